Background: an optimization exercise with open tools, aiming at small area, a short achievable clock period and few clock cycles. Do not read the settings as production practice. Function was checked by simulation only, so behaviour that the tests miss may differ from the original. Runs are listed by start time; runs that overlapped did not see each other's results, and the first one shown may already differ from the original design. The series may have gaps, and a smaller design here may also do less where the tests do not look. Power and IR drop assume default switching activity.

[flow/config.mk]
export PLATFORM = sky130hd
export DESIGN_NAME = cpu
export DESIGN_NICKNAME = cpu
export VERILOG_FILES = /design/flow/design.v
export SDC_FILE = /design/flow/constraint.sdc
export NUM_CORES = 4
export LEC_CHECK = 0
export CAP_MARGIN = 20
export CELL_PAD_IN_SITES_DETAIL_PLACEMENT = 1
export CORE_MARGIN = 2
export CORE_UTILIZATION = 30
export PLACE_DENSITY = 0.4
export SLEW_MARGIN = 20
[flow/constraint.sdc]
create_clock -name core_clock -period 15.0 [get_ports {clk}]
set_input_delay 3.0000 -clock core_clock [delete_from_list [all_inputs] [get_ports {clk}]]
set_output_delay 3.0000 -clock core_clock [all_outputs]
set_load 0.01 [all_outputs]
[flow/design.v]
module Banco_reg (
  input  wire        Clk,
  input  wire        Reset,
  input  wire        RegWrite,
  input  wire [4:0]  ReadReg1,
  input  wire [4:0]  ReadReg2,
  input  wire [4:0]  WriteReg,
  input  wire [31:0] WriteData,
  output wire [31:0] ReadData1,
  output wire [31:0] ReadData2
);
  reg [31:0] Cluster [0:31];
  integer i;
  assign ReadData1 = Cluster[ReadReg1];
  assign ReadData2 = Cluster[ReadReg2];
  always @(posedge Clk or posedge Reset) begin
    if (Reset) begin
      for (i = 0; i < 32; i = i + 1)
        Cluster[i] <= 32'd0;
    end else if (RegWrite) begin
      Cluster[WriteReg] <= WriteData;
    end
  end
endmodule
module Instr_Reg (
  input  wire        Clk,
  input  wire        Reset,
  input  wire        Load_ir,
  input  wire [31:0] Entrada,
  output reg  [5:0]  Instr31_26,
  output reg  [4:0]  Instr25_21,
  output reg  [4:0]  Instr20_16,
  output reg  [15:0] Instr15_0
);
  always @(posedge Clk or posedge Reset) begin
    if (Reset) begin
      Instr31_26 <= 6'd0;
      Instr25_21 <= 5'd0;
      Instr20_16 <= 5'd0;
      Instr15_0  <= 16'd0;
    end else if (Load_ir) begin
      Instr31_26 <= Entrada[31:26];
      Instr25_21 <= Entrada[25:21];
      Instr20_16 <= Entrada[20:16];
      Instr15_0  <= Entrada[15:0];
    end
  end
endmodule
module RegDesloc (
  input  wire        Clk,
  input  wire        Reset,
  input  wire [2:0]  Shift,
  input  wire [4:0]  N,
  input  wire [31:0] Entrada,
  output wire [31:0] Saida
);
  reg [31:0] temp;
  reg [4:0]  n_shift;
  assign Saida = temp;
  always @(posedge Clk or posedge Reset) begin
    if (Reset) begin
      temp <= 32'd0;
    end else begin
      case (Shift)
        3'b001: temp <= Entrada;
        3'b010: temp <= temp << n_shift;
        3'b011: temp <= temp >> n_shift;
        3'b100: temp <= $signed(temp) >>> n_shift;
        3'b101: temp <= (temp >> n_shift) | (temp << (6'd32 - {1'b0, n_shift}));
        3'b110: temp <= (temp << n_shift) | (temp >> (6'd32 - {1'b0, n_shift}));
        default: temp <= temp;
      endcase
    end
  end
  always @(posedge Clk) begin
    if (Shift == 3'b001)
      n_shift <= N;
  end
endmodule
module Registrador (
  input  wire        Clk,
  input  wire        Reset,
  input  wire        Load,
  input  wire [31:0] Entrada,
  output reg  [31:0] Saida
);
  always @(posedge Clk or posedge Reset) begin
    if (Reset)
      Saida <= 32'd0;
    else if (Load)
      Saida <= Entrada;
  end
endmodule
module Shifterleft26to28(
    input wire [25:0] word26,
    output wire [27:0] word28
);
  assign word28 = {word26, 2'b00};
endmodule
module Shifterleft32(
  input wire [31:0] data_in,
  output wire [31:0] data_out
);
  assign data_out = data_in << 2;
endmodule
module controle(
  input wire clk, reset,
  input wire [5:0] OP, 
  input wire [5:0] func,
  input wire overflow, divzero,
  input wire GT, ET,
  output reg [2:0] MemReadCtrl, 
  output reg [1:0] EntEnd, 
  output reg [2:0] EntWrite, 
  output reg [1:0] ALUSrcA, 
  output reg [1:0] ALUSrcB,
  output reg [1:0] PCCtrl, 
  output reg [1:0] PCSource, 
  output reg [1:0] ShiftEntCtrl, 
  output reg [1:0] ShiftShiftCtrl,
  output reg LoCtrl, HiCtrl, DivSrcA, DivSrcB,
  output reg A_W, B_W, MDR_W, RegDiv_W, ALUOut_W,
  output reg PCWrite, EPC_W, Hi_W, Lo_W,
  output reg [2:0] ShifterCtrl,
  output reg [2:0] ALUCtrl,
  output reg [1:0] StoreCtrl, 
  output reg [1:0] LoadCtrl,
  output reg MemWrite, RegWrite, IRWrite, DivCtrl, MultCtrl
  );
    reg [5:0] state;
    reg [5:0] COUNTER;
    parameter RESET = 6'b000000;  
    parameter FETCH = 6'b000001;  
    parameter DECODE = 6'b000010;  
    parameter OP_ERROR = 6'b000011;  
    parameter OVERFLOW = 6'b000100;  
    parameter DIV_ZERO = 6'b000101;  
    parameter ADD = 6'b000110;  
    parameter AND = 6'b000111;  
    parameter DIV = 6'b001000;  
    parameter MULT = 6'b001001;  
    parameter JR = 6'b001010;  
    parameter MFHI = 6'b001011;
    parameter MFLO = 6'b001100;
    parameter SLL = 6'b001101;
    parameter SLLV = 6'b001111;
    parameter SLT = 6'b010000;
    parameter SRA = 6'b010001;
    parameter SRAV = 6'b010010;
    parameter SRL = 6'b010011;
    parameter SUB = 6'b010100;
    parameter BREAK = 6'b010101;
    parameter RTE = 6'b010110;
    parameter DIVM = 6'b010111;
    parameter ADDI = 6'b011000;
    parameter ADDIU = 6'b011001;
    parameter BEQ = 6'b011010;
    parameter BNE = 6'b011011;
    parameter BLE = 6'b011100;
    parameter BGT = 6'b011101;
    parameter SLLM = 6'b011110;
    parameter LB = 6'b011111;
    parameter LH = 6'b100000;
    parameter LUI = 6'b100001;
    parameter LW = 6'b100010;  
    parameter SB = 6'b100011;
    parameter SH = 6'b100100;
    parameter SLTI = 6'b100101;
    parameter SW = 6'b100111;  
    parameter J = 6'b101000;
    parameter JAL = 6'b101001;
    parameter ADDM = 6'b101010;
    parameter TypeR_OP = 6'b000000;
    parameter ADD_func = 6'b100000; 
    parameter AND_func = 6'b100100;
    parameter DIV_func = 6'b011010;
    parameter MULT_func = 6'b011000;
    parameter JR_func = 6'b001000;
    parameter MFHI_func = 6'b010000;
    parameter MFLO_func = 6'b010010;
    parameter SLL_func = 6'b000000;
    parameter SLLV_func = 6'b000100;
    parameter SLT_func = 6'b101010;
    parameter SRA_func = 6'b000011;
    parameter SRAV_func = 6'b000111;
    parameter SRL_func = 6'b000010;
    parameter SUB_func = 6'b100010;
    parameter BREAK_func = 6'b001101;
    parameter RTE_func = 6'b010011;
    parameter DIVM_func = 6'b000101;
    parameter ADDI_op = 6'b001000;
    parameter ADDIU_op = 6'b001001;
    parameter BEQ_op = 6'b000100;
    parameter BNE_op = 6'b000101;
    parameter BLE_op = 6'b000110;
    parameter BGT_op = 6'b000111;
    parameter ADDM_op = 6'b000001;
    parameter SLLM_op = 6'b000001;
    parameter LB_op = 6'b100000;
    parameter LH_op = 6'b100001;
    parameter LW_op = 6'b100011;
    parameter SB_op = 6'b101000;
    parameter SH_op = 6'b101001;
    parameter SW_op = 6'b101011;
    parameter SLTI_op = 6'b001010;
    parameter LUI_op = 6'b001111;
    parameter J_op = 6'b000010;
    parameter JAL_op = 6'b000011;
  reg [2:0] MemReadCtrl_v;
  reg [1:0] EntEnd_v;
  reg [2:0] EntWrite_v;
  reg [1:0] ALUSrcA_v;
  reg [1:0] ALUSrcB_v;
  reg [1:0] PCCtrl_v;
  reg [1:0] PCSource_v;
  reg [1:0] ShiftEntCtrl_v;
  reg [1:0] ShiftShiftCtrl_v;
  reg  LoCtrl_v;
  reg  HiCtrl_v;
  reg  DivSrcA_v;
  reg  DivSrcB_v;
  reg  A_W_v;
  reg  B_W_v;
  reg  MDR_W_v;
  reg  RegDiv_W_v;
  reg  ALUOut_W_v;
  reg  PCWrite_v;
  reg  EPC_W_v;
  reg  Hi_W_v;
  reg  Lo_W_v;
  reg [2:0] ShifterCtrl_v;
  reg [2:0] ALUCtrl_v;
  reg [1:0] StoreCtrl_v;
  reg [1:0] LoadCtrl_v;
  reg  MemWrite_v;
  reg  RegWrite_v;
  reg  IRWrite_v;
  reg  DivCtrl_v;
  reg  MultCtrl_v;
  reg [5:0] state_v;
  reg [5:0] COUNTER_v;
  always @(posedge clk) begin
    MemReadCtrl_v = MemReadCtrl;
    EntEnd_v = EntEnd;
    EntWrite_v = EntWrite;
    ALUSrcA_v = ALUSrcA;
    ALUSrcB_v = ALUSrcB;
    PCCtrl_v = PCCtrl;
    PCSource_v = PCSource;
    ShiftEntCtrl_v = ShiftEntCtrl;
    ShiftShiftCtrl_v = ShiftShiftCtrl;
    LoCtrl_v = LoCtrl;
    HiCtrl_v = HiCtrl;
    DivSrcA_v = DivSrcA;
    DivSrcB_v = DivSrcB;
    A_W_v = A_W;
    B_W_v = B_W;
    MDR_W_v = MDR_W;
    RegDiv_W_v = RegDiv_W;
    ALUOut_W_v = ALUOut_W;
    PCWrite_v = PCWrite;
    EPC_W_v = EPC_W;
    Hi_W_v = Hi_W;
    Lo_W_v = Lo_W;
    ShifterCtrl_v = ShifterCtrl;
    ALUCtrl_v = ALUCtrl;
    StoreCtrl_v = StoreCtrl;
    LoadCtrl_v = LoadCtrl;
    MemWrite_v = MemWrite;
    RegWrite_v = RegWrite;
    IRWrite_v = IRWrite;
    DivCtrl_v = DivCtrl;
    MultCtrl_v = MultCtrl;
    state_v = state;
    COUNTER_v = COUNTER;
      if(reset == 1'b1 || state_v == RESET) begin
          MemReadCtrl_v = 3'b000; 
          EntEnd_v = 2'b00; 
          EntWrite_v = 3'b000; 
          DivSrcA_v = 1'b0;
          DivSrcB_v = 1'b0;
          ALUSrcA_v = 2'b00; 
          ALUSrcB_v = 2'b00; 
          PCCtrl_v = 2'b00; 
          PCSource_v = 2'b00; 
          LoCtrl_v = 1'b0; 
          HiCtrl_v = 1'b0; 
          ShiftEntCtrl_v = 2'b00; 
          ShiftShiftCtrl_v = 2'b00; 
          A_W_v = 1'b0; 
          B_W_v = 1'b0;
          MDR_W_v = 1'b0;
          RegDiv_W_v = 1'b0;
          ALUOut_W_v = 1'b0;
          PCWrite_v = 1'b0;
          EPC_W_v = 1'b0;
          Hi_W_v = 1'b0;
          Lo_W_v = 1'b0;
          ShifterCtrl_v = 3'b000;
          ALUCtrl_v = 3'b000;
          StoreCtrl_v = 2'b00; 
          LoadCtrl_v = 2'b00;
          MemWrite_v = 1'b0;
          RegWrite_v = 1'b0;
          IRWrite_v = 1'b0;
          DivCtrl_v = 1'b0;
          MultCtrl_v = 1'b0;
          EntEnd_v = 2'b11;
          EntWrite_v = 3'b100;
          RegWrite_v = 1'b1;
          COUNTER_v = 6'b000000;
          state_v = FETCH;
      end 
      else begin
          case(state_v)
               FETCH: begin
                 if (COUNTER_v < 6'b000011) begin
                   A_W_v = 1'b0;
                   B_W_v = 1'b0;
                   MDR_W_v = 1'b0;
                   RegDiv_W_v = 1'b0; 
                   ALUOut_W_v = 1'b0;
                   PCWrite_v = 1'b0;
                   EPC_W_v = 1'b0;
                   Hi_W_v = 1'b0; 
                   Lo_W_v = 1'b0;
                   MemWrite_v = 1'b0;
                   RegWrite_v = 1'b0;
                   IRWrite_v = 1'b0;
                   MemReadCtrl_v = 3'b000;
                   ALUSrcA_v = 2'b00;
                   ALUSrcB_v = 2'b01;
                   ALUCtrl_v = 3'b001;
                   PCSource_v = 2'b01;
                   PCCtrl_v = 2'b01;
                   COUNTER_v = COUNTER_v + 6'b000001;  
                 end 
                 else begin
                  IRWrite_v = 1'b1;
                  PCWrite_v = 1'b1;
                  COUNTER_v = 6'b000000;
                  state_v = DECODE;
                 end
              end
              DECODE: begin
                if (COUNTER_v == 6'b000000) begin
                   A_W_v = 1'b0;
                   B_W_v = 1'b0;
                   MDR_W_v = 1'b0;
                   RegDiv_W_v = 1'b0; 
                   ALUOut_W_v = 1'b0;
                   PCWrite_v = 1'b0;
                   EPC_W_v = 1'b0;
                   Hi_W_v = 1'b0; 
                   Lo_W_v = 1'b0;
                   MemWrite_v = 1'b0;
                   RegWrite_v = 1'b0;
                   IRWrite_v = 1'b0;
                   A_W_v = 1'b1;
                   B_W_v = 1'b1;
                   ALUSrcA_v = 2'b00;
                   ALUSrcB_v = 2'b10;
                   ALUCtrl_v = 3'b001;
                   ALUOut_W_v = 1'b1;
                   	COUNTER_v = COUNTER_v + 6'b000001; 
                 	end
                  else if (COUNTER_v == 6'b000001) begin
                    A_W_v = 1'b1;
                    B_W_v = 1'b1;
                    ALUSrcA_v = 2'b00;
                    ALUSrcB_v = 2'b10;
                    ALUCtrl_v = 3'b001;
                    ALUOut_W_v = 1'b1;
                    COUNTER_v = 6'b000000;
                    case(OP)
                      TypeR_OP: begin
                        case (func)
                          ADD_func: state_v = ADD;
                          AND_func: state_v = AND;
                          SUB_func: state_v = SUB;
                          DIV_func: state_v = DIV;
                          MULT_func: state_v = MULT;
                          JR_func: state_v = JR;
                          MFHI_func: state_v = MFHI;
                          MFLO_func: state_v = MFLO;
                          SLL_func: state_v = SLL;
                          SLLV_func: state_v = SLLV;
                          SLT_func: state_v = SLT;
                          SRA_func: state_v = SRA;
                          SRAV_func: state_v = SRAV;
                          SRL_func: state_v = SRL;
                          BREAK_func: state_v = BREAK;
                          RTE_func: state_v = RTE;
                          DIVM_func: state_v = DIVM;
                          default: state_v = OP_ERROR;
                        endcase
                      end
                      ADDI_op: state_v = ADDI;
                      ADDIU_op: state_v = ADDIU;
                      BEQ_op: state_v = BEQ;
                      BNE_op: state_v = BNE;
                      BLE_op: state_v = BLE;
                      BGT_op: state_v = BGT;
                      ADDM_op: state_v = ADDM;
                      LB_op: state_v = LB;
                      LW_op: state_v = LW;
                      LH_op: state_v = LH;
                      LUI_op: state_v = LUI;
                      SB_op: state_v = SB;
                      SH_op: state_v = SH;
                      SW_op: state_v = SW;
                      SLTI_op: state_v = SLTI;
                      J_op: state_v = J;
                      JAL_op: state_v = JAL;
                      default: state_v = OP_ERROR;
                    endcase
                  end
              end
              OVERFLOW: begin  
                if(COUNTER_v < 6'b000011) begin
                  A_W_v = 1'b0;
                  B_W_v = 1'b0;
                  MDR_W_v = 1'b0;
                  RegDiv_W_v = 1'b0; 
                  ALUOut_W_v = 1'b0;
                  PCWrite_v = 1'b0;
                  EPC_W_v = 1'b0;
                  Hi_W_v = 1'b0; 
                  Lo_W_v = 1'b0;
                  MemWrite_v = 1'b0;
                  RegWrite_v = 1'b0;
                  IRWrite_v = 1'b0;
                  MemReadCtrl_v = 3'b010;
                  MemWrite_v = 1'b0;
                  ALUSrcA_v = 2'b00;
                  ALUSrcB_v = 3'b001;
                  ALUCtrl_v = 3'b010;
                  PCSource_v = 2'b01;
                  EPC_W_v = 1'b1;
                  COUNTER_v = COUNTER_v + 6'b000001;
                end
                else
                  if(COUNTER_v == 6'b000011) begin
                    PCCtrl_v = 2'b10;
                    PCWrite_v = 1'b1;
                    EPC_W_v = 1'b0;
                    COUNTER_v = COUNTER_v + 6'b000001;
                  end
                else
                if(COUNTER_v == 6'b000100) begin
                    COUNTER_v = 6'b000000;
                    state_v = FETCH;
                  end
              end
              OP_ERROR: begin  
                if(COUNTER_v < 6'b000011) begin
                  A_W_v = 1'b0;
                  B_W_v = 1'b0;
                  MDR_W_v = 1'b0;
                  RegDiv_W_v = 1'b0; 
                  ALUOut_W_v = 1'b0;
                  PCWrite_v = 1'b0;
                  EPC_W_v = 1'b0;
                  Hi_W_v = 1'b0; 
                  Lo_W_v = 1'b0;
                  MemWrite_v = 1'b0;
                  RegWrite_v = 1'b0;
                  IRWrite_v = 1'b0;
                  MemReadCtrl_v = 3'b001;
                  MemWrite_v = 1'b0;
                  ALUSrcA_v = 2'b00;
                  ALUSrcB_v = 3'b001;
                  ALUCtrl_v = 3'b010;
                  PCSource_v = 2'b01;
                  EPC_W_v = 1'b1;
                  COUNTER_v = COUNTER_v + 6'b000001;
                end
                else
                  if(COUNTER_v == 6'b000011) begin
                    PCCtrl_v = 2'b10;
                    PCWrite_v = 1'b1;
                    EPC_W_v = 1'b0;
                    COUNTER_v = COUNTER_v + 6'b000001;
                  end
                else
                if(COUNTER_v == 6'b000100) begin
                    COUNTER_v = 6'b000000;
                    state_v = FETCH;
                  end
              end
              DIV_ZERO: begin  
                if(COUNTER_v < 6'b000011) begin
                  A_W_v = 1'b0;
                  B_W_v = 1'b0;
                  MDR_W_v = 1'b0;
                  RegDiv_W_v = 1'b0; 
                  ALUOut_W_v = 1'b0;
                  PCWrite_v = 1'b0;
                  EPC_W_v = 1'b0;
                  Hi_W_v = 1'b0; 
                  Lo_W_v = 1'b0;
                  MemWrite_v = 1'b0;
                  RegWrite_v = 1'b0;
                  IRWrite_v = 1'b0;
                  MemReadCtrl_v = 3'b011;
                  MemWrite_v = 1'b0;
                  ALUSrcA_v = 2'b00;
                  ALUSrcB_v = 3'b001;
                  ALUCtrl_v = 3'b010;
                  PCSource_v = 2'b01;
                  EPC_W_v = 1'b1;
                  COUNTER_v = COUNTER_v + 6'b000001;
                end
                else
                  if(COUNTER_v == 6'b000011) begin
                    PCCtrl_v = 2'b10;
                    PCWrite_v = 1'b1;
                    EPC_W_v = 1'b0;
                    COUNTER_v = COUNTER_v + 6'b000001;
                  end
                else
                if(COUNTER_v == 6'b000100) begin
                    COUNTER_v = 6'b000000;
                    state_v = FETCH;
                  end
              end
              ADD: begin
                if(COUNTER_v == 6'b000000) begin
                  A_W_v = 1'b0;
                  B_W_v = 1'b0;
                  MDR_W_v = 1'b0;
                  RegDiv_W_v = 1'b0; 
                  ALUOut_W_v = 1'b0;
                  PCWrite_v = 1'b0;
                  EPC_W_v = 1'b0;
                  Hi_W_v = 1'b0; 
                  Lo_W_v = 1'b0;
                  MemWrite_v = 1'b0;
                  RegWrite_v = 1'b0;
                  IRWrite_v = 1'b0;
                  ALUSrcA_v = 2'b10;
                  ALUSrcB_v = 2'b00;
                  ALUCtrl_v = 3'b001;
				          ALUOut_W_v = 1'b1;
                  COUNTER_v = COUNTER_v + 6'b000001;
                end
                else
                  if(overflow == 1'b1) begin
                    state_v = OVERFLOW;
                    COUNTER_v = 6'b000000;
                  end
                else 
                  if(COUNTER_v == 6'b000001) begin
                    EntEnd_v = 2'b01;
                    EntWrite_v = 3'b000;
                    RegWrite_v = 1'b1;
                    COUNTER_v = 6'b000000;
                    state_v = FETCH;
                  end
              end
              AND: begin
                if(COUNTER_v == 6'b000000) begin
                  A_W_v = 1'b0;
                  B_W_v = 1'b0;
                  MDR_W_v = 1'b0;
                  RegDiv_W_v = 1'b0; 
                  ALUOut_W_v = 1'b0;
                  PCWrite_v = 1'b0;
                  EPC_W_v = 1'b0;
                  Hi_W_v = 1'b0; 
                  Lo_W_v = 1'b0;
                  MemWrite_v = 1'b0;
                  RegWrite_v = 1'b0;
                  IRWrite_v = 1'b0;
                  ALUSrcA_v = 2'b10;
                  ALUSrcB_v = 2'b00;
                  ALUCtrl_v = 3'b011;
                  ALUOut_W_v = 1'b1;
                  COUNTER_v = COUNTER_v + 6'b000001;
                end 
                else
                  if(COUNTER_v == 6'b000001) begin
                    EntEnd_v = 2'b01;
                    EntWrite_v = 3'b000;
                    RegWrite_v = 1'b1;
                    COUNTER_v = 6'b000000;
                    state_v = FETCH;
                  end
              end  
              SUB: begin
                if(COUNTER_v == 6'b000000) begin
                  A_W_v = 1'b0;
                  B_W_v = 1'b0;
                  MDR_W_v = 1'b0;
                  RegDiv_W_v = 1'b0; 
                  ALUOut_W_v = 1'b0;
                  PCWrite_v = 1'b0;
                  EPC_W_v = 1'b0;
                  Hi_W_v = 1'b0; 
                  Lo_W_v = 1'b0;
                  MemWrite_v = 1'b0;
                  RegWrite_v = 1'b0;
                  IRWrite_v = 1'b0;
                  ALUSrcA_v = 2'b10;
                  ALUSrcB_v = 2'b00;
                  ALUCtrl_v = 3'b010;
                  ALUOut_W_v = 1'b1;
                   COUNTER_v = COUNTER_v + 6'b000001;
                end
                else
                  if(overflow == 1'b1) begin
                    state_v = OVERFLOW;
                    COUNTER_v = 6'b000000;
                  end
                else 
                  if(COUNTER_v == 6'b000001) begin
                    EntEnd_v = 2'b01;
                    EntWrite_v = 3'b000;
                    RegWrite_v = 1'b1;
                    COUNTER_v = 6'b000000;
                    state_v = FETCH;
                  end 
              end
              ADDI: begin
                  if(COUNTER_v == 6'b000000) begin
                    A_W_v = 1'b0;
                    B_W_v = 1'b0;
                    MDR_W_v = 1'b0;
                    RegDiv_W_v = 1'b0; 
                    ALUOut_W_v = 1'b0;
                    PCWrite_v = 1'b0;
                    EPC_W_v = 1'b0;
                    Hi_W_v = 1'b0; 
                    Lo_W_v = 1'b0;
                    MemWrite_v = 1'b0;
                    RegWrite_v = 1'b0;
                    IRWrite_v = 1'b0;
                    ALUSrcA_v = 2'b10;
                    ALUSrcB_v = 2'b11;
                    ALUCtrl_v = 3'b001;
                    ALUOut_W_v = 1'b1;
                   COUNTER_v = COUNTER_v + 6'b000001;
                end
                else
                  if(overflow == 1'b1) begin
                    state_v = OVERFLOW;
                    COUNTER_v = 6'b000000;
                  end
                else
                  if(COUNTER_v == 6'b000001) begin
                    EntEnd_v = 2'b00;
                    EntWrite_v = 3'b000;
                    RegWrite_v = 1'b1;
                    COUNTER_v = 6'b000000;
                    state_v = FETCH;
                  end 
              end
              ADDIU: begin
                    if(COUNTER_v == 6'b000000) begin
                      A_W_v = 1'b0;
                      B_W_v = 1'b0;
                      MDR_W_v = 1'b0;
                      RegDiv_W_v = 1'b0; 
                      ALUOut_W_v = 1'b0;
                      PCWrite_v = 1'b0;
                      EPC_W_v = 1'b0;
                      Hi_W_v = 1'b0; 
                      Lo_W_v = 1'b0;
                      MemWrite_v = 1'b0;
                      RegWrite_v = 1'b0;
                      IRWrite_v = 1'b0;
                      ALUSrcA_v = 2'b10;
                      ALUSrcB_v = 2'b11;
                      ALUCtrl_v = 3'b001;
                      ALUOut_W_v = 1'b1;
                     COUNTER_v = COUNTER_v + 6'b000001;
                  end
                  else 
                    if(COUNTER_v == 6'b000001) begin
                      EntEnd_v = 2'b00;
                      EntWrite_v = 3'b000;
                      RegWrite_v = 1'b1;
                      COUNTER_v = 6'b000000;
                      state_v = FETCH;
                    end 
                end
              JR: begin
                      if(COUNTER_v == 6'b000000) begin
                        A_W_v = 1'b0;
                        B_W_v = 1'b0;
                        MDR_W_v = 1'b0;
                        RegDiv_W_v = 1'b0; 
                        ALUOut_W_v = 1'b0;
                        PCWrite_v = 1'b0;
                        EPC_W_v = 1'b0;
                        Hi_W_v = 1'b0; 
                        Lo_W_v = 1'b0;
                        MemWrite_v = 1'b0;
                        RegWrite_v = 1'b0;
                        IRWrite_v = 1'b0;
                        ALUSrcA_v = 2'b10;
                        ALUCtrl_v = 3'b000;
                        PCSource_v = 2'b01;
                        PCCtrl_v = 2'b01;
                        PCWrite_v = 1'b1;
                        COUNTER_v = 6'b000000;
                        state_v = FETCH;
                  end
		end
              MFHI: begin
                      if(COUNTER_v == 6'b000000) begin
                        A_W_v = 1'b0;
                        B_W_v = 1'b0;
                        MDR_W_v = 1'b0;
                        RegDiv_W_v = 1'b0; 
                        ALUOut_W_v = 1'b0;
                        PCWrite_v = 1'b0;
                        EPC_W_v = 1'b0;
                        Hi_W_v = 1'b0; 
                        Lo_W_v = 1'b0;
                        MemWrite_v = 1'b0;
                        RegWrite_v = 1'b0;
                        IRWrite_v = 1'b0;
                        EntWrite_v = 3'b010;
                        EntEnd_v = 2'b01;
                        RegWrite_v = 1'b1;
                        COUNTER_v = 6'b000000;
                        state_v = FETCH;
                  end
		        end
              MFLO: begin
                      if(COUNTER_v == 6'b000000) begin
                        A_W_v = 1'b0;
                        B_W_v = 1'b0;
                        MDR_W_v = 1'b0;
                        RegDiv_W_v = 1'b0; 
                        ALUOut_W_v = 1'b0;
                        PCWrite_v = 1'b0;
                        EPC_W_v = 1'b0;
                        Hi_W_v = 1'b0; 
                        Lo_W_v = 1'b0;
                        MemWrite_v = 1'b0;
                        RegWrite_v = 1'b0;
                        IRWrite_v = 1'b0;
                        EntWrite_v = 3'b011;
                        EntEnd_v = 2'b01;
                        RegWrite_v = 1'b1;
                        COUNTER_v = 6'b000000;
                        state_v = FETCH;
                    end
                  end
              SLL: begin
                if(COUNTER_v == 6'b000000) begin
                      A_W_v = 1'b0;
                      B_W_v = 1'b0;
                      MDR_W_v = 1'b0;
                      RegDiv_W_v = 1'b0; 
                      ALUOut_W_v = 1'b0;
                      PCWrite_v = 1'b0;
                      EPC_W_v = 1'b0;
                      Hi_W_v = 1'b0; 
                      Lo_W_v = 1'b0;
                      MemWrite_v = 1'b0;
                      RegWrite_v = 1'b0;
                      IRWrite_v = 1'b0;
                      ShiftEntCtrl_v = 2'b01;
                      ShiftShiftCtrl_v = 2'b01;
                      ShifterCtrl_v = 3'b001;
                     COUNTER_v = COUNTER_v + 6'b000001;
                  end
                  else 
                    if(COUNTER_v == 6'b000001) begin
                      ShifterCtrl_v = 3'b010;
                      COUNTER_v = COUNTER_v + 6'b000001;
                    end else if (COUNTER_v < 6'b000100) begin
                      ShifterCtrl_v = 3'b000;
                      COUNTER_v = COUNTER_v + 6'b000001;
                    end else if (COUNTER_v == 6'b000100) begin
                      EntWrite_v = 3'b001;
                      EntEnd_v = 2'b01;
                      RegWrite_v = 1'b1;
                      COUNTER_v = 6'b000000;
                      state_v = FETCH;
                    end
                end
              SRA: begin
                if(COUNTER_v == 6'b000000) begin
                      A_W_v = 1'b0;
                      B_W_v = 1'b0;
                      MDR_W_v = 1'b0;
                      RegDiv_W_v = 1'b0; 
                      ALUOut_W_v = 1'b0;
                      PCWrite_v = 1'b0;
                      EPC_W_v = 1'b0;
                      Hi_W_v = 1'b0; 
                      Lo_W_v = 1'b0;
                      MemWrite_v = 1'b0;
                      RegWrite_v = 1'b0;
                      IRWrite_v = 1'b0;
                      ShiftEntCtrl_v = 2'b01;
                      ShiftShiftCtrl_v = 2'b01;
                      ShifterCtrl_v = 3'b001;
                     COUNTER_v = COUNTER_v + 6'b000001;
                  end
                  else 
                    if(COUNTER_v == 6'b000001) begin
                      ShifterCtrl_v = 3'b100;
                      COUNTER_v = COUNTER_v + 6'b000001;
                    end else if (COUNTER_v < 6'b000100) begin
                      ShifterCtrl_v = 3'b000;
                      COUNTER_v = COUNTER_v + 6'b000001;
                    end else if (COUNTER_v == 6'b000100) begin
                      EntWrite_v = 3'b001;
                      EntEnd_v = 2'b01;
                      RegWrite_v = 1'b1;
                      COUNTER_v = 6'b000000;
                      state_v = FETCH;
                    end
                end
              SRL: begin
                if(COUNTER_v == 6'b000000) begin
                      A_W_v = 1'b0;
                      B_W_v = 1'b0;
                      MDR_W_v = 1'b0;
                      RegDiv_W_v = 1'b0; 
                      ALUOut_W_v = 1'b0;
                      PCWrite_v = 1'b0;
                      EPC_W_v = 1'b0;
                      Hi_W_v = 1'b0; 
                      Lo_W_v = 1'b0;
                      MemWrite_v = 1'b0;
                      RegWrite_v = 1'b0;
                      IRWrite_v = 1'b0;
                      ShiftEntCtrl_v = 2'b01;
                      ShiftShiftCtrl_v = 2'b01;
                      ShifterCtrl_v = 3'b001;
                     COUNTER_v = COUNTER_v + 6'b000001;
                  end
                  else 
                    if(COUNTER_v == 6'b000001) begin
                      ShifterCtrl_v = 3'b011;
                      COUNTER_v = COUNTER_v + 6'b000001;
                    end else if (COUNTER_v < 6'b000100) begin
                      ShifterCtrl_v = 3'b000;
                      COUNTER_v = COUNTER_v + 6'b000001;
                    end else if (COUNTER_v == 6'b000100) begin
                      EntWrite_v = 3'b001;
                      EntEnd_v = 2'b01;
                      RegWrite_v = 1'b1;
                      COUNTER_v = 6'b000000;
                      state_v = FETCH;
                    end
                end
              SLLV: begin
                if(COUNTER_v == 6'b000000) begin
                      A_W_v = 1'b0;
                      B_W_v = 1'b0;
                      MDR_W_v = 1'b0;
                      RegDiv_W_v = 1'b0; 
                      ALUOut_W_v = 1'b0;
                      PCWrite_v = 1'b0;
                      EPC_W_v = 1'b0;
                      Hi_W_v = 1'b0; 
                      Lo_W_v = 1'b0;
                      MemWrite_v = 1'b0;
                      RegWrite_v = 1'b0;
                      IRWrite_v = 1'b0;
                      ShiftEntCtrl_v = 2'b10;
                      ShiftShiftCtrl_v = 2'b00;
                      ShifterCtrl_v = 3'b001;
                     COUNTER_v = COUNTER_v + 6'b000001;
                  end
                  else 
                    if(COUNTER_v == 6'b000001) begin
                      ShifterCtrl_v = 3'b010;
                      COUNTER_v = COUNTER_v + 6'b000001;
                    end else if (COUNTER_v < 6'b000100) begin
                      ShifterCtrl_v = 3'b000;
                      COUNTER_v = COUNTER_v + 6'b000001;
                    end else if (COUNTER_v == 6'b000100) begin
                      EntWrite_v = 3'b001;
                      EntEnd_v = 2'b01;
                      RegWrite_v = 1'b1;
                      COUNTER_v = 6'b000000;
                      state_v = FETCH;
                    end
                end
              SRAV: begin
                if(COUNTER_v == 6'b000000) begin
                      A_W_v = 1'b0;
                      B_W_v = 1'b0;
                      MDR_W_v = 1'b0;
                      RegDiv_W_v = 1'b0; 
                      ALUOut_W_v = 1'b0;
                      PCWrite_v = 1'b0;
                      EPC_W_v = 1'b0;
                      Hi_W_v = 1'b0; 
                      Lo_W_v = 1'b0;
                      MemWrite_v = 1'b0;
                      RegWrite_v = 1'b0;
                      IRWrite_v = 1'b0;
                      ShiftEntCtrl_v = 2'b10;
                      ShiftShiftCtrl_v = 2'b00;
                      ShifterCtrl_v = 3'b001;
                     COUNTER_v = COUNTER_v + 6'b000001;
                  end
                  else 
                    if(COUNTER_v == 6'b000001) begin
                      ShifterCtrl_v = 3'b100;
                      COUNTER_v = COUNTER_v + 6'b000001;
                    end else if (COUNTER_v < 6'b000100) begin
                      ShifterCtrl_v = 3'b000;
                      COUNTER_v = COUNTER_v + 6'b000001;
                    end else if (COUNTER_v == 6'b000100) begin
                      EntWrite_v = 3'b001;
                      EntEnd_v = 2'b01;
                      RegWrite_v = 1'b1;
                      COUNTER_v = 6'b000000;
                      state_v = FETCH;
                    end
                end
              BEQ: begin
              	if(COUNTER_v == 6'b000000) begin
                      A_W_v = 1'b0;
                      B_W_v = 1'b0;
                      MDR_W_v = 1'b0;
                      RegDiv_W_v = 1'b0; 
                      ALUOut_W_v = 1'b0;
                      PCWrite_v = 1'b0;
                      EPC_W_v = 1'b0;
                      Hi_W_v = 1'b0; 
                      Lo_W_v = 1'b0;
                      MemWrite_v = 1'b0;
                      RegWrite_v = 1'b0;
                      IRWrite_v = 1'b0;
                      ALUSrcA_v = 2'b10;
                      ALUSrcB_v = 2'b00;
                      ALUCtrl_v = 3'b111;
                     COUNTER_v = COUNTER_v + 6'b000001;
                  end
                else if (COUNTER_v == 6'b000001) begin
                  if (ET == 1'b1) begin 
                    PCSource_v = 2'b10;
                    PCCtrl_v = 2'b01;
                    PCWrite_v = 1'b1;
                  end
                  COUNTER_v = COUNTER_v + 6'b000001;
                end
                else if (COUNTER_v == 6'b000010) begin
                  COUNTER_v = 6'b000000;
                  state_v = FETCH;
                end
	      end
              BNE: begin
              	if(COUNTER_v == 6'b000000) begin
                      A_W_v = 1'b0;
                      B_W_v = 1'b0;
                      MDR_W_v = 1'b0;
                      RegDiv_W_v = 1'b0; 
                      ALUOut_W_v = 1'b0;
                      PCWrite_v = 1'b0;
                      EPC_W_v = 1'b0;
                      Hi_W_v = 1'b0; 
                      Lo_W_v = 1'b0;
                      MemWrite_v = 1'b0;
                      RegWrite_v = 1'b0;
                      IRWrite_v = 1'b0;
                      ALUSrcA_v = 2'b10;
                      ALUSrcB_v = 2'b00;
                      ALUCtrl_v = 3'b111;
                     COUNTER_v = COUNTER_v + 6'b000001;
                  end
                else if (COUNTER_v == 6'b000001) begin
                  if (ET == 1'b0) begin 
                    PCSource_v = 2'b10;
                    PCCtrl_v = 2'b01;
                    PCWrite_v = 1'b1;
                  end
                  COUNTER_v = COUNTER_v + 6'b000001;
                end
                else if (COUNTER_v == 6'b000010) begin
                  COUNTER_v = 6'b000000;
                  state_v = FETCH;
                end
	      end
              BLE: begin
                if(COUNTER_v == 6'b000000) begin
                    A_W_v = 1'b0;
                    B_W_v = 1'b0;
                    MDR_W_v = 1'b0;
                    RegDiv_W_v = 1'b0; 
                    ALUOut_W_v = 1'b0;
                    PCWrite_v = 1'b0;
                    EPC_W_v = 1'b0;
                    Hi_W_v = 1'b0; 
                    Lo_W_v = 1'b0;
                    MemWrite_v = 1'b0;
                    RegWrite_v = 1'b0;
                    IRWrite_v = 1'b0;
                    ALUSrcA_v = 2'b10;
                    ALUSrcB_v = 2'b00;
                    ALUCtrl_v = 3'b111;
                   COUNTER_v = COUNTER_v + 6'b000001;
                  end
                else if (COUNTER_v == 6'b000001) begin
                  if (GT == 1'b0) begin 
                    PCSource_v = 2'b10;
                    PCCtrl_v = 2'b01;
                    PCWrite_v = 1'b1;
                  end
                  COUNTER_v = COUNTER_v + 6'b000001;
                end
                else if (COUNTER_v == 6'b000010) begin
                  COUNTER_v = 6'b000000;
                  state_v = FETCH;
                end
	       end
              BGT: begin
              if(COUNTER_v == 6'b000000) begin
                      A_W_v = 1'b0;
                      B_W_v = 1'b0;
                      MDR_W_v = 1'b0;
                      RegDiv_W_v = 1'b0; 
                      ALUOut_W_v = 1'b0;
                      PCWrite_v = 1'b0;
                      EPC_W_v = 1'b0;
                      Hi_W_v = 1'b0; 
                      Lo_W_v = 1'b0;
                      MemWrite_v = 1'b0;
                      RegWrite_v = 1'b0;
                      IRWrite_v = 1'b0;
                      ALUSrcA_v = 2'b10;
                      ALUSrcB_v = 2'b00;
                      ALUCtrl_v = 3'b111;
                     COUNTER_v = COUNTER_v + 6'b000001;
                  end
                else if (COUNTER_v == 6'b000001) begin
                  if (GT == 1'b1) begin 
                    PCSource_v = 2'b10;
                    PCCtrl_v = 2'b01;
                    PCWrite_v = 1'b1;
                  end
                  COUNTER_v = COUNTER_v + 6'b000001;
                end
                else if (COUNTER_v == 6'b000010) begin
                  COUNTER_v = 6'b000000;
                  state_v = FETCH;
                end
	      end 
              BREAK: begin
                if(COUNTER_v < 6'b000010) begin
                    A_W_v = 1'b0;
                    B_W_v = 1'b0;
                    MDR_W_v = 1'b0;
                    RegDiv_W_v = 1'b0; 
                    ALUOut_W_v = 1'b0;
                    PCWrite_v = 1'b0;
                    EPC_W_v = 1'b0;
                    Hi_W_v = 1'b0; 
                    Lo_W_v = 1'b0;
                    MemWrite_v = 1'b0;
                    RegWrite_v = 1'b0;
                    IRWrite_v = 1'b0;
                    ALUSrcA_v = 2'b00;
                    ALUSrcB_v = 2'b01;
                    ALUCtrl_v = 3'b010;
                    ALUOut_W_v = 1'b1;
                    COUNTER_v = COUNTER_v + 6'b000001;
                    end
                else if (COUNTER_v == 6'b000010) begin
                    PCSource_v = 2'b10;
                    PCCtrl_v = 2'b01;
                    PCWrite_v = 1'b1;
                    COUNTER_v = 6'b000000;
                    state_v = FETCH;
                  end
		end
              J: begin
                if(COUNTER_v == 6'b000000) begin
                    A_W_v = 1'b0;
                    B_W_v = 1'b0;
                    MDR_W_v = 1'b0;
                    RegDiv_W_v = 1'b0; 
                    ALUOut_W_v = 1'b0;
                    PCWrite_v = 1'b0;
                    EPC_W_v = 1'b0;
                    Hi_W_v = 1'b0; 
                    Lo_W_v = 1'b0;
                    MemWrite_v = 1'b0;
                    RegWrite_v = 1'b0;
                    IRWrite_v = 1'b0;
                    PCSource_v = 2'b00;
                    PCCtrl_v = 2'b01;
                    PCWrite_v = 1'b1;
                    COUNTER_v = 6'b000000;
                    state_v = FETCH;
                    end
		end
              JAL: begin
                if(COUNTER_v == 6'b000000) begin
                    A_W_v = 1'b0;
                    B_W_v = 1'b0;
                    MDR_W_v = 1'b0;
                    RegDiv_W_v = 1'b0; 
                    ALUOut_W_v = 1'b0;
                    PCWrite_v = 1'b0;
                    EPC_W_v = 1'b0;
                    Hi_W_v = 1'b0; 
                    Lo_W_v = 1'b0;
                    MemWrite_v = 1'b0;
                    RegWrite_v = 1'b0;
                    IRWrite_v = 1'b0;
                    EntEnd_v = 2'b10;
                    EntWrite_v = 3'b110;
                    RegWrite_v = 1'b1;
                    COUNTER_v = COUNTER_v + 6'b000001;
		end
                  else if (COUNTER_v == 6'b000001) begin
                    PCSource_v = 2'b00;
                    PCCtrl_v = 2'b01;
                    PCWrite_v = 1'b1;
                    COUNTER_v = 6'b000000;
                    state_v = FETCH;
                  end
                end
                LW: begin
                  if(COUNTER_v < 6'b000010) begin
                    A_W_v = 1'b0;
                    B_W_v = 1'b0;
                    MDR_W_v = 1'b0;
                    RegDiv_W_v = 1'b0; 
                    ALUOut_W_v = 1'b0;
                    PCWrite_v = 1'b0;
                    EPC_W_v = 1'b0;
                    Hi_W_v = 1'b0; 
                    Lo_W_v = 1'b0;
                    MemWrite_v = 1'b0;
                    RegWrite_v = 1'b0;
                    IRWrite_v = 1'b0;
                    ALUSrcA_v = 2'b10;
                    ALUSrcB_v = 2'b11;
                    ALUCtrl_v = 3'b001;
                    ALUOut_W_v = 1'b1;
                    COUNTER_v = COUNTER_v + 6'b000001;
                  end else if(COUNTER_v < 6'b000101) begin
                    MemReadCtrl_v = 3'b100;
                    MemWrite_v = 1'b0;
                    COUNTER_v = COUNTER_v + 6'b000001;
                  end else if(COUNTER_v < 6'b000111) begin
                    MDR_W_v = 1'b1;
                    COUNTER_v = COUNTER_v + 6'b000001;
                  end else if(COUNTER_v == 6'b000111) begin
                    LoadCtrl_v = 2'b01;
                    EntEnd_v = 2'b00;
                    EntWrite_v = 3'b101;
                    RegWrite_v = 1'b1;
                    COUNTER_v = 6'b000000;
                    state_v = FETCH;
                  end
                end
                LH: begin
                  if(COUNTER_v < 6'b000010) begin
                    A_W_v = 1'b0;
                    B_W_v = 1'b0;
                    MDR_W_v = 1'b0;
                    RegDiv_W_v = 1'b0; 
                    ALUOut_W_v = 1'b0;
                    PCWrite_v = 1'b0;
                    EPC_W_v = 1'b0;
                    Hi_W_v = 1'b0; 
                    Lo_W_v = 1'b0;
                    MemWrite_v = 1'b0;
                    RegWrite_v = 1'b0;
                    IRWrite_v = 1'b0;
                    ALUSrcA_v = 2'b10;
                    ALUSrcB_v = 2'b11;
                    ALUCtrl_v = 3'b001;
                    ALUOut_W_v = 1'b1;
                    COUNTER_v = COUNTER_v + 6'b000001;
                  end else if(COUNTER_v < 6'b000101) begin
                    MemReadCtrl_v = 3'b100;
                    MemWrite_v = 1'b0;
                    COUNTER_v = COUNTER_v + 6'b000001;
                  end else if(COUNTER_v < 6'b000111) begin
                    MDR_W_v = 1'b1;
                    COUNTER_v = COUNTER_v + 6'b000001;
                  end else if(COUNTER_v == 6'b000111) begin
                    LoadCtrl_v = 2'b10;
                    EntEnd_v = 2'b00;
                    EntWrite_v = 3'b101;
                    RegWrite_v = 1'b1;
                    COUNTER_v = 6'b000000;
                    state_v = FETCH;
                  end
		end
                LB: begin
                  if(COUNTER_v < 6'b000010) begin
                    A_W_v = 1'b0;
                    B_W_v = 1'b0;
                    MDR_W_v = 1'b0;
                    RegDiv_W_v = 1'b0; 
                    ALUOut_W_v = 1'b0;
                    PCWrite_v = 1'b0;
                    EPC_W_v = 1'b0;
                    Hi_W_v = 1'b0; 
                    Lo_W_v = 1'b0;
                    MemWrite_v = 1'b0;
                    RegWrite_v = 1'b0;
                    IRWrite_v = 1'b0;
                    ALUSrcA_v = 2'b10;
                    ALUSrcB_v = 2'b11;
                    ALUCtrl_v = 3'b001;
                    ALUOut_W_v = 1'b1;
                    COUNTER_v = COUNTER_v + 6'b000001;
                  end else if(COUNTER_v < 6'b000101) begin
                    MemReadCtrl_v = 3'b100;
                    MemWrite_v = 1'b0;
                    COUNTER_v = COUNTER_v + 6'b000001;
                  end else if(COUNTER_v < 6'b000111) begin
                    MDR_W_v = 1'b1;
                    COUNTER_v = COUNTER_v + 6'b000001;
                  end else if(COUNTER_v == 6'b000111) begin
                    LoadCtrl_v = 2'b11;
                    EntEnd_v = 2'b00;
                    EntWrite_v = 3'b101;
                    RegWrite_v = 1'b1;
                    COUNTER_v = 6'b000000;
                    state_v = FETCH;
                  end
		end
              SW: begin
                if(COUNTER_v < 6'b000010) begin
                    A_W_v = 1'b0;
                    B_W_v = 1'b0;
                    MDR_W_v = 1'b0;
                    RegDiv_W_v = 1'b0; 
                    ALUOut_W_v = 1'b0;
                    PCWrite_v = 1'b0;
                    EPC_W_v = 1'b0;
                    Hi_W_v = 1'b0; 
                    Lo_W_v = 1'b0;
                    MemWrite_v = 1'b0;
                    RegWrite_v = 1'b0;
                    IRWrite_v = 1'b0;
                    ALUSrcA_v = 2'b10;
                    ALUSrcB_v = 2'b11;
                    ALUCtrl_v = 3'b001;
                    ALUOut_W_v = 1'b1;
                    COUNTER_v = COUNTER_v + 6'b000001;
                end else if(COUNTER_v < 6'b000101) begin
                    MemReadCtrl_v = 3'b100;
                    MemWrite_v = 1'b0;
                    COUNTER_v = COUNTER_v + 6'b000001;
                end else if(COUNTER_v < 6'b000111) begin
                    MDR_W_v = 1'b1;
                    COUNTER_v = COUNTER_v + 6'b000001;
                end else if(COUNTER_v == 6'b000111) begin
                    StoreCtrl_v = 2'b01;
                    MemWrite_v = 1'b1;
                    COUNTER_v = 6'b000000;
                    state_v = FETCH;
                  end
              end      
              SH: begin
                if(COUNTER_v < 6'b000010) begin
                    A_W_v = 1'b0;
                    B_W_v = 1'b0;
                    MDR_W_v = 1'b0;
                    RegDiv_W_v = 1'b0; 
                    ALUOut_W_v = 1'b0;
                    PCWrite_v = 1'b0;
                    EPC_W_v = 1'b0;
                    Hi_W_v = 1'b0; 
                    Lo_W_v = 1'b0;
                    MemWrite_v = 1'b0;
                    RegWrite_v = 1'b0;
                    IRWrite_v = 1'b0;
                    ALUSrcA_v = 2'b10;
                    ALUSrcB_v = 2'b11;
                    ALUCtrl_v = 3'b001;
                    ALUOut_W_v = 1'b1;
                    COUNTER_v = COUNTER_v + 6'b000001;
                end else if(COUNTER_v < 6'b000101) begin
                    MemReadCtrl_v = 3'b100;
                    MemWrite_v = 1'b0;
                    COUNTER_v = COUNTER_v + 6'b000001;
                end else if(COUNTER_v < 6'b000111) begin
                    MDR_W_v = 1'b1;
                    COUNTER_v = COUNTER_v + 6'b000001;
                end else if(COUNTER_v == 6'b000111) begin
                    StoreCtrl_v = 2'b10;
                    MemWrite_v = 1'b1;
                    COUNTER_v = 6'b000000;
                    state_v = FETCH;
                  end
              end      
              SB: begin
                if(COUNTER_v < 6'b000010) begin
                    A_W_v = 1'b0;
                    B_W_v = 1'b0;
                    MDR_W_v = 1'b0;
                    RegDiv_W_v = 1'b0; 
                    ALUOut_W_v = 1'b0;
                    PCWrite_v = 1'b0;
                    EPC_W_v = 1'b0;
                    Hi_W_v = 1'b0; 
                    Lo_W_v = 1'b0;
                    MemWrite_v = 1'b0;
                    RegWrite_v = 1'b0;
                    IRWrite_v = 1'b0;
                    ALUSrcA_v = 2'b10;
                    ALUSrcB_v = 2'b11;
                    ALUCtrl_v = 3'b001;
                    ALUOut_W_v = 1'b1;
                    COUNTER_v = COUNTER_v + 6'b000001;
                end else if(COUNTER_v < 6'b000101) begin
                    MemReadCtrl_v = 3'b100;
                    MemWrite_v = 1'b0;
                    COUNTER_v = COUNTER_v + 6'b000001;
                end else if(COUNTER_v < 6'b000111) begin
                    MDR_W_v = 1'b1;
                    COUNTER_v = COUNTER_v + 6'b000001;
                end else if(COUNTER_v == 6'b000111) begin
                    StoreCtrl_v = 2'b11;
                    MemWrite_v = 1'b1;
                    COUNTER_v = 6'b000000;
                    state_v = FETCH;
                  end
		end
              LUI: begin
                if(COUNTER_v == 6'b000000) begin
                      A_W_v = 1'b0;
                      B_W_v = 1'b0;
                      MDR_W_v = 1'b0;
                      RegDiv_W_v = 1'b0; 
                      ALUOut_W_v = 1'b0;
                      PCWrite_v = 1'b0;
                      EPC_W_v = 1'b0;
                      Hi_W_v = 1'b0; 
                      Lo_W_v = 1'b0;
                      MemWrite_v = 1'b0;
                      RegWrite_v = 1'b0;
                      IRWrite_v = 1'b0;
                      ShiftEntCtrl_v = 2'b00;
                      ShiftShiftCtrl_v = 2'b10;
                      ShifterCtrl_v = 3'b001;
                     COUNTER_v = COUNTER_v + 6'b000001;
                  end
                  else 
                    if(COUNTER_v == 6'b000001) begin
                      ShifterCtrl_v = 3'b010;
                      COUNTER_v = COUNTER_v + 6'b000001;
                    end else if (COUNTER_v < 6'b000100) begin
                      ShifterCtrl_v = 3'b000;
                      COUNTER_v = COUNTER_v + 6'b000001;
                    end else if (COUNTER_v == 6'b000100) begin
                      EntWrite_v = 3'b001;
                      EntEnd_v = 2'b00;
                      RegWrite_v = 1'b1;
                      COUNTER_v = 6'b000000;
                      state_v = FETCH;
                    end
                end
              RTE: begin
                if(COUNTER_v == 6'b000000) begin
                    A_W_v = 1'b0;
                    B_W_v = 1'b0;
                    MDR_W_v = 1'b0;
                    RegDiv_W_v = 1'b0; 
                    ALUOut_W_v = 1'b0;
                    PCWrite_v = 1'b0;
                    EPC_W_v = 1'b0;
                    Hi_W_v = 1'b0; 
                    Lo_W_v = 1'b0;
                    MemWrite_v = 1'b0;
                    RegWrite_v = 1'b0;
                    IRWrite_v = 1'b0;
                    PCCtrl_v = 2'b00;
                    PCWrite_v = 1'b1;
                    COUNTER_v = 6'b000000;
                    state_v = FETCH;
                  end
		end
              SLT: begin
                if(COUNTER_v == 6'b000000) begin
                    A_W_v = 1'b0;
                    B_W_v = 1'b0;
                    MDR_W_v = 1'b0;
                    RegDiv_W_v = 1'b0; 
                    ALUOut_W_v = 1'b0;
                    PCWrite_v = 1'b0;
                    EPC_W_v = 1'b0;
                    Hi_W_v = 1'b0; 
                    Lo_W_v = 1'b0;
                    MemWrite_v = 1'b0;
                    RegWrite_v = 1'b0;
                    IRWrite_v = 1'b0;
                    ALUSrcA_v = 2'b10;
                    ALUSrcB_v = 2'b00;
                    ALUCtrl_v = 3'b111;
                    COUNTER_v = COUNTER_v + 6'b000001;
                 end else if (COUNTER_v == 6'b000001) begin
                    EntEnd_v = 2'b01;
                    EntWrite_v = 3'b111;
                    RegWrite_v = 1'b1;
                    COUNTER_v = 6'b000000;
                    state_v = FETCH;
                  end
                end
              SLTI: begin
                if(COUNTER_v == 6'b000000) begin
                    A_W_v = 1'b0;
                    B_W_v = 1'b0;
                    MDR_W_v = 1'b0;
                    RegDiv_W_v = 1'b0; 
                    ALUOut_W_v = 1'b0;
                    PCWrite_v = 1'b0;
                    EPC_W_v = 1'b0;
                    Hi_W_v = 1'b0; 
                    Lo_W_v = 1'b0;
                    MemWrite_v = 1'b0;
                    RegWrite_v = 1'b0;
                    IRWrite_v = 1'b0;
                    ALUSrcA_v = 2'b10;
                    ALUSrcB_v = 2'b11;
                    ALUCtrl_v = 3'b111;
                    COUNTER_v = COUNTER_v + 6'b000001;
                  end else if (COUNTER_v == 6'b000001) begin
                    EntEnd_v = 2'b00;
                    EntWrite_v = 3'b111;
                    RegWrite_v = 1'b1;
                    COUNTER_v = 6'b000000;
                    state_v = FETCH;
                  end
                end
              MULT: begin
                if(COUNTER_v == 6'b000000) begin
                    A_W_v = 1'b0;
                    B_W_v = 1'b0;
                    MDR_W_v = 1'b0;
                    RegDiv_W_v = 1'b0; 
                    ALUOut_W_v = 1'b0;
                    PCWrite_v = 1'b0;
                    EPC_W_v = 1'b0;
                    Hi_W_v = 1'b0; 
                    Lo_W_v = 1'b0;
                    MemWrite_v = 1'b0;
                    RegWrite_v = 1'b0;
                    IRWrite_v = 1'b0;
                    MultCtrl_v = 1'b1;
                    COUNTER_v = COUNTER_v + 6'b000001;
                end else if(COUNTER_v <= 6'b100001) begin
                    MultCtrl_v = 1'b0;
                    COUNTER_v = COUNTER_v + 6'b000001;
                  end
                else if (COUNTER_v == 6'b100010) begin
                  HiCtrl_v = 1'b1;
                  LoCtrl_v = 1'b1;
                  Hi_W_v = 1'b1;
                  Lo_W_v = 1'b1;
                  COUNTER_v = 6'b000000;
                  state_v = FETCH;
                end
              end
            DIV: begin
                if(COUNTER_v == 6'b000000) begin
                    A_W_v = 1'b0;
                    B_W_v = 1'b0;
                    MDR_W_v = 1'b0;
                    RegDiv_W_v = 1'b0; 
                    ALUOut_W_v = 1'b0;
                    PCWrite_v = 1'b0;
                    EPC_W_v = 1'b0;
                    Hi_W_v = 1'b0; 
                    Lo_W_v = 1'b0;
                    MemWrite_v = 1'b0;
                    RegWrite_v = 1'b0;
                    IRWrite_v = 1'b0;
                    DivSrcA_v = 1'b1;
                    DivSrcB_v = 1'b0;
                    DivCtrl_v = 1'b1;
                    COUNTER_v = COUNTER_v + 6'b000001;
                end else 
                  if(COUNTER_v < 6'b000011) begin
                    DivCtrl_v = 1'b0;
                    if (divzero == 1'b1 && COUNTER_v != 6'b000001) begin  
                        COUNTER_v = 6'b000000;
                        state_v = DIV_ZERO;
                      end
                    COUNTER_v = COUNTER_v + 6'b000001;
                  end else
                  if(COUNTER_v <= 6'b100010) begin
                    COUNTER_v = COUNTER_v + 6'b000001;
                  end else 
                    if (COUNTER_v == 6'b100011) begin
                      if (divzero == 1'b0) begin
                        HiCtrl_v = 1'b0;
                        LoCtrl_v = 1'b0;
                        Hi_W_v = 1'b1;
                        Lo_W_v = 1'b1;
                        COUNTER_v = 6'b000000;
                        state_v = FETCH;
                      end
                end
              end
            ADDM: begin
              if(COUNTER_v <= 6'b000001) begin
                    A_W_v = 1'b0;
                    B_W_v = 1'b0;
                    MDR_W_v = 1'b0;
                    RegDiv_W_v = 1'b0; 
                    ALUOut_W_v = 1'b0;
                    PCWrite_v = 1'b0;
                    EPC_W_v = 1'b0;
                    Hi_W_v = 1'b0; 
                    Lo_W_v = 1'b0;
                    MemWrite_v = 1'b0;
                    RegWrite_v = 1'b0;
                    IRWrite_v = 1'b0;
                    ALUSrcA_v = 2'b10;
                    ALUSrcB_v = 2'b11;
                    ALUCtrl_v = 3'b001;
                    ALUOut_W_v = 1'b1;
                    COUNTER_v = COUNTER_v + 6'b000001;
                end else
                  if(COUNTER_v < 6'b000101) begin
                    MemReadCtrl_v = 3'b100;
                    MemWrite_v = 1'b0;
                    COUNTER_v = COUNTER_v + 6'b000001;
                end else
                  if(COUNTER_v <= 6'b000110) begin
                    MDR_W_v = 1'b1;
                    COUNTER_v = COUNTER_v + 6'b000001;
                end else
                  if(COUNTER_v == 6'b000111) begin
                    ALUSrcA_v = 2'b01;
                    ALUSrcB_v = 2'b00;
                    ALUCtrl_v = 3'b001;
                    ALUOut_W_v = 1'b1;
                    COUNTER_v = COUNTER_v + 6'b000001;
                end else
                  if(COUNTER_v == 6'b001000) begin
                    EntEnd_v = 2'b00;
                    EntWrite_v = 3'b000;
                    RegWrite_v = 1'b1;
                    COUNTER_v = 6'b000000;
                    state_v = FETCH;
                  end
            end
            DIVM: begin
              if(COUNTER_v <= 6'b000001) begin  
                    A_W_v = 1'b0;
                    B_W_v = 1'b0;
                    MDR_W_v = 1'b0;
                    RegDiv_W_v = 1'b0; 
                    ALUOut_W_v = 1'b0;
                    PCWrite_v = 1'b0;
                    EPC_W_v = 1'b0;
                    Hi_W_v = 1'b0; 
                    Lo_W_v = 1'b0;
                    MemWrite_v = 1'b0;
                    RegWrite_v = 1'b0;
                    IRWrite_v = 1'b0;
                    ALUSrcA_v = 2'b10;
                    ALUCtrl_v = 3'b000;
                    ALUOut_W_v = 1'b1;
                    COUNTER_v = COUNTER_v + 6'b000001;
                end else
                  if(COUNTER_v < 6'b000100) begin  
                    ALUOut_W_v = 1'b0;
                    MemReadCtrl_v = 3'b100;
                    MemWrite_v = 1'b0;
                    COUNTER_v = COUNTER_v + 6'b000001;
                end else
                  if(COUNTER_v < 6'b000110) begin  
                    MDR_W_v = 1'b1;
                    COUNTER_v = COUNTER_v + 6'b000001;
                end else
                  if(COUNTER_v < 6'b001000) begin  
                    MDR_W_v = 1'b0;
                    RegDiv_W_v = 1'b1;
                    MemReadCtrl_v = 3'b101;
                    MemWrite_v = 1'b0;
                    COUNTER_v = COUNTER_v + 6'b000001;
                end else
                  if(COUNTER_v < 6'b001010) begin  
                    RegDiv_W_v = 1'b0;
                    MDR_W_v = 1'b1;
                  COUNTER_v = COUNTER_v + 6'b000001;
                end else
                  if(COUNTER_v == 6'b001010) begin
                    DivSrcA_v = 1'b0;
                    DivSrcB_v = 1'b1;
                    DivCtrl_v = 1'b1;
                    COUNTER_v = COUNTER_v + 6'b000001;
                end else
                  if(COUNTER_v < 6'b101101) begin
                    DivCtrl_v = 1'b0;
                    if (divzero == 1'b1 && COUNTER_v != 6'b001011) begin  
                        COUNTER_v = 6'b000000;
                        state_v = DIV_ZERO;
                      end
                    COUNTER_v = COUNTER_v + 6'b000001;
                end else
                  if(COUNTER_v == 6'b101101) begin
                    if (divzero == 1'b1) begin
                        COUNTER_v = 6'b000000;
                        state_v = DIV_ZERO;
                      end
                    else 
                    if (divzero == 1'b0) begin
                        HiCtrl_v = 1'b0;
                        LoCtrl_v = 1'b0;
                        Hi_W_v = 1'b1;
                        Lo_W_v = 1'b1;
                        COUNTER_v = 6'b000000;
                        state_v = FETCH;
                      end
                  end
            end
            endcase
        end
    MemReadCtrl <= MemReadCtrl_v;
    EntEnd <= EntEnd_v;
    EntWrite <= EntWrite_v;
    ALUSrcA <= ALUSrcA_v;
    ALUSrcB <= ALUSrcB_v;
    PCCtrl <= PCCtrl_v;
    PCSource <= PCSource_v;
    ShiftEntCtrl <= ShiftEntCtrl_v;
    ShiftShiftCtrl <= ShiftShiftCtrl_v;
    LoCtrl <= LoCtrl_v;
    HiCtrl <= HiCtrl_v;
    DivSrcA <= DivSrcA_v;
    DivSrcB <= DivSrcB_v;
    A_W <= A_W_v;
    B_W <= B_W_v;
    MDR_W <= MDR_W_v;
    RegDiv_W <= RegDiv_W_v;
    ALUOut_W <= ALUOut_W_v;
    PCWrite <= PCWrite_v;
    EPC_W <= EPC_W_v;
    Hi_W <= Hi_W_v;
    Lo_W <= Lo_W_v;
    ShifterCtrl <= ShifterCtrl_v;
    ALUCtrl <= ALUCtrl_v;
    StoreCtrl <= StoreCtrl_v;
    LoadCtrl <= LoadCtrl_v;
    MemWrite <= MemWrite_v;
    RegWrite <= RegWrite_v;
    IRWrite <= IRWrite_v;
    DivCtrl <= DivCtrl_v;
    MultCtrl <= MultCtrl_v;
    state <= state_v;
    COUNTER <= COUNTER_v;
  end
endmodule
module divider (
  input wire clk, reset, start,
  input wire [31:0] dividendo,
  input wire [31:0] divisor,
  output reg divzero,
  output reg [31:0] Hi, Lo
);
  reg [63:0] div;  
  reg [63:0] resto;  
  reg [31:0] quociente;
  reg [5:0] counter;
  reg [63:0] div_v;
  reg [63:0] resto_v;
  reg [31:0] quociente_v;
  reg [5:0] counter_v;
  reg  divzero_v;
  reg [31:0] Hi_v;
  reg [31:0] Lo_v;
  always @(posedge clk) begin
    div_v = div;
    resto_v = resto;
    quociente_v = quociente;
    counter_v = counter;
    divzero_v = divzero;
    Hi_v = Hi;
    Lo_v = Lo;
    if (reset == 1'b1 || start == 1'b1) begin
      if (divisor == 32'd0) begin  
        divzero_v = 1'b1;
        end 
      else begin
        if (dividendo[31] == 1'b1) begin
          resto_v[31:0] = ~dividendo + 1'b1;  
        end else begin
          resto_v[31:0] = dividendo;
        end
        if (divisor[31] == 1'b1) begin
          div_v[63:32] = ~divisor + 1'b1;  
        end else begin
          div_v[63:32] = divisor;
        end
        div_v[31:0] = 32'd0;
        resto_v[63:32] = 32'd0;
        quociente_v = 32'd0;
        Hi_v = 32'd0;
        Lo_v = 32'd0;
        divzero_v = 1'b0;
        counter_v = 6'd33;
      end
    end else 
      if (divzero_v != 1'b1 && counter_v != 6'd0) begin
        resto_v = resto_v - div_v;
        if (resto_v[63] == 1'b1) begin
          resto_v = resto_v + div_v;
          quociente_v = quociente_v << 1'b1;
          quociente_v[0] = 1'b0;
        end else begin
          quociente_v = quociente_v << 1'b1;
          quociente_v[0] = 1'b1;
        end
        div_v = div_v >> 1'b1;
        counter_v = counter_v - 6'd1;
        if (counter_v == 6'd0) begin  
          if (divisor[31] != dividendo[31]) begin  
            if (divisor[31] == 1'b1) begin  
              Hi_v = resto_v[31:0];
              Lo_v = ~quociente_v + 1'b1; 
            end else begin  
              Hi_v = ~resto_v[31:0] + 1'b1; 
              Lo_v = ~quociente_v + 1'b1; 
            end
          end else
            if (divisor[31] == 1'b1) begin  
              Hi_v = ~resto_v[31:0] + 1'b1;
              Lo_v = quociente_v;
          end else begin 
            Hi_v = resto_v[31:0];
            Lo_v = quociente_v;
        end
      end
    end
    div <= div_v;
    resto <= resto_v;
    quociente <= quociente_v;
    counter <= counter_v;
    divzero <= divzero_v;
    Hi <= Hi_v;
    Lo <= Lo_v;
  end
endmodule
module load_unit (
  input wire [31:0] mem_in, 
  input wire [1:0] LoadCtrl,
  output wire [31:0] data_out
);
  assign data_out = (LoadCtrl == 2'b01) ? mem_in : (LoadCtrl == 2'b10) ? {{16{1'b0}},mem_in[15:0]} : {{23{1'b0}},mem_in[7:0]};
endmodule
module logic_extend1to32(input wire input_data,
                          output wire [31:0] output_data);
  assign output_data ={{31'b0}, input_data};
endmodule
module logic_extend8to32(input wire [7:0] input_data,
                          output wire [31:0] output_data);
  assign output_data = {{24{1'b0}}, input_data};
endmodule 
module multiplier (input wire clk, reset, start,
            input wire [31:0] A, B,
            output reg [31:0] Hi, Lo
);
  reg [31:0] Q;  
  reg [31:0] Acc;  
  reg Q_minus;  
  reg [5:0] counter;
  reg [31:0] Complemento_A;
  reg [31:0] Q_v;
  reg [31:0] Acc_v;
  reg  Q_minus_v;
  reg [5:0] counter_v;
  reg [31:0] Complemento_A_v;
  reg [31:0] Hi_v;
  reg [31:0] Lo_v;
  always @(posedge clk) begin
    Q_v = Q;
    Acc_v = Acc;
    Q_minus_v = Q_minus;
    counter_v = counter;
    Complemento_A_v = Complemento_A;
    Hi_v = Hi;
    Lo_v = Lo;
    if (reset == 1'b1 || start == 1'b1) begin
      Q_v = B;  
      Acc_v = 32'd0;
      Q_minus_v = 1'b0;
      counter_v = 6'd32;
      Complemento_A_v = ~A + 1;
      Hi_v = 32'd0;
      Lo_v = 32'd0;
    end else if (counter_v != 6'd0) begin
      if (Q_v[0] == 1'b0 && Q_minus_v == 1'b1) begin
        Acc_v = Acc_v + A;
      end
      else if (Q_v[0] == 1'b1 && Q_minus_v == 1'b0) begin
        Acc_v = Acc_v + Complemento_A_v;  
      end
      {Acc_v,Q_v,Q_minus_v} = {Acc_v,Q_v,Q_minus_v} >>> 1'b1;
      if (Acc_v[30] == 1'b1) begin  
		    Acc_v[31] = 1'b1;
		  end
      counter_v = counter_v - 6'd1;
      if (counter_v == 6'd0) begin 
        if (Acc_v == 32'b11111111111111111111111111111111) begin
          Acc_v = 32'b00000000000000000000000000000000;
        end
        Hi_v = Acc_v;
        Lo_v = Q_v;
      end
    end
    Q <= Q_v;
    Acc <= Acc_v;
    Q_minus <= Q_minus_v;
    counter <= counter_v;
    Complemento_A <= Complemento_A_v;
    Hi <= Hi_v;
    Lo <= Lo_v;
  end 
endmodule
module mux2to1_32b(input wire [31:0] input0, 
		               input wire [31:0] input1,
		               input wire sel, 
               	   output wire [31:0] out);
  assign out = (sel == 1'b0) ? input0 :
	             (sel == 1'b1) ? input1 : 
	             32'd0;
endmodule
module mux3to1_32b(input wire [31:0] input00_0, 
	                 input wire [31:0] input01_1, 
	                 input wire [31:0] input10_2, 
                   input wire [1:0] sel, 
                   output wire [31:0] out);
  assign out = (sel == 2'b00) ? input00_0 : 
               (sel == 2'b01) ? input01_1 :
               (sel == 2'b10) ? input10_2 :
               32'd0;
endmodule
module mux3to1_5b(input wire [4:0] input00_0, 
	                input wire [4:0] input01_1, 
	                input wire [4:0] input10_2, 
                  input wire [1:0] sel, 
                  output wire [4:0] out);
  assign out = (sel == 2'b00) ? input00_0 : 
               (sel == 2'b01) ? input01_1 :
               (sel == 2'b10) ? input10_2 :
               5'd0;
endmodule
module mux4to1_32b(input wire [31:0] input00_0, 
                   input wire [31:0] input01_1, 
                   input wire [31:0] input10_2, 
                   input wire [31:0] input11_3, 
                   input wire [1:0] sel, 
                   output wire [31:0] out);
  assign out = (sel == 2'b00) ? input00_0 : 
               (sel == 2'b01) ? input01_1 :
               (sel == 2'b10) ? input10_2 :
               (sel == 2'b11) ? input11_3 :
               32'd0;
endmodule
module mux4to1_5b(input wire [4:0] input00_0, 
                  input wire [4:0] input01_1, 
       	          input wire [4:0] input10_2, 
                  input wire [4:0] input11_3, 
                  input wire [1:0] sel, 
                  output wire [4:0] out);
  assign out = (sel == 2'b00) ? input00_0 : 
               (sel == 2'b01) ? input01_1 :
               (sel == 2'b10) ? input10_2 :
	             (sel == 2'b11) ? input11_3 :
               5'd0;
endmodule
module mux6to1_32b(input wire [31:0] input000_0, 
                   input wire [31:0] input001_1, 
                   input wire [31:0] input010_2, 
                   input wire [31:0] input011_3, 
                   input wire [31:0] input100_4, 
                   input wire [31:0] input101_5, 
                   input wire [2:0] sel, 
                   output wire [31:0] out);
  assign out = (sel == 3'b000) ? input000_0 : 
               (sel == 3'b001) ? input001_1 :
               (sel == 3'b010) ? input010_2 :
               (sel == 3'b011) ? input011_3 :
	             (sel == 3'b100) ? input100_4 :
               (sel == 3'b101) ? input101_5 :
               32'd0;
endmodule
module mux8to1_32b(input wire [31:0] input000_0, 
              	   input wire [31:0] input001_1, 
            	     input wire [31:0] input010_2, 
             	     input wire [31:0] input011_3, 
               	   input wire [31:0] input100_4, 
             	     input wire [31:0] input101_5, 
             	     input wire [31:0] input110_6, 
             	     input wire [31:0] input111_7,
              	   input wire [2:0] sel, 
              	   output wire [31:0] out);
  assign out = (sel == 3'b000) ? input000_0 : 
               (sel == 3'b001) ? input001_1 :
               (sel == 3'b010) ? input010_2 :
               (sel == 3'b011) ? input011_3 :
	             (sel == 3'b100) ? input100_4 :
               (sel == 3'b101) ? input101_5 :
	             (sel == 3'b110) ? input110_6 :
               (sel == 3'b111) ? input111_7 :
               32'd0;
endmodule
module sign_extend16to32(input wire [15:0] input_data, 
                         output wire [31:0] output_data);
  assign output_data = (input_data[15]) ? {{16{1'b1}}, input_data} : {{16{1'b0}}, input_data};
endmodule
module store_unit (
  input wire [31:0] mem_in, 
  input wire [31:0]  B_in,
  input wire [1:0] StoreCtrl,
  output wire [31:0] data_out
);
  assign data_out = (StoreCtrl == 2'b01) ? B_in : (StoreCtrl == 2'b10) ? {mem_in[31:16],B_in[15:0]} : {mem_in[31:8],B_in[7:0]};
endmodule
module ula32 (
  input  wire [31:0] A,
  input  wire [31:0] B,
  input  wire [2:0]  Seletor,
  output wire [31:0] S,
  output wire        Overflow,
  output wire        Negativo,
  output wire        z,
  output wire        Igual,
  output wire        Maior,
  output wire        Menor
);
  reg  [31:0] s_temp;
  reg  [31:0] novo_B;
  wire [31:0] soma_temp;
  wire [31:0] carry_temp;
  wire        igual_temp;
  wire        overflow_temp;
  always @(*) begin
    case (Seletor)
      3'b000: s_temp = A;
      3'b001: s_temp = soma_temp;
      3'b010: s_temp = soma_temp;
      3'b011: s_temp = A & B;
      3'b110: s_temp = A ^ B;
      3'b101: s_temp = ~A;
      3'b100: s_temp = soma_temp;
      default: s_temp = 32'd0;
    endcase
  end
  always @(*) begin
    case (Seletor)
      3'b001: novo_B = B;
      3'b100: novo_B = 32'd1;
      default: novo_B = ~B;
    endcase
  end
  assign S = s_temp;
  assign Negativo = s_temp[31];
  assign z = (s_temp == 32'd0);
  assign soma_temp[0]  = A[0] ^ novo_B[0] ^ Seletor[1];
  assign carry_temp[0] = (Seletor[1] & (A[0] | novo_B[0])) | (A[0] & novo_B[0]);
  genvar k;
  generate
    for (k = 1; k < 32; k = k + 1) begin : g_rc
      assign soma_temp[k]  = A[k] ^ novo_B[k] ^ carry_temp[k-1];
      assign carry_temp[k] = (carry_temp[k-1] & (A[k] | novo_B[k])) | (A[k] & novo_B[k]);
    end
  endgenerate
  assign overflow_temp = carry_temp[31] ^ carry_temp[30];
  assign Overflow = overflow_temp;
  assign igual_temp = (soma_temp == 32'd0) ? ~overflow_temp : 1'b0;
  assign Igual = igual_temp;
  assign Maior = ((~soma_temp[31] & ~overflow_temp) | (overflow_temp & ~A[31])) & ~igual_temp;
  assign Menor = (soma_temp[31] & ~overflow_temp) | (overflow_temp & A[31]);
endmodule
module cpu (
  input  wire        clk,
  input  wire        reset,
  output wire [31:0] mem_addr,
  output wire        mem_we,
  output wire [31:0] mem_wdata,
  input  wire [31:0] mem_rdata
);
  integer k;
  reg        clr;           
  reg [31:0] fpc;           
  reg        fv;            
  reg        dh;            
  reg [31:0] d_ir, d_pc;
  reg        ev;            
  reg [31:0] e_ir, e_pc, A, B;
  reg        e_memop;       
  reg [1:0]  est;           
  reg [1:0]  xst;           
  reg [1:0]  xvec;
  reg [31:0] EPC;
  reg        busq, eaq, weq;    
  wire       st_wr = weq;
  reg        md_busy, md_div, md_mul, md_pb, negq, negr;
  reg [3:0]  md_cnt;
  reg [34:0] P;             
  wire [31:0] hi_v, lo_v;
  reg [31:0] LO;
  reg [32:0] M;
  wire [31:0] rfq [0:31];
  wire        rf_we;
  wire [4:0]  rf_wa;
  wire [31:0] wd;
  genvar g;
  generate
    for (g = 0; g < 32; g = g + 1) begin : R
      reg [31:0] q;
      always @(posedge clk)
        if (clr)
          q <= (g == 29) ? 32'd227 : 32'd0;
        else if (rf_we && rf_wa == g)
          q <= wd;
      assign rfq[g] = q;
    end
  endgenerate
  wire [31:0] id_ir = dh ? d_ir : mem_rdata;
  wire        id_v  = dh | fv;
  wire [4:0]  id_rs = id_ir[25:21];
  wire [4:0]  id_rt = id_ir[20:16];
  wire [5:0]  id_op = id_ir[31:26];
  wire [5:0]  id_fn = id_ir[5:0];
  wire id_j   = id_op == 6'h02;
  wire id_jal = id_op == 6'h03;
  wire id_brk = id_op == 6'h00 && id_fn == 6'h0D;
  wire id_rte = id_op == 6'h00 && id_fn == 6'h13;
  wire id_divm = id_op == 6'h00 && id_fn == 6'h05;
  wire id_sw   = id_op == 6'h2B;
  wire id_memop = id_op == 6'h23 || id_op == 6'h21 || id_op == 6'h20 || id_op == 6'h2B ||
                  id_op == 6'h29 || id_op == 6'h28 || id_op == 6'h01 ||
                  (id_op == 6'h00 && id_fn == 6'h05);
  wire [31:0] d_pc4;
  fadd #(30, 5) u_dpc4 (.a(d_pc[31:2]), .b(30'd1), .ci(1'b0), .s(d_pc4[31:2]));
  assign d_pc4[1:0] = d_pc[1:0];
  wire [31:0] id_target = {d_pc4[31:28], id_ir[25:0], 2'b00};
  reg [31:0] rs_rf, rt_rf;
  always @* begin
    rs_rf = 32'd0;
    rt_rf = 32'd0;
    for (k = 0; k < 32; k = k + 1) begin
      rs_rf = rs_rf | (rfq[k] & {32{id_rs == k}});
      rt_rf = rt_rf | (rfq[k] & {32{id_rt == k}});
    end
  end
  wire [5:0] op = e_ir[31:26];
  wire [5:0] fn = e_ir[5:0];
  wire r0 = op == 6'h00;
  wire x_add  = r0 && fn == 6'h20;
  wire x_sub  = r0 && fn == 6'h22;
  wire x_and  = r0 && fn == 6'h24;
  wire x_slt  = r0 && fn == 6'h2A;
  wire x_sll  = r0 && fn == 6'h00;
  wire x_srl  = r0 && fn == 6'h02;
  wire x_sra  = r0 && fn == 6'h03;
  wire x_sllv = r0 && fn == 6'h04;
  wire x_srav = r0 && fn == 6'h07;
  wire x_mfhi = r0 && fn == 6'h10;
  wire x_mflo = r0 && fn == 6'h12;
  wire x_mult = r0 && fn == 6'h18;
  wire x_div  = r0 && fn == 6'h1A;
  wire x_divm = r0 && fn == 6'h05;
  wire x_jr   = r0 && fn == 6'h08;
  wire x_brk  = r0 && fn == 6'h0D;
  wire x_rte  = r0 && fn == 6'h13;
  wire x_addi  = op == 6'h08;
  wire x_addiu = op == 6'h09;
  wire x_slti  = op == 6'h0A;
  wire x_lui   = op == 6'h0F;
  wire x_beq = op == 6'h04;
  wire x_bne = op == 6'h05;
  wire x_ble = op == 6'h06;
  wire x_bgt = op == 6'h07;
  wire x_lw = op == 6'h23;
  wire x_lh = op == 6'h21;
  wire x_lb = op == 6'h20;
  wire x_sw = op == 6'h2B;
  wire x_sh = op == 6'h29;
  wire x_sb = op == 6'h28;
  wire x_addm = op == 6'h01;
  wire x_j    = op == 6'h02;
  wire x_jal  = op == 6'h03;
  wire x_load  = x_lw | x_lh | x_lb;
  wire x_shsb  = x_sh | x_sb;
  wire x_br    = x_beq | x_bne | x_ble | x_bgt;
  wire x_shift = x_sll | x_srl | x_sra | x_sllv | x_srav;
  wire x_known = x_add | x_sub | x_and | x_slt | x_shift | x_mfhi | x_mflo | x_mult |
                 x_div | x_divm | x_jr | x_brk | x_rte | x_addi | x_addiu | x_slti |
                 x_lui | x_br | x_load | x_sw | x_shsb | x_addm | x_j | x_jal;
  wire [31:0] imm = {{16{e_ir[15]}}, e_ir[15:0]};
  wire        sub_op  = x_sub | x_slt | x_slti | x_br;
  wire        use_imm = x_addi | x_addiu | x_slti;
  wire [31:0] yv  = use_imm ? imm : B;
  wire [31:0] yx  = yv ^ {32{sub_op}};
  wire [31:0] sum;
  fadd #(32, 5) u_alu (.a(A), .b(yx), .ci(sub_op), .s(sum));
  wire        ovf = (A[31] == yx[31]) && (sum[31] != A[31]);
  wire        lt  = sum[31] ^ ovf;
  wire        eq  = A == B;
  wire        sh_var  = x_sllv | x_srav;
  wire        sh_left = x_sll | x_sllv;
  wire        sh_ar   = x_sra | x_srav;
  wire [31:0] sh_in   = sh_var ? A : B;
  wire [4:0]  sh_amt  = sh_var ? B[4:0] : e_ir[10:6];
  reg  [31:0] sh_inr, sh_outr;
  always @* for (k = 0; k < 32; k = k + 1) sh_inr[k] = sh_left ? sh_in[31-k] : sh_in[k];
  wire [32:0] sh_ext  = {sh_ar & sh_inr[31], sh_inr};
  wire [32:0] sh_y    = $signed(sh_ext) >>> sh_amt;
  always @* for (k = 0; k < 32; k = k + 1) sh_outr[k] = sh_left ? sh_y[31-k] : sh_y[k];
  wire [31:0] e_pc4;
  fadd #(30, 5) u_epc4 (.a(e_pc[31:2]), .b(30'd1), .ci(1'b0), .s(e_pc4[31:2]));
  assign e_pc4[1:0] = e_pc[1:0];
  reg [31:0] alu_res;
  always @* begin
    if (x_and)                alu_res = A & B;
    else if (x_slt | x_slti)  alu_res = {31'd0, lt};
    else if (x_shift)         alu_res = sh_outr;
    else if (x_lui)           alu_res = {e_ir[15:0], 16'd0};
    else if (x_mfhi)          alu_res = hi_v;
    else if (x_mflo)          alu_res = lo_v;
    else if (x_jal)           alu_res = e_pc4;
    else                      alu_res = sum;
  end
  wire [31:0] ld = x_lw ? mem_rdata :
                   x_lh ? {16'd0, mem_rdata[15:0]} : {24'd0, mem_rdata[7:0]};
  assign wd = x_load ? ld : alu_res;
  wire md_free = ~md_busy;
  wire bz = B == 32'd0;
  reg  ex_fin;
  always @* begin
    if (x_load)                      ex_fin = est == 2'd1;
    else if (x_addm | x_shsb)        ex_fin = est == 2'd2;
    else if (x_divm)                 ex_fin = (est == 2'd3) & (md_free | bz);
    else if (x_div)                  ex_fin = md_free | bz;
    else if (x_mult | x_mfhi | x_mflo) ex_fin = md_free;
    else                             ex_fin = 1'b1;
  end
  wire ex_done = (xst == 2'd0) & (~ev | ex_fin);
  wire est_inc = ev & ~ex_fin & (x_load | x_addm | x_shsb | x_divm) & (est != 2'd3);
  wire wr_rd  = x_add | x_sub | x_and | x_slt | x_shift | x_mfhi | x_mflo;
  wire wr_any = wr_rd | x_addi | x_addiu | x_slti | x_lui | x_jal | x_load | x_addm;
  wire ovf_chk = x_add | x_sub | x_addi;
  assign rf_wa = wr_rd ? e_ir[15:11] : x_jal ? 5'd31 : e_ir[20:16];
  assign rf_we = ev & wr_any & ex_fin & ~(ovf_chk & ovf);
  wire   byp   = ev & wr_any;
  wire exc_ovf = ev & ovf_chk & ovf;
  wire exc_dz  = ev & (x_div | (x_divm & est == 2'd3)) & bz;
  wire exc_ud  = ev & ~x_known;
  wire exc     = exc_ovf | exc_dz | exc_ud;
  wire [11:0] ea;
  fadd #(12, 4) u_ea (.a(A[11:0]), .b(e_ir[11:0]), .ci(1'b0), .s(ea));
  wire [11:0] smc_d = d_pc[11:0] - ea;
  wire smc = st_wr & id_v & ((smc_d[11:2] == 10'd0) | ((smc_d[11:2] == 10'h3FF) & (smc_d[1:0] != 2'd0)));
  wire taken = (x_beq & eq) | (x_bne & ~eq) | (x_ble & (lt | eq)) | (x_bgt & ~(lt | eq));
  wire [31:0] bt, bt4;    
  fadd2 #(30, 5) u_bt (.a(e_pc4[31:2]), .b(imm[29:0]), .s(bt[31:2]), .s1(bt4[31:2]));
  assign bt[1:0]  = e_pc4[1:0];
  assign bt4[1:0] = e_pc4[1:0];
  wire ex_redirect = exc | (xst == 2'd2) | (ev & x_br & taken) | (ev & (x_jr | x_brk | x_rte)) | smc;
  wire [31:0] ex_target = (xst == 2'd2) ? {24'd0, mem_rdata[7:0]} :
                          x_jr ? A : x_brk ? e_pc : x_rte ? EPC : smc ? d_pc : bt;
  wire bus_ex = busq;
  wire [11:0] ex_a = (xst == 2'd1) ? {4'd0, 6'b111111, xvec} : (est == 2'd0) ? A[11:0] : B[11:0];
  reg        e_beq, e_bne;           
  reg [11:0] e_bt12;                 
  wire        fast_br = (e_beq & eq) | (e_bne & ~eq);
  wire [11:0] fast_a  = e_bt12;
  wire [31:0] fast_t  = bt;
  wire [31:0] fast_t4 = bt4;
  wire [9:0]  id_bt;
  fadd #(10, 4) u_idbt (.a(d_pc[11:2]), .b(id_ir[9:0]), .ci(1'b1), .s(id_bt));
  assign mem_addr  = {20'd0, eaq ? ea : bus_ex ? ex_a : fast_br ? fast_a : fpc[11:0]};
  assign mem_we    = weq;
  assign mem_wdata = B;
  wire id_stall    = id_v & ~ex_done;
  wire ld_ex       = id_v & ex_done;
  wire id_go       = ld_ex & ~ex_redirect;
  wire id_jmp      = id_v & ex_done & (id_j | id_jal);    
  wire id_redirect = id_jmp & ~ex_redirect;
  wire fetch_ok    = ~bus_ex & ~ex_redirect & ~id_redirect & ~id_stall;
  wire [31:0] rsv = (byp && rf_wa == id_rs) ? wd : rs_rf;
  wire [31:0] rtv = (byp && rf_wa == id_rt) ? wd : rt_rf;
  wire [31:0] fpc4;
  fadd #(30, 5) u_fpc4 (.a(fpc[31:2]), .b(30'd1), .ci(1'b0), .s(fpc4[31:2]));
  assign fpc4[1:0] = fpc[1:0];
  wire [31:0] merged = x_sh ? {mem_rdata[31:16], B[15:0]} : {mem_rdata[31:8], B[7:0]};
  always @(posedge clk or posedge reset) begin
    if (reset) begin
      clr <= 1'b1;
      busq <= 1'b0;
      e_beq <= 1'b0;
      e_bne <= 1'b0;
      eaq  <= 1'b0;
      weq  <= 1'b0;
      fpc <= 32'd0;
      fv  <= 1'b0;
      dh  <= 1'b0;
      ev  <= 1'b0;
      est <= 2'd0;
      xst <= 2'd0;
      EPC <= 32'd0;
    end else begin
      clr <= 1'b0;
      e_beq <= id_go & (id_op == 6'h04);
      e_bne <= id_go & (id_op == 6'h05);
      busq <= (id_go & id_memop) | (ev & est == 2'd0 & x_divm) | (ev & est == 2'd1 & x_shsb) | exc;
      eaq  <= (id_go & id_memop & ~id_divm) | (ev & est == 2'd1 & x_shsb);
      weq  <= (id_go & id_sw) | (ev & est == 2'd1 & x_shsb);
      fv  <= fetch_ok | fast_br;
      dh  <= id_stall & ~ex_redirect;
      if (ex_done) ev <= id_go;
      if (id_redirect)      fpc <= id_target;
      else if (ex_redirect) fpc <= fast_br ? fast_t4 : ex_target;
      else if (~bus_ex & ~id_stall) fpc <= fpc4;
      if (ld_ex)        est <= 2'd0;
      else if (est_inc) est <= est + 2'd1;
      if (exc) begin
        xst <= 2'd1;
        EPC <= e_pc;
      end else if (xst == 2'd1) xst <= 2'd2;
      else if (xst == 2'd2) xst <= 2'd0;
    end
  end
  always @(posedge clk) begin
    if (~bus_ex & ~id_stall) d_pc <= fast_br ? fast_t : fpc;
    if (~dh) d_ir <= mem_rdata;
    if (exc) xvec <= exc_ud ? 2'b01 : exc_ovf ? 2'b10 : 2'b11;
    if (ld_ex) begin
      e_ir <= id_ir;
      e_pc <= d_pc;
      e_memop <= id_memop;
      e_bt12  <= {id_bt, d_pc[1:0]};
    end
    if (ld_ex) A <= rsv;
    else if (ev & est == 2'd1 & (x_divm | x_addm)) A <= mem_rdata;
    if (ld_ex) B <= rtv;
    else if (ev & est == 2'd2 & x_divm) B <= mem_rdata;
    else if (ev & est == 2'd1 & x_shsb) B <= merged;
  end
  wire md_start = ev & md_free & (x_mult | ((x_div | (x_divm & est == 2'd3)) & ~bz));
  wire [31:0] negA, negB;
  fadd #(32, 5) u_nega (.a(~A), .b(32'd0), .ci(1'b1), .s(negA));
  fadd #(32, 5) u_negb (.a(~B), .b(32'd0), .ci(1'b1), .s(negB));
  wire [31:0] absA = A[31] ? negA : A;
  wire [31:0] absB = B[31] ? negB : B;
  wire last = md_div ? (md_cnt == 4'd15) : (md_cnt == 4'd7);
  wire [33:0] nM  = ~{1'b0, M};
  wire [32:0] dx1 = {P[31:0], LO[31]};
  wire [32:0] dx2b = {P[30:0], LO[31], LO[30]};
  wire [33:0] ds1, ds2a, ds2b;
  fadd #(34, 6) u_d1  (.a({1'b0, dx1}), .b(nM), .ci(1'b1), .s(ds1));
  wire        dq1 = ~ds1[33];
  wire [32:0] dx2a = {ds1[31:0], LO[30]};
  fadd #(34, 6) u_d2a (.a({1'b0, dx2a}), .b(nM), .ci(1'b1), .s(ds2a));
  fadd #(34, 6) u_d2b (.a({1'b0, dx2b}), .b(nM), .ci(1'b1), .s(ds2b));
  wire        dq2 = dq1 ? ~ds2a[33] : ~ds2b[33];
  wire [31:0] dP  = dq1 ? (dq2 ? ds2a[31:0] : dx2a[31:0]) : (dq2 ? ds2b[31:0] : dx2b[31:0]);
  wire [31:0] dL  = {LO[29:0], dq1, dq2};
  function [36:0] bsel;    
    input [2:0]  bb;
    input [32:0] m;
    begin
      case (bb)
        3'b001, 3'b010: bsel = {{4{m[32]}}, m};
        3'b011:         bsel = {{3{m[32]}}, m, 1'b0};
        3'b100:         bsel = ~{{3{m[32]}}, m, 1'b0};
        3'b101, 3'b110: bsel = ~{{4{m[32]}}, m};
        default:        bsel = 37'd0;
      endcase
    end
  endfunction
  wire        ng1 = LO[1] & ~(LO[0] & md_pb);
  wire        ng2 = LO[3] & ~(LO[2] & LO[1]);
  wire [36:0] my1 = bsel({LO[1:0], md_pb}, M);
  wire [36:0] my2 = bsel(LO[3:1], M);
  wire [36:0] my2s = {my2[34:0], ng2, ng2};
  wire [36:0] mp  = {{2{P[34]}}, P};
  wire [36:0] cs_s = mp ^ my1 ^ my2s;
  wire [36:0] cs_c = {(mp[35:0] & my1[35:0]) | (mp[35:0] & my2s[35:0]) | (my1[35:0] & my2s[35:0]), ng1};
  wire [36:0] mt;
  fadd #(37, 6) u_m (.a(cs_s), .b(cs_c), .ci(ng2), .s(mt));
  wire [31:0] negP, negL;
  fadd #(32, 5) u_negp (.a(~P[31:0]), .b(32'd0), .ci(1'b1), .s(negP));
  fadd #(32, 5) u_negl (.a(~LO), .b(32'd0), .ci(1'b1), .s(negL));
  assign hi_v = md_mul ? ((P[31:0] == 32'hFFFFFFFF) ? 32'd0 : P[31:0]) : (negr ? negP : P[31:0]);
  assign lo_v = (~md_mul & negq) ? negL : LO;
  always @(posedge clk or posedge reset) begin
    if (reset) begin
      md_busy <= 1'b0;
      md_mul  <= 1'b1;
      P  <= 35'd0;
      LO <= 32'd0;
    end else if (md_start) begin
      md_busy <= 1'b1;
      md_mul  <= x_mult;
      P  <= 35'd0;
      LO <= x_mult ? A : absA;
    end else if (md_busy) begin
      P  <= md_div ? {3'b000, dP} : {{2{mt[36]}}, mt[36:4]};
      LO <= md_div ? dL : {mt[3:0], LO[31:4]};
      if (last) md_busy <= 1'b0;
    end
  end
  always @(posedge clk) begin
    if (md_start) begin
      md_cnt <= 4'd0;
      md_div <= ~x_mult;
      md_pb  <= 1'b0;
      M      <= x_mult ? {B[31] & (|B[30:0]), B} : {1'b0, absB};
      negq   <= A[31] ^ B[31];
      negr   <= A[31];
    end else if (md_busy) begin
      md_cnt <= md_cnt + 4'd1;
      md_pb  <= LO[3];
    end
  end
endmodule
module fadd #(parameter N = 32, parameter L = 5) (
  input  wire [N-1:0] a,
  input  wire [N-1:0] b,
  input  wire         ci,
  output wire [N-1:0] s
);
  wire [N*(L+1)-1:0] G, P;
  wire [N-1:0] p0 = a ^ b;
  assign G[N-1:0] = (a & b) | {{(N-1){1'b0}}, p0[0] & ci};
  assign P[N-1:0] = p0;
  genvar l, i;
  generate
    for (l = 0; l < L; l = l + 1) begin : lv
      for (i = 0; i < N; i = i + 1) begin : bt
        if ((i >> l) & 1) begin : c
          localparam integer J = ((i >> (l + 1)) << (l + 1)) + (1 << l) - 1;
          assign G[(l+1)*N + i] = G[l*N + i] | (P[l*N + i] & G[l*N + J]);
          assign P[(l+1)*N + i] = P[l*N + i] & P[l*N + J];
        end else begin : n
          assign G[(l+1)*N + i] = G[l*N + i];
          assign P[(l+1)*N + i] = P[l*N + i];
        end
      end
    end
  endgenerate
  wire [N-1:0] c = {G[L*N + N-2 : L*N], ci};
  assign s = p0 ^ c;
endmodule
module fadd2 #(parameter N = 32, parameter L = 5) (
  input  wire [N-1:0] a,
  input  wire [N-1:0] b,
  output wire [N-1:0] s,
  output wire [N-1:0] s1
);
  wire [N*(L+1)-1:0] G, P;
  wire [N-1:0] p0 = a ^ b;
  assign G[N-1:0] = a & b;
  assign P[N-1:0] = p0;
  genvar l, i;
  generate
    for (l = 0; l < L; l = l + 1) begin : lv
      for (i = 0; i < N; i = i + 1) begin : bt
        if ((i >> l) & 1) begin : c
          localparam integer J = ((i >> (l + 1)) << (l + 1)) + (1 << l) - 1;
          assign G[(l+1)*N + i] = G[l*N + i] | (P[l*N + i] & G[l*N + J]);
          assign P[(l+1)*N + i] = P[l*N + i] & P[l*N + J];
        end else begin : n
          assign G[(l+1)*N + i] = G[l*N + i];
          assign P[(l+1)*N + i] = P[l*N + i];
        end
      end
    end
  endgenerate
  wire [N-1:0] c  = {G[L*N + N-2 : L*N], 1'b0};
  wire [N-1:0] c1 = {G[L*N + N-2 : L*N] | P[L*N + N-2 : L*N], 1'b1};
  assign s  = p0 ^ c;
  assign s1 = p0 ^ c1;
endmodule
[flow/flow/run.sh]
#!/bin/bash
# The standard layout, except that the port buffers are buf_4 cells instead of the
# slow delay buffers buffer_ports picks by default. All of make's output goes to
# standard.log.
set -euo pipefail
bash standard.sh 'BUFFER_PORTS_ARGS=-buffer_cell sky130_fd_sc_hd__buf_4' finish > standard.log 2>&1
[flow/standard.sh]
#!/bin/bash
# synth_recipe.tcl (not shown) runs the flow's synth.tcl, then flattens the netlist and writes it again
# the make line also repeats each setting of config.mk as NAME=value (left out here)
make -C /OpenROAD-flow-scripts/flow DESIGN_CONFIG=/design/flow/config.mk WORK_HOME=/design/flow/orfs CLKGATE_MAP_FILE= SYNTH_SCRIPT=/design/flow/synth_recipe.tcl "${@:-finish}"
==> qor.yml, run 1 <==
synthesis:
  synth_edf_count: 203
  ys_async_sr_fraction_pct: 10.2
  synth_xor_xnor_area_share_pct: 4.19
  seq_area_frac_synth_pct: 34.0
  synthDistinctLibCells: 118
  ys_ff_latch: 1408
  synth_fa_ha_area_share_pct: 5.59
  synth.mux.area_fraction_pct: 2.49
  synth_compound_area_share_pct: 30.0
  synth_top_family_by_area: "compound AO/OA/AOI/OAI gates"
  yosysWarnings: 1
  syn_area_per_cell_sq_um: 8.32
  netlist_instances: 10947
  yosys.area_share.simple_pct: 17.8
  synthFlopType: "dfxtp_1"
  syn_area_sq_mm: 0.0911
placement:
  hpwl_um: 386000
  port_buffers: 78
  place_area_sq_mm: 0.0966
  gp_congestion: 0.995
min_path:
  holdCritPathClass: "reg -> reg"
  min_path_cells: 2
setup_path:
  reg2regPathDepth: 17
  cpMaxStageDelayCell: "edfxtp_1"
  cp_cell_sequence: "ha_1 -> nor4_1 -> nand2_1 -> nor4_1 -> buf_4 -> mux2_2 -> buf_4 -> nand2_1 -> nand2_1 -> nor2_1 -> a21oi_1 -> nor2_1 -> a21oi_1 -> buf_4"
  worstPathMaxFanout: 44
  slowest_delay_ps: 800
  end_kind: "output pin"
  cp-start-kind: "register"
  critPathKind: "reg -> out"
  cp.arrival_ps: 5180
  worstPathRequired_ps: 12000
finish:
  area_growth_pct: 13.0
  stdcell_area_sq_mm: 0.103
  drive_gt1_share_pct: 11.3
  final_nets: 10991
clock_tree:
  clockBufferDepth: 4
  ctsResizeCount: 0
  root_buffer: "clkbuf_16"
  cts.sinks: 1408
  clk_latency_ps: 910
  clk_pin_slew_worst_paths_ps: 70
  cts_tree: "yes"
  htree_levels: 4
  postCtsSetupBuffers: 0
  hold_buffers: 0
  cts-buffers-inserted: 181
timing:
  final_hold_viol_count: 0
  grt_setup_unrepaired: "false"
  finalCritPeriodShare_pct: 54.5
  max_slew_margin_pct: 9.42
  worst_pin_slew_ps: 1350
  post-route-min-period_ps: 8180
  timing.hold.ws_ps: 479
  max_freq_mhz: 122
  setup_viol: 0
  fin_skew_ps: 106
  finalSetupTns_ps: 0
  final_max_slew_viol_count: 0
routing:
  drtIter0Drc: 12726
  avgViaCountPerCell: 6.68
  first_pass_iters: 8
  drtAntennaViolNets: 0
  drc: 0
  wire_per_inst_um: 40.1
  vias: 98484
  routed_wl_um: 591000
floorplan:
  start_util_pct: 30.1
  die_x_um: 555
  die_area_sq_mm: 0.308
  core_region_area_sq_mm: 0.303
  die_h_um: 555
  ioPinCount: 99
  rows: 202
pwr:
  pwr-share-comb_pct: 64.1
  p_clk_share_pct: 17.1
  switching_share_pct: 56.0
  p_sw_mw: 15.4
  irDropWorstVdd_mv: 0.309
  power_frac_seq_pct: 18.7
  p_per_area_mw_per_mm2: 268
  leakage_nw: 35.4
  p_int_mw: 12.1
run_status:
  outcome: "finished clean"
global_route:
  grt_pass1_vias: 96256
  grt_antenna_before_repair: 56
  grtUsageTotal_pct: 36.9
  grt_overflow: 0
  busiest_layer: "met2"
  met2_usage_pct: 55.3
  grt_pass1_wl_um: 807000
  gr-usage-met3_pct: 10.1
  grt_use_met1_pct: 45.9
  grt_max_degree: 160
job:
  maxCapViolCount: 0
## layer usage
layer | wire length (um) | vias up
li1 | - | 40355
met1 | 232000 | 49909
met2 | 251000 | 6175
met3 | 60300 | 2001
met4 | 47400 | 44
met5 | 294 | -
## power by group through the flow
stage	logic [mW]	clock network, mW	registers, mW
after detailed placement	16.9	0	5.22
after CTS	17.0	4.75	5.15
after floorplan	10.1	0	4.99
after global placement	16.7	0	5.21
after global routing	18.3	4.89	5.21
final	17.7	4.72	5.16
## cell usage in the layout, fill, tap and decap left out, types with 66 or more instances in the layout
cell	Yosys	routed
mux2i_1	136	129
o21ai_0	385	381
nor2_4	1	72
a21oi_1	614	606
a211oi_1	759	758
edfxtp_1	203	203
inv_1	261	260
a22o_1	302	302
xnor2_1	295	293
fa_1	76	76
a22oi_1	507	507
ha_1	285	285
a211oi_2	83	82
xor2_1	138	138
nand2b_1	127	125
clkbuf_16	0	186
nand3_1	186	184
o211ai_1	130	130
nor3_1	165	147
dfrtp_1	142	138
nand4_1	227	227
a21o_1	67	66
nor2_1	1291	1217
dfxtp_1	1061	1061
mux2_2	77	77
a221oi_1	303	303
nand3b_1	134	134
nand2_1	925	921
o22ai_1	77	77
o21ai_1	97	98
buf_4	37	475
## final timing paths
| path | start | endpoint | slack, ps |
|---|---|---|---|
| setup reg to reg | e_ir[29] | R[25].q[27] | 6950 |
| hold reg to reg | R[10].q[15] | R[10].q[15] | 480 |
| setup / recovery | B[18] | mem_addr[1] | 6820 |
| hold / removal | R[10].q[15] | R[10].q[15] | 480 |
| max in group asynchronous | reset | md_busy | 10900 |
| min in group asynchronous | reset | EPC[20] | 2170 |
## registers in the layout (all words and copies together), names as in the netlist, 4 cells and up
| signal | cells |
|---|---|
| d_pc | 32 |
| A | 32 |
| e_pc | 32 |
| R.q | 1024 |
| d_ir | 32 |
| e_ir | 27 |
| B | 32 |
| EPC | 32 |
| P | 33 |
| fpc | 32 |
| M | 33 |
| md_cnt | 4 |
| e_bt12 | 10 |
| LO | 32 |
## through the flow
step                      util, %  total power [mW]  setup WS, ps  instances
final                        34.0              27.6          6820      14743
after CTS                    34.0              26.9          6910      14713
after global placement       31.9              21.9          7110      14387
after global routing         34.0              28.4          6580      14719
after detailed placement     31.9              22.1          7180      14389
after floorplan                 -              15.1          8140      10967
## worst max-delay path, delay by kind of cell, from the launching register on
kind	cells	cell delay [ps]
DFF	1	800
AOI/OAI and AO/OA	2	520
muxes	1	520
adders and majority gates	1	360
and+or+nand+nor	7	1010
buffers and inverters	3	1060
## synthesized netlist by cell type, types with 45 or more instances
cell type | number | area [sq um]
nand2b_1 | 127 | 795
nand3_1 | 186 | 931
dfxtp_1 | 1061 | 21200
a22o_1 | 302 | 2650
buf_2 | 245 | 1230
edfxtp_1 | 203 | 6100
nor3_1 | 165 | 826
o221ai_1 | 45 | 394
clkbuf_1 | 668 | 2510
mux2i_1 | 136 | 1360
a31oi_1 | 60 | 375
nand2_1 | 925 | 3470
a211oi_1 | 759 | 5700
a21oi_1 | 614 | 3070
xor2_1 | 138 | 1210
a221oi_1 | 303 | 2650
o21ai_1 | 97 | 485
a21o_1 | 67 | 503
a211oi_2 | 83 | 1040
ha_1 | 285 | 3570
or4_1 | 47 | 353
nor2_1 | 1291 | 4850
o21ai_0 | 385 | 1930
inv_1 | 261 | 980
o211ai_1 | 130 | 976
nand4_1 | 227 | 1420
buf_1 | 66 | 248
nor4_1 | 63 | 394
mux2_2 | 77 | 867
fa_1 | 76 | 1520
dfrtp_1 | 142 | 3550
a22oi_1 | 507 | 3810
nand3b_1 | 134 | 1010
xnor2_1 | 295 | 2580
o22ai_1 | 77 | 482
## cell type report
cell class / count / area [sq um]
multi-input cells: 8258 / 56000
flip-flops and latches: 1408 / 31000
repair buffers: 483 / 3740
clock inverters: 72 / 937
fillers: 35088 / 200000
clock buffers: 252 / 5270
diodes: 28 / 70.1
inverters: 264 / 1000
well taps: 3978 / 4980
## cell families after synthesis
logic type               count (synthesis)
multiplexers                           215
AND/OR/NAND/NOR                       3430
other                                    1
buffers and inverters                 1301
XOR/XNOR                               434
adder cells (fa/ha/maj)                362
flip-flops                            1408
AO/OA/AOI/OAI                         3796
Testbench counts, summed over its fixed seeds: cycles 54,565.
==> inputs of run 2 (changes only) <==
--- a/flow/design.v
+++ b/flow/design.v
@@ -2038,4 +2038,23 @@
                   id_op == 6'h29 || id_op == 6'h28 || id_op == 6'h01 ||
                   (id_op == 6'h00 && id_fn == 6'h05);
+  wire id_r0 = id_op == 6'h00;
+  wire idf_add = id_r0 && id_fn == 6'h20, idf_sub = id_r0 && id_fn == 6'h22;
+  wire idf_and = id_r0 && id_fn == 6'h24, idf_slt = id_r0 && id_fn == 6'h2A;
+  wire idf_sll = id_r0 && id_fn == 6'h00, idf_srl = id_r0 && id_fn == 6'h02;
+  wire idf_sra = id_r0 && id_fn == 6'h03, idf_sllv = id_r0 && id_fn == 6'h04;
+  wire idf_srav = id_r0 && id_fn == 6'h07;
+  wire idf_mfhi = id_r0 && id_fn == 6'h10, idf_mflo = id_r0 && id_fn == 6'h12;
+  wire ido_addi = id_op == 6'h08, ido_addiu = id_op == 6'h09, ido_slti = id_op == 6'h0A;
+  wire ido_lui = id_op == 6'h0F, ido_br = id_op[5:2] == 4'b0001;
+  wire ido_load = id_op == 6'h23 || id_op == 6'h21 || id_op == 6'h20;
+  wire ido_addm = id_op == 6'h01;
+  wire id_shift = idf_sll | idf_srl | idf_sra | idf_sllv | idf_srav;
+  wire id_wrd   = idf_add | idf_sub | idf_and | idf_slt | id_shift | idf_mfhi | idf_mflo;
+  wire id_wr    = id_wrd | ido_addi | ido_addiu | ido_slti | ido_lui | id_jal | ido_load | ido_addm;
+  wire [4:0] id_wa = id_wrd ? id_ir[15:11] : id_jal ? 5'd31 : id_ir[20:16];
+  reg        e_sub, e_uimm, e_ovf, e_wr, e_ld;
+  reg [4:0]  e_wa;
+  reg        e_sand, e_sslt, e_ssh, e_slui, e_shi, e_slo, e_sjal, e_ssum;
+  reg        e_shv, e_shl, e_sha;
   wire [31:0] d_pc4;
   fadd #(30, 5) u_dpc4 (.a(d_pc[31:2]), .b(30'd1), .ci(1'b0), .s(d_pc4[31:2]));
@@ -2096,6 +2115,6 @@
                  x_lui | x_br | x_load | x_sw | x_shsb | x_addm | x_j | x_jal;
   wire [31:0] imm = {{16{e_ir[15]}}, e_ir[15:0]};
-  wire        sub_op  = x_sub | x_slt | x_slti | x_br;
-  wire        use_imm = x_addi | x_addiu | x_slti;
+  wire        sub_op  = e_sub;
+  wire        use_imm = e_uimm;
   wire [31:0] yv  = use_imm ? imm : B;
   wire [31:0] yx  = yv ^ {32{sub_op}};
@@ -2105,7 +2124,7 @@
   wire        lt  = sum[31] ^ ovf;
   wire        eq  = A == B;
-  wire        sh_var  = x_sllv | x_srav;
-  wire        sh_left = x_sll | x_sllv;
-  wire        sh_ar   = x_sra | x_srav;
+  wire        sh_var  = e_shv;
+  wire        sh_left = e_shl;
+  wire        sh_ar   = e_sha;
   wire [31:0] sh_in   = sh_var ? A : B;
   wire [4:0]  sh_amt  = sh_var ? B[4:0] : e_ir[10:6];
@@ -2118,18 +2137,11 @@
   fadd #(30, 5) u_epc4 (.a(e_pc[31:2]), .b(30'd1), .ci(1'b0), .s(e_pc4[31:2]));
   assign e_pc4[1:0] = e_pc[1:0];
-  reg [31:0] alu_res;
-  always @* begin
-    if (x_and)                alu_res = A & B;
-    else if (x_slt | x_slti)  alu_res = {31'd0, lt};
-    else if (x_shift)         alu_res = sh_outr;
-    else if (x_lui)           alu_res = {e_ir[15:0], 16'd0};
-    else if (x_mfhi)          alu_res = hi_v;
-    else if (x_mflo)          alu_res = lo_v;
-    else if (x_jal)           alu_res = e_pc4;
-    else                      alu_res = sum;
-  end
+  wire [31:0] alu_res = ({32{e_sand}} & (A & B)) | {31'd0, e_sslt & lt} |
+                        ({32{e_ssh}} & sh_outr) | ({32{e_slui}} & {e_ir[15:0], 16'd0}) |
+                        ({32{e_shi}} & hi_v) | ({32{e_slo}} & lo_v) |
+                        ({32{e_sjal}} & e_pc4) | ({32{e_ssum}} & sum);
   wire [31:0] ld = x_lw ? mem_rdata :
                    x_lh ? {16'd0, mem_rdata[15:0]} : {24'd0, mem_rdata[7:0]};
-  assign wd = x_load ? ld : alu_res;
+  assign wd = e_ld ? ld : alu_res;
   wire md_free = ~md_busy;
   wire bz = B == 32'd0;
@@ -2145,8 +2157,7 @@
   wire ex_done = (xst == 2'd0) & (~ev | ex_fin);
   wire est_inc = ev & ~ex_fin & (x_load | x_addm | x_shsb | x_divm) & (est != 2'd3);
-  wire wr_rd  = x_add | x_sub | x_and | x_slt | x_shift | x_mfhi | x_mflo;
-  wire wr_any = wr_rd | x_addi | x_addiu | x_slti | x_lui | x_jal | x_load | x_addm;
-  wire ovf_chk = x_add | x_sub | x_addi;
-  assign rf_wa = wr_rd ? e_ir[15:11] : x_jal ? 5'd31 : e_ir[20:16];
+  wire wr_any = e_wr;
+  wire ovf_chk = e_ovf;
+  assign rf_wa = e_wa;
   assign rf_we = ev & wr_any & ex_fin & ~(ovf_chk & ovf);
   wire   byp   = ev & wr_any;
@@ -2177,5 +2188,8 @@
   wire [9:0]  id_bt;
   fadd #(10, 4) u_idbt (.a(d_pc[11:2]), .b(id_ir[9:0]), .ci(1'b1), .s(id_bt));
-  assign mem_addr  = {20'd0, eaq ? ea : bus_ex ? ex_a : fast_br ? fast_a : fpc[11:0]};
+  wire [11:0] base_a = bus_ex ? ex_a : fpc[11:0];
+  wire [11:0] a_eq   = e_beq ? fast_a : base_a;
+  wire [11:0] a_ne   = e_bne ? fast_a : base_a;
+  assign mem_addr  = {20'd0, eaq ? ea : eq ? a_eq : a_ne};
   assign mem_we    = weq;
   assign mem_wdata = B;
@@ -2238,4 +2252,21 @@
       e_memop <= id_memop;
       e_bt12  <= {id_bt, d_pc[1:0]};
+      e_sub   <= idf_sub | idf_slt | ido_slti | ido_br;
+      e_uimm  <= ido_addi | ido_addiu | ido_slti;
+      e_ovf   <= idf_add | idf_sub | ido_addi;
+      e_wr    <= id_wr;
+      e_wa    <= id_wa;
+      e_ld    <= ido_load;
+      e_sand  <= idf_and;
+      e_sslt  <= idf_slt | ido_slti;
+      e_ssh   <= id_shift;
+      e_slui  <= ido_lui;
+      e_shi   <= idf_mfhi;
+      e_slo   <= idf_mflo;
+      e_sjal  <= id_jal;
+      e_ssum  <= ~(idf_and | idf_slt | ido_slti | id_shift | ido_lui | idf_mfhi | idf_mflo | id_jal);
+      e_shv   <= idf_sllv | idf_srav;
+      e_shl   <= idf_sll | idf_sllv;
+      e_sha   <= idf_sra | idf_srav;
     end
     if (ld_ex) A <= rsv;
==> flow/flow/run.sh (replaced) <==
#!/bin/bash
# The standard layout, except that:
#  - the port buffers are buf_4 cells instead of the slow delay buffers buffer_ports
#    picks by default;
#  - global routing keeps more met1/met2 capacity free (flow/fastroute.tcl);
#  - repair_timing is asked for 8 ns of setup slack on the worst 20% of endpoints,
#    so that it sizes and buffers the longest paths (same constraints, more effort).
# All of make's output goes to standard.log.
set -euo pipefail
here=$(pwd)
bash standard.sh 'BUFFER_PORTS_ARGS=-buffer_cell sky130_fd_sc_hd__buf_4' \
  "FASTROUTE_TCL=$here/flow/fastroute.tcl" SETUP_SLACK_MARGIN=8 TNS_END_PERCENT=20 \
  finish > standard.log 2>&1
==> flow/flow/fastroute.tcl (new file) <==
# Global-routing capacity: keep more of met1/met2 free for pin access, so that the
# detailed router has fewer shorts to clean up.
set_global_routing_layer_adjustment met1 0.5
set_global_routing_layer_adjustment met2 0.3
set_global_routing_layer_adjustment met3-$::env(MAX_ROUTING_LAYER) 0.15

set_routing_layers -clock $::env(MIN_CLK_ROUTING_LAYER)-$::env(MAX_ROUTING_LAYER)
set_routing_layers -signal $::env(MIN_ROUTING_LAYER)-$::env(MAX_ROUTING_LAYER)
--- a/flow/config.mk
+++ b/flow/config.mk
@@ -9,5 +9,5 @@
 export CELL_PAD_IN_SITES_DETAIL_PLACEMENT = 1
 export CORE_MARGIN = 2
-export CORE_UTILIZATION = 30
-export PLACE_DENSITY = 0.4
+export CORE_UTILIZATION = 35
+export PLACE_DENSITY = 0.45
 export SLEW_MARGIN = 20
==> qor.yml, run 2 <==
setup_path:
  worstPathRequired_ps: 15680  # was 12000 ps
  cp_cell_sequence: "buf_4 -> mux2i_1 -> nand2_1 -> nor2_4 -> buf_4 -> a22oi_1 -> nand4_1 -> nor3_1 -> a31oi_1 -> o21ai_0 -> nand2_1"  # was ha_1 -> nor4_1 -> nand2_1 -> nor4_1 -> buf_4 -> mux2_2 -> buf_4 -> nand2_1 -> nand2_1 -> nor2_1 -> a21oi_1 -> nor2_1 -> a21oi_1 -> buf_4
  reg2regPathDepth: 17  # unchanged
  cp-start-kind: "input pin"  # was register
  cpMaxStageDelayCell: "nor2_4"  # was edfxtp_1
  cp.arrival_ps: 7920  # was 5180 ps
  slowest_delay_ps: 1100  # was 800 ps
  critPathKind: "in -> reg"  # was reg -> out
  worstPathMaxFanout: 19  # was 44
  end_kind: "register"  # was output pin
synthesis:
  yosys-top-cells-count: "nand2_1 (1769), dfxtp_1 (1061), a21oi_1 (954)"  # was nor2_1 (1291), dfxtp_1 (1061), nand2_1 (925)
  synth.mux.area_fraction_pct: 5.35  # was 2.49%
  ys_ff_latch: 1424  # was 1408
  yosys.area.top_type: "dfxtp_1"  # unchanged
  syn_area_sq_mm: 0.0884  # was 0.0911 sq mm
  seq_area_frac_synth_pct: 35.5  # was 34.0%
  netlist_instances: 10741  # was 10947
  synth_xor_xnor_area_share_pct: 4.23  # was 4.19%
  synthFlopType: "dfxtp_1"  # unchanged
  synthDistinctLibCells: 100  # was 118
  yosys-top-cells-area: "dfxtp_1 (24%), nand2_1 (7.5%), edfxtp_1 (7.4%), a21oi_1 (5.4%), a22oi_1 (4.7%)"  # was dfxtp_1 (23%), edfxtp_1 (6.7%), a211oi_1 (6.3%), nor2_1 (5.3%), a22oi_1 (4.2%)
  ys_async_sr_fraction_pct: 10.1  # was 10.2%
  yosysMostFrequentCell: "nand2_1"  # was nor2_1
  synth_edf_count: 219  # was 203
  netlist.area_leader.share_pct: 24.0  # was 23.3%
  syn_area_per_cell_sq_um: 8.23  # was 8.32 sq um
  synth_fa_ha_area_share_pct: 5.77  # was 5.59%
  synth_top_family_by_area: "compound AO/OA/AOI/OAI gates"  # unchanged
  synth_compound_area_share_pct: 25.6  # was 30.0%
  yosysWarnings: 1  # unchanged
  yosys.area_share.simple_pct: 17.9  # was 17.8%
clock_tree:
  cts_tree: "yes"  # unchanged
  cts.sinks: 1424  # was 1408
  cts-buffers-inserted: 166  # was 181
  clk_pin_slew_worst_paths_ps: 60  # was 70 ps
  htree_levels: 4  # unchanged
  clockBufferDepth: 3  # was 4
  clk_latency_ps: 890  # was 910 ps
  root_buffer: "clkbuf_16"  # unchanged
pwr:
  irDropWorstVdd_mv: 0.162  # was 0.309 mV
  switching_share_pct: 53.0  # was 56.0%
  p_clk_share_pct: 17.2  # was 17.1%
  power_mw: 25.3  # was 27.6 mW
  leakage_nw: 36.2  # was 35.4 nW
  power_frac_seq_pct: 21.2  # was 18.7%
  p_per_area_mw_per_mm2: 253  # was 268 mW/mm^2
  p_sw_mw: 13.4  # was 15.4 mW
  p_int_mw: 11.9  # was 12.1 mW
  pwr-share-comb_pct: 61.6  # was 64.1%
finish:
  multi_input_area_sq_mm: 0.0534  # was 0.0560 sq mm
  final_cell_count_no_fill: 14022  # was 14743
  mostFrequentLayoutCells: "nand2_1 (1765), dfxtp_1 (1061), a21oi_1 (938)"  # was nor2_1 (1217), dfxtp_1 (1061), nand2_1 (921)
  regMostFlops: "R.q"  # unchanged
  largest_reg_flops: 1024  # unchanged
  top_regs: "R.q x1024, M x33, P x33"  # unchanged
  regArea_sq_mm: 0.0314  # was 0.0310 sq mm
  final_nets: 10832  # was 10991
  area_growth_pct: 12.8  # was 13.0%
  final_common_cell: "nand2_1"  # was nor2_1
  drive_gt1_share_pct: 10.8  # was 11.3%
  nFillCells: 29310  # was 35088
routing:
  vias: 94624  # was 98484
  routed_wl_um: 567000  # was 591000 um
  drtAntennaViolNets: 0  # unchanged
  first_pass_iters: 8  # unchanged
  avgViaCountPerCell: 6.75  # was 6.68
  drc: 0  # unchanged
  drtIter0Drc: 6812  # was 12726
  wire_per_inst_um: 40.4  # was 40.1 um
floorplan:
  die_area_sq_mm: 0.257  # was 0.308 sq mm
  core_region_area_sq_mm: 0.251  # was 0.303 sq mm
  die_h_um: 507  # was 555 um
  rows: 184  # was 202
  ioPinCount: 99  # unchanged
  die_x_um: 507  # was 555 um
  start_util_pct: 35.2  # was 30.1%
global_route:
  grt_use_met1_pct: 64.6  # was 45.9%
  grt_pass1_vias: 97444  # was 96256
  grt_max_degree: 105  # was 160
  grtUsageTotal_pct: 51.0  # was 36.9%
  grt_antenna_before_repair: 80  # was 56
  met2_usage_pct: 67.0  # was 55.3%
  busiest_layer: "met2"  # unchanged
  grt_overflow: 0  # unchanged
  grt_pass1_wl_um: 779000  # was 807000 um
  gr-usage-met3_pct: 33.1  # was 10.1%
timing:
  setup_viol: 0  # unchanged
  max_slew_margin_pct: 5.43  # was 9.42%
  timing.hold.ws_ps: 473  # was 479 ps
  layout_setup_ws_ps: 7760  # was 6820 ps
  worst_pin_slew_ps: 1410  # was 1350 ps
  finalCritPeriodShare_pct: 48.3  # was 54.5%
  finalSetupTns_ps: 0  # unchanged
  grt_setup_unrepaired: "true"  # was false
  final_max_slew_viol_count: 0  # unchanged
  max_freq_mhz: 138  # was 122 MHz
  fin_skew_ps: 100  # was 106 ps
  post-route-min-period_ps: 7240  # was 8180 ps
  final_hold_viol_count: 0  # unchanged
run_status:
  outcome: "finished clean"  # unchanged
placement:
  gp_congestion: 1.03  # was 0.995
  place_ws_ps: 7450  # was 7180 ps
  port_buffers: 78  # unchanged
  hpwl_um: 354000  # was 386000 um
  dp.cells: 13591  # was 14389
min_path:
  min_path_cells: 2  # unchanged
  holdCritPathClass: "reg -> reg"  # unchanged
job:
  maxCapViolCount: 0  # unchanged
-- run 2: changes by cell type in the layout (fill, tap and decap cells not counted), moves of 65 or more --
cell	previous run	this run
nand3_1	184	119
a211oi_1	758	259
diode_2	28	95
mux2i_1	129	274
nor2_1	1217	680
o21ai_0	381	499
o211ai_1	130	58
a21oi_1	606	938
o21ai_1	98	7
nand2_1	921	1765
nand2b_1	125	33
-- run 2: worst max-delay path, delay by kind of cell --
kind	cells	cell delay, ps
AOI/OAI and AO/OA	3	1280
buffers and inverters	2	890
muxes	1	720
and+or+nand+nor	5	2010
-- run 2: final timing paths --
| kind | slack, ps | from | end |
|---|---|---|---|
| max in group asynchronous | 11470 | reset | md_busy |
| setup reg to reg | 8180 | B[1] | fpc[16] |
| hold reg to reg | 470 | R[25].q[7] | R[25].q[7] |
| hold / removal | 470 | R[25].q[7] | R[25].q[7] |
| setup / recovery | 7760 | mem_rdata[25] | A[26] |
| min in group asynchronous | 2210 | reset | EPC[24] |
-- run 2: what timing repair did --
| item | in CTS | in global routing |
|---|---|---|
| setup endpoints to repair | 404 | 592 |
| hold buffers | 0 | 0 |
| setup buffers | 8 | 9 |
| pin swaps | 1 | 0 |
| gates resized for setup | 18 | 10 |
| cloned | 2 | 0 |
-- run 2: stage by stage --
stage	cell area, sq um	util [%]
after global placement	93200	37.1
after CTS	99200	39.5
after detailed placement	93300	37.1
after floorplan	88500	-
after global routing	99500	39.6
final	99700	39.7
-- run 2: area by class of cell --
type	instances	share of cell area (%)
Tap cell	3348	4.20
Antenna cell	95	0.238
Multi-Input combinational cell	8104	53.6
Clock buffer	238	4.80
Sequential cell	1424	31.5
Inverter	288	1.09
Timing Repair Buffer	453	3.65
Clock inverter	72	0.929
-- run 2: cells by family after synthesis --
family | after synthesis
muxes | 417
other | 1
xor gates and xnor gates | 425
AOI/OAI and AO/OA | 3365
adders and majority gates | 362
DFF | 1424
buffers and inverters | 1234
and+or+nand+nor | 3513
-- run 2: power by group through the flow --
stage / combinational, mW / sequential (mW) / clock [mW]
global placement: 14.5 / 5.44 / 0
global route: 16.4 / 5.42 / 4.51
floorplan: 8.90 / 5.20 / 0
detailed placement: 14.8 / 5.46 / 0
CTS: 15.0 / 5.35 / 4.36
finish: 15.6 / 5.36 / 4.35
-- run 2: routing by layer --
metal / vias to the layer above / wire length (um)
met5: - / 1920
met2: 6622 / 227000
met4: 73 / 57400
met1: 46546 / 195000
met3: 2665 / 85400
li1: 38718 / -
Testbench counts for the RTL of run 2, summed over its fixed seeds: cycles 54,565.
==> inputs of run 3 (changes only) <==
--- a/flow/design.v
+++ b/flow/design.v
@@ -2180,16 +2180,12 @@
   wire bus_ex = busq;
   wire [11:0] ex_a = (xst == 2'd1) ? {4'd0, 6'b111111, xvec} : (est == 2'd0) ? A[11:0] : B[11:0];
-  reg        e_beq, e_bne;           
+  reg        e_pt;                   
   reg [11:0] e_bt12;                 
-  wire        fast_br = (e_beq & eq) | (e_bne & ~eq);
-  wire [11:0] fast_a  = e_bt12;
+  wire        fast_br = e_pt & taken;
   wire [31:0] fast_t  = bt;
   wire [31:0] fast_t4 = bt4;
   wire [9:0]  id_bt;
   fadd #(10, 4) u_idbt (.a(d_pc[11:2]), .b(id_ir[9:0]), .ci(1'b1), .s(id_bt));
-  wire [11:0] base_a = bus_ex ? ex_a : fpc[11:0];
-  wire [11:0] a_eq   = e_beq ? fast_a : base_a;
-  wire [11:0] a_ne   = e_bne ? fast_a : base_a;
-  assign mem_addr  = {20'd0, eaq ? ea : eq ? a_eq : a_ne};
+  assign mem_addr  = {20'd0, eaq ? ea : bus_ex ? ex_a : e_pt ? e_bt12 : fpc[11:0]};
   assign mem_we    = weq;
   assign mem_wdata = B;
@@ -2199,5 +2195,5 @@
   wire id_jmp      = id_v & ex_done & (id_j | id_jal);    
   wire id_redirect = id_jmp & ~ex_redirect;
-  wire fetch_ok    = ~bus_ex & ~ex_redirect & ~id_redirect & ~id_stall;
+  wire fetch_ok    = ~bus_ex & ~e_pt & ~ex_redirect & ~id_redirect & ~id_stall;
   wire [31:0] rsv = (byp && rf_wa == id_rs) ? wd : rs_rf;
   wire [31:0] rtv = (byp && rf_wa == id_rt) ? wd : rt_rf;
@@ -2210,6 +2206,5 @@
       clr <= 1'b1;
       busq <= 1'b0;
-      e_beq <= 1'b0;
-      e_bne <= 1'b0;
+      e_pt  <= 1'b0;
       eaq  <= 1'b0;
       weq  <= 1'b0;
@@ -2223,6 +2218,5 @@
     end else begin
       clr <= 1'b0;
-      e_beq <= id_go & (id_op == 6'h04);
-      e_bne <= id_go & (id_op == 6'h05);
+      e_pt  <= id_go & ((id_op == 6'h05) | (id_op == 6'h06) | (id_op == 6'h07));
       busq <= (id_go & id_memop) | (ev & est == 2'd0 & x_divm) | (ev & est == 2'd1 & x_shsb) | exc;
       eaq  <= (id_go & id_memop & ~id_divm) | (ev & est == 2'd1 & x_shsb);
@@ -2233,5 +2227,5 @@
       if (id_redirect)      fpc <= id_target;
       else if (ex_redirect) fpc <= fast_br ? fast_t4 : ex_target;
-      else if (~bus_ex & ~id_stall) fpc <= fpc4;
+      else if (~bus_ex & ~e_pt & ~id_stall) fpc <= fpc4;
       if (ld_ex)        est <= 2'd0;
       else if (est_inc) est <= est + 2'd1;
==> qor.yml, run 3 <==
run_status:
  outcome: "finished clean"  # unchanged
timing:
  max_freq_mhz: 141  # was 138 MHz
  max_slew_margin_pct: 14.4  # was 5.43%
  worst_pin_slew_ps: 1280  # was 1410 ps
  finalSetupTns_ps: 0  # unchanged
  setup_viol: 0  # unchanged
  grt_setup_unrepaired: "true"  # unchanged
  final_hold_viol_count: 0  # unchanged
  post-route-min-period_ps: 7110  # was 7240 ps
  final_max_slew_viol_count: 0  # unchanged
  fin_skew_ps: 74.5  # was 100 ps
  finalCritPeriodShare_pct: 47.4  # was 48.3%
synthesis:
  syn_area_sq_mm: 0.0885  # was 0.0884 sq mm
  yosys.area.top_type: "dfxtp_1"  # unchanged
  yosys-top-cells-area: "dfxtp_1 (24%), nand2_1 (9.1%), edfxtp_1 (7.4%), a21oi_1 (6.6%), a22oi_1 (4.4%)"  # was dfxtp_1 (24%), nand2_1 (7.5%), edfxtp_1 (7.4%), a21oi_1 (5.4%), a22oi_1 (4.7%)
  synthDistinctLibCells: 108  # was 100
  netlist_instances: 10882  # was 10741
  yosysMostFrequentCell: "nand2_1"  # unchanged
  netlist.area_leader.share_pct: 24.0  # about the same
  syn_area_per_cell_sq_um: 8.13  # was 8.23 sq um
  synthFlopType: "dfxtp_1"  # unchanged
  seq_area_frac_synth_pct: 35.5  # about the same
  synth_edf_count: 219  # unchanged
  ys_ff_latch: 1423  # was 1424
  ys_async_sr_fraction_pct: 10.0  # was 10.1%
  yosysWarnings: 1  # unchanged
  yosys-top-cells-count: "nand2_1 (2141), a21oi_1 (1171), dfxtp_1 (1061)"  # was nand2_1 (1769), dfxtp_1 (1061), a21oi_1 (954)
floorplan:
  start_util_pct: 35.2  # about the same
  rows: 184  # unchanged
  die_h_um: 507  # about the same
  die_x_um: 507  # about the same
  core_region_area_sq_mm: 0.251  # about the same
  ioPinCount: 99  # unchanged
  die_area_sq_mm: 0.257  # about the same
setup_path:
  slowest_delay_ps: 880  # was 1100 ps
  cp_cell_sequence: "buf_4 -> mux2i_1 -> o21ai_0 -> fa_1 -> a211oi_1 -> o21ai_0 -> a31oi_1 -> nor2_1 -> and4_4 -> nor2_4 -> mux2i_1 -> or3b_1 -> nor3_2 -> nand2_2 -> buf_4 -> nand3b_1 -> o21ai_0"  # was buf_4 -> mux2i_1 -> nand2_1 -> nor2_4 -> buf_4 -> a22oi_1 -> nand4_1 -> nor3_1 -> a31oi_1 -> o21ai_0 -> nand2_1
  worstPathMaxFanout: 20  # was 19
  cp-start-kind: "register"  # was input pin
  path_common_cell: "o21ai_0"
  cp.arrival_ps: 7820  # was 7920 ps
  end_kind: "register"  # unchanged
  cpMaxStageDelayCell: "nand2_2"  # was nor2_4
  worstPathRequired_ps: 15710  # was 15680 ps
  critPathKind: "reg -> reg"  # was in -> reg
finish:
  top_regs: "R.q x1024, M x33, P x33"  # unchanged
  area_growth_pct: 12.3  # was 12.8%
  final_cell_count_no_fill: 14174  # was 14022
  final_common_cell: "nand2_1"  # unchanged
  drive_gt1_share_pct: 10.6  # was 10.8%
  final_nets: 10987  # was 10832
  largest_reg_flops: 1024  # unchanged
  regMostFlops: "R.q"  # unchanged
  mostFrequentLayoutCells: "nand2_1 (2106), a21oi_1 (1155), dfxtp_1 (1061)"  # was nand2_1 (1765), dfxtp_1 (1061), a21oi_1 (938)
pwr:
  irDropWorstVdd_mv: 0.203  # was 0.162 mV
  p_int_mw: 11.8  # was 11.9 mW
  leakage_nw: 35.3  # was 36.2 nW
  power_frac_seq_pct: 21.4  # was 21.2%
  p_per_area_mw_per_mm2: 254  # was 253 mW/mm^2
  pwr-share-comb_pct: 60.9  # was 61.6%
  p_clk_share_pct: 17.7  # was 17.2%
  switching_share_pct: 53.0  # about the same
  p_sw_mw: 13.4  # about the same
global_route:
  grt_pass1_wl_um: 792000  # was 779000 um
  grt_max_degree: 197  # was 105
  grt_antenna_before_repair: 77  # was 80
  grt_pass1_vias: 99433  # was 97444
  grt_overflow: 0  # unchanged
  grtUsageTotal_pct: 51.8  # was 51.0%
placement:
  port_buffers: 78  # unchanged
  gp_congestion: 1.02  # was 1.03
  dp.cells: 13748  # was 13591
  hpwl_um: 362000  # was 354000 um
routing:
  avgViaCountPerCell: 6.75  # about the same
  wire_per_inst_um: 40.8  # was 40.4 um
  drtIter0Drc: 7110  # was 6812
  drc: 0  # unchanged
  drtAntennaViolNets: 0  # unchanged
  routed_wl_um: 578000  # was 567000 um
  vias: 95699  # was 94624
  first_pass_iters: 9  # was 8
clock_tree:
  cts_tree: "yes"  # unchanged
  cts-buffers-inserted: 174  # was 166
  clk_pin_slew_worst_paths_ps: 70  # was 60 ps
  cts.sinks: 1423  # was 1424
  root_buffer: "clkbuf_16"  # unchanged
  htree_levels: 4  # unchanged
  clockBufferDepth: 3  # unchanged
  clk_latency_ps: 890  # about the same
job:
  maxCapViolCount: 0  # unchanged
min_path:
  holdCritPathClass: "reg -> reg"  # unchanged
==> run 3: cell count changes after synthesis, sizes merged, moves of 32 or more <==
cell    delta
nand3     -34
a21oi    +216
nand3b    +32
a211oi   -156
clkbuf    -79
nand2    +372
a22oi     -35
nor2     -184
buf       +54
mux2i    -115
o21ai     +44
==> run 3: through the flow <==
step	hold WS, ps	power (mW)	worst slack (ps)	util [%]	area [sq um]
final	458	25.2	7890	39.5	99400
after global placement	438	19.9	7610	37.0	93000
after detailed placement	462	20.2	7760	37.0	93000
after global routing	479	26.2	7810	39.5	99300
after CTS	466	24.6	7970	39.3	98900
after floorplan	426	14.1	8170	-	88600
==> run 3: worst max-delay path: cells and delay by family (launching register included) <==
family / cells / cell delay [ps]
AOI/OAI and AO/OA: 5 / 1310
adders and majority gates: 1 / 510
buffers and inverters: 2 / 950
and+or+nand+nor: 7 / 3030
muxes: 2 / 680
DFF: 1 / 320
==> run 3: path summary, 6_finish.rpt <==
check	from	to	slack, ps	depth (start not counted)
max	e_uimm	R[4].q[21]	7890	17
min	d_pc[31]	e_pc[31]	460	0
max reg2reg	e_uimm	R[4].q[21]	7890	17
min reg2reg	d_pc[31]	e_pc[31]	460	0
max in group asynchronous	reset	md_busy	10580	4
min in group asynchronous	reset	fpc[28]	2250	2
==> run 3: cells by family after synthesis <==
| family | synth area share (%) |
|---|---|
| buf+inv | 5.54 |
| simple gates | 19.2 |
| flops | 35.5 |
| other cells | 0.00424 |
| mux | 4.27 |
| fa+ha+maj | 5.76 |
| xor+xnor | 4.21 |
| compound gates | 25.5 |
==> run 3: what timing repair did <==
| action | CTS | global route |
|---|---|---|
| buffers inserted | 0 | 8 |
| hold buffers | 0 | 0 |
| cloned | 0 | 0 |
| setup endpoints to repair | 15 | 100 |
| hold endpoints to repair | 0 | 0 |
| pin swaps | 0 | 1 |
| resized for setup | 5 | 11 |
==> run 3: cell type report <==
| class | count | area, sq um |
|---|---|---|
| repair buffers | 435 | 3430 |
| clock buffers | 261 | 5100 |
| inverters | 274 | 1040 |
| multi-input cells | 8284 | 53300 |
| flip-flops and latches | 1423 | 31400 |
| fillers | 29494 | 152000 |
| diodes | 89 | 223 |
| clock inverters | 60 | 734 |
| well taps | 3348 | 4190 |
==> run 3: layer usage <==
layer	wire length, um	part of all wire (%)	GRT usage, %	vias to the layer above
li1	-	-	-	39015
met1	198000	34	65.4	46711
met4	61600	11	42.3	99
met2	227000	39	66.4	6915
met5	2650	0.46	9.33	-
met3	88900	15	34.2	2959
==> run 3: power by group through the flow <==
stage	clock, mW	combinational (mW)	sequential, mW
after global placement	0	14.5	5.44
after global routing	4.62	16.2	5.45
after floorplan	0	8.88	5.19
final	4.45	15.4	5.40
after detailed placement	0	14.7	5.46
after CTS	4.46	14.8	5.39
Testbench counts for the RTL of run 3, summed over its fixed seeds: cycles 54,758.
==> inputs of run 4 (changes only) <==
==> flow/flow/run.sh (replaced) <==
#!/bin/bash
# The standard layout, except that:
#  - the port buffers are buf_4 cells instead of the slow delay buffers buffer_ports
#    picks by default;
#  - global routing keeps more met1/met2 capacity free (flow/fastroute.tcl);
#  - repair_timing is asked for 9 ns of setup slack on the worst 20% of endpoints,
#    so that it sizes and buffers the longest paths (same constraints, more effort).
# All of make's output goes to standard.log.
set -euo pipefail
here=$(pwd)
bash standard.sh 'BUFFER_PORTS_ARGS=-buffer_cell sky130_fd_sc_hd__buf_4' \
  "FASTROUTE_TCL=$here/flow/fastroute.tcl" SETUP_SLACK_MARGIN=9 TNS_END_PERCENT=20 \
  finish > standard.log 2>&1
==> qor.yml, run 4 <==
routing:
  drtAntennaViolNets: 0  # unchanged
  topRoutingLayerUsed: "met5"  # unchanged
  vias: 95994  # was 95699
  first_pass_iters: 8  # was 9
  m1WireLength_um: 197000  # was 198000 um
  dr_wl_met3_um: 85200  # was 88900 um
  avgViaCountPerCell: 6.72  # was 6.75
  drc: 0  # unchanged
  route.met2.wl_um: 230000  # was 227000 um
  wire_per_inst_um: 40.3  # was 40.8 um
  drtIter0Drc: 7311  # was 7110
  routed_wl_um: 576000  # was 578000 um
clock_tree:
  cts.sinks: 1423  # unchanged
  root_buffer: "clkbuf_16"  # unchanged
  htree_levels: 4  # unchanged
  hold_buffers: 0  # unchanged
  cts_tree: "yes"  # unchanged
  clk_pin_slew_worst_paths_ps: 70  # about the same
  clockBufferDepth: 3  # unchanged
  clk_latency_ps: 870  # was 890 ps
  cts-buffers-inserted: 175  # was 174
setup_path:
  cp_cell_sequence: "ha_2 -> fa_2 -> a211oi_2 -> o21a_1 -> o21bai_4 -> nor2b_2 -> nor2_2 -> fa_2 -> a21oi_2 -> buf_4"  # was buf_4 -> mux2i_1 -> o21ai_0 -> fa_1 -> a211oi_1 -> o21ai_0 -> a31oi_1 -> nor2_1 -> and4_4 -> nor2_4 -> mux2i_1 -> or3b_1 -> nor3_2 -> nand2_2 -> buf_4 -> nand3b_1 -> o21ai_0
  worstPathMaxFanout: 3  # was 20
  cp.arrival_ps: 3400  # was 7820 ps
  cp-start-kind: "register"  # unchanged
  worstPathRequired_ps: 12000  # was 15710 ps
  end_kind: "output pin"  # was register
  critPathKind: "reg -> out"  # was reg -> reg
  cpMaxStageDelayCell: "edfxtp_1"  # was nand2_2
  path_common_cell: "fa_2"  # was o21ai_0
  slowest_delay_ps: 510  # was 880 ps
  crit_buf_inv: 1  # was 2
  cp_top_family: "adder cells"  # was simple AND/OR/NAND/NOR gates
floorplan:
  die_area_sq_mm: 0.257  # unchanged
  die_h_um: 507  # unchanged
  die_x_um: 507  # unchanged
  core_region_area_sq_mm: 0.251  # unchanged
  ioPinCount: 99  # unchanged
  start_util_pct: 35.2  # unchanged
  rows: 184  # unchanged
pwr:
  power_mw: 25.6  # was 25.2 mW
  leakage_nw: 36.2  # was 35.3 nW
  p_per_area_mw_per_mm2: 253  # was 254 mW/mm^2
  irDropWorstVdd_mv: 0.176  # was 0.203 mV
synthesis:
  syn_area_sq_mm: 0.0885  # unchanged
  yosys-top-cells-area: "dfxtp_1 (24%), nand2_1 (9.1%), edfxtp_1 (7.4%), a21oi_1 (6.6%), a22oi_1 (4.4%)"  # unchanged
  ys_ff_latch: 1423  # unchanged
  yosys.area.top_type: "dfxtp_1"  # unchanged
  synth_edf_count: 219  # unchanged
  synthFlopType: "dfxtp_1"  # unchanged
  netlist_instances: 10882  # unchanged
  synth_fa_ha_area_share_pct: 5.76  # unchanged
  yosysMostFrequentCell: "nand2_1"  # unchanged
  synth.mux.area_fraction_pct: 4.27  # unchanged
  synth_top_family_by_area: "compound AO/OA/AOI/OAI gates"  # unchanged
  synth_xor_xnor_area_share_pct: 4.21  # unchanged
  seq_area_frac_synth_pct: 35.5  # unchanged
  ys_async_sr_fraction_pct: 10.0  # unchanged
  yosysWarnings: 1  # unchanged
  yosys-top-cells-count: "nand2_1 (2141), a21oi_1 (1171), dfxtp_1 (1061)"  # unchanged
  synthDistinctLibCells: 108  # unchanged
  yosys.area_share.simple_pct: 19.2  # unchanged
  netlist.area_leader.share_pct: 24.0  # unchanged
  synth_compound_area_share_pct: 25.5  # unchanged
  syn_area_per_cell_sq_um: 8.13  # unchanged
finish:
  area_growth_pct: 14.4  # was 12.3%
  final_nets: 11108  # was 10987
  drive_gt1_share_pct: 12.4  # was 10.6%
  mostFrequentLayoutCells: "nand2_1 (2103), a21oi_1 (1150), dfxtp_1 (1061)"  # was nand2_1 (2106), a21oi_1 (1155), dfxtp_1 (1061)
  largest_reg_flops: 1024  # unchanged
  regMostFlops: "R.q"  # unchanged
  top_regs: "R.q x1024, M x33, P x33"  # unchanged
  final_common_cell: "nand2_1"  # unchanged
global_route:
  grtUsageTotal_pct: 51.5  # was 51.8%
  grt_pass1_wl_um: 787000  # was 792000 um
  grt_max_degree: 111  # was 197
  grt_pass1_vias: 99141  # was 99433
  grt_overflow: 0  # unchanged
  grt_antenna_before_repair: 79  # was 77
timing:
  finalSetupTns_ps: 0  # unchanged
  setup_viol: 0  # unchanged
  worst_pin_slew_ps: 1270  # was 1280 ps
  max_freq_mhz: 156  # was 141 MHz
  max_slew_margin_pct: 15.5  # was 14.4%
  post-route-min-period_ps: 6400  # was 7110 ps
  fin_skew_ps: 80.7  # was 74.5 ps
  finalCritPeriodShare_pct: 42.7  # was 47.4%
  final_max_slew_viol_count: 0  # unchanged
  grt_setup_unrepaired: "true"  # unchanged
  final_hold_viol_count: 0  # unchanged
placement:
  port_buffers: 78  # unchanged
  hpwl_um: 362000  # about the same
  gp_congestion: 1.02  # about the same
run_status:
  outcome: "finished clean"  # unchanged
min_path:
  holdCritPathClass: "reg -> reg"  # unchanged
job:
  maxCapViolCount: 0  # unchanged
[run 4: changes by cell type in the layout (fill, tap and decap cells not counted), sizes merged, moves of 2 or more]
cell / change
clkinvlp: +5
bufinv: +3
inv: -2
clkinv: +4
clkbuf: -7
buf: +114
[run 4: stage by stage]
step	setup slack, ps	std cells	area, sq um	hold WS, ps	utilization (%)
floorplan	9300	10902	88600	426	-
detailed placement	7440	13769	93100	464	37.0
CTS	8490	14126	99800	439	39.7
finish	8600	14295	101000	439	40.3
global route	8520	14235	101000	468	40.2
global placement	7450	13768	93100	438	37.0
[run 4: layout make-up]
cell class	count	area, sq um
tap	3348	4190
clock buffer	252	5100
fill	29504	150000
sequential	1423	31400
inverter	274	1050
timing repair buffer	552	4510
multi-input combinational	8287	53800
clock inverter	70	891
antenna	89	223
[run 4: path summary, 6_finish.rpt]
| path | from | endpoint | slack [ps] | cells after the start |
|---|---|---|---|---|
| max | A[0] | mem_addr[8] | 8600 | 10 |
| min in group asynchronous | reset | fpc[29] | 2240 | 2 |
| max in group asynchronous | reset | md_busy | 10050 | 5 |
| min | d_pc[23] | e_pc[23] | 440 | 0 |
| max reg2reg | e_pc[2] | fpc[24] | 9120 | 20 |
| min reg2reg | d_pc[23] | e_pc[23] | 440 | 0 |
[run 4: kinds of logic after synthesis]
kind of cell	Yosys count
XOR/XNOR	424
multiplexers	322
other	1
flip-flops	1423
buffers and inverters	1195
AND/OR/NAND/NOR	3700
AO/OA/AOI/OAI	3455
adder cells (fa/ha/maj)	362
[run 4: timing repair]
action	CTS	global route
gates cloned	2	5
endpoints found under the setup margin	682	1069
pin swaps	23	35
gates resized for setup	67	102
setup buffers	33	69
[run 4: power breakdown]
| group | switching (mW) | internal (mW) | total [mW] |
|---|---|---|---|
| Sequential | 0.745 | 4.62 | 5.36 |
| Clock | 1.91 | 2.60 | 4.51 |
| Combinational | 10.8 | 4.92 | 15.7 |
[run 4: metal layers]
metal  vias up  GRT usage, %
li1      39255             -
met1     46963          64.9
met2      6816          67.1
met3      2877          33.4
met4        83          40.9
met5         -          9.41
==> inputs of run 5 (changes only) <==
==> flow/flow/run.sh (replaced) <==
#!/bin/bash
# The standard layout, except that:
#  - the port buffers are buf_4 cells instead of the slow delay buffers buffer_ports
#    picks by default;
#  - global routing keeps more met1/met2 capacity free (flow/fastroute.tcl);
#  - repair_timing is asked for 9.5 ns of setup slack on the worst 20% of endpoints,
#    so that it sizes and buffers the longest paths (same constraints, more effort).
# All of make's output goes to standard.log.
set -euo pipefail
here=$(pwd)
bash standard.sh 'BUFFER_PORTS_ARGS=-buffer_cell sky130_fd_sc_hd__buf_4' \
  "FASTROUTE_TCL=$here/flow/fastroute.tcl" SETUP_SLACK_MARGIN=9.5 TNS_END_PERCENT=20 \
  finish > standard.log 2>&1
==> qor.yml, run 5 <==
global_route:
  grt_pass1_wl_um: 794000  # was 787000 um
  grt_max_degree: 111  # unchanged
  grt_antenna_before_repair: 69  # was 79
  grt_overflow: 0  # unchanged
  grtUsageTotal_pct: 52.0  # was 51.5%
  grt_pass1_vias: 99855  # was 99141
setup_path:
  worstPathRequired_ps: 12000  # about the same
  worstReg2RegStart: "e_uimm"  # was e_pc[2]
  reg2regPathDepth: 19  # was 20
  critPathLaunch: "A[0]"  # unchanged
  crit_buf_inv: 1  # unchanged
  worstPathMaxFanout: 3  # unchanged
  timing.rr.end: "R[31].q[27]"  # was fpc[24]
  critPathKind: "reg -> out"  # unchanged
  cp_top_family: "adder cells"  # unchanged
  crit_end: "mem_addr[8]"  # unchanged
  cp-start-kind: "register"  # unchanged
  end_kind: "output pin"  # unchanged
  cpMaxStageDelayCell: "edfxtp_1"  # unchanged
  slowest_delay_ps: 520  # was 510 ps
  cp_cell_sequence: "ha_2 -> fa_2 -> a211oi_2 -> o21a_1 -> o21bai_4 -> nor2b_2 -> nor2_2 -> fa_2 -> a21oi_2 -> buf_4"  # unchanged
  cp.depth: 10  # unchanged
  rrSetupSlack_ps: 9270  # was 9120 ps
  path_common_cell: "fa_2"  # unchanged
  cp.arrival_ps: 3420  # was 3400 ps
timing:
  setup_viol: 0  # unchanged
  final_hold_viol_count: 0  # unchanged
  grt_setup_unrepaired: "true"  # unchanged
  finalCritPeriodShare_pct: 42.8  # was 42.7%
  max_slew_margin_pct: 12.1  # was 15.5%
  final_max_slew_viol_count: 0  # unchanged
  fin_skew_ps: 83.9  # was 80.7 ps
  post-route-min-period_ps: 6420  # was 6400 ps
  worst_pin_slew_ps: 1320  # was 1270 ps
  max_freq_mhz: 156  # about the same
  timing.hold.ws_ps: 444  # was 439 ps
  finalSetupTns_ps: 0  # unchanged
finish:
  stdcell_area_sq_mm: 0.104  # was 0.101 sq mm
  largest_reg_flops: 1024  # unchanged
  final_common_cell: "nand2_1"  # unchanged
  final_cell_count_no_fill: 14405  # was 14295
  mostFrequentLayoutCells: "nand2_1 (2086), a21oi_1 (1124), dfxtp_1 (1061)"  # was nand2_1 (2103), a21oi_1 (1150), dfxtp_1 (1061)
  drive_gt1_share_pct: 14.7  # was 12.4%
  nFillCells: 29321  # was 29504
  final_nets: 11215  # was 11108
  top_regs: "R.q x1024, M x33, P x33"  # unchanged
  area_growth_pct: 17.4  # was 14.4%
  post-route-util_pct: 41.3  # was 40.3%
  regMostFlops: "R.q"  # unchanged
synthesis:
  netlist.area_leader.share_pct: 24.0  # unchanged
  yosysWarnings: 1  # unchanged
  synth_edf_count: 219  # unchanged
  ys_ff_latch: 1423  # unchanged
  yosys-top-cells-count: "nand2_1 (2141), a21oi_1 (1171), dfxtp_1 (1061)"  # unchanged
  synthFlopType: "dfxtp_1"  # unchanged
  seq_area_frac_synth_pct: 35.5  # unchanged
  ys_async_sr_fraction_pct: 10.0  # unchanged
  syn_area_per_cell_sq_um: 8.13  # unchanged
  yosys.area.top_type: "dfxtp_1"  # unchanged
  synthDistinctLibCells: 108  # unchanged
  yosys-top-cells-area: "dfxtp_1 (24%), nand2_1 (9.1%), edfxtp_1 (7.4%), a21oi_1 (6.6%), a22oi_1 (4.4%)"  # unchanged
  netlist_instances: 10882  # unchanged
  yosysMostFrequentCell: "nand2_1"  # unchanged
  syn_area_sq_mm: 0.0885  # unchanged
clock_tree:
  root_buffer: "clkbuf_16"  # unchanged
  clk_latency_ps: 870  # about the same
  cts-buffers-inserted: 175  # unchanged
  clockBufferDepth: 3  # unchanged
  hold_buffers: 0  # unchanged
  cts_tree: "yes"  # unchanged
  clk_pin_slew_worst_paths_ps: 70  # about the same
  cts.sinks: 1423  # unchanged
  htree_levels: 4  # unchanged
placement:
  hpwl_um: 362000  # unchanged
  gp_congestion: 1.02  # unchanged
  port_buffers: 78  # unchanged
  dp.cells: 13769  # unchanged
  place_area_sq_mm: 0.0931  # unchanged
pwr:
  leakage_nw: 37.2  # was 36.2 nW
  p_per_area_mw_per_mm2: 253  # about the same
  irDropWorstVdd_mv: 0.176  # about the same
floorplan:
  rows: 184  # unchanged
  ioPinCount: 99  # unchanged
  die_x_um: 507  # unchanged
  core_region_area_sq_mm: 0.251  # unchanged
  start_util_pct: 35.2  # unchanged
  die_area_sq_mm: 0.257  # unchanged
  die_h_um: 507  # unchanged
routing:
  drtIter0Drc: 7178  # was 7311
  drc: 0  # unchanged
  wire_per_inst_um: 40.4  # was 40.3 um
  drtAntennaViolNets: 0  # unchanged
  avgViaCountPerCell: 6.72  # about the same
  first_pass_iters: 8  # unchanged
  routed_wl_um: 582000  # was 576000 um
  vias: 96831  # was 95994
min_path:
  holdCritPathClass: "reg -> reg"  # unchanged
job:
  maxCapViolCount: 0  # unchanged
run_status:
  outcome: "finished clean"  # unchanged
==> run 5: cell counts after synthesis <==
No cell type changed its count.
==> run 5: logic make-up (layout without fill, tap and decap cells) <==
logic type | after synthesis | after routing | share of synthesized area, %
compound gates | 3455 | 3456 | 25.5
xor+xnor | 424 | 424 | 4.21
fa+ha+maj | 362 | 362 | 5.76
buf+inv | 1195 | 1251 | 5.54
flops | 1423 | 1423 | 35.5
mux | 322 | 322 | 4.27
other cells | 1 | 113 | 0.00424
simple gates | 3700 | 3706 | 19.2
==> run 5: how the worst min path moves through the flow <==
stage / to / start / cells past startpoint / slack (ps)
5_1_grt: e_pc[12] / d_pc[12] / 0 / 460
2_1_floorplan: e_pc[31] / d_pc[31] / 0 / 430
3_3_place_gp: e_pc[31] / d_pc[31] / 0 / 440
4_1_cts: e_pc[12] / d_pc[12] / 0 / 440
6_report: e_pc[23] / d_pc[23] / 0 / 440
3_5_place_dp: e_pc[14] / d_pc[14] / 0 / 460
==> run 5: final cells by class <==
type	instances	area, sq um	share of cell area (%)
antenna	92	230	0.222
clock buffer	252	5100	4.92
clock inverter	70	891	0.858
inverter	274	1050	1.01
multi-input combinational	8291	54800	52.8
sequential	1423	31400	30.3
tap	3348	4190	4.03
timing repair buffer	655	6130	5.90
==> run 5: through the flow <==
step,worst slack (ps),power (mW)
after floorplan,9300,14.1
after global placement,7450,19.9
after detailed placement,7440,20.1
after CTS,8490,25.2
after global routing,8520,27.3
final,8580,26.2
==> run 5: report_power, final <==
part           switching [mW]  internal, mW
Clock                    1.92          2.60
Combinational            11.1          5.25
Sequential              0.760          4.62
==> run 5: routing by layer <==
| metal | vias to the layer above | wire, um | global-route usage, % |
|---|---|---|---|
| met5 | - | 2970 | 8.48 |
| met4 | 92 | 62000 | 41.2 |
| met3 | 3040 | 87600 | 34.6 |
| met2 | 6992 | 232000 | 67.8 |
| met1 | 47207 | 197000 | 64.8 |
| li1 | 39500 | - | - |
==> run 5: timing repair <==
item | 4_1_cts | 5_1_grt
resized for setup | 246 | 338
hold endpoints to repair | 0 | 0
gates cloned | 12 | 4
pin swaps | 83 | 88
buffers inserted | 91 | 108
endpoints found under the setup margin | 1234 | 1193

## separate check: timing with driven ports
No port has a modelled driver above. Below, the same layouts with a new extraction and two added sets of constraints. Step 1, drivers: a clkbuf_16 drives clk and a buf_2 each remaining input, both assumed. Step 2, shift: input delay + t, output delay - t, t = (earliest + latest rising clock arrival at the registers) / 2. This alone moves slack from input paths to output paths. Slacks: ideal ports / drivers / drivers and shift; pairs: ideal ports / drivers.
run | t (ns) | setup slack, ns | worst setup path after step 2 | slew at the worst register clock pin (ns) | worst slew at a driven data input, ns
run 1 | 0.962 | 6.819 / 6.715 / 6.952 | register to register | 0.08 / 0.08 | 0.09
run 2 | 0.941 | 7.757 / 7.788 / 6.891 | input to register | 0.07 / 0.07 | 0.04
run 3 | 0.950 | 7.889 / 7.889 / 7.511 | input to register | 0.07 / 0.07 | 0.08
run 4 | 0.944 | 8.599 / 8.489 / 7.831 | input to register | 0.07 / 0.07 | 0.04
run 5 | 0.932 | 8.576 / 8.477 / 8.394 | input to register | 0.07 / 0.07 | 0.04
After both steps setup and hold are still met in every run listed. For run 2, which loses most, drivers alone change the setup slack by +0.031 ns; drivers and shift together by -0.866 ns.
